What follows belongs to an exercise in optimizing a design on an open flow for small area, a short achievable clock period and few clock cycles per item; a production flow would make more cautious choices.
Only simulation tests tie the RTL to the original design; equivalence was not proved.
Runs are listed by start time; runs that overlapped did not see each other's results, and the first one shown may already differ from the original design.
The series may have gaps, and a smaller design here may also do less where the tests do not look.
Power and IR drop assume default switching activity.

--- design.v ---
function [5:0] clz(input [63:0] x);
    integer i;
    reg found;
    begin
        clz = 6'd0;
        found = 1'b0;
        for (i = 63; i >= 0; i = i - 1) begin
            if (!found && x[i] == 1'b1)   begin
                clz = 6'd63 - i[5:0];
                found = 1'b1;
            end
        end
    end
endfunction
module qselect (
    input           [3:0]   b,
    input   signed  [5:0]   p,
    output          [2:0]   q
);
    wire b_1000 = (b == 4'b1000);
    wire b_1001 = (b == 4'b1001);
    wire b_1010 = (b == 4'b1010);
    wire b_1011 = (b == 4'b1011);
    wire b_1100 = (b == 4'b1100);
    wire b_1101 = (b == 4'b1101);
    wire b_1110 = (b == 4'b1110);
    wire b_1111 = (b == 4'b1111);
    wire p_ge_neg22 = p >= -22;
    wire p_ge_neg20 = p >= -20;
    wire p_ge_neg19 = p >= -19;
    wire p_ge_neg18 = p >= -18;
    wire p_ge_neg16 = p >= -16;
    wire p_ge_neg15 = p >= -15;
    wire p_ge_neg14 = p >= -14;
    wire p_ge_neg12 = p >= -12;
    wire p_ge_neg11 = p >= -11;
    wire p_ge_neg10 = p >= -10;
    wire p_ge_neg9 = p >= -9;
    wire p_ge_neg8 = p >= -8;
    wire p_ge_neg7 = p >= -7;
    wire p_ge_neg6 = p >= -6;
    wire p_ge_neg5 = p >= -5;
    wire p_ge_neg4 = p >= -4;
    wire p_ge_neg3 = p >= -3;
    wire p_ge_neg2 = p >= -2;
    wire p_ge_1 = p >= 1;
    wire p_ge_2 = p >= 2;
    wire p_ge_3 = p >= 3;
    wire p_ge_4 = p >= 4;
    wire p_ge_5 = p >= 5;
    wire p_ge_6 = p >= 6;
    wire p_ge_7 = p >= 7;
    wire p_ge_8 = p >= 8;
    wire p_ge_9 = p >= 9;
    wire p_ge_10 = p >= 10;
    wire p_ge_11 = p >= 11;
    wire p_ge_12 = p >= 12;
    wire p_ge_13 = p >= 13;
    wire p_ge_14 = p >= 14;
    wire p_ge_15 = p >= 15;
    wire p_ge_16 = p >= 16;
    wire p_ge_17 = p >= 17;
    wire p_ge_18 = p >= 18;
    wire p_ge_19 = p >= 19;
    wire p_ge_20 = p >= 20;
    wire p_ge_21 = p >= 21;
    wire p_ge_22 = p >= 22;
    wire p_1000_q_neg2 = (b_1000 & p_ge_neg12 & ~p_ge_neg6);
    wire p_1000_q_neg1 = (b_1000 & p_ge_neg6 & ~p_ge_neg2);
    wire p_1000_q_0 = (b_1000 & p_ge_neg2 & ~p_ge_2);
    wire p_1000_q_1 = (b_1000 & p_ge_2 & ~p_ge_6);
    wire p_1000_q_2 = (b_1000 & p_ge_6 & ~p_ge_12);
    wire p_1001_q_neg2 = (b_1001 & p_ge_neg14 & ~p_ge_neg7);
    wire p_1001_q_neg1 = (b_1001 & p_ge_neg7 & ~p_ge_neg2);
    wire p_1001_q_0 = (b_1001 & p_ge_neg3 & ~p_ge_3);
    wire p_1001_q_1 = (b_1001 & p_ge_2 & ~p_ge_7);
    wire p_1001_q_2 = (b_1001 & p_ge_7 & ~p_ge_14);
    wire p_1010_q_neg2 = (b_1010 & p_ge_neg15 & ~p_ge_neg8);
    wire p_1010_q_neg1 = (b_1010 & p_ge_neg8 & ~p_ge_neg2);
    wire p_1010_q_0 = (b_1010 & p_ge_neg3 & ~p_ge_3);
    wire p_1010_q_1 = (b_1010 & p_ge_2 & ~p_ge_8);
    wire p_1010_q_2 = (b_1010 & p_ge_8 & ~p_ge_15);
    wire p_1011_q_neg2 = (b_1011 & p_ge_neg16 & ~p_ge_neg8);
    wire p_1011_q_neg1 = (b_1011 & p_ge_neg9 & ~p_ge_neg2);
    wire p_1011_q_0 = (b_1011 & p_ge_neg3 & ~p_ge_3);
    wire p_1011_q_1 = (b_1011 & p_ge_2 & ~p_ge_9);
    wire p_1011_q_2 = (b_1011 & p_ge_8 & ~p_ge_16);
    wire p_1100_q_neg2 = (b_1100 & p_ge_neg18 & ~p_ge_neg9);
    wire p_1100_q_neg1 = (b_1100 & p_ge_neg10 & ~p_ge_neg3);
    wire p_1100_q_0 = (b_1100 & p_ge_neg4 & ~p_ge_4);
    wire p_1100_q_1 = (b_1100 & p_ge_3 & ~p_ge_10);
    wire p_1100_q_2 = (b_1100 & p_ge_9 & ~p_ge_18);
    wire p_1101_q_neg2 = (b_1101 & p_ge_neg19 & ~p_ge_neg10);
    wire p_1101_q_neg1 = (b_1101 & p_ge_neg10 & ~p_ge_neg3);
    wire p_1101_q_0 = (b_1101 & p_ge_neg4 & ~p_ge_4);
    wire p_1101_q_1 = (b_1101 & p_ge_3 & ~p_ge_10);
    wire p_1101_q_2 = (b_1101 & p_ge_10 & ~p_ge_19);
    wire p_1110_q_neg2 = (b_1110 & p_ge_neg20 & ~p_ge_neg10);
    wire p_1110_q_neg1 = (b_1110 & p_ge_neg11 & ~p_ge_neg3);
    wire p_1110_q_0 = (b_1110 & p_ge_neg4 & ~p_ge_4);
    wire p_1110_q_1 = (b_1110 & p_ge_3 & ~p_ge_11);
    wire p_1110_q_2 = (b_1110 & p_ge_10 & ~p_ge_20);
    wire p_1111_q_neg2 = (b_1111 & p_ge_neg22 & ~p_ge_neg11);
    wire p_1111_q_neg1 = (b_1111 & p_ge_neg12 & ~p_ge_neg3);
    wire p_1111_q_0 = (b_1111 & p_ge_neg5 & ~p_ge_5);
    wire p_1111_q_1 = (b_1111 & p_ge_3 & ~p_ge_12);
    wire p_1111_q_2 = (b_1111 & p_ge_11 & ~p_ge_22);
    wire q_neg2 = p_1000_q_neg2 | p_1001_q_neg2 | p_1010_q_neg2 | p_1011_q_neg2 | 
                p_1100_q_neg2 | p_1101_q_neg2 | p_1110_q_neg2 | p_1111_q_neg2;
    wire q_neg1 = p_1000_q_neg1 | p_1001_q_neg1 | p_1010_q_neg1 | p_1011_q_neg1 | 
                p_1100_q_neg1 | p_1101_q_neg1 | p_1110_q_neg1 | p_1111_q_neg1;
    wire q_0 = p_1000_q_0 | p_1001_q_0 | p_1010_q_0 | p_1011_q_0 | 
                p_1100_q_0 | p_1101_q_0 | p_1110_q_0 | p_1111_q_0;
    wire q_1 = p_1000_q_1 | p_1001_q_1 | p_1010_q_1 | p_1011_q_1 | 
                p_1100_q_1 | p_1101_q_1 | p_1110_q_1 | p_1111_q_1;
    wire q_2 = p_1000_q_2 | p_1001_q_2 | p_1010_q_2 | p_1011_q_2 | 
                p_1100_q_2 | p_1101_q_2 | p_1110_q_2 | p_1111_q_2;
    assign q = q_neg2? -2:
        q_neg1? -1:
        q_0? 0:
        q_1? 1:
        2;
endmodule
module SRT4_div(
    input               clock,
    input               reset,
    input               start,
    input               is_signed,
    input       [63:0]  a,
    input       [63:0]  b,
    output  reg         ready,
    output  reg         error,
    output      [63:0]  q,
    output      [63:0]  r
);
    reg [130:0] PA;
    reg [63:0] B;
    wire [63:0] abs_a = (is_signed & a[63])? ~a + 1 : a,
        abs_b = (is_signed & b[63])? ~b + 1 : b;
    reg [63:0] q_pos_acc, q_neg_acc;
    reg [5:0] cnt;   
    localparam DivFree = 2'd0, DivByZero = 2'd1, DivOn = 2'd2, DivEnd = 2'd3;
    reg [1:0] state;
    reg [1:0] next_state;
    wire signed [2:0] qi;
    qselect qsc(
        .b(B[63:60]),
        .p(PA[130:125]),
        .q(qi)
    );
    always @(*)   begin
        next_state = DivFree;
        case (state)
            DivFree:    begin
                if (start & (cnt == 32))  begin
                    next_state = (b == 0)? DivByZero : DivOn;
                end
                else    begin
                    next_state = DivFree;
                end
            end
            DivByZero:  begin
                next_state = DivFree;
            end
            DivOn:      begin
                next_state = (cnt == 0)? DivEnd: DivOn;
            end
            DivEnd:     begin
                next_state = DivFree;
            end
        endcase
    end
    always @(posedge clock) begin
        if (reset)
            state <= DivFree;
        else
            state <= next_state;
    end
    wire [130:0] B_1 = {1'b0, B, 66'b0};
    wire [130:0] B_2 = {B, 67'b0};
    wire [130:0] B_neg1 = ~B_1 + 1;
    wire [130:0] B_neg2 = B_neg1 << 1;
    always @(posedge clock) begin
        ready <= 1'b0;
        error <= 1'b0;
        case (state)
            DivFree:    begin    
                q_pos_acc <= 0;
                q_neg_acc <= 0;
                if (next_state == DivOn)    begin
                    cnt <= 32;
                    B <= (abs_b << clz(abs_b));
                    PA <= ({67'd0, abs_a}) << clz(abs_b);
                end
            end
            DivByZero:  begin
                ready <= 1'b1;
                error <= 1'b1;
            end
            DivOn:      begin
                case (qi)
                    -2: PA <= (PA << 2) - B_neg2;
                    -1: PA <= (PA << 2) - B_neg1;
                    0:  PA <= (PA << 2);
                    1:  PA <= (PA << 2) - B_1;
                    2:  PA <= (PA << 2) - B_2;
                    default:;
                endcase
                case (qi)
                    -2: q_neg_acc <= q_neg_acc + (64'd2 << ({cnt, 1'b0}));
                    -1: q_neg_acc <= q_neg_acc + (64'd1 << ({cnt, 1'b0}));
                    1:  q_pos_acc <= q_pos_acc + (64'd1 << ({cnt, 1'b0}));
                    2:  q_pos_acc <= q_pos_acc + (64'd2 << ({cnt, 1'b0}));
                    default:;
                endcase
                cnt <= cnt - 1;
            end
            DivEnd:     begin
                ready <= 1'b1;
                cnt <= 6'd32;
                if (PA[130])  begin
                    PA <= (PA + {1'b0, B, 66'b0}) >> clz(abs_b);
                    q_neg_acc <= q_neg_acc + 1;
                end
                else    begin
                    PA <= PA >> clz(abs_b);
                end
            end
        endcase
        if (reset)  begin
            ready <= 1'b0;
            error <= 1'b0;
            cnt <= 6'd32;
        end
    end
    reg [63:0] q_pos_temp, q_neg_temp, r_temp;
    always @*   begin
        q_pos_temp = q_pos_acc;
        q_neg_temp = q_neg_acc;
        r_temp = PA[129:66];
        if (ready)  begin
            if (is_signed)  begin
                case ({a[63], b[63]})
                    2'b00:;          
                    2'b01:  begin    
                        q_neg_temp = q_pos_acc;
                        q_pos_temp = q_neg_acc;
                    end
                    2'b10:  begin    
                        q_neg_temp = q_pos_acc;
                        q_pos_temp = q_neg_acc;
                        r_temp = ~r_temp + 1;
                    end
                    2'b11:  begin    
                        r_temp = ~r_temp + 1;
                    end
                endcase
            end
        end
    end
    assign q = q_pos_temp - q_neg_temp;
    assign r = r_temp;
endmodule
--- run.sh ---
#!/bin/bash
# synth_recipe.tcl (not shown) runs the flow's synth.tcl, then flattens the netlist and writes it again
# the make line also repeats each setting of config.mk as NAME=value (left out here)
make -C /OpenROAD-flow-scripts/flow DESIGN_CONFIG=/design/flow/config.mk WORK_HOME=/design/flow/orfs CLKGATE_MAP_FILE= SYNTH_SCRIPT=/design/flow/synth_recipe.tcl finish
--- config.mk ---
export PLATFORM = sky130hd
export DESIGN_NAME = SRT4_div
export DESIGN_NICKNAME = SRT4_div
export VERILOG_FILES = /design/flow/design.v
export SDC_FILE = /design/flow/constraint.sdc
export NUM_CORES = 4
export LEC_CHECK = 0
export CAP_MARGIN = 20
export CORE_MARGIN = 2
export CORE_UTILIZATION = 40
export PLACE_DENSITY = 0.6
export SLEW_MARGIN = 20
--- constraint.sdc ---
create_clock -name core_clock -period 11.0 [get_ports {clock}]
set_input_delay 2.2000 -clock core_clock [delete_from_list [all_inputs] [get_ports {clock}]]
set_output_delay 2.2000 -clock core_clock [all_outputs]
set_load 0.01 [all_outputs]
==> results of run 1 <==
## worst reg2reg max path, delay by kind of cell (launching register included)
| kind | cells | cell delay [ns] |
|---|---|---|
| compound gates | 18 | 4.63 |
| xor+xnor | 1 | 0.14 |
| fa+ha+maj | 1 | 0.38 |
| buf+inv | 3 | 1.20 |
| flops | 1 | 0.86 |
| simple gates | 11 | 2.70 |
## routing by layer
metal,vias up,routed length (um),track usage
met2,3359,128000,0.533
met1,34000,123000,0.445
met5,-,214,0
met3,642,24300,0.0605
li1,33100,-,-
met4,26,16400,0.167
## power by group
group | internal [uW] | leakage (uW) | switching [uW]
clock network | 922 | 0.000744 | 701
registers | 2230 | 0.00346 | 983
logic | 7730 | 0.0257 | 12300
## cells in the mapped netlist (all sizes together) (81+ instances only)
master | instances | share of area
a21o | 199 | 0.023
inv | 283 | 0.016
nor2 | 1006 | 0.059
edfxtp | 323 | 0.15
clkbuf | 300 | 0.017
nor2b | 142 | 0.014
o21ai | 620 | 0.048
nor3 | 222 | 0.017
mux2i | 612 | 0.095
a211oi | 98 | 0.012
o31ai | 91 | 0.011
xor2 | 250 | 0.034
nand2b | 130 | 0.013
buf | 183 | 0.015
a21oi | 714 | 0.055
o211ai | 116 | 0.014
or3 | 84 | 0.0082
and2 | 92 | 0.0089
nand3 | 175 | 0.014
nand2 | 980 | 0.057
xnor2 | 406 | 0.055
mux2 | 112 | 0.020
ha | 461 | 0.089
a31oi | 122 | 0.012
o21a | 81 | 0.0094
## final cells by class
cell class / instances / area [um^2] / area share
Clock inverter: 35 / 403 / 0.00553
Tap cell: 2160 / 2700 / 0.0371
Timing Repair Buffer: 618 / 5630 / 0.0773
Clock buffer: 49 / 1140 / 0.0157
Antenna cell: 9 / 22.5 / 0.000309
Multi-Input combinational cell: 7743 / 52000 / 0.713
Inverter: 284 / 1070 / 0.0147
Sequential cell: 333 / 9900 / 0.136
## per-stage QoR
| stage | area [um^2] | instances | utilization | hold slack (ns) |
|---|---|---|---|---|
| 3_5_place_dp | 70900 | 11100 | 0.442 | 0.536 |
| 3_3_place_gp | 70900 | 11100 | 0.442 | 0.530 |
| 2_1_floorplan | 64600 | 8843 | - | 0.480 |
| 4_1_cts | 72600 | 11200 | 0.453 | 0.548 |
| 6_report | 72800 | 11200 | 0.454 | 0.549 |
| 5_1_grt | 72800 | 11200 | 0.454 | 0.602 |
## logic make-up after synthesis
logic type,share of synthesized area
simple gates,0.228
xor+xnor,0.0891
fa+ha+maj,0.0976
buf+inv,0.0488
mux,0.116
compound gates,0.268
flops,0.153
## path summary, 6_finish.rpt
| kind | from | end | slack [ns] | depth (start not counted) |
|---|---|---|---|---|
| worst max-delay path | is_signed | q[54] | 0.30 | 32 |
| worst min-delay path | cnt[5] | cnt[5] | 0.55 | 1 |
| worst max register to register | PA[125] | q_pos_acc[63] | 0.84 | 34 |
| worst min register to register | cnt[5] | cnt[5] | 0.55 | 1 |
## registers in the layout, indices dropped and copies added, names as in the netlist
| register | count |
|---|---|
| cnt | 6 |
| B | 64 |
| q_pos_acc | 64 |
| error | 1 |
| PA | 131 |
| state | 2 |
| ready | 1 |
| q_neg_acc | 64 |
## repair_timing
item	in CTS	in global routing
buffers inserted	11	5
hold endpoints to repair	0	0
endpoints found under the setup margin	11	12
pin swaps	15	16
gates cloned	1	0
resized for setup	35	28
==> metrics.md, run 1 <==
| Metric | Value |
|---|---|
| Clock buffer depth | 3 |
| Fin nets | between 9k and 10k |
| Fraction of registers with async set or reset after synthesis | 0 |
| Max Clock Skew | roughly 0.047 ns |
| Clock latency (worst-skew pair) | between 0.6 and 0.7 ns |
| Initial antenna violation count | 27 |
| Number of port buffers | about 260 |
| Commonest non-fill, non-tap cell in the layout | nor2_1 |
| GRT Total Usage | 0.339 |
| Final TNS setup | 0 ns |
| Worst path bufs/invs | 9 |
| Delay-heaviest family, CP | compound AO/OA/AOI/OAI gates |
| Worst path required time | about 8.8 ns |
| FP Rows | about 150 |
| Worst min-delay path category | reg -> reg |
| Power per Cell Area | 341 nW/um^2 |
| DRC | 0 |
| Drt first pass iters | 7 |
| Number of synthesized register bits | 333 |
| CP Capture Type | primary output |
| Minimum clock period | approximately 11 ns |
| Clk slew on worst S/H paths | around 0.060 ns |
| Clk sinks | around 330 |
| Total nets after synthesis | around 9.4k |
| Max incr delay on CP | 0.59 ns |
| Core Area | around 160,000 um^2 |
| EDFF count, synth | 323 |
| Die Height | 406 um |
| Crit path kind | in -> out |
| DP Wirelength | approximately 230,000 um |
| CTS Buf Count | 45 |
| Crit-path slowest cell | clkdlybuf4s50_1 |
| Main flop type after synthesis | edfxtp_1 |
| Most frequent cells in the layout | nor2_1, nand2_1, a21oi_1 |
| Mapped Cells | 8,843 |
| Total Power | around 25,000 uW |
| Layout cell share with drive strength beyond 1 | 0.0779 |
| Average cell area after synthesis | ~7.3 um^2 |
| Full die area | ~160,000 um^2 |
| Lkg Pwr | 0.0299 uW |
| Fmax | between 90 and 100 MHz |
| Hold buffers post-CTS | 0 |
| Netlist Area Pre-Place | 64,500 um^2 |
| Post-DRT Antenna Nets | 0 |
| Slew headroom | 0.162 |
| Die Width | ~410 um |
| Post-Place Setup Slack | -0.839 ns |
| Status | no timing/DRC/antenna violations |
| Critical Path AT | between 8 and 9 ns |
| Vias | 71.1k |
| Slew at the pin with the worst max-slew slack | between 1 and 1.5 ns |
| Largest net degree at the start of global routing | 87 |
| CP max FO | 6 |
| Max-cap violation count | 0 |
| Global route overflow | 0 |
| Peak supply drop | roughly 0.23 mV |
| Gpl congestion | around 1.1 |
| Critical path's most frequent cell | buf_4 |
| First-pass GRT wire length | roughly 430,000 um |
| Setup crit start kind | input pin |
| Synth cell types | 110 |
| Initial drt markers | about 7.6k |
| Routed len/inst | between 20 and 30 um |
| H-tree depth | 2 |
| Fillers | around 16k |
| Slew Limit Fails | 0 |
| Root Driver | clkbuf_16 |
| Vias in the first global route | roughly 66k |
| Num ports | 262 |
| Tcrit/Tclk final | 0.973 |
| Register area share after synthesis | 0.153 |
| Via density | 6.33 |
| Area Overhead vs Synth | 12.8% |
| # setup viols final | 0 |
| Initial Utilization | 0.402 |
| Ys Warns | 1 |
| Final WL | around 290,000 um |
| CTS tree | built |
| Fin. Hold Viols | 0 |
| Final WS setup | just under 0.3 ns |
Testbench counts, summed over its fixed seeds: cycles 432,000, divs 12,000.
==> run 2: changes to the inputs <==
==> design.v (replaced) <==
module lzc64 (
    input  [63:0] x,
    output [6:0]  n
);
    wire [31:0] v1;
    wire [31:0] c1;
    genvar i;
    generate
        for (i = 0; i < 32; i = i + 1) begin : l1
            assign v1[i] = x[2*i+1] | x[2*i];
            assign c1[i] = ~x[2*i+1];
        end
    endgenerate
    wire [15:0] v2;
    wire [31:0] c2;
    generate
        for (i = 0; i < 16; i = i + 1) begin : l2
            assign v2[i] = v1[2*i+1] | v1[2*i];
            assign c2[2*i+1:2*i] = v1[2*i+1] ? {1'b0, c1[2*i+1]} : {1'b1, c1[2*i]};
        end
    endgenerate
    wire [7:0] v3;
    wire [23:0] c3;
    generate
        for (i = 0; i < 8; i = i + 1) begin : l3
            assign v3[i] = v2[2*i+1] | v2[2*i];
            assign c3[3*i+2:3*i] = v2[2*i+1] ? {1'b0, c2[4*i+3:4*i+2]} : {1'b1, c2[4*i+1:4*i]};
        end
    endgenerate
    wire [3:0] v4;
    wire [15:0] c4;
    generate
        for (i = 0; i < 4; i = i + 1) begin : l4
            assign v4[i] = v3[2*i+1] | v3[2*i];
            assign c4[4*i+3:4*i] = v3[2*i+1] ? {1'b0, c3[6*i+5:6*i+3]} : {1'b1, c3[6*i+2:6*i]};
        end
    endgenerate
    wire [1:0] v5;
    wire [9:0] c5;
    generate
        for (i = 0; i < 2; i = i + 1) begin : l5
            assign v5[i] = v4[2*i+1] | v4[2*i];
            assign c5[5*i+4:5*i] = v4[2*i+1] ? {1'b0, c4[8*i+7:8*i+4]} : {1'b1, c4[8*i+3:8*i]};
        end
    endgenerate
    assign n = v5[1] ? {2'b00, c5[9:5]} :
               v5[0] ? {2'b01, c5[4:0]} : 7'd64;
endmodule
module SRT4_div(
    input               clock,
    input               reset,
    input               start,
    input               is_signed,
    input       [63:0]  a,
    input       [63:0]  b,
    output              ready,
    output              error,
    output      [63:0]  q,
    output      [63:0]  r
);
    wire sa_in = is_signed & a[63];
    wire sb_in = is_signed & b[63];
    wire [6:0] ca_in, cb_in;
    lzc64 lza (.x(a ^ {64{sa_in}}), .n(ca_in));
    lzc64 lzb (.x(b ^ {64{sb_in}}), .n(cb_in));
    reg        st_norm, st_iter, st_done;
    wire       st_idle = ~(st_norm | st_iter | st_done);
    reg [6:0]  CA, CB;
    reg        SA, SB;
    reg        err;
    reg [5:0]  cnt;
    reg [64:0] R;      
    reg [64:0] D;      
    reg [63:0] Q;      
    wire [7:0] k = {1'b0, CB} - {1'b0, CA} + {7'd0, SA & ~SB};
    wire kneg = k[7];
    wire bz = CB[6] & ~SB;   
    wire last = (cnt == 6'd0);
    wire        sub = (SA == SB);
    wire [64:0] Y = sub ? ~D : D;
    wire [64:0] T = R + Y + {64'd0, sub};
    wire [64:0] P = R ^ Y;
    wire [64:0] K = {R[63:0] | Y[63:0], sub};
    wire        tz = &(P ~^ K);
    wire        acc = SA ? (T[64] | tz) : ~T[64];
    wire [62:0] nq = ~Q[62:0] + 63'd1;
    always @(posedge clock) begin
        CA <= ca_in;
        CB <= cb_in;
        SA <= sa_in;
        SB <= sb_in;
        if (reset) begin
            st_norm <= 1'b0;
            st_iter <= 1'b0;
            st_done <= 1'b0;
        end else begin
            st_norm <= st_idle & start;
            st_iter <= (st_norm & ~kneg & ~bz) | (st_iter & ~last);
            st_done <= (st_norm & (kneg | bz)) | (st_iter & last);
        end
        if (st_norm) begin
            err <= bz;
            cnt <= k[5:0];
            D <= {SB, b} << k[5:0];
        end else begin
            cnt <= cnt - 6'd1;
            D <= {D[64], D[64:1]};
        end
        if (st_idle)
            R <= {sa_in, a};
        else if (st_iter & acc)
            R <= T;
        if (st_idle)
            Q <= 64'd0;
        else if (st_iter) begin
            if (last & (SA ^ SB))
                Q <= acc ? {~Q[62:0], 1'b1} : {nq, 1'b0};
            else
                Q <= {Q[62:0], acc};
        end
    end
    assign ready = st_done;
    assign error = err;
    assign q = Q;
    assign r = R[63:0];
endmodule
==> metrics.md, run 2 <==
| Metric | Value |
|---|---|
| Status | no timing/DRC/antenna violations |
| Fillers | between 5k and 6k |
| CP startpoint | SA |
| Peak supply drop | ~0.16 mV |
| Critical Path AT | around 7 ns |
| Clk slew on worst S/H paths | approximately 0.060 ns |
| Worst path bufs/invs | 4 |
| Slew at the pin with the worst max-slew slack | around 1.1 ns |
| Worst min-delay path category | reg -> reg |
| Final WL | between 80,000 and 90,000 um |
| CTS Buf Count | 28 |
| Hold_ws | 0.495 ns |
| Vias | 24.3k |
| Fmax | 147 MHz |
| Slew headroom | 0.299 |
| Area of the multi-input gates | 16,200 um^2 |
| Drt first pass iters | 6 |
| Die Height | between 200 and 250 um |
| Postcts setup bufs | 0 |
| Delay-heaviest family, CP | buffers and inverters |
| Clk sinks | 220 |
| Critical Path Stages | 16 |
| Ordered cell list for the critical path | ha_4 > buf_4 > xor2_1 > inv_1 > ha_1 > xor2_1 > nand4_1 > nor4_1 > nand3_1 > o41ai_1 > o21ai_0 > o2111ai_2 > buf_4 > nor2_1 > o21ai_4 > buf_4 |
| Area Overhead vs Synth | 15.3% |
| CP Capture Type | register |
| Critical path's most frequent cell | buf_4 |
| Crit path kind | reg -> reg |
| Average cell area after synthesis | a little over 7 um^2 |
| DRC | 0 |
| Mapped Cells | approximately 3.2k |
| Num ports | 262 |
| Core Area | about 58,000 um^2 |
| Dominant cells by area after synthesis | dfxtp_1, edfxtp_1, ha_1 |
| EDFF count, synth | 67 |
| H-tree depth | 1 |
| Clock latency (worst-skew pair) | about 0.6 ns |
| Ys Warns | 1 |
| Reg-to-Reg Start | SA |
| Main flop type after synthesis | dfxtp_1 |
| Final TNS setup | 0 ns |
| Post-DRT Antenna Nets | 0 |
| Vias in the first global route | roughly 23k |
| FP Rows | around 90 |
| Root Driver | clkbuf_16 |
| GRT Total Usage | 0.281 |
| # setup viols final | 0 |
| Tcrit/Tclk final | 0.618 |
| Crit Reg-Reg Endpoint | R[13] |
| CTS tree | built |
| Number of port buffers | 261 |
| Most frequent cells in the layout | nand2_1, clkdlybuf4s50_1, nor2_1 |
| Register area share after synthesis | 0.217 |
| CP max FO | 65 |
| Full die area | roughly 60,000 um^2 |
| Routed len/inst | ~22 um |
| Via density | 5.97 |
| Number of synthesized register bits | 220 |
| Fin. Hold Viols | 0 |
| RSZ-0062 raised after global routing | no |
| Die Width | 246 um |
| Reg2reg setup slack | around 4.2 ns |
| Clock buffer depth | 3 |
| Slew Limit Fails | 0 |
| Commonest non-fill, non-tap cell in the layout | nand2_1 |
| DP Wirelength | around 69,000 um |
| Largest net degree at the start of global routing | slightly below 90 |
| Resized Gates After CTS | 0 |
| Minimum clock period | 6.80 ns |
| Global route overflow | 0 |
| CP endpoint | R[13] |
| Layout cell share with drive strength beyond 1 | 0.0515 |
| Hold buffers post-CTS | 0 |
| Max Clock Skew | roughly 0.042 ns |
| Register Area | between 5000 and 6000 um^2 |
| Leading area contributor after synthesis | dfxtp_1 |
| Gpl congestion | approximately 0.93 |
| Netlist Area Pre-Place | roughly 23,000 um^2 |
| Initial antenna violation count | 1 |
| R2r worst-path depth | 16 |
| Most frequent cell after synthesis | nand2_1 |
| Max-cap violation count | 0 |
| Total nets after synthesis | ~3.5k |
| Area share of the largest cell type after synthesis | 0.131 |
| First-pass GRT wire length | about 130,000 um |
| Commonest cells post-synth | nand2_1, nor2_1, a21oi_1, inv_1, o21ai_0 |
| Fin nets | about 3.6k |
| Largest registers | D (65), R (65), Q (64) |
| Synth cell types | 79 |
| Crit-path slowest cell | o41ai_1 |
| Fraction of registers with async set or reset after synthesis | 0 |
| Initial drt markers | between 2k and 2.5k |
| Lkg Pwr | approximately 0.011 uW |
| Initial Utilization | 0.405 |
| Worst path required time | 11.19 ns |
| Setup crit start kind | register |
| Max incr delay on CP | about 0.80 ns |
| Power per Cell Area | between 300 and 400 nW/um^2 |
-- run 2: cell types whose count changed in the layout (fill, tap and decap cells not counted), sizes merged, moves of 318 or more --
cell   before  now
ha        461  143
a21oi     714  241
nand2     980  378
nor2     1006  250
o21ai     620  215
mux2i     612   85
buf       356   35
xnor2     406   82
-- run 2: final cells by class --
cell class / count / area share
Tap cell: 765 / 0.0355
Sequential cell: 220 / 0.188
Inverter: 234 / 0.0326
Timing Repair Buffer: 296 / 0.107
Antenna cell: 1 / 0.0000929
Multi-Input combinational cell: 2499 / 0.603
Clock buffer: 38 / 0.0292
Clock inverter: 14 / 0.00474
-- run 2: worst min-delay path, delay by kind of cell (launching register included) --
| kind | cells | cell delay [ns] |
|---|---|---|
| flops | 1 | 0.32 |
| compound gates | 1 | 0.07 |
| buf+inv | 1 | 0.05 |
-- run 2: kinds of logic after synthesis --
group,after synthesis,synth area share
compound gates,847,0.227
xor+xnor,211,0.0791
fa+ha+maj,145,0.0783
buf+inv,522,0.0941
flops,220,0.217
mux,124,0.0636
simple gates,1172,0.241
-- run 2: worst min-delay path by stage --
stage | start | end | slack [ns] | cells past startpoint
after floorplan | D[62] | D[61] | 0.44 | 2
after global placement | Q[63] | Q[63] | 0.47 | 2
after detailed placement | D[30] | D[29] | 0.48 | 2
after CTS | cnt[0] | cnt[0] | 0.50 | 1
after global routing | D[41] | D[40] | 0.52 | 2
final | D[58] | D[57] | 0.49 | 2
-- run 2: metrics by stage --
step / instance area, um^2 / total power [uW] / setup WS (ns) / util / std cells
after global routing: 27000 / 8790 / 3.98 / 0.467 / 4067
final: 27000 / 8230 / 4.20 / 0.467 / 4067
after detailed placement: 26000 / 7180 / 4.34 / 0.451 / 4014
after floorplan: 23400 / 5360 / 1.17 / - / 3241
after global placement: 26000 / 7190 / 4.19 / 0.451 / 4014
after CTS: 26900 / 8160 / 4.30 / 0.467 / 4066
-- run 2: routing by layer --
layer | vias up | share of wire | global-route usage
li1 | 11600 | - | -
met1 | 11700 | 0.46 | 0.407
met2 | 906 | 0.45 | 0.452
met3 | 105 | 0.060 | 0.0216
met4 | 0 | 0.023 | 0.0667
met5 | - | 0 | 0
-- run 2: where the power goes --
group	leakage [uW]	internal [uW]	switching [uW]
Sequential	0.00193	1140	320
Clock	0.000462	529	409
Combinational	0.00879	2150	3690
Testbench counts for the RTL of run 2, summed over its fixed seeds: cycles 176,512, divs 12,000.
==> run 3: changes to the inputs <==
--- a/design.v
+++ b/design.v
@@ -77,7 +77,7 @@
     wire bz = CB[6] & ~SB;   
     wire last = (cnt == 6'd0);
     wire        sub = (SA == SB);
-    wire [64:0] Y = sub ? ~D : D;
+    wire [64:0] Y = D;
     wire [64:0] T = R + Y + {64'd0, sub};
     wire [64:0] P = R ^ Y;
     wire [64:0] K = {R[63:0] | Y[63:0], sub};
@@ -101,7 +101,7 @@
         if (st_norm) begin
             err <= bz;
             cnt <= k[5:0];
-            D <= {SB, b} << k[5:0];
+            D <= ({SB, b} << k[5:0]) ^ {65{sub}};
         end else begin
             cnt <= cnt - 6'd1;
             D <= {D[64], D[64:1]};
--- a/config.mk
+++ b/config.mk
@@ -9,4 +9,5 @@
 export CORE_MARGIN = 2
 export CORE_UTILIZATION = 40
 export PLACE_DENSITY = 0.6
+export SETUP_SLACK_MARGIN = 5
 export SLEW_MARGIN = 20
==> metrics.md, run 3 <==
| Metric | Value |
|---|---|
| Status | no timing/DRC/antenna violations |
| Commonest cells post-synth | nand2_1, nor2_1, a21oi_1, o21ai_0, inv_1 |
| Final TNS setup | 0 ns |
| Ordered cell list for the critical path | clkdlybuf4s50_1 > nand2_2 > clkinv_1 > buf_4 > nand2_1 > o21ai_0 > o311ai_0 > a32oi_1 > nor2_1 > o21ai_0 > a21oi_1 > a211oi_1 > a211oi_1 |
| Register Area | a little over 5000 um^2 |
| Postcts setup bufs | 0 |
| Mux share of post-synthesis cell area | 0.0840 |
| H-tree depth | 1 |
| RSZ-0062 raised after global routing | no |
| Reg-to-Reg Start | SA |
| Switching Share | 0.525 |
| Total nets after synthesis | 3,382 |
| Lkg Pwr | 0.0105 uW |
| Sw power | roughly 4200 uW |
| DRC | 0 |
| FP Rows | 87 |
| Area of the multi-input gates | about 16,000 um^2 |
| Register area share after synthesis | 0.220 |
| Worst min-delay path category | reg -> reg |
| Clk sinks | 220 |
| CTS tree | built |
| R2r worst-path depth | 16 |
| Gpl congestion | about 0.96 |
| Reg2reg setup slack | roughly 5.4 ns |
| CTS Buf Count | 27 |
| Seq pwr share | 0.185 |
| Area Overhead vs Synth | 15.0% |
| Vias | between 20k and 25k |
| Final WL | between 80,000 and 90,000 um |
| Post-Place Setup Slack | 4.70 ns |
| Most frequent cells in the layout | nand2_1, nor2_1, a21oi_1 |
| CP startpoint | is_signed |
| Delay-heaviest family, CP | compound AO/OA/AOI/OAI gates |
| Netlist Area Pre-Place | 23,000 um^2 |
| DP Wirelength | about 67,000 um |
| Most frequent cell after synthesis | nand2_1 |
| Commonest non-fill, non-tap cell in the layout | nand2_1 |
| Clock latency (worst-skew pair) | between 0.5 and 0.6 ns |
| EDFF count, synth | 67 |
| Max incr delay on CP | slightly below 0.9 ns |
| Number of port buffers | 261 |
| Hold_ws | approximately 0.47 ns |
| Initial antenna violation count | 4 |
| Critical Path Stages | 13 |
| Worst path required time | around 11 ns |
| Logic pwr share | 0.699 |
| Fin nets | 3,422 |
| Post-Synth Adder-Cell Area | 0.0809 |
| Tcrit/Tclk final | 0.516 |
| Max-cap violation count | 0 |
| Minimum clock period | 5.68 ns |
| Hold Crit Depth | 1 |
| Area share of the largest cell type after synthesis | 0.133 |
| Core Area | around 57,000 um^2 |
| Die Width | roughly 240 um |
| Main flop type after synthesis | dfxtp_1 |
| Slew Limit Fails | 0 |
| Via density | about 6 |
| Layout cell share with drive strength beyond 1 | 0.0518 |
| Global route overflow | 0 |
| Fillers | 5,676 |
| Hold Startpoint | cnt[0] |
| Number of synthesized register bits | 220 |
| Compound-cell area share of the yosys netlist | 0.224 |
| Die Height | ~240 um |
| Crit path kind | in -> reg |
| Post-Synth Simple-Gate Area | 0.212 |
| Synth cell types | between 80 and 90 |
| Vias in the first global route | 21.5k |
| Clock buffer depth | 3 |
| Initial Utilization | 0.407 |
| Mapped Cells | 3,103 |
| Largest net degree at the start of global routing | roughly 100 |
| Num ports | about 260 |
| Routed len/inst | 21.7 um |
| Max Clock Skew | 0.0307 ns |
| Fraction of registers with async set or reset after synthesis | 0 |
| CP max FO | 60 |
| Slew at the pin with the worst max-slew slack | approximately 1.1 ns |
| Clock power frac | 0.115 |
| Ys Warns | 1 |
| Largest registers | D (65), R (65), Q (64) |
| Full die area | just under 60,000 um^2 |
| Leading area contributor after synthesis | dfxtp_1 |
| Largest family of logic cells by synthesized area | compound AO/OA/AOI/OAI gates |
| Clk slew on worst S/H paths | roughly 0.06 ns |
| Slew headroom | 0.294 |
| Drt first pass iters | 5 |
| Fmax | 176 MHz |
| CP Capture Type | register |
| Power per Cell Area | roughly 300 nW/um^2 |
| Initial drt markers | ~2.0k |
| # setup viols final | 0 |
| First-pass GRT wire length | approximately 130,000 um |
| Crit-path slowest cell | clkdlybuf4s50_1 |
| Int Pwr | around 3800 uW |
| Post-DRT Antenna Nets | 0 |
| Xor/xnor share of the synthesized area | 0.0864 |
| GRT Total Usage | 0.273 |
| Dominant cells by area after synthesis | dfxtp_1, edfxtp_1, ha_1 |
| Fin. Hold Viols | 0 |
| Peak supply drop | around 0.21 mV |
| Critical Path AT | roughly 6.1 ns |
| Root Driver | clkbuf_16 |
| Final WS setup | 5.32 ns |
| Average cell area after synthesis | 7.42 um^2 |
| Worst path bufs/invs | 3 |
| Setup crit start kind | input pin |
[run 3: area by class of cell]
cell class / count / area share
inverter: 195 / 0.0277
multi-input combinational: 2411 / 0.603
clock inverter: 12 / 0.00454
timing repair buffer: 288 / 0.108
clock buffer: 38 / 0.0290
tap: 756 / 0.0357
sequential: 220 / 0.192
antenna: 2 / 0.000189
[run 3: worst paths after layout]
check | end
max reg2reg | R[27]
max | CA[0]
min | cnt[0]
min reg2reg | cnt[0]
[run 3: layer usage]
metal / GRT usage / wire [um] / part of all wire / up-vias
li1: - / - / - / 11000
met1: 0.379 / 38100 / 0.45 / 11000
met2: 0.434 / 37900 / 0.45 / 921
met3: 0.0427 / 6350 / 0.075 / 135
met4: 0.0861 / 2630 / 0.031 / 0
met5: 0 / 0 / 0 / -
[run 3: repair_timing]
action                                 in CTS  in global routing
gates resized for setup                     0                  1
setup endpoints to repair                   0                  1
endpoints found under the hold margin       0                  0
hold buffers                                0                  0
[run 3: cell families (layout without fill, tap and decap cells)]
| kind of cell | Yosys count | in the layout |
|---|---|---|
| other cells | 0 | 2 |
| fa+ha+maj | 147 | 147 |
| mux | 153 | 153 |
| xor+xnor | 227 | 227 |
| flops | 220 | 220 |
| buf+inv | 472 | 533 |
| compound gates | 838 | 838 |
| simple gates | 1046 | 1046 |
[run 3: metrics by stage]
stage / area [um^2] / cells / util / total power, uW
after CTS: 26500 / 3920 / 0.467 / 7900
after global placement: 25500 / 3868 / 0.451 / 6900
after floorplan: 23000 / 3103 / - / 5310
final: 26500 / 3922 / 0.468 / 7990
after detailed placement: 25600 / 3870 / 0.452 / 6940
after global routing: 26500 / 3922 / 0.468 / 8520
[run 3: power groups by stage]
stage	clock, uW	sequential [uW]	combinational (uW)
2_1_floorplan	0	1310	4000
6_report	921	1480	5580
4_1_cts	932	1470	5490
5_1_grt	968	1500	6050
3_5_place_dp	0	1490	5460
3_3_place_gp	0	1480	5420
Testbench counts for the RTL of run 3, summed over its fixed seeds: cycles 176,512, divs 12,000.
==> run 4: changes to the inputs <==
--- a/design.v
+++ b/design.v
@@ -63,12 +63,14 @@
     wire [6:0] ca_in, cb_in;
     lzc64 lza (.x(a ^ {64{sa_in}}), .n(ca_in));
     lzc64 lzb (.x(b ^ {64{sb_in}}), .n(cb_in));
-    reg        st_norm, st_iter, st_done;
-    wire       st_idle = ~(st_norm | st_iter | st_done);
+    reg        st_norm, st_iter, st_corr, st_done;
+    wire       st_idle = ~(st_norm | st_iter | st_corr | st_done);
     reg [6:0]  CA, CB;
     reg        SA, SB;
     reg        err;
     reg [5:0]  cnt;
+    reg        first;
+    reg        OPS;    
     reg [64:0] R;      
     reg [64:0] D;      
     reg [63:0] Q;      
@@ -76,48 +78,48 @@
     wire kneg = k[7];
     wire bz = CB[6] & ~SB;   
     wire last = (cnt == 6'd0);
-    wire        sub = (SA == SB);
-    wire [64:0] Y = D;
-    wire [64:0] T = R + Y + {64'd0, sub};
+    wire ops0 = (SA == SB);
+    wire [64:0] Y = D ^ {65{OPS}};
+    wire [64:0] T = R + Y + {64'd0, OPS};
     wire [64:0] P = R ^ Y;
-    wire [64:0] K = {R[63:0] | Y[63:0], sub};
+    wire [64:0] K = {R[63:0] | Y[63:0], OPS};
     wire        tz = &(P ~^ K);
-    wire        acc = SA ? (T[64] | tz) : ~T[64];
-    wire [62:0] nq = ~Q[62:0] + 63'd1;
+    wire        sT = tz ? SA : T[64];
+    wire        need = (sT != SA);
     always @(posedge clock) begin
         CA <= ca_in;
         CB <= cb_in;
         SA <= sa_in;
         SB <= sb_in;
+        err <= bz;
         if (reset) begin
             st_norm <= 1'b0;
             st_iter <= 1'b0;
+            st_corr <= 1'b0;
             st_done <= 1'b0;
         end else begin
             st_norm <= st_idle & start;
             st_iter <= (st_norm & ~kneg & ~bz) | (st_iter & ~last);
-            st_done <= (st_norm & (kneg | bz)) | (st_iter & last);
+            st_corr <= st_iter & last & need;
+            st_done <= (st_norm & (kneg | bz)) | (st_iter & last & ~need) | st_corr;
         end
-        if (st_norm) begin
-            err <= bz;
-            cnt <= k[5:0];
-            D <= ({SB, b} << k[5:0]) ^ {65{sub}};
-        end else begin
-            cnt <= cnt - 6'd1;
+        first <= st_norm;
+        cnt <= st_norm ? k[5:0] : cnt - 6'd1;
+        OPS <= st_norm ? ops0 : (sT == SB);
+        if (st_iter | st_corr)
+            R <= T;
+        else
+            R <= {sa_in, a};
+        if (st_norm)
+            D <= {SB, b} << k[5:0];
+        else if (st_iter & ~last)
             D <= {D[64], D[64:1]};
-        end
-        if (st_idle)
-            R <= {sa_in, a};
-        else if (st_iter & acc)
-            R <= T;
-        if (st_idle)
-            Q <= 64'd0;
-        else if (st_iter) begin
-            if (last & (SA ^ SB))
-                Q <= acc ? {~Q[62:0], 1'b1} : {nq, 1'b0};
-            else
-                Q <= {Q[62:0], acc};
-        end
+        if (st_iter)
+            Q <= {Q[62:1], first ? ~OPS : OPS, 1'b1};
+        else if (st_corr)
+            Q <= OPS ? {Q[63:1] + 63'd1, 1'b0} : {Q[63:1], 1'b0};
+        else
+            Q <= kneg ? 64'd0 : {{63{~ops0}}, 1'b1};
     end
     assign ready = st_done;
     assign error = err;
==> flow/run.sh (new file) <==
#!/bin/bash
# Standard layout, with repair_timing aiming 7 ns below the 11 ns clock so the
# resizer sizes up the divider's critical paths. Make's output goes to flow.log.
set -euo pipefail
bash standard.sh SETUP_SLACK_MARGIN=7 finish > flow.log 2>&1
==> standard.sh (new file) <==
#!/bin/bash
# synth_recipe.tcl (not shown) runs the flow's synth.tcl, then flattens the netlist and writes it again
# the make line also repeats each setting of config.mk as NAME=value (left out here)
make -C /OpenROAD-flow-scripts/flow DESIGN_CONFIG=/design/flow/config.mk WORK_HOME=/design/flow/orfs CLKGATE_MAP_FILE= SYNTH_SCRIPT=/design/flow/synth_recipe.tcl "${@:-finish}"
--- a/config.mk
+++ b/config.mk
@@ -9,5 +9,4 @@
 export CORE_MARGIN = 2
 export CORE_UTILIZATION = 40
 export PLACE_DENSITY = 0.6
-export SETUP_SLACK_MARGIN = 5
 export SLEW_MARGIN = 20
removed: run.sh
==> metrics.md, run 4 <==
| Metric | Value |
|---|---|
| Average cell area after synthesis | about 7.7 um^2 |
| Worst min-delay path category | reg -> reg |
| Full die area | a little over 60,000 um^2 |
| Mapped Cells | 3,070 |
| Largest registers | D (65), R (65), Q (64) |
| Most frequent cells in the layout | nand2_1, a21oi_1, inv_1 |
| GRT Total Usage | 0.275 |
| Minimum clock period | about 4.0 ns |
| R2r worst-path depth | 13 |
| Fraction of registers with async set or reset after synthesis | 0 |
| Met2 Use GR | 0.441 |
| Clock latency (worst-skew pair) | 0.59 ns |
| Register Area | 5760 um^2 |
| Final WS setup | between 7 and 8 ns |
| Root Driver | clkbuf_16 |
| # diodes | 0 |
| Die Width | between 200 and 250 um |
| Leading area contributor after synthesis | edfxtp_1 |
| Worst path bufs/invs | 2 |
| Number of port buffers | approximately 260 |
| Most frequent cell after synthesis | nand2_1 |
| Fmax | 251 MHz |
| Fillers | 5,700 |
| Register area share after synthesis | 0.243 |
| Gr busiest metal | met2 |
| Initial Utilization | 0.403 |
| Worst path required time | between 10 and 15 ns |
| Area share of the largest cell type after synthesis | 0.163 |
| Global route overflow | 0 |
| CTS tree | built |
| Ordered cell list for the critical path | dlygate4sd2_1 > or4_1 > mux2i_2 > inv_1 > o32ai_2 > nand2_1 > a21oi_1 > a21oi_1 > o211ai_1 > o211a_1 |
| Number of synthesized register bits | 223 |
| Crit-path slowest cell | or4_1 |
| Via density | between 5 and 6 |
| Crit path kind | in -> reg |
| Delay-heaviest family, CP | compound AO/OA/AOI/OAI gates |
| Reg-to-Reg Start | OPS |
| Status | no timing/DRC/antenna violations |
| DRC | 0 |
| H-tree depth | 1 |
| Final TNS setup | 0 ns |
| Die Height | between 200 and 250 um |
| CTS Buf Count | 28 |
| Vias in the first global route | about 22k |
| GR Util met3 | 0.0326 |
| Commonest cells post-synth | nand2_1, a21oi_1, inv_1, nor2_1 |
| Post-Place Setup Slack | roughly 4.7 ns |
| Hold Startpoint | st_done |
| Slew at the pin with the worst max-slew slack | ~0.9 ns |
| FP Rows | between 80 and 90 |
| Fin nets | roughly 3.4k |
| Slew headroom | 0.402 |
| Routed len/inst | around 22 um |
| Initial drt markers | around 1.9k |
| Main flop type after synthesis | edfxtp_1 |
| Hold Crit Depth | 1 |
| Vias | about 23k |
| Commonest non-fill, non-tap cell in the layout | nand2_1 |
| Area of the multi-input gates | ~17,000 um^2 |
| CP Capture Type | register |
| Clk sinks | 223 |
| Ys Warns | 1 |
| Post-DRT Antenna Nets | 0 |
| DP Wirelength | 67,400 um |
| Core Area | ~59,000 um^2 |
| Num ports | 262 |
| Lkg Pwr | between 0.01 and 0.015 uW |
| Largest net degree at the start of global routing | 75 |
| Total nets after synthesis | 3,349 |
| Slew Limit Fails | 0 |
| Clock buffer depth | 3 |
| Tcrit/Tclk final | 0.363 |
| Drt first pass iters | 6 |
| Max-cap violation count | 0 |
| Initial antenna violation count | 0 |
| Fin. Hold Viols | 0 |
| Power per Cell Area | roughly 260 nW/um^2 |
| M1 GR Usage | 0.388 |
| Area Overhead vs Synth | 21.1% |
| Crit Reg-Reg Endpoint | R[46] |
| Gpl congestion | around 0.99 |
| Netlist Area Pre-Place | about 24,000 um^2 |
| Critical path's most frequent cell | a21oi_1 |
| Reg2reg setup slack | 7.10 ns |
| Dominant cells by area after synthesis | edfxtp_1, dfxtp_1, ha_1 |
| Critical Path AT | 4.51 ns |
| Final WL | 87,600 um |
| Synth cell types | 91 |
| WHS Endpoint | st_norm |
| RSZ-0062 raised after global routing | yes |
| Peak supply drop | around 0.15 mV |
| Setup crit start kind | input pin |
| # setup viols final | 0 |
| CP max FO | 10 |
| First-pass GRT wire length | ~130,000 um |
| EDFF count, synth | around 130 |
| Clk slew on worst S/H paths | 0.07 ns |
| Max Clock Skew | 0.0266 ns |
| Layout cell share with drive strength beyond 1 | 0.118 |
| Max incr delay on CP | roughly 0.56 ns |
[run 4: cell types whose count changed after synthesis, sizes merged, moves of 48 or more]
cell    previous run  this run
inv              193       241
xor2              38       170
nor2             278       228
dfxtp            153        95
xnor2            189        72
edfxtp            67       128
[run 4: report_power, final]
part	switching (uW)	internal, uW
logic	3170	1990
registers	209	1060
clock network	414	580
[run 4: worst max path at each step]
| stage | slack, ns | cells past startpoint | from | end |
|---|---|---|---|---|
| after floorplan | 6.92 | 11 | a[63] | CA[0] |
| after global placement | 4.91 | 11 | is_signed | CB[1] |
| after detailed placement | 4.72 | 11 | is_signed | CB[1] |
| after CTS | 6.89 | 17 | SB | D[50] |
| after global routing | 6.87 | 11 | b[63] | CB[1] |
| final | 7.01 | 10 | b[10] | CB[0] |
[run 4: layout make-up]
type / count / share of cell area
clock buffer: 40 / 0.0294
clock inverter: 12 / 0.00459
timing repair buffer: 318 / 0.114
sequential: 223 / 0.201
inverter: 242 / 0.0326
multi-input combinational: 2338 / 0.584
tap: 773 / 0.0338
[run 4: what timing repair did]
action / 4_1_cts / 5_1_grt
pin swaps: 7 / 15
resized for setup: 130 / 178
setup buffers: 19 / 11
hold endpoints to repair: 0 / 0
setup endpoints to repair: 176 / 141
hold buffers: 0 / 0
gates cloned: 2 / 3
[run 4: kinds of logic (layout without fill, tap and decap cells)]
family                   after synthesis  count (layout)  share of synthesized area
AO/OA/AOI/OAI                        809             809                      0.211
adder cells (fa/ha/maj)              147             147                     0.0784
flip-flops                           223             223                      0.243
buffers and inverters                509             612                     0.0929
multiplexers                         133             133                     0.0842
XOR/XNOR                             242             242                     0.0904
AND/OR/NAND/NOR                     1007            1007                      0.200
[run 4: stage by stage]
stage                     area [um^2]  hold slack, ns  total power [uW]  std cells   util
final                           28600           0.417              7430       3946  0.488
after detailed placement        26300           0.409              5900       3859  0.448
after global routing            28600           0.432              7890       3946  0.488
after global placement          26300           0.402              5870       3859  0.448
after CTS                       27800           0.419              7090       3932  0.473
after floorplan                 23700           0.382              4450       3070      -
[run 4: layer usage]
layer / wire length, um / share of wire
met1: 39700 / 0.45
met2: 39800 / 0.45
met3: 5540 / 0.063
met4: 2590 / 0.030
met5: 0 / 0
Testbench counts for the RTL of run 4, summed over its fixed seeds: cycles 179,909, divs 12,000.
==> run 5: changes to the inputs <==
--- a/design.v
+++ b/design.v
@@ -67,9 +67,9 @@
     wire       st_idle = ~(st_norm | st_iter | st_corr | st_done);
     reg [6:0]  CA, CB;
     reg        SA, SB;
-    reg        err;
     reg [5:0]  cnt;
     reg        first;
+    reg        Z;      
     reg        OPS;    
     reg [64:0] R;      
     reg [64:0] D;      
@@ -79,19 +79,14 @@
     wire bz = CB[6] & ~SB;   
     wire last = (cnt == 6'd0);
     wire ops0 = (SA == SB);
-    wire [64:0] Y = D ^ {65{OPS}};
-    wire [64:0] T = R + Y + {64'd0, OPS};
-    wire [64:0] P = R ^ Y;
-    wire [64:0] K = {R[63:0] | Y[63:0], OPS};
-    wire        tz = &(P ~^ K);
-    wire        sT = tz ? SA : T[64];
-    wire        need = (sT != SA);
+    wire rz = ~|R;
+    wire [64:0] T = R + (D ^ {65{OPS}}) + {64'd0, OPS};
+    wire need = SA ? (~T[64] | Z | rz) : T[64];
     always @(posedge clock) begin
         CA <= ca_in;
         CB <= cb_in;
         SA <= sa_in;
         SB <= sb_in;
-        err <= bz;
         if (reset) begin
             st_norm <= 1'b0;
             st_iter <= 1'b0;
@@ -104,25 +99,31 @@
             st_done <= (st_norm & (kneg | bz)) | (st_iter & last & ~need) | st_corr;
         end
         first <= st_norm;
+        Z <= st_iter & (Z | rz);
         cnt <= st_norm ? k[5:0] : cnt - 6'd1;
-        OPS <= st_norm ? ops0 : (sT == SB);
-        if (st_iter | st_corr)
+        OPS <= st_norm ? ops0 : (T[64] == SB);
+        if (st_iter | (st_corr & ~rz))
             R <= T;
+        else if (st_corr)
+            R <= 65'd0;
         else
             R <= {sa_in, a};
         if (st_norm)
-            D <= {SB, b} << k[5:0];
-        else if (st_iter & ~last)
-            D <= {D[64], D[64:1]};
+            D <= D << k[5:0];
+        else if (st_iter) begin
+            if (~last)
+                D <= {D[64], D[64:1]};
+        end else if (~st_corr)
+            D <= {sb_in, b};
         if (st_iter)
             Q <= {Q[62:1], first ? ~OPS : OPS, 1'b1};
         else if (st_corr)
-            Q <= OPS ? {Q[63:1] + 63'd1, 1'b0} : {Q[63:1], 1'b0};
+            Q <= {(OPS & ~rz) ? Q[63:1] + 63'd1 : Q[63:1], rz};
         else
             Q <= kneg ? 64'd0 : {{63{~ops0}}, 1'b1};
     end
     assign ready = st_done;
-    assign error = err;
+    assign error = bz;
     assign q = Q;
     assign r = R[63:0];
 endmodule
==> metrics.md, run 5 <==
| Metric | Value |
|---|---|
| Largest registers | D (65), R (65), Q (64) |
| Ordered cell list for the critical path | clkdlybuf4s50_1 > and3_1 > a31oi_1 > or2_4 > or3_4 > a31oi_1 > a21oi_1 > a211oi_1 |
| Tcrit/Tclk final | 0.358 |
| Hold Crit Depth | 1 |
| Crit path kind | in -> reg |
| Slew Limit Fails | 0 |
| Full die area | roughly 56,000 um^2 |
| R2r worst-path depth | 16 |
| Post-Synth Adder-Cell Area | 0.0477 |
| Logic pwr share | 0.663 |
| Power per Cell Area | approximately 260 nW/um^2 |
| Reg-to-Reg Start | SB |
| Core Area | approximately 54,000 um^2 |
| Max Clock Skew | between 0.015 and 0.02 ns |
| Hold_ws | about 0.41 ns |
| Main flop type after synthesis | edfxtp_1 |
| Vias in the first global route | approximately 21k |
| Clock power frac | 0.139 |
| Slew at the pin with the worst max-slew slack | a little over 1 ns |
| Initial drt markers | slightly below 2k |
| EDFF count, synth | roughly 130 |
| WHS Endpoint | st_norm |
| Area Overhead vs Synth | 22.0% |
| Worst path required time | approximately 11 ns |
| Fillers | approximately 5.3k |
| Gpl congestion | between 0.9 and 1 |
| Final Core Density | 0.494 |
| Root Driver | clkbuf_16 |
| Commonest cells post-synth | nand2_1, o21ai_0, a21oi_1, nor2_1, clkbuf_1 |
| Crit-path slowest cell | clkdlybuf4s50_1 |
| Int Pwr | between 3000 and 4000 uW |
| Final WL | between 80,000 and 90,000 um |
| First-pass GRT wire length | 124,000 um |
| Die Width | between 200 and 250 um |
| Commonest non-fill, non-tap cell in the layout | nand2_1 |
| Clock latency (worst-skew pair) | 0.57 ns |
| H-tree depth | 1 |
| Final instance area | approximately 27,000 um^2 |
| Worst min-delay path category | reg -> reg |
| Mux share of post-synthesis cell area | 0.102 |
| Lkg Pwr | slightly above 0.01 uW |
| Hold Startpoint | st_done |
| Clk sinks | between 200 and 250 |
| Xor/xnor share of the synthesized area | 0.0747 |
| Layout cell share with drive strength beyond 1 | 0.108 |
| Fin. Hold Viols | 0 |
| Final TNS setup | 0 ns |
| Mapped Cells | between 2k and 3k |
| Total nets after synthesis | between 3k and 4k |
| Initial Utilization | 0.405 |
| Compound-cell area share of the yosys netlist | 0.234 |
| Status | no timing/DRC/antenna violations |
| Crit Reg-Reg Endpoint | D[51] |
| Number of synthesized register bits | approximately 220 |
| Drt first pass iters | 6 |
| Initial antenna violation count | 1 |
| Switching Share | 0.492 |
| Die Height | about 240 um |
| # setup viols final | 0 |
| Netlist Area Pre-Place | 21,800 um^2 |
| Post-Synth Simple-Gate Area | 0.210 |
| Largest family of logic cells by synthesized area | compound AO/OA/AOI/OAI gates |
| Reg2reg setup slack | just over 7 ns |
| CTS Buf Count | 28 |
| Synth cell types | 83 |
| Area of the multi-input gates | between 15,000 and 20,000 um^2 |
| Fin nets | roughly 3.1k |
| Post-DP Area | 24,500 um^2 |
| Fmax | between 200 and 300 MHz |
| Minimum clock period | roughly 3.9 ns |
| CP max FO | 7 |
| Vias | around 22k |
| Clock buffer depth | 3 |
| GRT Total Usage | 0.279 |
| CP Capture Type | register |
| CTS tree | built |
| Most frequent cells in the layout | nand2_1, o21ai_0, clkdlybuf4s50_1 |
| RSZ-0062 raised after global routing | yes |
| Average cell area after synthesis | just under 8 um^2 |
| Routed len/inst | about 23 um |
| FP Rows | between 80 and 90 |
| Hold buffers post-CTS | 0 |
| Max incr delay on CP | a little over 0.6 ns |
| Dominant cells by area after synthesis | edfxtp_1, dfxtp_1, nand2_1 |
| Largest net degree at the start of global routing | 103 |
| Number of port buffers | 261 |
| Most frequent cell after synthesis | nand2_1 |
| Max-cap violation count | 0 |
| Global route overflow | 0 |
| Area share of the largest cell type after synthesis | 0.176 |
| Seq pwr share | 0.198 |
| Num ports | approximately 260 |
| # diodes | 0 |
| Clk slew on worst S/H paths | roughly 0.060 ns |
| Critical path's most frequent cell | a31oi_1 |
| Setup crit start kind | input pin |
| DRC | 0 |
| DP Wirelength | between 60,000 and 70,000 um |
| Register area share after synthesis | 0.263 |
| Slew headroom | 0.324 |
| Critical Path AT | 4.42 ns |
| Via density | just over 6 |
| Leading area contributor after synthesis | edfxtp_1 |
| Post-DRT Antenna Nets | 0 |
| Peak supply drop | 0.140 mV |
| Fraction of registers with async set or reset after synthesis | 0 |
| Ys Warns | 1 |
| Sw power | between 3000 and 4000 uW |
| Register Area | just under 6000 um^2 |
==> run 5: cell count changes after synthesis, sizes merged, moves of 23 or more <==
cell / before / now
a21oi: 265 / 203
mux2i: 67 / 120
ha: 145 / 80
o21ai: 216 / 283
inv: 241 / 91
nand2: 344 / 385
xor2: 170 / 103
o211ai: 33 / 56
nor2: 228 / 172
clkbuf: 171 / 141
==> run 5: per-stage QoR <==
| step | total power (uW) | instances | setup slack (ns) |
|---|---|---|---|
| detailed placement | 5460 | 3542 | 5.41 |
| CTS | 6600 | 3618 | 6.93 |
| global placement | 5440 | 3542 | 5.51 |
| finish | 6870 | 3644 | 7.06 |
| floorplan | 4230 | 2799 | 6.86 |
| global route | 7290 | 3644 | 6.96 |
==> run 5: cell type report <==
cell class	instances	area share
Timing Repair inverter	4	0.00160
Timing Repair Buffer	330	0.127
Clock buffer	41	0.0296
Clock inverter	11	0.00545
Tap cell	696	0.0327
Sequential cell	223	0.216
Multi-Input combinational cell	2247	0.573
Inverter	92	0.0142
==> run 5: kinds of logic after synthesis <==
group	count (synthesis)
and+or+nand+nor	978
AOI/OAI and AO/OA	831
buffers and inverters	330
DFF	223
xor gates and xnor gates	186
muxes	169
adders and majority gates	82
==> run 5: what timing repair did <==
action / 4_1_cts / 5_1_grt
setup buffers: 18 / 23
gates cloned: 6 / 3
endpoints found under the setup margin: 168 / 124
resized for setup: 84 / 129
endpoints found under the hold margin: 0 / 0
pin swaps: 6 / 20
==> run 5: worst max path at each step <==
stage / cells after the start / endpoint / startpoint / slack, ns
floorplan: 10 / CB[0] / is_signed / 6.86
global placement: 11 / CB[0] / b[63] / 5.51
detailed placement: 11 / CB[0] / b[63] / 5.41
CTS: 9 / CB[0] / b[53] / 6.93
global route: 14 / st_corr / OPS / 6.96
finish: 8 / CA[1] / a[31] / 7.06
==> run 5: per-layer routing <==
| metal | global-route usage | part of all wire |
|---|---|---|
| met2 | 0.486 | 0.49 |
| met4 | 0.0863 | 0.033 |
| met5 | 0 | 0 |
| met3 | 0.0331 | 0.061 |
| met1 | 0.359 | 0.42 |
==> run 5: worst max-delay path: cells and delay by family <==
family,cells,cell delay [ns]
buffers and inverters,1,0.62
AOI/OAI and AO/OA,4,0.68
and+or+nand+nor,3,0.92
==> run 5: power by group through the flow <==
stage / clock network, uW / registers [uW] / logic (uW)
floorplan: 0 / 1250 / 2980
global placement: 0 / 1420 / 4020
detailed placement: 0 / 1420 / 4030
CTS: 969 / 1360 / 4270
global route: 1000 / 1380 / 4910
finish: 955 / 1360 / 4560
Testbench counts for the RTL of run 5, summed over its fixed seeds: cycles 179,963, divs 12,000.
==> run 6: changes to the inputs <==
--- a/design.v
+++ b/design.v
@@ -68,6 +68,7 @@
     reg [6:0]  CA, CB;
     reg        SA, SB;
     reg [5:0]  cnt;
+    reg        err;
     reg        first;
     reg        Z;      
     reg        OPS;    
@@ -87,6 +88,7 @@
         CB <= cb_in;
         SA <= sa_in;
         SB <= sb_in;
+        err <= bz;
         if (reset) begin
             st_norm <= 1'b0;
             st_iter <= 1'b0;
@@ -123,7 +125,7 @@
             Q <= kneg ? 64'd0 : {{63{~ops0}}, 1'b1};
     end
     assign ready = st_done;
-    assign error = bz;
+    assign error = err;
     assign q = Q;
     assign r = R[63:0];
 endmodule
==> flow/run.sh (replaced) <==
#!/bin/bash
# Standard layout, with repair_timing aiming 7 ns below the 11 ns clock so the
# resizer sizes up the divider's critical paths, and the ports buffered with
# the smallest buffer (the resizer still sizes them up where timing needs it).
# Make's output goes to flow.log; ORFS keeps each step's log under orfs/logs.
set -euo pipefail
bash standard.sh SETUP_SLACK_MARGIN=7 "BUFFER_PORTS_ARGS=-buffer_cell sky130_fd_sc_hd__buf_1" finish > flow.log 2>&1
==> metrics.md, run 6 <==
| Metric | Value |
|---|---|
| Leading area contributor after synthesis | edfxtp_1 |
| Die Width | ~240 um |
| Slew Limit Fails | 0 |
| Post-Synth Simple-Gate Area | 0.207 |
| EDFF count, synth | about 130 |
| Initial Utilization | 0.402 |
| Initial antenna violation count | 1 |
| Area share of the largest cell type after synthesis | 0.174 |
| Worst path required time | between 10 and 15 ns |
| CTS tree | built |
| Clk sinks | approximately 220 |
| Status | no timing/DRC/antenna violations |
| RSZ-0062 raised after global routing | yes |
| Mapped Cells | 2,788 |
| FP Rows | 86 |
| Die Height | 239 um |
| # diodes | 0 |
| Vias in the first global route | about 20k |
| Fraction of registers with async set or reset after synthesis | 0 |
| Core Area | roughly 55,000 um^2 |
| Hold buffers post-CTS | 0 |
| Routed len/inst | roughly 23 um |
| Total nets after synthesis | ~3.0k |
| Critical path's most frequent cell | or3_4 |
| CP Capture Type | register |
| Max-cap violation count | 0 |
| Vias | roughly 22k |
| Clk slew on worst S/H paths | roughly 0.060 ns |
| Commonest cells post-synth | nand2_1, o21ai_0, a21oi_1, nor2_1, clkbuf_1 |
| Lkg Pwr | between 0.009 and 0.01 uW |
| Commonest non-fill, non-tap cell in the layout | nand2_1 |
| Full die area | approximately 57,000 um^2 |
| Slew at the pin with the worst max-slew slack | 0.953 ns |
| Register Area | 5780 um^2 |
| Total Power | 6800 uW |
| Slew headroom | 0.363 |
| Tcrit/Tclk final | 0.358 |
| Fin. Hold Viols | 0 |
| CP max FO | 7 |
| Post-DRT Antenna Nets | 0 |
| Via density | around 6.1 |
| Most frequent cells in the layout | nand2_1, buf_1, o21ai_0 |
| Power per Cell Area | 273 nW/um^2 |
| Number of port buffers | ~260 |
| Compound-cell area share of the yosys netlist | 0.237 |
| Ys Warns | 1 |
| GRT Total Usage | 0.275 |
| Fin nets | around 3.1k |
| Setup crit start kind | input pin |
| Main flop type after synthesis | edfxtp_1 |
| Synth cell types | 98 |
| Most frequent cell after synthesis | nand2_1 |
| Ordered cell list for the critical path | buf_1 > or3_4 > or3_1 > o21ai_0 > and2_1 > inv_1 > or3_4 > a221o_1 > and4_1 |
| Largest registers | D (65), R (65), Q (64) |
| Final WL | a little over 80,000 um |
| Max incr delay on CP | roughly 0.42 ns |
| Post-Synth Adder-Cell Area | 0.0472 |
| Fmax | 254 MHz |
| First-pass GRT wire length | ~120,000 um |
| # setup viols final | 0 |
| Mux share of post-synthesis cell area | 0.105 |
| Final Core Density | 0.453 |
| Crit-path slowest cell | or3_4 |
| DRC | 0 |
| Initial drt markers | roughly 2.0k |
| Max Clock Skew | between 0.02 and 0.03 ns |
| Peak supply drop | about 0.14 mV |
| Register area share after synthesis | 0.261 |
| Root Driver | clkbuf_16 |
| Area Overhead vs Synth | 12.7% |
| Xor/xnor share of the synthesized area | 0.0738 |
| Post-Place Setup Slack | 5.15 ns |
| Layout cell share with drive strength beyond 1 | 0.103 |
| Area of the multi-input gates | between 15,000 and 20,000 um^2 |
| Gpl congestion | between 0.9 and 1 |
| Largest net degree at the start of global routing | between 80 and 90 |
| Final TNS setup | 0 ns |
| Minimum clock period | between 3 and 4 ns |
| Clock buffer depth | 3 |
| Fillers | between 5k and 6k |
| Netlist Area Pre-Place | around 22,000 um^2 |
| Crit path kind | in -> reg |
| Num ports | around 260 |
| Clock latency (worst-skew pair) | between 0.5 and 0.6 ns |
| Average cell area after synthesis | a little under 8 um^2 |
| DP Wirelength | 62,000 um |
| H-tree depth | 1 |
| Critical Path AT | 4.40 ns |
| Final WS setup | 7.06 ns |
| Global route overflow | 0 |
| CTS Buf Count | 28 |
| Drt first pass iters | 6 |
| Dominant cells by area after synthesis | edfxtp_1, dfxtp_1, nand2_1 |
| Worst min-delay path category | reg -> reg |
| Number of synthesized register bits | between 200 and 250 |
| Largest family of logic cells by synthesized area | compound AO/OA/AOI/OAI gates |
[run 6: cell count changes in the layout (fill, tap and decap cells not counted), sizes merged, moves of 17 or more]
cell           change
buf              +257
clkdlybuf4s50    -235
nand2             -37
o211ai            -34
nand3             -17
dlymetal6s2s      -18
a211oi            +20
a21oi             +28
o21ai             -30
[run 6: kinds of logic after synthesis]
| family | after synthesis |
|---|---|
| and+or+nand+nor | 947 |
| AOI/OAI and AO/OA | 841 |
| buffers and inverters | 331 |
| DFF | 224 |
| xor gates and xnor gates | 186 |
| muxes | 177 |
| adders and majority gates | 82 |
[run 6: final cells by class]
type,count,area share
multi-input cells,2235,0.616
flip-flops and latches,224,0.232
repair buffers,328,0.0653
well taps,704,0.0354
clock buffers,47,0.0344
inverters,88,0.0148
clock inverters,5,0.00161
[run 6: path summary, 6_finish.rpt]
check,start,end,slack [ns],cells past startpoint
max,b[43],CB[0],7.06,9
min,st_done,st_norm,0.42,1
max reg2reg,SB,D[49],7.08,16
min reg2reg,st_done,st_norm,0.42,1
[run 6: power by group]
part | leakage, uW | switching (uW) | internal, uW | total (uW)
clock network | 0.000437 | 387 | 528 | 915
registers | 0.00225 | 287 | 1090 | 1370
logic | 0.00668 | 2760 | 1750 | 4510
[run 6: metrics by stage]
stage | hold WS (ns) | area, um^2 | std cells
after floorplan | 0.329 | 22100 | 2788
final | 0.421 | 24900 | 3631
after global placement | 0.400 | 23100 | 3533
after detailed placement | 0.417 | 23100 | 3533
after global routing | 0.452 | 24900 | 3631
after CTS | 0.424 | 24300 | 3595
[run 6: layer usage]
metal | global-route usage | vias up | wire length [um]
met5 | 0 | - | 13
met4 | 0.104 | 2 | 3350
li1 | - | 10500 | -
met1 | 0.354 | 10600 | 34500
met3 | 0.0348 | 169 | 4840
met2 | 0.470 | 846 | 39400
[run 6: what timing repair did]
item / in CTS / in global routing
endpoints found under the hold margin: 0 / 0
endpoints found under the setup margin: 172 / 115
gates resized for setup: 69 / 62
pin swaps: 6 / 13
buffers inserted: 9 / 34
cloned: 1 / 2
[run 6: critical path: cells and delay by family]
family / cells / cell delay, ns
AND/OR/NAND/NOR: 5 / 1.55
AO/OA/AOI/OAI: 2 / 0.38
buffers and inverters: 2 / 0.25
Testbench counts for the RTL of run 6, summed over its fixed seeds: cycles 179,963, divs 12,000.
==> run 7: changes to the inputs <==
--- a/design.v
+++ b/design.v
@@ -112,10 +112,9 @@
             R <= {sa_in, a};
         if (st_norm)
             D <= D << k[5:0];
-        else if (st_iter) begin
-            if (~last)
-                D <= {D[64], D[64:1]};
-        end else if (~st_corr)
+        else if (st_iter & ~last)
+            D <= {D[64], D[64:1]};
+        else
             D <= {sb_in, b};
         if (st_iter)
             Q <= {Q[62:1], first ? ~OPS : OPS, 1'b1};
==> metrics.md, run 7 <==
| Metric | Value |
|---|---|
| Worst min-delay path category | reg -> reg |
| # setup viols final | 0 |
| Dominant cells by area after synthesis | dfxtp_1, edfxtp_1, o21ai_0 |
| Full die area | between 50,000 and 60,000 um^2 |
| Setup crit start kind | input pin |
| Die Height | 235 um |
| Hold buffers post-CTS | 0 |
| Final WS setup | approximately 7 ns |
| Register Area | just over 5000 um^2 |
| Post-Synth Adder-Cell Area | 0.0492 |
| Slew headroom | 0.306 |
| Max Clock Skew | 0.0164 ns |
| Vias in the first global route | between 20k and 25k |
| Num ports | 262 |
| Gpl congestion | ~0.95 |
| First-pass GRT wire length | approximately 120,000 um |
| Fin. Hold Viols | 0 |
| Slew Limit Fails | 0 |
| DP Wirelength | between 60,000 and 70,000 um |
| Power per Cell Area | between 200 and 300 nW/um^2 |
| Worst path bufs/invs | 4 |
| Most frequent cells in the layout | nand2_1, o21ai_0, buf_1 |
| Total nets after synthesis | between 2k and 3k |
| Average cell area after synthesis | between 7 and 8 um^2 |
| Synth cell types | between 100 and 150 |
| Clock buffer depth | 3 |
| Fraction of registers with async set or reset after synthesis | 0 |
| Critical path's most frequent cell | buf_6 |
| Critical Path AT | ~4.5 ns |
| Post-Place Setup Slack | 5.10 ns |
| Register area share after synthesis | 0.240 |
| Compound-cell area share of the yosys netlist | 0.240 |
| Worst path required time | about 11 ns |
| Tcrit/Tclk final | 0.365 |
| Leading area contributor after synthesis | dfxtp_1 |
| Core Area | 52,800 um^2 |
| Routed len/inst | 22.9 um |
| Hold_ws | 0.406 ns |
| GRT Total Usage | 0.282 |
| Area share of the largest cell type after synthesis | 0.149 |
| Final Core Density | 0.458 |
| Crit path kind | in -> reg |
| Largest net degree at the start of global routing | around 110 |
| Max incr delay on CP | 0.36 ns |
| Clock latency (worst-skew pair) | roughly 0.59 ns |
| Clk slew on worst S/H paths | approximately 0.060 ns |
| CTS tree | built |
| DRC | 0 |
| Mapped Cells | 2,777 |
| Layout cell share with drive strength beyond 1 | 0.0987 |
| Die Width | roughly 240 um |
| Initial Utilization | 0.406 |
| Area Overhead vs Synth | 12.9% |
| Initial antenna violation count | 2 |
| Netlist Area Pre-Place | between 20,000 and 25,000 um^2 |
| Fin nets | between 3k and 4k |
| Number of synthesized register bits | roughly 220 |
| Drt first pass iters | 6 |
| Delay-heaviest family, CP | compound AO/OA/AOI/OAI gates |
| Vias | about 22k |
| Lkg Pwr | around 0.0095 uW |
| Xor/xnor share of the synthesized area | 0.0772 |
| Global route overflow | 0 |
| CP Capture Type | register |
| CP max FO | 7 |
| Peak supply drop | roughly 0.15 mV |
| Final TNS setup | 0 ns |
| Clk sinks | ~220 |
| CTS Buf Count | 28 |
| Initial drt markers | approximately 1.9k |
| Root Driver | clkbuf_16 |
| H-tree depth | 1 |
| RSZ-0062 raised after global routing | yes |
| Slew at the pin with the worst max-slew slack | approximately 1.0 ns |
| Ys Warns | 1 |
| Largest family of logic cells by synthesized area | compound AO/OA/AOI/OAI gates |
| Main flop type after synthesis | dfxtp_1 |
| Crit-path slowest cell | a221oi_2 |
| Max-cap violation count | 0 |
| Fillers | between 5k and 6k |
| Fmax | around 250 MHz |
| Commonest non-fill, non-tap cell in the layout | nand2_1 |
| Area of the multi-input gates | 15,200 um^2 |
| Status | no timing/DRC/antenna violations |
| Post-DRT Antenna Nets | 0 |
| Number of port buffers | between 200 and 300 |
| Via density | 6.11 |
| Largest registers | D (65), R (65), Q (64) |
| EDFF count, synth | 65 |
| Ordered cell list for the critical path | buf_6 > nand2_4 > buf_12 > clkinvlp_4 > buf_6 > or3_4 > o22ai_2 > o311ai_1 > a22oi_1 > o21ai_0 > nand3_1 > o21ai_1 > a221oi_2 > nor2b_1 |
| Commonest cells post-synth | nand2_1, o21ai_0, nor2_1, a21oi_1, dfxtp_1 |
| Post-Synth Simple-Gate Area | 0.217 |
| Most frequent cell after synthesis | nand2_1 |
| Mux share of post-synthesis cell area | 0.108 |
| Minimum clock period | 4.02 ns |
| Final WL | between 80,000 and 90,000 um |
| FP Rows | 84 |
-- run 7: cell types whose count changed in the layout (fill, tap and decap cells not counted), sizes merged, moves of 19 or more --
cell and delta:
nand3 +19, dfxtp +63, mux2i -35, buf -19, o211ai +19, a211oi -24
edfxtp -63, nand2 +45, o21ai +56, a21oi -47
-- run 7: layout make-up --
type	count	area share
multi-input cells	2236	0.629
flip-flops and latches	224	0.213
repair buffers	313	0.0677
well taps	688	0.0356
clock buffers	39	0.0329
inverters	82	0.0136
clock inverters	13	0.00761
repair inverters	1	0.000207
diodes	2	0.000207
-- run 7: cells by family after synthesis --
family,Yosys count
AND/OR/NAND/NOR,978
buffers and inverters,317
multiplexers,158
XOR/XNOR,187
flip-flops,224
AO/OA/AOI/OAI,830
adder cells (fa/ha/maj),83
-- run 7: where the power goes --
group,switching (uW),internal [uW]
sequential,261,1020
clock,392,598
combinational,2600,1620
total,3250,3240
-- run 7: worst paths after layout --
path                            slack, ns  startpoint  endpoint  cells after the start
worst min register to register       0.41     st_done   st_norm                      1
worst max-delay path                 6.98   is_signed     CB[0]                     14
worst max register to register       7.11          SB     D[61]                     17
worst min-delay path                 0.41     st_done   st_norm                      1
-- run 7: metal layers --
layer | up-vias | share of wire | track usage
met4 | 0 | 0.040 | 0.107
met5 | - | 0 | 0
li1 | 10400 | - | -
met1 | 10500 | 0.41 | 0.365
met3 | 164 | 0.067 | 0.0359
met2 | 901 | 0.48 | 0.481
-- run 7: through the flow --
step                      std cells  instance area [um^2]  total power (uW)
after floorplan                2777                 21400              4150
after global placement         3515                 22400              5200
after detailed placement       3515                 22400              5220
after CTS                      3582                 23800              6320
after global routing           3596                 24200              6910
final                          3598                 24200              6490
-- run 7: worst reg2reg max path, delay by kind of cell (launching register included) --
kind            cells  cell delay, ns
buf+inv             4            0.40
fa+ha+maj           4            1.20
compound gates      5            0.96
flops               1            0.37
mux                 1            0.41
simple gates        3            0.41
-- run 7: timing repair --
action,in CTS,in global routing
gates resized for setup,54,51
setup buffers,11,11
pin swaps,8,11
endpoints found under the setup margin,159,137
endpoints found under the hold margin,0,0
gates cloned,4,3
Testbench counts for the RTL of run 7, summed over its fixed seeds: cycles 179,963, divs 12,000.
==> run 8: changes to the inputs <==
==> flow/run.sh (replaced) <==
#!/bin/bash
# Standard layout, with repair_timing aiming 7.25 ns below the 11 ns clock so
# the resizer sizes up the divider's critical paths, the ports buffered with the
# smallest buffer (the resizer still sizes them up where timing needs it), and a
# clock tree of clkbuf_8 with clusters of up to 20 sinks.
# Make's output goes to flow.log; ORFS keeps each step's log under orfs/logs.
set -euo pipefail
bash standard.sh SETUP_SLACK_MARGIN=7.25 \
  "BUFFER_PORTS_ARGS=-buffer_cell sky130_fd_sc_hd__buf_1" \
  CTS_BUF_LIST=sky130_fd_sc_hd__clkbuf_8 CTS_CLUSTER_SIZE=20 \
  finish > flow.log 2>&1
==> metrics.md, run 8 <==
| Metric | Value |
|---|---|
| Status | no timing/DRC/antenna violations |
| Average cell area after synthesis | a little under 8 um^2 |
| Commonest cells post-synth | nand2_1, o21ai_0, nor2_1, a21oi_1, dfxtp_1 |
| WHS Endpoint | st_norm |
| Hold Crit Depth | 1 |
| CP max FO | 25 |
| Routed len/inst | 22.6 um |
| Int Pwr | 3320 uW |
| Final TNS setup | 0 ns |
| Area Overhead vs Synth | 15.4% |
| Largest net degree at the start of global routing | ~100 |
| Fraction of registers with async set or reset after synthesis | 0 |
| Drt first pass iters | 5 |
| Largest family of logic cells by synthesized area | compound AO/OA/AOI/OAI gates |
| Root Driver | clkbuf_8 |
| Crit path kind | in -> reg |
| Mapped Cells | 2,777 |
| Logic pwr share | 0.663 |
| Clk slew on worst S/H paths | 0.07 ns |
| Slew Limit Fails | 0 |
| Register area share after synthesis | 0.240 |
| Crit Reg-Reg Endpoint | D[35] |
| Final instance area | roughly 25,000 um^2 |
| Post-Synth Adder-Cell Area | 0.0492 |
| Seq pwr share | 0.191 |
| Hold buffers post-CTS | 0 |
| Ys Warns | 1 |
| Core Area | 52,800 um^2 |
| Full die area | 55,400 um^2 |
| Vias in the first global route | 20.9k |
| Final Core Density | 0.468 |
| Clock latency (worst-skew pair) | approximately 0.64 ns |
| Post-DRT Antenna Nets | 0 |
| Max-cap violation count | 0 |
| CTS tree | built |
| First-pass GRT wire length | ~120,000 um |
| Reg-to-Reg Start | SB |
| Commonest non-fill, non-tap cell in the layout | nand2_1 |
| Netlist Area Pre-Place | 21,400 um^2 |
| Leading area contributor after synthesis | dfxtp_1 |
| R2r worst-path depth | 16 |
| Worst min-delay path category | reg -> reg |
| Clock power frac | 0.146 |
| Met2 WL post-DR | around 39,000 um |
| Lkg Pwr | about 0.0097 uW |
| Power per Cell Area | ~270 nW/um^2 |
| Sw power | 3340 uW |
| Fin nets | roughly 3.1k |
| Dominant cells by area after synthesis | dfxtp_1, edfxtp_1, o21ai_0 |
| Slew at the pin with the worst max-slew slack | approximately 1.1 ns |
| Layout cell share with drive strength beyond 1 | 0.131 |
| Synth cell types | roughly 100 |
| Global route overflow | 0 |
| Switching Share | 0.502 |
| Reg2reg setup slack | 7.29 ns |
| Compound-cell area share of the yosys netlist | 0.240 |
| Most frequent cells in the layout | nand2_1, o21ai_0, buf_1 |
| Num ports | between 200 and 300 |
| Post-DP Area | around 22,000 um^2 |
| Slew headroom | 0.238 |
| DRC | 0 |
| Clock buffer depth | 3 |
| EDFF count, synth | 65 |
| Max Clock Skew | roughly 0.048 ns |
| Number of synthesized register bits | approximately 220 |
| # setup viols final | 0 |
| Die Height | 235 um |
| H-tree depth | 2 |
| Peak supply drop | between 0.15 and 0.2 mV |
| Final WL | just over 80,000 um |
| CTS Buf Count | 44 |
| CP Capture Type | register |
| Largest registers | D (65), R (65), Q (64) |
| Hold Startpoint | st_done |
| Critical Path AT | 4.32 ns |
| Worst path required time | 11.55 ns |
| # diodes | 0 |
| Most frequent cell after synthesis | nand2_1 |
| Fmax | between 200 and 300 MHz |
| Gpl congestion | around 0.95 |
| Main flop type after synthesis | dfxtp_1 |
| Initial Utilization | 0.406 |
| M1 WL | between 30,000 and 40,000 um |
| Initial drt markers | 1,996 |
| Via density | between 6 and 7 |
| DP Wirelength | between 60,000 and 70,000 um |
| DR WL met3 | 5360 um |
| Mux share of post-synthesis cell area | 0.108 |
| Setup crit start kind | input pin |
| Area share of the largest cell type after synthesis | 0.149 |
| Total nets after synthesis | around 3k |
| Clk sinks | roughly 220 |
| Die Width | roughly 240 um |
| Fin. Hold Viols | 0 |
| Xor/xnor share of the synthesized area | 0.0772 |
| FP Rows | 84 |
| Tcrit/Tclk final | 0.343 |
| Number of port buffers | approximately 260 |
| Minimum clock period | approximately 3.8 ns |
| Total Power | approximately 6700 uW |
| RSZ-0062 raised after global routing | yes |
| Vias | approximately 22k |
| Post-Synth Simple-Gate Area | 0.217 |
| GRT Total Usage | 0.282 |
| Top Layer Used | met5 |
| Initial antenna violation count | 2 |
## run 8: worst max-delay path by stage
| stage | startpoint | endpoint | slack [ns] | depth (start not counted) |
|---|---|---|---|---|
| final | b[63] | CB[0] | 7.23 | 12 |
| after global placement | is_signed | CB[0] | 5.35 | 12 |
| after detailed placement | is_signed | CB[0] | 5.23 | 12 |
| after CTS | is_signed | CB[0] | 7.15 | 12 |
| after global routing | b[63] | CB[0] | 7.14 | 12 |
| after floorplan | b[43] | CB[0] | 7.19 | 8 |
## run 8: cells by family after synthesis
group,count (synthesis)
adders and majority gates,83
xor gates and xnor gates,187
and+or+nand+nor,978
buffers and inverters,317
AOI/OAI and AO/OA,830
DFF,224
muxes,158
## run 8: cell type report
class / count / area [um^2]
clock inverters: 16 / 140
inverters: 82 / 360
well taps: 688 / 861
repair buffers: 329 / 1770
multi-input cells: 2237 / 15500
flip-flops and latches: 224 / 5150
repair inverters: 1 / 11.3
clock buffers: 64 / 881
fillers: 5336 / 28100
## run 8: repair_timing
action	in CTS	in global routing
gates resized for setup	71	132
setup endpoints to repair	195	151
cloned	3	5
setup buffers	12	27
pin swaps	5	25
endpoints found under the hold margin	0	0
## run 8: routing by layer
metal | vias up | track usage
li1 | 10400 | -
met1 | 10600 | 0.350
met2 | 950 | 0.481
met3 | 196 | 0.0439
met4 | 2 | 0.127
met5 | - | 0
## run 8: power groups by stage
stage | Sequential, uW | Combinational [uW] | Clock [uW]
after floorplan | 1190 | 2970 | 0
after global placement | 1300 | 3890 | 0
after detailed placement | 1300 | 3900 | 0
after CTS | 1270 | 4090 | 994
after global routing | 1290 | 4780 | 1030
final | 1270 | 4420 | 974
## run 8: critical path, cell delays in order
cell	delay, ns
clkbuf_4	0.18
nand2_8	0.17
clkinv_16	0.12
nor3_1	0.18
a31oi_1	0.08
a21oi_1	0.16
o21ai_0	0.08
o22ai_1	0.18
o21ai_0	0.12
a221o_1	0.30
a222oi_1	0.34
nor2b_1	0.18
## run 8: through the flow
| stage | worst slack (ns) | hold slack, ns | instances |
|---|---|---|---|
| after detailed placement | 5.23 | 0.396 | 3514 |
| after global placement | 5.35 | 0.395 | 3514 |
| final | 7.23 | 0.436 | 3641 |
| after floorplan | 7.19 | 0.394 | 2777 |
| after CTS | 7.15 | 0.424 | 3609 |
| after global routing | 7.14 | 0.457 | 3641 |
==> run 9: changes to the inputs <==
--- a/design.v
+++ b/design.v
@@ -46,6 +46,27 @@
     assign n = v5[1] ? {2'b00, c5[9:5]} :
                v5[0] ? {2'b01, c5[4:0]} : 7'd64;
 endmodule
+module inc63 (
+    input  [62:0] x,
+    output [62:0] s
+);
+    wire [63:0] c;           
+    wire [8:0]  bc;          
+    assign bc[0] = 1'b1;
+    genvar i;
+    generate
+        for (i = 0; i < 8; i = i + 1) begin : blk
+            assign bc[i+1] = bc[i] & (&x[(i*8+7 < 62 ? i*8+7 : 62):i*8]);
+        end
+        for (i = 0; i < 63; i = i + 1) begin : bit_
+            if (i % 8 == 0)
+                assign c[i] = bc[i/8];
+            else
+                assign c[i] = c[i-1] & x[i-1];
+        end
+    endgenerate
+    assign s = x ^ c[62:0];
+endmodule
 module SRT4_div(
     input               clock,
     input               reset,
@@ -81,6 +102,8 @@
     wire last = (cnt == 6'd0);
     wire ops0 = (SA == SB);
     wire rz = ~|R;
+    wire [62:0] qinc;
+    inc63 qi (.x(Q[63:1]), .s(qinc));
     wire [64:0] T = R + (D ^ {65{OPS}}) + {64'd0, OPS};
     wire need = SA ? (~T[64] | Z | rz) : T[64];
     always @(posedge clock) begin
@@ -119,7 +142,7 @@
         if (st_iter)
             Q <= {Q[62:1], first ? ~OPS : OPS, 1'b1};
         else if (st_corr)
-            Q <= {(OPS & ~rz) ? Q[63:1] + 63'd1 : Q[63:1], rz};
+            Q <= {(OPS & ~rz) ? qinc : Q[63:1], rz};
         else
             Q <= kneg ? 64'd0 : {{63{~ops0}}, 1'b1};
     end
==> metrics.md, run 9 <==
| Metric | Value |
|---|---|
| Number of synthesized register bits | around 220 |
| Synth cell types | between 70 and 80 |
| Vias | 21.9k |
| Drt first pass iters | 6 |
| CP Capture Type | register |
| EDFF count, synth | 65 |
| Logic pwr share | 0.659 |
| Largest registers | D (65), R (65), Q (64) |
| Non-Filler Instances | 3,642 |
| Peak supply drop | approximately 0.12 mV |
| Post-DRT Antenna Nets | 0 |
| Full die area | 54,300 um^2 |
| Global route overflow | 0 |
| Vias in the first global route | ~20k |
| Tcrit/Tclk final | 0.338 |
| Switching Share | 0.502 |
| Clk slew on worst S/H paths | about 0.060 ns |
| Netlist Area Pre-Place | about 21,000 um^2 |
| Area share of the largest cell type after synthesis | 0.152 |
| Status | no timing/DRC/antenna violations |
| Dominant cells by area after synthesis | dfxtp_1, edfxtp_1, ha_1 |
| Slew at the pin with the worst max-slew slack | around 1.1 ns |
| Largest net degree at the start of global routing | 129 |
| Average cell area after synthesis | 7.57 um^2 |
| Clock buffer depth | 3 |
| CP max FO | 29 |
| Fin. Hold Viols | 0 |
| Worst path required time | around 12 ns |
| Ys Warns | 1 |
| Gpl congestion | 0.962 |
| Max Clock Skew | a little over 0.02 ns |
| # setup viols final | 0 |
| Seq pwr share | 0.195 |
| Final WL | just under 80,000 um |
| DRC | 0 |
| Slew Limit Fails | 0 |
| Main flop type after synthesis | dfxtp_1 |
| Initial antenna violation count | 1 |
| Fin nets | between 3k and 4k |
| Commonest non-fill, non-tap cell in the layout | nand2_1 |
| Clock power frac | 0.146 |
| Final TNS setup | 0 ns |
| DP Wirelength | 58,300 um |
| First-pass GRT wire length | around 120,000 um |
| Number of port buffers | ~260 |
| H-tree depth | 2 |
| Leading area contributor after synthesis | dfxtp_1 |
| Hold Crit Depth | 1 |
| Initial Utilization | 0.406 |
| Int Pwr | 3220 uW |
| Total nets after synthesis | 3,041 |
| R2r worst-path depth | 16 |
| Commonest cells post-synth | nand2_1, o21ai_0, a21oi_1, dfxtp_1, nor2_1 |
| Die Width | between 200 and 250 um |
| Final WS setup | 7.28 ns |
| CTS Buf Count | 44 |
| Post-Place Setup Slack | around 6 ns |
| Routed len/inst | about 22 um |
| Crit path kind | in -> reg |
| Dpl cells | 3,488 |
| Max-cap violation count | 0 |
| Root Driver | clkbuf_8 |
| CTS tree | built |
| Register area share after synthesis | 0.245 |
| Sw power | between 3000 and 4000 uW |
| Fillers | slightly above 5k |
| Clock latency (worst-skew pair) | between 0.6 and 0.7 ns |
| Reg2reg setup slack | between 7 and 8 ns |
| Num ports | ~260 |
| Most frequent cells in the layout | nand2_1, o21ai_0, buf_1 |
| Lkg Pwr | 0.00996 uW |
| Setup crit start kind | input pin |
| Worst min-delay path category | reg -> reg |
| GRT Total Usage | 0.278 |
| Area Overhead vs Synth | 18.6% |
| Clk sinks | 224 |
| Layout cell share with drive strength beyond 1 | 0.134 |
| RSZ-0062 raised after global routing | yes |
| M1 WL | ~33,000 um |
| Critical Path AT | 4.26 ns |
| Die Height | 233 um |
| Top Layer Used | met4 |
| DR WL met3 | ~5000 um |
| Met2 WL post-DR | 37,800 um |
| Via density | 6.00 |
| Fmax | around 270 MHz |
| FP Rows | slightly above 80 |
| Fraction of registers with async set or reset after synthesis | 0 |
| Power per Cell Area | about 260 nW/um^2 |
| Core Area | roughly 52,000 um^2 |
| Initial drt markers | 1,683 |
| Minimum clock period | roughly 3.7 ns |
| Mapped Cells | between 2k and 3k |
| Slew headroom | 0.276 |
| Most frequent cell after synthesis | nand2_1 |
run 9: cell types whose count changed after synthesis, moves of 27 or more:
cell      delta
nand3_1     -29
xnor2_1     -41
ha_1        +53
o211ai_1    +27
a21oi_1     +67
nor2_1      -47
o21ai_0     +29
mux2i_1     +28
mux4_2      -32
run 9: power groups by stage:
stage / registers, uW / clock network, uW / logic, uW
after CTS: 1250 / 967 / 3900
after floorplan: 1160 / 0 / 2790
after global routing: 1280 / 1000 / 4610
after detailed placement: 1310 / 0 / 3640
after global placement: 1310 / 0 / 3630
final: 1260 / 946 / 4260
run 9: worst paths after layout:
check,from,endpoint
setup / recovery,is_signed,CB[1]
hold / removal,st_done,st_norm
setup reg to reg,SB,D[53]
hold reg to reg,st_done,st_norm
run 9: cell type report:
| class | count | area, um^2 | share of cell area |
|---|---|---|---|
| multi-input combinational | 2238 | 15600 | 0.626 |
| sequential | 224 | 5150 | 0.207 |
| timing repair buffer | 352 | 2040 | 0.0821 |
| tap | 680 | 851 | 0.0342 |
| clock buffer | 56 | 771 | 0.0310 |
| inverter | 64 | 265 | 0.0107 |
| clock inverter | 26 | 214 | 0.00860 |
| timing repair inverter | 1 | 8.76 | 0.000352 |
| antenna | 1 | 2.50 | 0.000101 |
run 9: cell families (layout without fill, tap and decap cells):
group,count (synthesis),after routing,share of synthesized area
AOI/OAI and AO/OA,893,893,0.254
xor gates and xnor gates,143,143,0.0597
adders and majority gates,136,136,0.0818
buffers and inverters,311,499,0.0685
DFF,224,224,0.245
muxes,161,161,0.0921
other,0,1,0
and+or+nand+nor,905,905,0.199
run 9: critical path, cell delays in order:
cell      delay (ns)
buf_1           0.08
buf_6           0.16
nand2_8         0.13
inv_16          0.08
or3_1           0.33
or3_4           0.35
o21ai_4         0.08
nand2_2         0.11
nor3_4          0.20
nand2_2         0.12
nor3_2          0.14
a211oi_2        0.05
nor3_1          0.22
run 9: timing repair:
action                     CTS  global route
pin swaps                   12            43
setup endpoints to repair  179           136
hold buffers                 0             0
gates cloned                 5             5
buffers inserted            23            38
resized for setup           94           179
run 9: routing by layer:
metal | vias to the layer above | global-route usage
li1 | 10500 | -
met1 | 10300 | 0.347
met2 | 865 | 0.471
met3 | 196 | 0.0354
met4 | 0 | 0.138
met5 | - | 0
run 9: through the flow:
stage          utilization  hold WS, ns  power, uW  cell area (um^2)
2_1_floorplan            -        0.329       3960             21100
3_3_place_gp         0.427        0.405       4930             22000
3_5_place_dp         0.427        0.437       4950             22000
4_1_cts              0.460        0.449       6110             23700
5_1_grt              0.482        0.482       6890             24900
6_report             0.482        0.455       6470             24900
Testbench counts for the RTL of run 9, summed over its fixed seeds: cycles 179,963, divs 12,000.
==> run 10: changes to the inputs <==
--- a/design.v
+++ b/design.v
@@ -94,7 +94,7 @@
     reg        Z;      
     reg        OPS;    
     reg [64:0] R;      
-    reg [64:0] D;      
+    reg [63:0] D;      
     reg [63:0] Q;      
     wire [7:0] k = {1'b0, CB} - {1'b0, CA} + {7'd0, SA & ~SB};
     wire kneg = k[7];
@@ -104,7 +104,7 @@
     wire rz = ~|R;
     wire [62:0] qinc;
     inc63 qi (.x(Q[63:1]), .s(qinc));
-    wire [64:0] T = R + (D ^ {65{OPS}}) + {64'd0, OPS};
+    wire [64:0] T = R + ({SB, D} ^ {65{OPS}}) + {64'd0, OPS};
     wire need = SA ? (~T[64] | Z | rz) : T[64];
     always @(posedge clock) begin
         CA <= ca_in;
@@ -136,9 +136,9 @@
         if (st_norm)
             D <= D << k[5:0];
         else if (st_iter & ~last)
-            D <= {D[64], D[64:1]};
+            D <= {SB, D[63:1]};
         else
-            D <= {sb_in, b};
+            D <= b;
         if (st_iter)
             Q <= {Q[62:1], first ? ~OPS : OPS, 1'b1};
         else if (st_corr)
==> metrics.md, run 10 <==
| Metric | Value |
|---|---|
| Status | no timing/DRC/antenna violations |
| CP max FO | 8 |
| CTS Buf Count | 43 |
| Total nets after synthesis | 2,881 |
| Worst min-delay path category | reg -> reg |
| Post-DRT Antenna Nets | 0 |
| Minimum clock period | a little under 4 ns |
| Max-cap violation count | 0 |
| Tcrit/Tclk final | 0.352 |
| Netlist Area Pre-Place | between 20,000 and 25,000 um^2 |
| Main flop type after synthesis | dfxtp_1 |
| Area of the multi-input gates | around 15,000 um^2 |
| Flip-flop count of the largest register after layout | 65 |
| Slew at the pin with the worst max-slew slack | 1.11 ns |
| Peak supply drop | between 0.15 and 0.2 mV |
| Dominant cells by area after synthesis | dfxtp_1, edfxtp_1, ha_1 |
| Max Clock Skew | 0.0393 ns |
| Worst path required time | approximately 11 ns |
| Clk slew on worst S/H paths | ~0.06 ns |
| CTS tree | built |
| Reg with most FFs | R |
| Hold buffers post-CTS | 0 |
| Critical Path AT | between 4 and 5 ns |
| Largest registers | R (65), D (64), Q (64) |
| Final WL | just under 80,000 um |
| FP Rows | 83 |
| Global route overflow | 0 |
| RSZ-0062 raised after global routing | yes |
| Clock power frac | 0.137 |
| Layout cell share with drive strength beyond 1 | 0.124 |
| Number of port buffers | 261 |
| Vias | approximately 21k |
| # setup viols final | 0 |
| Clock latency (worst-skew pair) | between 0.6 and 0.7 ns |
| Gpl congestion | a little under 1 |
| Crit path kind | in -> reg |
| Fin nets | slightly above 3k |
| Clock buffer depth | 3 |
| Setup crit start kind | input pin |
| Most frequent cells in the layout | nand2_1, buf_1, o21ai_0 |
| First-pass GRT wire length | ~120,000 um |
| Register area share after synthesis | 0.249 |
| Logic pwr share | 0.668 |
| Fillers | just over 5k |
| Final Core Density | 0.473 |
| Fraction of registers with async set or reset after synthesis | 0 |
| DP Wirelength | around 57,000 um |
| Num ports | 262 |
| Seq pwr share | 0.195 |
| Vias in the first global route | approximately 20k |
| Initial antenna violation count | 1 |
| Die Height | 231 um |
| Commonest cells post-synth | nand2_1, o21ai_0, a21oi_1, nor2_1, dfxtp_1 |
| H-tree depth | 2 |
| Lkg Pwr | between 0.01 and 0.015 uW |
| Area Overhead vs Synth | 17.5% |
| Total Power | 6390 uW |
| Commonest non-fill, non-tap cell in the layout | nand2_1 |
| Final TNS setup | 0 ns |
| DRC | 0 |
| CP Capture Type | register |
| Area share of the largest cell type after synthesis | 0.154 |
| Number of synthesized register bits | between 200 and 250 |
| Leading area contributor after synthesis | dfxtp_1 |
| Fmax | 258 MHz |
| Drt first pass iters | 6 |
| Clk sinks | 223 |
| Switching Share | 0.512 |
| Hold_ws | around 0.43 ns |
| GRT Total Usage | 0.277 |
| Synth cell types | slightly below 90 |
| Largest net degree at the start of global routing | around 80 |
| EDFF count, synth | 65 |
| Power per Cell Area | ~260 nW/um^2 |
| Average cell area after synthesis | slightly below 8 um^2 |
| Die Width | between 200 and 250 um |
| Slew Limit Fails | 0 |
| Ys Warns | 1 |
| Register Area | just over 5000 um^2 |
| Core Area | roughly 51,000 um^2 |
| Fin. Hold Viols | 0 |
| Most frequent cell after synthesis | nand2_1 |
| Post-DP Area | 21,600 um^2 |
| Int Pwr | between 3000 and 4000 uW |
| Via density | 6.01 |
| Routed len/inst | ~22 um |
| Root Driver | clkbuf_8 |
| Full die area | approximately 53,000 um^2 |
| Initial Utilization | 0.402 |
| Final instance area | 24,200 um^2 |
| Sw power | approximately 3300 uW |
| Mapped Cells | 2,613 |
| Slew headroom | 0.258 |
| Initial drt markers | between 1.5k and 2k |
## run 10: final timing paths
check	start	to	slack [ns]	depth (start not counted)
worst max-delay path	is_signed	CB[0]	7.13	14
worst min-delay path	st_done	st_norm	0.43	1
worst max register to register	SB	D[60]	7.30	16
worst min register to register	st_done	st_norm	0.43	1
## run 10: power by group through the flow
stage | Combinational [uW] | Sequential (uW) | Clock, uW
global route | 4620 | 1260 | 931
finish | 4270 | 1250 | 875
CTS | 3980 | 1240 | 895
detailed placement | 3750 | 1310 | 0
floorplan | 2890 | 1160 | 0
global placement | 3730 | 1300 | 0
## run 10: layout make-up
class,count,area share
Inverter,62,0.0119
Clock buffer,52,0.0296
Multi-Input combinational cell,2107,0.623
Antenna cell,1,0.000104
Sequential cell,223,0.212
Timing Repair inverter,2,0.00114
Clock inverter,23,0.00741
Tap cell,680,0.0352
Timing Repair Buffer,338,0.0792
## run 10: logic make-up after synthesis
group	after synthesis	share of synthesized area
multiplexers	162	0.0910
XOR/XNOR	148	0.0630
flip-flops	223	0.249
buffers and inverters	283	0.0662
adder cells (fa/ha/maj)	136	0.0835
AND/OR/NAND/NOR	848	0.193
AO/OA/AOI/OAI	813	0.255
## run 10: stage by stage
step,std cells,setup slack (ns)
final,3488,7.13
after global routing,3487,7.07
after CTS,3459,7.12
after detailed placement,3354,5.35
after global placement,3354,5.44
after floorplan,2613,6.98
## run 10: repair_timing
item	in CTS	in global routing
buffers inserted	24	25
gates cloned	6	3
endpoints found under the setup margin	170	124
pin swaps	13	46
resized for setup	85	159
## run 10: worst max-delay path: stages
cell,delay [ns]
buf_8,0.10
buf_12,0.14
nand2_4,0.07
buf_12,0.15
clkinv_16,0.08
nor3_4,0.22
a2bb2oi_4,0.10
nor2b_4,0.14
a221oi_2,0.29
nor2_1,0.08
o21ai_1,0.16
o21ai_2,0.11
a2111oi_4,0.42
a211oi_1,0.09
## run 10: routing by layer
metal / vias to the layer above / wire length [um] / GRT usage
li1: 10000 / - / -
met1: 10000 / 32200 / 0.345
met2: 772 / 37200 / 0.474
met3: 180 / 4660 / 0.0382
met4: 0 / 3450 / 0.126
met5: - / 0 / 0
Testbench counts for the RTL of run 10, summed over its fixed seeds: cycles 179,963, divs 12,000.
==> run 11: changes to the inputs <==
--- a/design.v
+++ b/design.v
@@ -1,6 +1,7 @@
 module lzc64 (
     input  [63:0] x,
-    output [6:0]  n
+    output [6:0]  n,
+    output [7:0]  g8     
 );
     wire [31:0] v1;
     wire [31:0] c1;
@@ -27,6 +28,7 @@
             assign c3[3*i+2:3*i] = v2[2*i+1] ? {1'b0, c2[4*i+3:4*i+2]} : {1'b1, c2[4*i+1:4*i]};
         end
     endgenerate
+    assign g8 = v3;
     wire [3:0] v4;
     wire [15:0] c4;
     generate
@@ -82,9 +84,20 @@
     wire sa_in = is_signed & a[63];
     wire sb_in = is_signed & b[63];
     wire [6:0] ca_in, cb_in;
-    lzc64 lza (.x(a ^ {64{sa_in}}), .n(ca_in));
-    lzc64 lzb (.x(b ^ {64{sb_in}}), .n(cb_in));
+    wire [7:0] ga_in, gb_in;
+    lzc64 lza (.x(a ^ {64{sa_in}}), .n(ca_in), .g8(ga_in));
+    lzc64 lzb (.x(b ^ {64{sb_in}}), .n(cb_in), .g8(gb_in));
+    wire [7:0] ga_above;     
+    genvar gi;
+    generate
+        for (gi = 0; gi < 8; gi = gi + 1) begin : gab
+            assign ga_above[gi] = |ga_in[7:gi];
+        end
+    endgenerate
+    wire small_in = (sa_in & ~sb_in) ? |(gb_in[7:1] & ~ga_above[6:0])
+                                     : |(gb_in & ~ga_above);
     reg        st_norm, st_iter, st_corr, st_done;
+    reg        SMALL;
     wire       st_idle = ~(st_norm | st_iter | st_corr | st_done);
     reg [6:0]  CA, CB;
     reg        SA, SB;
@@ -111,7 +124,8 @@
         CB <= cb_in;
         SA <= sa_in;
         SB <= sb_in;
-        err <= bz;
+        err <= ~st_idle & bz;
+        SMALL <= small_in;
         if (reset) begin
             st_norm <= 1'b0;
             st_iter <= 1'b0;
@@ -121,7 +135,7 @@
             st_norm <= st_idle & start;
             st_iter <= (st_norm & ~kneg & ~bz) | (st_iter & ~last);
             st_corr <= st_iter & last & need;
-            st_done <= (st_norm & (kneg | bz)) | (st_iter & last & ~need) | st_corr;
+            st_done <= (st_norm & (kneg | bz) & ~SMALL) | (st_iter & last & ~need) | st_corr;
         end
         first <= st_norm;
         Z <= st_iter & (Z | rz);
@@ -144,9 +158,9 @@
         else if (st_corr)
             Q <= {(OPS & ~rz) ? qinc : Q[63:1], rz};
         else
-            Q <= kneg ? 64'd0 : {{63{~ops0}}, 1'b1};
+            Q <= (kneg | st_idle) ? 64'd0 : {{63{~ops0}}, 1'b1};
     end
-    assign ready = st_done;
+    assign ready = st_done | (st_norm & SMALL);
     assign error = err;
     assign q = Q;
     assign r = R[63:0];
==> metrics.md, run 11 <==
| Metric | Value |
|---|---|
| Synth cell types | slightly above 90 |
| Number of port buffers | about 260 |
| Ys Warns | 1 |
| Vias in the first global route | between 20k and 25k |
| Clk sinks | between 200 and 250 |
| Clock power frac | 0.149 |
| Critical Path AT | between 4 and 5 ns |
| Vias | between 20k and 25k |
| Full die area | between 50,000 and 60,000 um^2 |
| Register area share after synthesis | 0.243 |
| Via density | ~6.1 |
| Switching Share | 0.512 |
| Area Overhead vs Synth | 21.5% |
| Final TNS setup | 0 ns |
| Worst path required time | between 10 and 15 ns |
| Worst min-delay path category | reg -> reg |
| Flip-flop count of the largest register after layout | 65 |
| Clk slew on worst S/H paths | ~0.060 ns |
| Minimum clock period | roughly 3.9 ns |
| Drt first pass iters | 6 |
| Initial antenna violation count | 12 |
| Top Layer Used | met5 |
| Post-DRT Antenna Nets | 0 |
| Max-cap violation count | 0 |
| Layout cell share with drive strength beyond 1 | 0.164 |
| Sw power | 3400 uW |
| Global route overflow | 0 |
| Final WS setup | ~7.1 ns |
| Slew Limit Fails | 0 |
| Seq pwr share | 0.181 |
| Netlist Area Pre-Place | about 21,000 um^2 |
| Die Width | around 230 um |
| Slew headroom | 0.322 |
| Tcrit/Tclk final | 0.354 |
| M1 WL | 36,900 um |
| DP Wirelength | 63,100 um |
| Peak supply drop | around 0.13 mV |
| Power per Cell Area | 258 nW/um^2 |
| DRC | 0 |
| Hold buffers post-CTS | 0 |
| Area share of the largest cell type after synthesis | 0.150 |
| Final WL | between 80,000 and 90,000 um |
| Root Driver | clkbuf_8 |
| Crit path kind | in -> reg |
| Int Pwr | ~3200 uW |
| CP max FO | 6 |
| Dpl cells | between 3k and 4k |
| DR WL met3 | approximately 9000 um |
| Lkg Pwr | between 0.01 and 0.015 uW |
| Largest net degree at the start of global routing | 95 |
| Fillers | 5,114 |
| Largest registers | R (65), D (64), Q (64) |
| Number of synthesized register bits | 224 |
| Initial drt markers | between 2k and 3k |
| EDFF count, synth | 65 |
| Max Clock Skew | ~0.048 ns |
| Commonest cells post-synth | nand2_1, o21ai_0, nor2_1, dfxtp_1, a21oi_1 |
| Dominant cells by area after synthesis | dfxtp_1, edfxtp_1, ha_1 |
| Status | no timing/DRC/antenna violations |
| Leading area contributor after synthesis | dfxtp_1 |
| RSZ-0062 raised after global routing | yes |
| # setup viols final | 0 |
| Logic pwr share | 0.670 |
| Met2 WL post-DR | about 40,000 um |
| Core Area | about 52,000 um^2 |
| Non-Filler Instances | 3,708 |
| Reg with most FFs | R |
| Fin. Hold Viols | 0 |
| Initial Utilization | 0.404 |
| Final Core Density | 0.491 |
| Fraction of registers with async set or reset after synthesis | 0 |
| Fin nets | 3,241 |
| Num ports | roughly 260 |
| Total nets after synthesis | between 3k and 4k |
| Setup crit start kind | input pin |
| Main flop type after synthesis | dfxtp_1 |
| Slew at the pin with the worst max-slew slack | roughly 1.0 ns |
| FP Rows | between 80 and 90 |
| Average cell area after synthesis | 7.69 um^2 |
| Post-DP Area | 22,300 um^2 |
| Routed len/inst | 24.0 um |
| First-pass GRT wire length | 128,000 um |
| Most frequent cells in the layout | nand2_1, buf_1, nor2_1 |
| Gpl congestion | between 0.9 and 1 |
| GRT Total Usage | 0.305 |
| Commonest non-fill, non-tap cell in the layout | nand2_1 |
| CP Capture Type | register |
| CTS tree | built |
| Clock latency (worst-skew pair) | 0.67 ns |
| Most frequent cell after synthesis | nand2_1 |
| Final instance area | around 26,000 um^2 |
| Post-Place Setup Slack | between 5 and 6 ns |
| Mapped Cells | around 2.8k |
| H-tree depth | 2 |
| Fmax | ~260 MHz |
| Die Height | between 200 and 250 um |
| Clock buffer depth | 3 |
| CTS Buf Count | 47 |
run 11: layer usage:
| metal | track usage | up-vias |
|---|---|---|
| met2 | 0.485 | 1188 |
| met3 | 0.0694 | 162 |
| met4 | 0.0918 | 6 |
| li1 | - | 10500 |
| met5 | 0.00268 | - |
| met1 | 0.411 | 10900 |
run 11: repair_timing:
item,CTS,global route
pin swaps,13,51
gates cloned,5,6
buffers inserted,38,62
resized for setup,117,194
setup endpoints to repair,179,154
run 11: layout make-up:
class / instances / area (um^2) / share of cell area
Antenna cell: 10 / 25.0 / 0.000972
Clock inverter: 27 / 201 / 0.00783
Inverter: 69 / 319 / 0.0124
Multi-Input combinational cell: 2238 / 16000 / 0.621
Clock buffer: 59 / 812 / 0.0316
Timing Repair inverter: 4 / 51.3 / 0.00199
Tap cell: 688 / 861 / 0.0335
Timing Repair Buffer: 389 / 2330 / 0.0904
Sequential cell: 224 / 5150 / 0.200
run 11: final timing paths:
path | startpoint | end | slack (ns) | depth (start not counted)
min | Z | Z | 0.46 | 2
min reg2reg | Z | Z | 0.46 | 2
max | is_signed | SMALL | 7.11 | 12
max reg2reg | OPS | R[57] | 7.26 | 12
run 11: critical path, cell delays in order:
cell       delay [ns]
clkbuf_2         0.12
buf_12           0.16
buf_6            0.12
a211o_1          0.31
o22ai_2          0.20
nand2b_4         0.10
nand2b_4         0.15
or3_4            0.43
nor3_4           0.26
a2111oi_4        0.12
o21ai_1          0.15
o211a_1          0.16
run 11: cells by family after synthesis:
family,count (synthesis),synth area share
AOI/OAI and AO/OA,817,0.242
buffers and inverters,291,0.0648
adders and majority gates,136,0.0811
DFF,224,0.243
and+or+nand+nor,963,0.208
xor gates and xnor gates,141,0.0590
muxes,180,0.103
run 11: power by group through the flow:
stage	logic, uW	clock network [uW]	registers [uW]
after CTS	4060	1000	1210
final	4460	988	1210
after detailed placement	3780	0	1240
after global placement	3760	0	1230
after floorplan	2820	0	1140
after global routing	4770	1040	1220
run 11: through the flow:
step,total power [uW],hold WS [ns]
6_report,6650,0.460
5_1_grt,7030,0.510
4_1_cts,6270,0.462
3_5_place_dp,5020,0.453
3_3_place_gp,5000,0.452
2_1_floorplan,3960,0.382
Testbench counts for the RTL of run 11, summed over its fixed seeds: cycles 175,424, divs 12,000.
==> run 12: changes to the inputs <==
--- a/design.v
+++ b/design.v
@@ -1,7 +1,6 @@
 module lzc64 (
     input  [63:0] x,
-    output [6:0]  n,
-    output [7:0]  g8     
+    output [6:0]  n
 );
     wire [31:0] v1;
     wire [31:0] c1;
@@ -28,7 +27,6 @@
             assign c3[3*i+2:3*i] = v2[2*i+1] ? {1'b0, c2[4*i+3:4*i+2]} : {1'b1, c2[4*i+1:4*i]};
         end
     endgenerate
-    assign g8 = v3;
     wire [3:0] v4;
     wire [15:0] c4;
     generate
@@ -84,13 +82,15 @@
     wire sa_in = is_signed & a[63];
     wire sb_in = is_signed & b[63];
     wire [6:0] ca_in, cb_in;
+    lzc64 lza (.x(a ^ {64{sa_in}}), .n(ca_in));
+    lzc64 lzb (.x(b ^ {64{sb_in}}), .n(cb_in));
     wire [7:0] ga_in, gb_in;
-    lzc64 lza (.x(a ^ {64{sa_in}}), .n(ca_in), .g8(ga_in));
-    lzc64 lzb (.x(b ^ {64{sb_in}}), .n(cb_in), .g8(gb_in));
     wire [7:0] ga_above;     
     genvar gi;
     generate
         for (gi = 0; gi < 8; gi = gi + 1) begin : gab
+            assign ga_in[gi] = sa_in ? ~&a[8*gi+7:8*gi] : |a[8*gi+7:8*gi];
+            assign gb_in[gi] = sb_in ? ~&b[8*gi+7:8*gi] : |b[8*gi+7:8*gi];
             assign ga_above[gi] = |ga_in[7:gi];
         end
     endgenerate
==> metrics.md, run 12 <==
| Metric | Value |
|---|---|
| Lkg Pwr | roughly 0.011 uW |
| DP Wirelength | about 64,000 um |
| Num ports | roughly 260 |
| Ys Warns | 1 |
| Netlist Area Pre-Place | roughly 21,000 um^2 |
| CTS Buf Count | 44 |
| Die Width | ~230 um |
| Drt first pass iters | 7 |
| Minimum clock period | about 3.8 ns |
| Slew at the pin with the worst max-slew slack | 0.963 ns |
| Hold Startpoint | cnt[0] |
| Post-DP Area | 22,300 um^2 |
| Hold Crit Depth | 1 |
| Full die area | approximately 55,000 um^2 |
| Final TNS setup | 0 ns |
| Largest net degree at the start of global routing | 84 |
| R2r worst-path depth | 17 |
| Initial antenna violation count | 5 |
| Tcrit/Tclk final | 0.342 |
| Slew Limit Fails | 0 |
| Max-cap violation count | 0 |
| Layout cell share with drive strength beyond 1 | 0.191 |
| Hold_ws | around 0.48 ns |
| Post-DRT Antenna Nets | 0 |
| Largest registers | R (65), D (64), Q (64) |
| H-tree depth | 2 |
| Fin nets | between 3k and 4k |
| Peak supply drop | ~0.15 mV |
| Die Height | between 200 and 250 um |
| Most frequent cells in the layout | nand2_1, buf_1, a21oi_1 |
| Area Overhead vs Synth | 23.0% |
| Worst path required time | roughly 11 ns |
| Initial Utilization | 0.405 |
| Register area share after synthesis | 0.241 |
| Fraction of registers with async set or reset after synthesis | 0 |
| Sw power | about 3400 uW |
| Clk sinks | between 200 and 250 |
| RSZ-0062 raised after global routing | yes |
| CP Capture Type | register |
| Crit Reg-Reg Endpoint | Q[56] |
| Number of synthesized register bits | ~220 |
| Final Core Density | 0.498 |
| Routed len/inst | ~24 um |
| Final WL | 89,100 um |
| CTS tree | built |
| Max Clock Skew | 0.0506 ns |
| Dpl cells | between 3k and 4k |
| Reg with most FFs | R |
| Commonest non-fill, non-tap cell in the layout | nand2_1 |
| Fin. Hold Viols | 0 |
| Clock buffer depth | 3 |
| Root Driver | clkbuf_8 |
| Status | no timing/DRC/antenna violations |
| Via density | 6.20 |
| Clock power frac | 0.133 |
| DRC | 0 |
| Int Pwr | 3470 uW |
| Area share of the largest cell type after synthesis | 0.149 |
| Average cell area after synthesis | 7.84 um^2 |
| Number of port buffers | approximately 260 |
| Dominant cells by area after synthesis | dfxtp_1, edfxtp_1, ha_1 |
| Power per Cell Area | roughly 260 nW/um^2 |
| Total nets after synthesis | between 2k and 3k |
| Most frequent cell after synthesis | nand2_1 |
| First-pass GRT wire length | ~130,000 um |
| GRT Total Usage | 0.301 |
| Non-Filler Instances | between 3k and 4k |
| Fillers | just over 5k |
| Core Area | around 53,000 um^2 |
| CP max FO | 3 |
| Slew headroom | 0.358 |
| Clk slew on worst S/H paths | ~0.060 ns |
| Switching Share | 0.497 |
| Clock latency (worst-skew pair) | approximately 0.67 ns |
| Fmax | between 200 and 300 MHz |
| Logic pwr share | 0.689 |
| # setup viols final | 0 |
| Reg2reg setup slack | 7.24 ns |
| Crit path kind | reg -> reg |
| Global route overflow | 0 |
| EDFF count, synth | 65 |
| Critical Path AT | ~4.2 ns |
| Worst min-delay path category | reg -> reg |
| Seq pwr share | 0.178 |
| Gpl congestion | between 0.9 and 1 |
| Flip-flop count of the largest register after layout | 65 |
| Vias | 22.6k |
| Synth cell types | 93 |
| Reg-to-Reg Start | Q[2] |
| Vias in the first global route | between 20k and 25k |
| Commonest cells post-synth | nand2_1, a21oi_1, o21ai_0, dfxtp_1, nor2_1 |
| Setup crit start kind | register |
| Final instance area | around 26,000 um^2 |
| Mapped Cells | ~2.7k |
| FP Rows | 84 |
| Leading area contributor after synthesis | dfxtp_1 |
| Initial drt markers | between 2k and 2.5k |
| Main flop type after synthesis | dfxtp_1 |
| WHS Endpoint | cnt[0] |
## run 12: cell count changes in the layout (fill, tap and decap cells not counted), moves of 27 or more
cell	previous run	this run
nor2_1	235	134
nand3_1	58	92
mux4_2	27	54
ha_1	115	81
a21oi_1	137	196
o21ai_0	211	174
mux2i_1	107	79
a31oi_1	81	24
nor2b_1	24	75
## run 12: layout make-up
type / instances / area, um^2 / share of cell area
Clock inverter: 22 / 139 / 0.00530
Timing Repair inverter: 1 / 8.76 / 0.000334
Tap cell: 688 / 861 / 0.0329
Inverter: 55 / 233 / 0.00888
Clock buffer: 57 / 785 / 0.0299
Timing Repair Buffer: 399 / 2510 / 0.0957
Sequential cell: 224 / 5150 / 0.197
Antenna cell: 2 / 5.00 / 0.000191
Multi-Input combinational cell: 2198 / 16500 / 0.630
## run 12: critical path: stages, from the launching register on
cell and delay (ns):
edfxtp_1 0.38, ha_2 0.23, nand3_4 0.09, nor4_4 0.28, nand2_2 0.12, or3_4 0.41, or3_4 0.40, nor3_4 0.21
ha_2 0.23, ha_4 0.13, ha_4 0.13, ha_4 0.13, ha_4 0.13, ha_4 0.13, ha_4 0.13, xnor2_2 0.10
nand2_1 0.07, a22o_1 0.21
## run 12: how the worst max path moves through the flow
stage	start	end	slack [ns]
final	Q[2]	Q[56]	7.24
after detailed placement	b[63]	CB[2]	5.37
after global placement	b[63]	CB[2]	5.51
after CTS	OPS	st_done	7.19
after floorplan	a[63]	CA[0]	7.08
after global routing	Q[2]	Q[56]	7.09
## run 12: power by group through the flow
stage	registers (uW)	logic (uW)	clock network (uW)
4_1_cts	1210	3990	932
6_report	1230	4760	921
5_1_grt	1240	5100	971
3_3_place_gp	1280	3630	0
2_1_floorplan	1140	2840	0
3_5_place_dp	1280	3640	0
## run 12: what timing repair did
item,in CTS,in global routing
setup endpoints to repair,185,140
cloned,5,9
setup buffers,50,55
gates resized for setup,117,283
hold buffers,0,0
pin swaps,31,70
## run 12: metal layers
| layer | vias up | wire length, um | track usage |
|---|---|---|---|
| li1 | 10400 | - | - |
| met1 | 10800 | 37000 | 0.406 |
| met3 | 228 | 8760 | 0.0705 |
| met5 | - | 44 | 0 |
| met4 | 6 | 4340 | 0.128 |
| met2 | 1179 | 38900 | 0.461 |
## run 12: through the flow
stage | setup slack [ns] | total power (uW)
after floorplan | 7.08 | 3980
after global placement | 5.51 | 4910
after detailed placement | 5.37 | 4920
after CTS | 7.19 | 6130
after global routing | 7.09 | 7310
final | 7.24 | 6910
## run 12: cell families (layout without fill, tap and decap cells)
logic type,count (synthesis),after routing,synth area share
buffers and inverters,297,534,0.0691
xor gates and xnor gates,136,136,0.0559
AOI/OAI and AO/OA,785,785,0.229
muxes,155,155,0.105
adders and majority gates,136,136,0.0806
and+or+nand+nor,984,986,0.219
DFF,224,224,0.241
other,0,2,0
Testbench counts for the RTL of run 12, summed over its fixed seeds: cycles 175,424, divs 12,000.
==> run 13: changes to the inputs <==
--- a/design.v
+++ b/design.v
@@ -84,20 +84,7 @@
     wire [6:0] ca_in, cb_in;
     lzc64 lza (.x(a ^ {64{sa_in}}), .n(ca_in));
     lzc64 lzb (.x(b ^ {64{sb_in}}), .n(cb_in));
-    wire [7:0] ga_in, gb_in;
-    wire [7:0] ga_above;     
-    genvar gi;
-    generate
-        for (gi = 0; gi < 8; gi = gi + 1) begin : gab
-            assign ga_in[gi] = sa_in ? ~&a[8*gi+7:8*gi] : |a[8*gi+7:8*gi];
-            assign gb_in[gi] = sb_in ? ~&b[8*gi+7:8*gi] : |b[8*gi+7:8*gi];
-            assign ga_above[gi] = |ga_in[7:gi];
-        end
-    endgenerate
-    wire small_in = (sa_in & ~sb_in) ? |(gb_in[7:1] & ~ga_above[6:0])
-                                     : |(gb_in & ~ga_above);
     reg        st_norm, st_iter, st_corr, st_done;
-    reg        SMALL;
     wire       st_idle = ~(st_norm | st_iter | st_corr | st_done);
     reg [6:0]  CA, CB;
     reg        SA, SB;
@@ -124,8 +111,7 @@
         CB <= cb_in;
         SA <= sa_in;
         SB <= sb_in;
-        err <= ~st_idle & bz;
-        SMALL <= small_in;
+        err <= bz;
         if (reset) begin
             st_norm <= 1'b0;
             st_iter <= 1'b0;
@@ -135,7 +121,7 @@
             st_norm <= st_idle & start;
             st_iter <= (st_norm & ~kneg & ~bz) | (st_iter & ~last);
             st_corr <= st_iter & last & need;
-            st_done <= (st_norm & (kneg | bz) & ~SMALL) | (st_iter & last & ~need) | st_corr;
+            st_done <= (st_norm & (kneg | bz)) | (st_iter & last & ~need) | st_corr;
         end
         first <= st_norm;
         Z <= st_iter & (Z | rz);
@@ -158,9 +144,9 @@
         else if (st_corr)
             Q <= {(OPS & ~rz) ? qinc : Q[63:1], rz};
         else
-            Q <= (kneg | st_idle) ? 64'd0 : {{63{~ops0}}, 1'b1};
+            Q <= kneg ? 64'd0 : {{63{~ops0}}, 1'b1};
     end
-    assign ready = st_done | (st_norm & SMALL);
+    assign ready = st_done;
     assign error = err;
     assign q = Q;
     assign r = R[63:0];
--- a/config.mk
+++ b/config.mk
@@ -5,6 +5,7 @@
 export SDC_FILE = /design/flow/constraint.sdc
 export NUM_CORES = 4
 export LEC_CHECK = 0
+export ABC_AREA = 1
 export CAP_MARGIN = 20
 export CORE_MARGIN = 2
 export CORE_UTILIZATION = 40
==> metrics.md, run 13 <==
| Metric | Value |
|---|---|
| RSZ-0062 raised after global routing | yes |
| Commonest cells post-synth | nand2_1, o21ai_0, inv_1, nor2_1, nand3_1 |
| Reg2reg setup slack | around 7.3 ns |
| Crit Reg-Reg Endpoint | D[33] |
| Minimum clock period | roughly 3.7 ns |
| Worst min-delay path category | reg -> reg |
| Final WL | 91,600 um |
| H-tree depth | 2 |
| Post-DRT Antenna Nets | 0 |
| Clk slew on worst S/H paths | around 0.060 ns |
| Non-Filler Instances | approximately 4.4k |
| Total nets after synthesis | about 3.8k |
| Max Clock Skew | approximately 0.035 ns |
| CP max FO | 15 |
| Initial drt markers | around 2.5k |
| Vias in the first global route | 22.1k |
| CTS Buf Count | 43 |
| FP Rows | 86 |
| Tcrit/Tclk final | 0.337 |
| Setup crit start kind | input pin |
| Switching Share | 0.568 |
| GRT Total Usage | 0.309 |
| Final instance area | 24,400 um^2 |
| Die Width | 239 um |
| Hold_ws | 0.429 ns |
| Area share of the largest cell type after synthesis | 0.170 |
| Full die area | 57,000 um^2 |
| Final TNS setup | 0 ns |
| CP endpoint | CA[1] |
| Clock latency (worst-skew pair) | 0.65 ns |
| Clk sinks | 223 |
| CP startpoint | is_signed |
| Reg-to-Reg Start | SA |
| Average cell area after synthesis | 6.22 um^2 |
| Final Core Density | 0.446 |
| Global route overflow | 0 |
| Mapped Cells | 3,542 |
| Initial Utilization | 0.402 |
| Synth cell types | 59 |
| Post-DP Area | between 20,000 and 25,000 um^2 |
| Netlist Area Pre-Place | 22,000 um^2 |
| Fmax | about 270 MHz |
| Via density | about 5.5 |
| Root Driver | clkbuf_8 |
| Routed len/inst | roughly 21 um |
| CTS tree | built |
| Core Area | ~55,000 um^2 |
| Ys Warns | 1 |
| Vias | around 24k |
| Critical Path AT | 4.23 ns |
| Area of the multi-input gates | about 15,000 um^2 |
| Int Pwr | 3010 uW |
| Largest net degree at the start of global routing | between 80 and 90 |
| Fraction of registers with async set or reset after synthesis | 0 |
| Drt first pass iters | 7 |
| Commonest non-fill, non-tap cell in the layout | nand2_1 |
| Initial antenna violation count | 2 |
| Max-cap violation count | 0 |
| Hold buffers post-CTS | 0 |
| Flip-flop count of the largest register after layout | 65 |
| Peak supply drop | 0.132 mV |
| Number of port buffers | about 260 |
| Crit path kind | in -> reg |
| Fin. Hold Viols | 0 |
| Gpl congestion | roughly 1.0 |
| Slew headroom | 0.413 |
| Status | no timing/DRC/antenna violations |
| Seq pwr share | 0.180 |
| Hold Crit Depth | 1 |
| # setup viols final | 0 |
| Lkg Pwr | 0.0112 uW |
| First-pass GRT wire length | about 130,000 um |
| DP Wirelength | 71,500 um |
| Largest registers | R (65), D (64), Q (64) |
| Reg with most FFs | R |
| Register area share after synthesis | 0.232 |
| Number of synthesized register bits | 223 |
| Clock power frac | 0.129 |
| Layout cell share with drive strength beyond 1 | 0.0559 |
| Sw power | just under 4000 uW |
| Most frequent cells in the layout | nand2_1, inv_1, o21ai_0 |
| Fillers | between 6k and 7k |
| Slew Limit Fails | 0 |
| EDFF count, synth | between 60 and 70 |
| Leading area contributor after synthesis | nand2_1 |
| Die Height | approximately 240 um |
| CP Capture Type | register |
| Fin nets | about 4.0k |
| Area Overhead vs Synth | 10.8% |
| Num ports | ~260 |
| Worst path required time | 11.53 ns |
| Dpl cells | approximately 4.3k |
| Clock buffer depth | 3 |
| Logic pwr share | 0.691 |
| Most frequent cell after synthesis | nand2_1 |
| DRC | 0 |
| Slew at the pin with the worst max-slew slack | about 0.87 ns |
| Main flop type after synthesis | dfxtp_1 |
| Register Area | roughly 5100 um^2 |
| R2r worst-path depth | 14 |
| Power per Cell Area | between 200 and 300 nW/um^2 |
| Dominant cells by area after synthesis | nand2_1, dfxtp_1, edfxtp_1 |
==> run 13: cell types whose count changed after synthesis, moves of 53 or more <==
cell / before / now
nand3_1: 97 / 207
nand2_1: 399 / 998
o21ai_0: 220 / 383
clkbuf_1: 129 / 76
nor2_1: 148 / 312
nor2b_1: 77 / 0
mux4_2: 54 / 0
inv_1: 54 / 354
mux2i_1: 94 / 18
==> run 13: layout make-up <==
| cell class | count | share of cell area |
|---|---|---|
| multi-input cells | 2743 | 0.596 |
| flip-flops and latches | 223 | 0.210 |
| repair buffers | 305 | 0.0630 |
| inverters | 370 | 0.0584 |
| well taps | 704 | 0.0361 |
| clock buffers | 50 | 0.0282 |
| clock inverters | 26 | 0.00800 |
| repair inverters | 1 | 0.000205 |
| diodes | 2 | 0.000205 |
==> run 13: how the worst min path moves through the flow <==
stage | startpoint | to | slack, ns
after floorplan | st_norm | first | 0.37
final | st_done | st_norm | 0.43
after global routing | st_done | st_norm | 0.46
after global placement | st_done | st_norm | 0.43
after CTS | st_done | st_norm | 0.44
after detailed placement | st_done | st_norm | 0.43
==> run 13: metrics by stage <==
step | total power (uW) | worst slack, ns
after floorplan | 4350 | 7.42
after global placement | 5730 | 6.10
after detailed placement | 5710 | 6.05
after CTS | 6720 | 7.23
after global routing | 7470 | 7.19
final | 6960 | 7.30
==> run 13: cells by family (layout without fill, tap and decap cells) <==
| family | after synthesis | in the layout | share of synthesized area |
|---|---|---|---|
| AOI/OAI and AO/OA | 794 | 794 | 0.198 |
| xor gates and xnor gates | 127 | 127 | 0.0519 |
| adders and majority gates | 136 | 136 | 0.0779 |
| buffers and inverters | 579 | 752 | 0.116 |
| DFF | 223 | 223 | 0.232 |
| muxes | 18 | 18 | 0.00818 |
| other | 0 | 2 | 0 |
| and+or+nand+nor | 1665 | 1668 | 0.316 |
==> run 13: power groups by stage <==
stage | clock, uW | sequential (uW) | combinational (uW)
global route | 934 | 1270 | 5270
global placement | 0 | 1280 | 4450
detailed placement | 0 | 1280 | 4430
finish | 899 | 1250 | 4810
CTS | 905 | 1260 | 4550
floorplan | 0 | 1180 | 3170
==> run 13: worst max-delay path: stages <==
cell	delay, ns
clkbuf_4	0.34
nand2_4	0.27
nor2_4	0.17
a21oi_2	0.08
nor2_1	0.19
inv_1	0.09
nor2_2	0.15
inv_1	0.13
o211ai_1	0.15
o21ai_0	0.15
nand2_1	0.07
o21ai_0	0.10
inv_1	0.09
a21oi_1	0.04
==> run 13: timing repair <==
item	CTS	global route
setup endpoints to repair	118	74
setup buffers	7	10
resized for setup	44	48
pin swaps	3	6
cloned	2	8
hold endpoints to repair	0	0
==> run 13: layer usage <==
metal / wire [um] / vias up / part of all wire / global-route usage
li1: - / 12000 / - / -
met1: 40300 / 11100 / 0.44 / 0.417
met2: 40400 / 1028 / 0.44 / 0.497
met3: 6850 / 174 / 0.075 / 0.0341
met4: 4010 / 2 / 0.044 / 0.134
met5: 13 / - / 0.00014 / 0
Testbench counts for the RTL of run 13, summed over its fixed seeds: cycles 179,963, divs 12,000.
==> run 14: changes to the inputs <==
==> flow/run.sh (replaced) <==
#!/bin/bash
# Standard layout, with repair_timing aiming 7.4 ns below the 11 ns clock so
# the resizer sizes up the divider's critical paths, the ports buffered with the
# smallest buffer (the resizer still sizes them up where timing needs it), and a
# clock tree of clkbuf_8 with clusters of up to 20 sinks.
# Make's output goes to flow.log; ORFS keeps each step's log under orfs/logs.
set -euo pipefail
bash standard.sh SETUP_SLACK_MARGIN=7.4 \
  "BUFFER_PORTS_ARGS=-buffer_cell sky130_fd_sc_hd__buf_1" \
  CTS_BUF_LIST=sky130_fd_sc_hd__clkbuf_8 CTS_CLUSTER_SIZE=20 \
  finish > flow.log 2>&1
==> metrics.md, run 14 <==
| Metric | Value |
|---|---|
| First-pass GRT wire length | roughly 140,000 um |
| Initial antenna violation count | 2 |
| Clk slew on worst S/H paths | around 0.070 ns |
| Layout cell share with drive strength beyond 1 | 0.0694 |
| Root Driver | clkbuf_8 |
| Lkg Pwr | about 0.011 uW |
| Main flop type after synthesis | dfxtp_1 |
| Setup crit start kind | register |
| Fin. Hold Viols | 0 |
| Crit path kind | reg -> reg |
| CP max FO | 17 |
| Slew Limit Fails | 0 |
| Fraction of registers with async set or reset after synthesis | 0 |
| Largest family of logic cells by synthesized area | simple AND/OR/NAND/NOR gates |
| Post-Synth Adder-Cell Area | 0.0779 |
| Initial Utilization | 0.402 |
| CP endpoint | D[42] |
| Post-Synth Simple-Gate Area | 0.316 |
| # setup viols final | 0 |
| Final WS setup | roughly 7.4 ns |
| Full die area | 57,000 um^2 |
| Commonest cells post-synth | nand2_1, o21ai_0, inv_1, nor2_1, nand3_1 |
| Slew headroom | 0.406 |
| Synth cell types | 59 |
| Hold Crit Depth | 1 |
| Register area share after synthesis | 0.232 |
| Delay-heaviest family, CP | adder cells |
| Reg-to-Reg Start | SA |
| Via density | between 5 and 6 |
| Mapped Cells | 3,542 |
| Area share of the largest cell type after synthesis | 0.170 |
| Die Height | 239 um |
| Area Overhead vs Synth | 12.7% |
| DRC | 0 |
| DP Wirelength | 71,500 um |
| Largest registers | R (65), D (64), Q (64) |
| CTS Buf Count | 43 |
| FP Rows | 86 |
| Number of synthesized register bits | about 220 |
| Slew at the pin with the worst max-slew slack | slightly below 0.9 ns |
| Flip-flop count of the largest register after layout | 65 |
| CP Capture Type | register |
| CTS tree | built |
| Vias in the first global route | between 20k and 25k |
| Compound-cell area share of the yosys netlist | 0.198 |
| Average cell area after synthesis | slightly above 6 um^2 |
| Peak supply drop | roughly 0.13 mV |
| CP startpoint | SA |
| Critical Path AT | roughly 4.1 ns |
| Drt first pass iters | 7 |
| Netlist Area Pre-Place | around 22,000 um^2 |
| Clk sinks | ~220 |
| Leading area contributor after synthesis | nand2_1 |
| Post-DP Area | 22,900 um^2 |
| Critical path's most frequent cell | o21ai_0 |
| Initial drt markers | 2,827 |
| Worst path required time | 11.51 ns |
| Final TNS setup | 0 ns |
| Max-cap violation count | 0 |
| Post-Place Setup Slack | ~6.0 ns |
| Most frequent cells in the layout | nand2_1, inv_1, o21ai_0 |
| Max incr delay on CP | 0.63 ns |
| Total nets after synthesis | 3,810 |
| H-tree depth | 2 |
| Post-DRT Antenna Nets | 0 |
| Fmax | between 200 and 300 MHz |
| Most frequent cell after synthesis | nand2_1 |
| Clock latency (worst-skew pair) | approximately 0.65 ns |
| Final Core Density | 0.453 |
| Worst path bufs/invs | 4 |
| RSZ-0062 raised after global routing | yes |
| Dominant cells by area after synthesis | nand2_1, dfxtp_1, edfxtp_1 |
| Fillers | about 6k |
| Largest net degree at the start of global routing | 87 |
| Global route overflow | 0 |
| Number of port buffers | around 260 |
| Power per Cell Area | ~290 nW/um^2 |
| Tcrit/Tclk final | 0.323 |
| Ys Warns | 1 |
| Crit Reg-Reg Endpoint | D[42] |
| Die Width | ~240 um |
| Reg2reg setup slack | about 7.4 ns |
| Crit-path slowest cell | fa_2 |
| Mux share of post-synthesis cell area | 0.00818 |
| Status | no timing/DRC/antenna violations |
| GRT Total Usage | 0.313 |
| Clock buffer depth | 3 |
| Ordered cell list for the critical path | ha_1 > inv_1 > ha_1 > inv_2 > ha_4 > fa_2 > buf_12 > inv_8 > mux2i_2 > mux2i_1 > o21ai_0 > o21ai_0 > o21ai_2 > o21ai_0 |
| Core Area | ~55,000 um^2 |
| Reg with most FFs | R |
| Num ports | around 260 |
| Routed len/inst | between 20 and 25 um |
| Vias | approximately 25k |
| Final instance area | between 20,000 and 25,000 um^2 |
| EDFF count, synth | between 60 and 70 |
| Commonest non-fill, non-tap cell in the layout | nand2_1 |
| Max Clock Skew | 0.0319 ns |
| Minimum clock period | ~3.6 ns |
| Final WL | a little over 90,000 um |
| Worst min-delay path category | reg -> reg |
| R2r worst-path depth | 14 |
| Hold_ws | between 0.4 and 0.5 ns |
| Critical Path Stages | 14 |
| Xor/xnor share of the synthesized area | 0.0519 |
| Fin nets | roughly 4.0k |
| Gpl congestion | around 1 |
run 14: cell counts after synthesis:
Identical to the previous run, type by type.
run 14: stage by stage:
stage                     instances  total power [uW]
final                          4439              7140
after global placement         4319              5730
after detailed placement       4319              5710
after floorplan                3542              4350
after global routing           4437              7640
after CTS                      4414              6790
run 14: power by group:
group / switching [uW] / internal (uW) / total [uW]
sequential: 223 / 1030 / 1250
combinational: 3390 / 1600 / 4990
clock: 429 / 467 / 896
total: 4040 / 3090 / 7140
run 14: metal layers:
layer  global-route usage  vias to the layer above  part of all wire
li1                     -                    12100                 -
met5                    0                        -           0.00014
met4                0.141                        2             0.047
met3               0.0329                      198             0.080
met1                0.428                    11200              0.43
met2                0.497                     1132              0.44
run 14: cell type report:
| class | instances | area [um^2] | area share |
|---|---|---|---|
| repair buffers | 315 | 1720 | 0.0692 |
| diodes | 4 | 10.0 | 0.000403 |
| clock buffers | 50 | 688 | 0.0277 |
| multi-input cells | 2744 | 14700 | 0.594 |
| clock inverters | 26 | 195 | 0.00787 |
| flip-flops and latches | 223 | 5120 | 0.206 |
| well taps | 704 | 881 | 0.0355 |
| repair inverters | 3 | 27.5 | 0.00111 |
| inverters | 370 | 1440 | 0.0581 |
run 14: worst min-delay path by stage:
stage | start | endpoint | slack (ns)
2_1_floorplan | st_norm | first | 0.37
3_3_place_gp | st_done | st_norm | 0.43
3_5_place_dp | st_done | st_norm | 0.43
4_1_cts | st_done | st_norm | 0.44
5_1_grt | st_done | st_norm | 0.45
6_report | st_done | st_norm | 0.43
run 14: logic make-up (layout without fill, tap and decap cells):
logic type                 Yosys count  in the layout
other                                0              4
muxes                               18             18
xor gates and xnor gates           127            127
DFF                                223            223
adders and majority gates          136            136
buffers and inverters              579            764
and+or+nand+nor                   1665           1669
AOI/OAI and AO/OA                  794            794
run 14: repair_timing:
item	4_1_cts	5_1_grt
buffers inserted	12	12
endpoints found under the setup margin	129	87
pin swaps	4	10
cloned	7	9
hold buffers	0	0
resized for setup	59	110
==> run 15: changes to the inputs <==
--- a/design.v
+++ b/design.v
@@ -67,6 +67,38 @@
     endgenerate
     assign s = x ^ c[62:0];
 endmodule
+module bkadd #(parameter W = 65) (
+    input  [W-1:0] x,
+    input  [W-1:0] y,
+    input          ci,
+    output [W-1:0] s
+);
+    localparam N = W + 1;    
+    reg [N-1:0] G, P;
+    integer l, i, d;
+    always @* begin
+        G = {x & y, ci};
+        P = {x ^ y, 1'b0};
+        for (l = 0; (1 << (l + 1)) <= N; l = l + 1) begin
+            d = 1 << l;
+            for (i = 0; i < N; i = i + 1)
+                if (((i + 1) % (2 * d)) == 0) begin
+                    G[i] = G[i] | (P[i] & G[i - d]);
+                    P[i] = P[i] & P[i - d];
+                end
+        end
+        for (l = 6; l >= 0; l = l - 1) begin
+            d = 1 << l;
+            if (2 * d < N)
+                for (i = 0; i < N; i = i + 1)
+                    if (((i + 1) % (2 * d)) == d && i >= 2 * d) begin
+                        G[i] = G[i] | (P[i] & G[i - d]);
+                        P[i] = P[i] & P[i - d];
+                    end
+        end
+    end
+    assign s = (x ^ y) ^ G[W-1:0];
+endmodule
 module SRT4_div(
     input               clock,
     input               reset,
@@ -104,7 +136,8 @@
     wire rz = ~|R;
     wire [62:0] qinc;
     inc63 qi (.x(Q[63:1]), .s(qinc));
-    wire [64:0] T = R + ({SB, D} ^ {65{OPS}}) + {64'd0, OPS};
+    wire [64:0] T;
+    bkadd #(.W(65)) add (.x(R), .y({SB, D} ^ {65{OPS}}), .ci(OPS), .s(T));
     wire need = SA ? (~T[64] | Z | rz) : T[64];
     always @(posedge clock) begin
         CA <= ca_in;
==> metrics.md, run 15 <==
| Metric | Value |
|---|---|
| Status | no timing/DRC/antenna violations |
| Final WS setup | a little over 7 ns |
| Slew headroom | 0.298 |
| Clock latency (worst-skew pair) | roughly 0.65 ns |
| Delay-heaviest family, CP | simple AND/OR/NAND/NOR gates |
| Final instance area | about 23,000 um^2 |
| Peak supply drop | roughly 0.12 mV |
| Ys Warns | 2 |
| H-tree depth | 2 |
| Register area share after synthesis | 0.260 |
| RSZ-0062 raised after global routing | yes |
| DP Wirelength | around 60,000 um |
| EDFF count, synth | 65 |
| Area Overhead vs Synth | 18.4% |
| Layout cell share with drive strength beyond 1 | 0.120 |
| Vias | 20.8k |
| Crit-path slowest cell | dfxtp_4 |
| Commonest non-fill, non-tap cell in the layout | nand2_1 |
| Die Height | between 200 and 250 um |
| Slew Limit Fails | 0 |
| Critical path's most frequent cell | nand2_2 |
| # setup viols final | 0 |
| Final Core Density | 0.477 |
| Hold Crit Depth | 1 |
| Fraction of registers with async set or reset after synthesis | 0 |
| Post-DP Area | 20,600 um^2 |
| Mapped Cells | 2,858 |
| Tcrit/Tclk final | 0.341 |
| CP max FO | 5 |
| Lkg Pwr | 0.0105 uW |
| Routed len/inst | ~22 um |
| DRC | 0 |
| Main flop type after synthesis | dfxtp_1 |
| R2r worst-path depth | 26 |
| Fin nets | between 3k and 4k |
| Largest registers | R (65), D (64), Q (64) |
| Worst path bufs/invs | 3 |
| Root Driver | clkbuf_8 |
| Clk sinks | between 200 and 250 |
| Critical Path AT | 4.28 ns |
| Core Area | 48,700 um^2 |
| Post-Place Setup Slack | between 6 and 7 ns |
| Critical Path Stages | 26 |
| Slew at the pin with the worst max-slew slack | about 1.1 ns |
| Gr busiest metal | met2 |
| Number of synthesized register bits | around 220 |
| Dominant cells by area after synthesis | dfxtp_1, nand2_1, edfxtp_1 |
| Crit path kind | reg -> reg |
| Flip-flop count of the largest register after layout | 65 |
| CP Capture Type | register |
| Commonest cells post-synth | nand2_1, o21ai_0, inv_1, nor2_1, dfxtp_1 |
| Max-cap violation count | 0 |
| Fin. Hold Viols | 0 |
| Average cell area after synthesis | 6.88 um^2 |
| Initial antenna violation count | 1 |
| Full die area | roughly 51,000 um^2 |
| # diodes | 0 |
| Drt first pass iters | 6 |
| Power per Cell Area | roughly 270 nW/um^2 |
| M1 GR Usage | 0.399 |
| Minimum clock period | approximately 3.8 ns |
| Worst min-delay path category | reg -> reg |
| CTS Buf Count | 43 |
| Initial Utilization | 0.403 |
| First-pass GRT wire length | around 120,000 um |
| CTS tree | built |
| Reg with most FFs | R |
| GR Util met3 | 0.0462 |
| Post-DRT Antenna Nets | 0 |
| Synth cell types | about 60 |
| Die Width | ~230 um |
| Leading area contributor after synthesis | dfxtp_1 |
| Max Clock Skew | approximately 0.035 ns |
| Total Power | approximately 6300 uW |
| Area share of the largest cell type after synthesis | 0.161 |
| Fmax | approximately 270 MHz |
| Gpl congestion | between 0.9 and 1 |
| Global route overflow | 0 |
| Netlist Area Pre-Place | just under 20,000 um^2 |
| Final TNS setup | 0 ns |
| Setup crit start kind | register |
| GRT Total Usage | 0.302 |
| Via density | roughly 5.6 |
| Most frequent cell after synthesis | nand2_1 |
| Vias in the first global route | ~19k |
| Most frequent cells in the layout | nand2_1, o21ai_0, buf_1 |
| Num ports | between 200 and 300 |
| Clk slew on worst S/H paths | 0.07 ns |
| Met2 Use GR | 0.484 |
| Largest net degree at the start of global routing | 83 |
| Clock buffer depth | 3 |
| Total nets after synthesis | between 3k and 4k |
| FP Rows | 81 |
| Worst path required time | about 12 ns |
| Number of port buffers | roughly 260 |
| Initial drt markers | 2,180 |
| Final WL | between 80,000 and 90,000 um |
| Max incr delay on CP | approximately 0.4 ns |
## run 15: cells by family (layout without fill, tap and decap cells)
kind of cell,count (synthesis),in the layout,share of synthesized area
xor gates and xnor gates,134,134,0.0605
adders and majority gates,166,166,0.118
DFF,223,223,0.260
buffers and inverters,481,699,0.110
muxes,25,25,0.0127
AOI/OAI and AO/OA,667,667,0.190
and+or+nand+nor,1162,1165,0.248
## run 15: where the power goes
part / total (uW) / internal [uW] / switching (uW)
registers: 1340 / 1030 / 307
clock network: 955 / 515 / 439
logic: 4010 / 1610 / 2400
## run 15: metal layers
metal  up-vias  wire length, um
met1      9833            33500
met2       912            36800
met3       204             6310
met5         -               13
li1       9878                -
met4         2             4290
## run 15: per-stage QoR
stage               hold WS [ns]  instances
floorplan                  0.329       2858
global placement           0.426       3598
detailed placement         0.417       3598
CTS                        0.433       3710
global route               0.441       3743
finish                     0.436       3743
## run 15: cell type report
| cell class | count | area, um^2 |
|---|---|---|
| clock buffer | 53 | 729 |
| fill | 4906 | 25500 |
| sequential | 223 | 5120 |
| clock inverter | 27 | 236 |
| multi-input combinational | 2157 | 13200 |
| timing repair buffer | 346 | 2100 |
| inverter | 273 | 1050 |
| tap | 664 | 831 |
## run 15: worst register-to-register path, cell delays in order (launching register included)
cell and delay, ns:
dfxtp_4 0.39, buf_12 0.16, buf_16 0.14, xor2_2 0.19, ha_1 0.34, a21o_1 0.20
a21boi_2 0.18, nand2_2 0.09, a21oi_2 0.17, nand2_4 0.09, nand2_4 0.07, nand2_4 0.06
nand2_2 0.07, nand2_2 0.06, nand2_2 0.08, nand2_4 0.06, a21oi_4 0.19, fa_2 0.25
xor2_2 0.18, xor2_1 0.21, nor2_1 0.08, nand3_1 0.10, nand2_2 0.07, nand2_1 0.06
nand3_1 0.06, nand2_1 0.06, inv_1 0.03
## run 15: worst paths after layout
path                            startpoint       to  slack (ns)
worst min register to register      cnt[0]   cnt[0]        0.44
worst max-delay path                   OPS  st_done        7.25
worst min-delay path                cnt[0]   cnt[0]        0.44
worst max register to register         OPS  st_done        7.25
## run 15: what timing repair did
item	in CTS	in global routing
setup endpoints to repair	117	74
cloned	8	7
hold buffers	0	0
pin swaps	25	46
gates resized for setup	87	122
setup buffers	24	26
Testbench counts for the RTL of run 15, summed over its fixed seeds: cycles 179,963, divs 12,000.
==> run 16: changes to the inputs <==
--- a/design.v
+++ b/design.v
@@ -67,7 +67,7 @@
     endgenerate
     assign s = x ^ c[62:0];
 endmodule
-module bkadd #(parameter W = 65) (
+module hcadd #(parameter W = 65) (
     input  [W-1:0] x,
     input  [W-1:0] y,
     input          ci,
@@ -75,27 +75,26 @@
 );
     localparam N = W + 1;    
     reg [N-1:0] G, P;
-    integer l, i, d;
+    integer i, d;
     always @* begin
         G = {x & y, ci};
         P = {x ^ y, 1'b0};
-        for (l = 0; (1 << (l + 1)) <= N; l = l + 1) begin
-            d = 1 << l;
-            for (i = 0; i < N; i = i + 1)
-                if (((i + 1) % (2 * d)) == 0) begin
+        for (i = N - 1; i >= 0; i = i - 1)
+            if (i % 2 == 1) begin
+                G[i] = G[i] | (P[i] & G[i - 1]);
+                P[i] = P[i] & P[i - 1];
+            end
+        for (d = 2; d < N; d = d * 2)
+            for (i = N - 1; i >= 0; i = i - 1)
+                if (i % 2 == 1 && i >= d) begin
                     G[i] = G[i] | (P[i] & G[i - d]);
                     P[i] = P[i] & P[i - d];
                 end
-        end
-        for (l = 6; l >= 0; l = l - 1) begin
-            d = 1 << l;
-            if (2 * d < N)
-                for (i = 0; i < N; i = i + 1)
-                    if (((i + 1) % (2 * d)) == d && i >= 2 * d) begin
-                        G[i] = G[i] | (P[i] & G[i - d]);
-                        P[i] = P[i] & P[i - d];
-                    end
-        end
+        for (i = N - 1; i >= 0; i = i - 1)
+            if (i % 2 == 0 && i >= 2) begin
+                G[i] = G[i] | (P[i] & G[i - 1]);
+                P[i] = P[i] & P[i - 1];
+            end
     end
     assign s = (x ^ y) ^ G[W-1:0];
 endmodule
@@ -137,7 +136,7 @@
     wire [62:0] qinc;
     inc63 qi (.x(Q[63:1]), .s(qinc));
     wire [64:0] T;
-    bkadd #(.W(65)) add (.x(R), .y({SB, D} ^ {65{OPS}}), .ci(OPS), .s(T));
+    hcadd #(.W(65)) add (.x(R), .y({SB, D} ^ {65{OPS}}), .ci(OPS), .s(T));
     wire need = SA ? (~T[64] | Z | rz) : T[64];
     always @(posedge clock) begin
         CA <= ca_in;
==> flow/run.sh (replaced) <==
#!/bin/bash
# Standard layout, with repair_timing aiming 7.25 ns below the 11 ns clock so
# the resizer sizes up the divider's critical paths, the ports buffered with the
# smallest buffer (the resizer still sizes them up where timing needs it), and a
# clock tree of clkbuf_8 with clusters of up to 20 sinks.
# Make's output goes to flow.log; ORFS keeps each step's log under orfs/logs.
set -euo pipefail
bash standard.sh SETUP_SLACK_MARGIN=7.25 \
  "BUFFER_PORTS_ARGS=-buffer_cell sky130_fd_sc_hd__buf_1" \
  CTS_BUF_LIST=sky130_fd_sc_hd__clkbuf_8 CTS_CLUSTER_SIZE=20 \
  finish > flow.log 2>&1
==> metrics.md, run 16 <==
| Metric | Value |
|---|---|
| Flip-flop count of the largest register after layout | 65 |
| Most frequent cells in the layout | nand2_1, inv_1, nand3_1 |
| Clock latency (worst-skew pair) | approximately 0.66 ns |
| Dominant cells by area after synthesis | nand2_1, dfxtp_1, edfxtp_1 |
| H-tree depth | 2 |
| Num ports | 262 |
| Area of the multi-input gates | about 14,000 um^2 |
| Routed len/inst | between 20 and 25 um |
| Peak supply drop | about 0.10 mV |
| Leading area contributor after synthesis | nand2_1 |
| Ordered cell list for the critical path | buf_4 > nand2_8 > clkinv_8 > nand2_1 > nand2_1 > nand2_1 > nor2_1 > nand2_1 > inv_2 > nand2_1 > nor2_4 > inv_1 > nand2_1 > o21ai_1 |
| Worst path required time | approximately 12 ns |
| RSZ-0062 raised after global routing | yes |
| Initial Utilization | 0.404 |
| Fraction of registers with async set or reset after synthesis | 0 |
| Slew Limit Fails | 0 |
| Clk slew on worst S/H paths | about 0.06 ns |
| Fin. Hold Viols | 0 |
| # setup viols final | 0 |
| Final WL | 84,900 um |
| Largest registers | R (65), D (64), Q (64) |
| Slew headroom | 0.328 |
| Core Area | ~52,000 um^2 |
| Final Core Density | 0.456 |
| Crit-path slowest cell | buf_4 |
| Clock buffer depth | 3 |
| CTS Buf Count | between 40 and 50 |
| Tcrit/Tclk final | 0.328 |
| Commonest non-fill, non-tap cell in the layout | nand2_1 |
| Worst min-delay path category | reg -> reg |
| CTS tree | built |
| Commonest cells post-synth | nand2_1, nand3_1, inv_1, o21ai_0, nor2_1 |
| EDFF count, synth | 65 |
| Delay-heaviest family, CP | simple AND/OR/NAND/NOR gates |
| Average cell area after synthesis | between 6 and 7 um^2 |
| Slew at the pin with the worst max-slew slack | between 1 and 1.5 ns |
| Reg-to-Reg Start | OPS |
| Minimum clock period | roughly 3.6 ns |
| CP Capture Type | register |
| Die Width | approximately 230 um |
| Non-Filler Instances | around 4.2k |
| First-pass GRT wire length | between 100,000 and 150,000 um |
| DP Wirelength | 63,500 um |
| Critical Path AT | 4.13 ns |
| Fin nets | 3,758 |
| CP startpoint | is_signed |
| Max-cap violation count | 0 |
| Global route overflow | 0 |
| # diodes | 0 |
| Max Clock Skew | ~0.046 ns |
| Initial drt markers | between 2k and 3k |
| Full die area | ~55,000 um^2 |
| CP max FO | 33 |
| Layout cell share with drive strength beyond 1 | 0.0742 |
| Area Overhead vs Synth | 13.0% |
| FP Rows | 84 |
| Gpl congestion | 0.989 |
| Setup crit start kind | input pin |
| GRT Total Usage | 0.293 |
| Die Height | ~230 um |
| Number of synthesized register bits | around 220 |
| Synth cell types | 52 |
| Power per Cell Area | about 270 nW/um^2 |
| Max incr delay on CP | 0.30 ns |
| Ys Warns | 2 |
| Largest net degree at the start of global routing | between 90 and 100 |
| Most frequent cell after synthesis | nand2_1 |
| Crit path kind | in -> reg |
| Mapped Cells | about 3.3k |
| Final TNS setup | 0 ns |
| Netlist Area Pre-Place | roughly 21,000 um^2 |
| Vias in the first global route | roughly 20k |
| Register area share after synthesis | 0.242 |
| Lkg Pwr | between 0.01 and 0.015 uW |
| Hold_ws | approximately 0.42 ns |
| Fmax | around 280 MHz |
| Status | no timing/DRC/antenna violations |
| Worst path bufs/invs | 4 |
| Main flop type after synthesis | dfxtp_1 |
| Drt first pass iters | 7 |
| Dpl cells | 4,069 |
| Hold Startpoint | st_done |
| Number of port buffers | between 200 and 300 |
| Register Area | approximately 5000 um^2 |
| Reg with most FFs | R |
| Via density | approximately 5.5 |
| Critical path's most frequent cell | nand2_1 |
| Initial antenna violation count | 0 |
| Vias | 23.0k |
| Clk sinks | roughly 220 |
| Area share of the largest cell type after synthesis | 0.182 |
| DRC | 0 |
| Total nets after synthesis | roughly 3.6k |
| Post-DRT Antenna Nets | 0 |
| Root Driver | clkbuf_8 |
| Fillers | between 5k and 6k |
-- run 16: worst paths after layout --
check | endpoint | depth (start not counted) | slack, ns
worst min register to register | st_norm | 1 | 0.42
worst max-delay path | CA[2] | 14 | 7.39
worst min-delay path | st_norm | 1 | 0.42
worst max register to register | st_done | 21 | 7.39
-- run 16: cell families after synthesis --
family	share of synthesized area
XOR/XNOR	0.0493
AND/OR/NAND/NOR	0.336
flip-flops	0.242
adder cells (fa/ha/maj)	0.110
buffers and inverters	0.113
AO/OA/AOI/OAI	0.149
-- run 16: power by group --
group / total, uW / internal (uW) / switching, uW
Clock: 869 / 444 / 425
Combinational: 4310 / 1550 / 2760
Sequential: 1310 / 1030 / 278
Total: 6490 / 3030 / 3460
-- run 16: what timing repair did --
item,4_1_cts,5_1_grt
pin swaps,1,14
cloned,2,11
buffers inserted,2,17
setup endpoints to repair,100,92
hold buffers,0,0
gates resized for setup,36,91
-- run 16: area by class of cell --
cell class,count,share of cell area
clock inverters,28,0.00718
repair buffers,312,0.0672
inverters,321,0.0521
multi-input cells,2556,0.594
well taps,688,0.0360
repair inverters,1,0.000210
clock buffers,50,0.0288
flip-flops and latches,223,0.214
-- run 16: metrics by stage --
| step | worst slack (ns) | area (um^2) | power, uW |
|---|---|---|---|
| final | 7.39 | 23900 | 6490 |
| after global routing | 7.09 | 23900 | 6990 |
| after CTS | 7.25 | 23100 | 6060 |
| after detailed placement | 5.95 | 22000 | 5090 |
| after global placement | 5.95 | 22000 | 5060 |
| after floorplan | 7.34 | 21100 | 4000 |
-- run 16: layer usage --
metal  routed length (um)  up-vias  track usage
li1                     -    11100            -
met1                36300    10600        0.406
met2                37400     1061        0.450
met3                 7260      184       0.0500
met4                 3920        0        0.126
met5                    0        -            0
Testbench counts for the RTL of run 16, summed over its fixed seeds: cycles 179,963, divs 12,000.

## port drivers added, routing unchanged
The flow's constraints put no driver on any port. The routed layouts listed below were extracted and timed again, unchanged, in two steps.
Step 1: set_driving_cell puts a clkbuf_16 on clock and a buf_2 on each other input, an assumption about the parent block.
Step 2 moves the port delays by t, midway between the first and last clock arrival at a register: inputs arrive t later, outputs are due t later. That takes back most of the time a late clock gives input paths.
Three values: no drivers, after step 1, after step 2; two values: the first two.
| run | shift t [ns] | slack for setup (ns) | hold WS [ns] | worst slew at a driven data input, ns |
|---|---|---|---|---|
| run 1 | 0.748 | 0.298 / 0.275 / 0.275 | 0.549 / 0.549 / 0.549 | 0.11 |
| run 2 | 0.645 | 4.202 / 4.202 / 4.154 | 0.495 / 0.495 / 0.495 | 0.08 |
| run 3 | 0.631 | 5.322 / 5.355 / 4.724 | 0.469 / 0.469 / 0.469 | 0.08 |
| run 4 | 0.637 | 7.011 / 7.030 / 6.404 | 0.417 / 0.417 / 0.417 | 0.07 |
| run 5 | 0.625 | 7.058 / 7.003 / 6.466 | 0.414 / 0.414 / 0.414 | 0.07 |
| run 6 | 0.634 | 7.058 / 7.079 / 6.457 | 0.421 / 0.421 / 0.421 | 0.07 |
| run 7 | 0.640 | 6.981 / 7.011 / 6.371 | 0.406 / 0.406 / 0.406 | 0.06 |
| run 8 | 0.676 | 7.230 / 7.256 / 6.580 | 0.436 / 0.436 / 0.436 | 0.06 |
| run 9 | 0.679 | 7.277 / 7.297 / 6.621 | 0.455 / 0.455 / 0.455 | 0.06 |
| run 10 | 0.674 | 7.125 / 7.135 / 6.460 | 0.431 / 0.431 / 0.431 | 0.07 |
| run 11 | 0.700 | 7.106 / 7.136 / 6.436 | 0.460 / 0.460 / 0.460 | 0.13 |
| run 12 | 0.707 | 7.243 / 7.223 / 6.516 | 0.476 / 0.476 / 0.476 | 0.11 |
| run 13 | 0.686 | 7.298 / 7.316 / 6.630 | 0.429 / 0.429 / 0.429 | 0.12 |
| run 14 | 0.683 | 7.446 / 7.393 / 6.797 | 0.431 / 0.431 / 0.431 | 0.13 |
| run 15 | 0.691 | 7.246 / 7.246 / 6.837 | 0.436 / 0.436 / 0.436 | 0.06 |
| run 16 | 0.691 | 7.387 / 7.384 / 6.718 | 0.418 / 0.418 / 0.418 | 0.08 |
After both steps setup and hold are still met in every run listed. The setup slack of run 12, which loses most, moves by -0.020 ns with the drivers and by -0.727 ns with both steps.
